Background: an optimization exercise with open tools, aiming at small area. Do not read the settings as production practice.
At most, simulation tests tie the RTL to the original design; equivalence was not proved.
The runs stand in the order in which they began. Some may have run side by side, so a run need not build on the results above it, and the first need not be the original design.
Not every run is shown, and edits may drop behaviour that the tests do not exercise.
The RTL of run 1 was laid out without a check of its function.
Power is estimated from default activity; no workload was simulated.

$ cat design/flow/run.sh
#!/bin/bash
# synth_recipe.tcl (not shown) runs the flow's synth.tcl, then flattens the netlist and writes it again
# the make line also repeats each setting of config.mk as NAME=value (left out here)
make -C /OpenROAD-flow-scripts/flow DESIGN_CONFIG=/design/flow/config.mk WORK_HOME=/design/flow/orfs CLKGATE_MAP_FILE= SYNTH_SCRIPT=/design/flow/synth_recipe.tcl finish
$ cat design/flow/config.mk
export PLATFORM = sky130hd
export DESIGN_NAME = CONTROLLER
export DESIGN_NICKNAME = CONTROLLER
export VERILOG_FILES = /design/flow/design.v
export SDC_FILE = /design/flow/constraint.sdc
export NUM_CORES = 4
export LEC_CHECK = 0
export CAP_MARGIN = 20
export CORE_MARGIN = 2
export CORE_UTILIZATION = 40
export PLACE_DENSITY = 0.6
export SLEW_MARGIN = 20
$ cat design/flow/constraint.sdc
create_clock -name core_clock -period 20.0 [get_ports {CONTROLLER_Clock}]
set_input_delay 4.0000 -clock core_clock [delete_from_list [all_inputs] [get_ports {CONTROLLER_Clock}]]
set_output_delay 4.0000 -clock core_clock [all_outputs]
set_load 0.01 [all_outputs]
$ cat design/flow/design.v
`timescale 1ns / 1ps
module alu(SRC_1,SRC_2,SRC_3,opcode,p_CY,dest,CY,OX,OVF);
input [7:0]SRC_1,SRC_2,SRC_3;
input [3:0]opcode;
input p_CY;
output reg [15:0]dest;
output reg CY,OX,OVF;
reg [3:0]l_nibble,u_nibble;
reg [7:0]temp;
always@(*) begin
dest = 16'h0000;
CY = 1'b0;
OX = 1'b0;
OVF = 1'b0;
l_nibble = 4'h0;
u_nibble = 4'h0;
temp = 8'h00;
case(opcode) 
4'b0001 : begin   
    {OX,l_nibble} = SRC_1[3:0] + SRC_2[3:0] + p_CY;
    {CY,u_nibble} = SRC_1[7:4] + SRC_2[7:4] + OX;
    dest = {u_nibble,l_nibble};
    OVF = 1'b0;
end 
4'b0010 : begin  
    temp = ~SRC_2 + 1'b1;
    {OX,l_nibble} = SRC_1[3:0] + temp[3:0];
    {CY,u_nibble} = SRC_1[7:4] + temp[7:4] + OX;
    dest = {u_nibble,l_nibble} - p_CY;
    OVF = 1'b0;
end 
4'b0011 : begin   
dest = SRC_1 * SRC_2;
if(dest>255) begin
    OVF = 1'b1;
    CY = 1'b0;
    OX = 1'b0;
end 
else begin
    OVF = 1'b0;
    CY = 1'b0;
    OX = 1'b0;
end 
end 
4'b0100 : begin
    if(SRC_2==1'b0) begin
        dest = 16'h0000;
        OVF = 1'b1;
        CY = 1'b0;
        OX = 1'b0;
    end 
    else begin
        dest[15:8] = SRC_1/SRC_2;
        dest[7:0] = SRC_1%SRC_2;
        OVF = 1'b0;
        CY = 1'b0;
        OX = 1'b0;  
    end
end
4'b0101 : begin   
{OX,l_nibble} = SRC_1[3:0] + SRC_2[3:0];
{CY,u_nibble} = SRC_1[7:4] + SRC_2[7:4] + OX;
if(l_nibble>9 || OX==1'b1) begin
l_nibble = l_nibble + 4'b0110;
CY = 1'b0 ;
OVF = 1'b0;
end 
if(u_nibble>9 || CY==1'b1) begin
u_nibble = u_nibble + 4'b0110;
OX = 1'b0;
OVF = 1'b0;
end
dest = {u_nibble,l_nibble};
end
4'b0110 : begin  
dest = ~SRC_1;
OX = 1'b0;
OVF = 1'b0;
CY = 1'b0 ;
end 
4'b0111 : begin  
dest = SRC_1 & SRC_2;
OX = 1'b0;
OVF = 1'b0;
CY = 1'b0 ;
end 
4'b1000 : begin  
dest = SRC_1 ^ SRC_2;
OX = 1'b0;
OVF = 1'b0;
CY = 1'b0 ;
end 
4'b1001 : begin   
dest = SRC_1 | SRC_2;
OX = 1'b0;
OVF = 1'b0;
CY = 1'b0 ;
end 
4'b1010 :  begin  
case(SRC_2) 
8'h01 : dest = {SRC_1[6:0],SRC_1[7]};
8'h02 : dest = {SRC_1[5:0],SRC_1[7:6]};
8'h03 : dest = {SRC_1[4:0],SRC_1[7:5]};
8'h04 : dest = {SRC_1[3:0],SRC_1[7:4]};
8'h05 : dest = {SRC_1[2:0],SRC_1[7:3]};
8'h06 : dest = {SRC_1[1:0],SRC_1[7:2]};
8'h07 : dest = {SRC_1[0],SRC_1[7:1]};
default : dest = SRC_1;
endcase
end 
4'b1011 : begin  
case(SRC_2) 
8'h01 : {CY,dest} = {SRC_1,p_CY}; 
8'h02 : {CY,dest} = {SRC_1[6:0],p_CY,SRC_1[7]};
8'h03 : {CY,dest} = {SRC_1[5:0],p_CY,SRC_1[7:6]};
8'h04 : {CY,dest} = {SRC_1[4:0],p_CY,SRC_1[7:5]};
8'h05 : {CY,dest} = {SRC_1[3:0],p_CY,SRC_1[7:4]};
8'h06 : {CY,dest} = {SRC_1[2:0],p_CY,SRC_1[7:3]};
8'h07 : {CY,dest} = {SRC_1[1:0],p_CY,SRC_1[7:2]};
8'h08 : {CY,dest} = {SRC_1[0],p_CY,SRC_1[7:1]};
endcase
end 
4'b1100: begin  
case(SRC_2) 
8'h01 : dest = {SRC_1[0],SRC_1[7:1]};
8'h02 : dest = {SRC_1[1:0],SRC_1[7:2]};
8'h03 : dest = {SRC_1[2:0],SRC_1[7:3]};
8'h04 : dest = {SRC_1[3:0],SRC_1[7:4]};
8'h05 : dest = {SRC_1[4:0],SRC_1[7:5]};
8'h06 : dest = {SRC_1[5:0],SRC_1[7:6]};
8'h07 : dest = {SRC_1[6:0],SRC_1[7]};
default : dest = SRC_1;
endcase
end 
4'b1101 : begin  
case(SRC_2) 
8'h01 : {dest} = {SRC_1[0],p_CY,SRC_1[7:1]};
8'h02 : {CY,dest} = {SRC_1[1:0],p_CY,SRC_1[7:2]};
8'h03 : {CY,dest} = {SRC_1[2:0],p_CY,SRC_1[7:3]};
8'h04 : {CY,dest} = {SRC_1[3:0],p_CY,SRC_1[7:4]};
8'h05 : {CY,dest} = {SRC_1[4:0],p_CY,SRC_1[7:5]};
8'h06 : {CY,dest} = {SRC_1[5:0],p_CY,SRC_1[7:6]};
8'h07 : {CY,dest} = {SRC_1[6:0],p_CY,SRC_1[7]};
8'h08 : {CY,dest} = {SRC_1[7:0],p_CY};
default : {CY,dest} = SRC_1;
endcase
end
4'b1110 : begin
if(SRC_3[7] == 1'b1) dest  = {SRC_1,SRC_2} + (~({8'b00000000,SRC_3})+1'b1) ;
else if (SRC_3[7] == 1'b0)  dest = {SRC_1,SRC_2} + {8'b00000000,SRC_3};
end 
4'b1111: begin
dest = {SRC_1,SRC_2} + {8'b00000000,SRC_3};
end 
endcase
end 
endmodule
`timescale 1ns / 1ps
module RAM (
    input clk,	
    input rst,
    input rd,
    input wr,
    input is_bit_addr,
    input in_bit_data,
    input [7:0] in_data,
    input [7:0] addr,
    output reg out_bit_data,
    output reg [7:0] out_data
);
wire [2047:0] mem_flat;
wire [7:0] bit_byte_addr = {4'b0010,addr[6:3]};  
wire [7:0] bit_byte = mem_flat[{bit_byte_addr,3'b000} +: 8];
genvar g;
generate
for (g = 0; g < 256; g = g + 1) begin : word
    reg [7:0] q;
    always @(posedge clk) begin
        if (rst)
            q <= 8'd4;
        else if (!rd && wr && !addr[7]) begin  
            if (is_bit_addr) begin
                if (bit_byte_addr == g) q[addr[2:0]] <= in_bit_data;
            end
            else if (addr == g)
                q <= in_data;
        end
    end
    assign mem_flat[g*8 +: 8] = q;
end
endgenerate
always @(posedge clk) begin
    if (rst) begin
        out_data <= 8'h00;
        out_bit_data <= 1'b0;
    end
    else if (rd && !addr[7]) begin  
        if (is_bit_addr) out_bit_data <= bit_byte[addr[2:0]];
        else out_data <= mem_flat[{addr,3'b000} +: 8];
    end
end
endmodule
module CONTROLLER(
input CONTROLLER_Reset,
input CONTROLLER_Clock,
output [11:0]rom_addr,
output rom_rd,
input [7:0]rom_data,
output reg [7:0]P0,
output reg [7:0]P1,
output reg [7:0]P2,
output reg [7:0]P3,
output reg [7:0]SP,
output reg [7:0]A,
output reg [15:0]PC,
output reg [7:0]PSW,
output reg [1:0]Current_Phase,
output reg [3:0]Current_State
);
localparam CS0 = 2'b00,CS1=2'b01,CS2=2'b10,CS3=2'b11;
reg [7:0]B;
reg [11:0]CONTROLLER_PC_TEMP;
reg CONTROLLER_rd;
reg CONTROLLER_wr;
reg   CONTROLLER_is_bit_addr;
reg   CONTROLLER_in_bit_data;
reg   [7:0]CONTROLLER_in_data;
reg   [7:0] CONTROLLER_addr;
wire   CONTROLLER_out_bit_data;
wire   [7:0] CONTROLLER_out_data;
reg [11:0]CONTROLLER_rom_addr;
reg  CONTROLLER_rom_rd;
wire  [7:0]CONTROLLER_rom_data;
reg [7:0]CONTROLLER_SRC_1,CONTROLLER_SRC_2,CONTROLLER_SRC_3;
reg [3:0]CONTROLLER_ALU_OPCODE;
reg CONTROLLER_p_CY,CONTROLLER_p_AX;
wire [15:0]CONTROLLER_dest;
wire CONTROLLER_CY , CONTROLLER_AX , CONTROLLER_OVF;
reg [7:0]CONTROLLER_OPERAND1,CONTROLLER_OPERAND2,CONTROLLER_OPERAND3;
localparam ES0=4'b0000,ES1=4'b0001,ES2=4'b0010,ES3=4'b0011,ES4=4'b0100,ES5=4'b0101,ES6=4'b0110,ES7=4'b0111,IES4=4'b1000,IES5=4'b1001,IES6=4'b1010,CJNE1 = 4'b1111; 
reg [3:0]Next_State;
reg [1:0]Next_Phase;
reg [7:0]CONTROLLER_OPCODE;
reg [7:0]CONTROLLER_TEMP_STORED_DATA;
reg CANNOT_USED_A_REGISTER;
reg CONTROLLER_A_NOT_USED;
reg [7:0]TEMPRARY_ROM_ADDRESS_STORED;
reg [7:0]TEMPRARY_RAM_ADDRESS_STORED;
reg CONTROLLER_DIRECT_ADDRSSING_A_NOT_USED;
reg CONTROLLER_ALU_NOT_NEEDED;
reg CONTROLLER_ROM_NEEDED;
reg CONTROLLER_IS_BIT_ADDRESSABLE;
reg CONTROLLER_INDIRECT_ADDRESSING_USED;
reg [2:0]MULTICYCLE_OPERATION;
reg CONTROLLER_A_DEINITIALIZE;
reg CONTROLLER_SRC1_DEINITIALIZE;
reg [7:0]CONTROLLER_TEMP_RAM_DATA_STORED;
reg [7:0]TEMP_ROM_DATA;
reg [15:0]DPTR;
reg CONTROLLER_out_bit_data_temp;
reg CONTROLLER_RAM_AND_ROM_BOTH;
reg CALL_TYPE_INSTRUCTION;
reg CONTROLLER_INT_NEEDED;
reg CONTROLLER_rd_q,CONTROLLER_wr_q,CONTROLLER_is_bit_addr_q,CONTROLLER_in_bit_data_q,CONTROLLER_rom_rd_q,CONTROLLER_p_CY_q;
reg [7:0]CONTROLLER_in_data_q,CONTROLLER_addr_q,CONTROLLER_SRC_1_q,CONTROLLER_SRC_2_q,CONTROLLER_SRC_3_q;
reg [11:0]CONTROLLER_rom_addr_q;
reg [3:0]CONTROLLER_ALU_OPCODE_q;
reg [7:0]CONTROLLER_rom_q;
assign rom_addr = CONTROLLER_rom_addr_q;
assign rom_rd = CONTROLLER_rom_rd_q;
assign CONTROLLER_rom_data = CONTROLLER_rom_q;
always@(posedge CONTROLLER_Clock) begin
if(CONTROLLER_Reset == 1'b1) CONTROLLER_rom_q <= 8'h00;
else if(CONTROLLER_rom_rd_q == 1'b1) CONTROLLER_rom_q <= rom_data;
end
 RAM CONTROLLER2 (
    .clk(CONTROLLER_Clock),
    .rst(CONTROLLER_Reset),
    .rd(CONTROLLER_rd_q),
     .wr(CONTROLLER_wr_q),
     .is_bit_addr(CONTROLLER_is_bit_addr_q),
      .in_bit_data(CONTROLLER_in_bit_data_q),
     .in_data(CONTROLLER_in_data_q),
      .addr(CONTROLLER_addr_q),
      .out_bit_data(CONTROLLER_out_bit_data),
    .out_data(CONTROLLER_out_data)
);
alu F98(
        .SRC_1(CONTROLLER_SRC_1_q),
		  .SRC_2(CONTROLLER_SRC_2_q),
		  .SRC_3(CONTROLLER_SRC_3_q),
		  .p_CY(CONTROLLER_p_CY_q),
		  .opcode(CONTROLLER_ALU_OPCODE_q),
		  .dest(CONTROLLER_dest),
		  .CY(CONTROLLER_CY),
		  .OX(CONTROLLER_AX),
		  .OVF(CONTROLLER_OVF)
);
always@(posedge CONTROLLER_Clock)
begin
CONTROLLER_rd = CONTROLLER_rd_q;
CONTROLLER_wr = CONTROLLER_wr_q;
CONTROLLER_is_bit_addr = CONTROLLER_is_bit_addr_q;
CONTROLLER_in_bit_data = CONTROLLER_in_bit_data_q;
CONTROLLER_in_data = CONTROLLER_in_data_q;
CONTROLLER_addr = CONTROLLER_addr_q;
CONTROLLER_rom_addr = CONTROLLER_rom_addr_q;
CONTROLLER_rom_rd = CONTROLLER_rom_rd_q;
CONTROLLER_SRC_1 = CONTROLLER_SRC_1_q;
CONTROLLER_SRC_2 = CONTROLLER_SRC_2_q;
CONTROLLER_SRC_3 = CONTROLLER_SRC_3_q;
CONTROLLER_ALU_OPCODE = CONTROLLER_ALU_OPCODE_q;
CONTROLLER_p_CY = CONTROLLER_p_CY_q;
if(CONTROLLER_Reset == 1'b1) 
begin
Next_Phase = CS0;
Next_State = ES0;
PC[15:0]=16'h0000;
A[7:0]=8'h00;
B[7:0]=8'h00;
PSW[7:0]=8'h00;
CONTROLLER_INT_NEEDED = 1'b0;
CANNOT_USED_A_REGISTER=1'b0;
P0=8'h00;P1=8'h00;P2=8'h00;P3=8'h00;SP=8'h00;
CONTROLLER_PC_TEMP=12'h000;
CONTROLLER_rd=1'b0;CONTROLLER_wr=1'b0;CONTROLLER_is_bit_addr=1'b0;CONTROLLER_in_bit_data=1'b0;
CONTROLLER_in_data=8'h00;CONTROLLER_addr=8'h00;
CONTROLLER_OPCODE=8'h00;CONTROLLER_TEMP_STORED_DATA=8'h00;CONTROLLER_A_NOT_USED=1'b0;
TEMPRARY_ROM_ADDRESS_STORED=8'h00;TEMPRARY_RAM_ADDRESS_STORED=8'h00;
CONTROLLER_DIRECT_ADDRSSING_A_NOT_USED=1'b0;CONTROLLER_ALU_NOT_NEEDED=1'b0;CONTROLLER_ROM_NEEDED=1'b0;
CONTROLLER_IS_BIT_ADDRESSABLE=1'b0;CONTROLLER_INDIRECT_ADDRESSING_USED=1'b0;MULTICYCLE_OPERATION=3'b000;
CONTROLLER_A_DEINITIALIZE=1'b0;CONTROLLER_SRC1_DEINITIALIZE=1'b0;CONTROLLER_TEMP_RAM_DATA_STORED=8'h00;
TEMP_ROM_DATA=8'h00;DPTR=16'h0000;CONTROLLER_out_bit_data_temp=1'b0;CONTROLLER_RAM_AND_ROM_BOTH=1'b0;
CALL_TYPE_INSTRUCTION=1'b0;
Current_Phase=CS0;Current_State=ES0;
CONTROLLER_rom_addr=12'h000;
CONTROLLER_rom_rd=1'b0;
CONTROLLER_SRC_1[7:0]=8'h00;
CONTROLLER_SRC_2=8'h00;
CONTROLLER_SRC_3=8'h00;
CONTROLLER_ALU_OPCODE[3:0]=4'h0;
CONTROLLER_p_CY=1'b0;
CONTROLLER_p_AX=1'b0;
end
else
begin
case(Current_Phase)
CS0:
begin
case(Current_State)
  ES0: begin  P0 = 8'hFF; Next_State = ES1;Next_Phase = CS0;end 
  ES1:begin P1 = 8'hFF; Next_State = ES2;Next_Phase = CS0; end 
  ES2:begin P2 = 8'hFF; Next_State = ES3;Next_Phase = CS0;end 
  ES3: begin P3 = 8'hFF; Next_State = ES4;Next_Phase = CS0;end 
  ES4: begin SP = 8'h07; Next_State = ES5;Next_Phase = CS0;end 
  ES5:begin Next_State = ES0;Next_Phase = CS2;end 
endcase
end
CS2:
begin 
case(Current_State)
ES0: 
begin
CONTROLLER_rom_addr=PC[11:0];
CONTROLLER_rom_rd=1'b1;
Next_State=ES1;
Next_Phase=CS2;
end
ES1: 
begin
CONTROLLER_rom_rd=1'b1;
CONTROLLER_SRC_1 = PC[15:8];
CONTROLLER_SRC_2 =  PC[7:0];
CONTROLLER_SRC_3 = 8'h01;
CONTROLLER_ALU_OPCODE  =4'b1111;
Next_State=ES2;
Next_Phase=CS2;
end
ES2: 
begin 
CONTROLLER_PC_TEMP = CONTROLLER_dest[11:0];
CONTROLLER_OPCODE=CONTROLLER_rom_data[7:0];
CONTROLLER_rom_rd=1'b0;
CONTROLLER_rom_addr=8'h00;
CONTROLLER_A_DEINITIALIZE=1'b0;
CONTROLLER_ALU_NOT_NEEDED = 1'b0;
CONTROLLER_ROM_NEEDED=1'b0;
CONTROLLER_ALU_NOT_NEEDED=1'b0;
CONTROLLER_DIRECT_ADDRSSING_A_NOT_USED = 1'b0;
CONTROLLER_IS_BIT_ADDRESSABLE=1'b0;
CONTROLLER_INDIRECT_ADDRESSING_USED = 1'b0;
MULTICYCLE_OPERATION[2:0]=3'B000;
CONTROLLER_SRC1_DEINITIALIZE=1'B0;
CONTROLLER_RAM_AND_ROM_BOTH = 1'b0;
CALL_TYPE_INSTRUCTION = 1'b0;
casex(CONTROLLER_OPCODE)
8'b0000_0010,8'b0001_0010: begin
CONTROLLER_SRC_3 = 8'h03;
CONTROLLER_rom_rd = 1'b1;
CONTROLLER_rom_addr = CONTROLLER_PC_TEMP;
CONTROLLER_ALU_NOT_NEEDED = 1'b0;
CALL_TYPE_INSTRUCTION = 1'b1;
Next_State=IES6;
Next_Phase=CS2;
end
8'bxxx0_0001 ,8'bxxx1_0001: begin
CONTROLLER_SRC_3 = 8'h02;
CONTROLLER_rom_rd = 1'b1;
CONTROLLER_rom_addr = CONTROLLER_PC_TEMP;
CONTROLLER_ALU_NOT_NEEDED = 1'b0;
CALL_TYPE_INSTRUCTION = 1'b1;
Next_State=IES6;
Next_Phase=CS2;
end
8'b0010_0000,8'b0001_0000 : begin
CONTROLLER_rom_rd = 1'b1;
CONTROLLER_rom_addr = CONTROLLER_PC_TEMP;    
CONTROLLER_SRC_3 = 8'h02;
CONTROLLER_rd=1'b1;
CONTROLLER_is_bit_addr = 1'b1;
CONTROLLER_addr = 8'h03;
CONTROLLER_ROM_NEEDED = 1'b0;
CONTROLLER_INDIRECT_ADDRESSING_USED = 1'b0;
CONTROLLER_ALU_NOT_NEEDED = 1'b1;
Next_State=ES3;
Next_Phase=CS2;
end 
8'b0010_1xxx ,8'b0011_1xxx , 8'b0000_1xxx ,8'b1001_1xxx , 8'b0001_1xxx,8'b1110_1xxx:
begin
CONTROLLER_SRC_3 = 8'h01;
CONTROLLER_addr={3'b000,PSW[4],PSW[3],CONTROLLER_OPCODE[2:0]};
CONTROLLER_rd=1'b1;
CONTROLLER_INT_NEEDED = 1'b0;
CONTROLLER_ALU_NOT_NEEDED = 1'b0;
CONTROLLER_ROM_NEEDED = 1'b0;
if((CONTROLLER_OPCODE & 8'hF8)== (8'b1110_1xxx & 8'hF8) )begin
CONTROLLER_A_DEINITIALIZE = 1'b1;
end
Next_State=ES3;
Next_Phase=CS2;
end
8'b0101_0100 ,8'b0010_0100 ,8'b0011_0100,8'b1001_0100 ,8'b0100_0100 , 8'b0110_0100 ,8'b0111_0100:
begin
CONTROLLER_SRC_3 = 8'h02;
CONTROLLER_rom_addr=CONTROLLER_PC_TEMP[11:0];
CONTROLLER_rom_rd=1'b1;
CONTROLLER_INT_NEEDED = 1'b0;
if(CONTROLLER_OPCODE == 8'b0111_0100) CONTROLLER_A_DEINITIALIZE = 1'b1;
Next_State=ES3;
Next_Phase=CS2;
end
8'b0010_011x , 8'b0011_011x ,8'b1110_011x ,8'b0000_011x ,8'b1001_011x:
begin
CONTROLLER_SRC_3 = 8'h01;
CONTROLLER_addr={3'b000,PSW[4],PSW[3],2'b00,CONTROLLER_OPCODE[0]};
CONTROLLER_rd=1'b1;
CONTROLLER_INT_NEEDED=1'b1;
Next_State=ES3;
Next_Phase=CS2;
end
8'b0010_0101, 8'b0011_0101 ,8'b0101_0101  ,8'b0101_0010 ,8'b1001_0101, 8'b0100_0101 ,8'b0100_0010 , 8'b0110_0101 , 8'b0110_0010,8'b1110_0101,8'b1111_0101,8'b1100_0000:
begin
CONTROLLER_rom_rd = 1'b1;
CONTROLLER_rom_addr = CONTROLLER_PC_TEMP;
CONTROLLER_SRC_3 = 8'h02;
CONTROLLER_INT_NEEDED = 1'b1;
CONTROLLER_ROM_NEEDED=1'b1;
if(CONTROLLER_OPCODE == 8'b1110_0101)CONTROLLER_A_DEINITIALIZE = 1'b1;
if(CONTROLLER_OPCODE == 8'b1111_0101)CONTROLLER_SRC1_DEINITIALIZE = 1'b1;
Next_State=ES3;
Next_Phase=CS2;
end
8'b0111_1xxx : begin
CONTROLLER_rom_rd = 1'b1;
CONTROLLER_rom_addr = CONTROLLER_PC_TEMP;
CONTROLLER_SRC_3 = 8'h02;
CONTROLLER_INT_NEEDED = 1'b0;
CONTROLLER_ALU_NOT_NEEDED = 1'b1;
Next_State=ES3;
Next_Phase=CS2;
end
 8'b1010_1xxx: begin
CONTROLLER_rom_rd = 1'b1;
CONTROLLER_rom_addr = CONTROLLER_PC_TEMP;
CONTROLLER_SRC_3 = 8'h02;
CONTROLLER_INT_NEEDED = 1'b0;
CONTROLLER_ALU_NOT_NEEDED = 1'b1;
CONTROLLER_ROM_NEEDED=1'b1;
Next_State=ES3;
Next_Phase=CS2;
end
8'b1111_1xxx: begin
CONTROLLER_SRC_3 = 8'h01;
CONTROLLER_in_data = A[7:0];
CONTROLLER_addr={3'b000,PSW[4],PSW[3],CONTROLLER_OPCODE[2:0]};
CONTROLLER_wr=1'b1;
Next_State=ES6;
Next_Phase=CS2;
end
8'b1000_1xxx: begin
CONTROLLER_addr={3'b000,PSW[4],PSW[3],CONTROLLER_OPCODE[2:0]};
CONTROLLER_rom_addr = CONTROLLER_PC_TEMP;
CONTROLLER_rom_rd = 1'b1;
CONTROLLER_INT_NEEDED = 1'b0;
CONTROLLER_ALU_NOT_NEEDED = 1'b1;
CONTROLLER_ROM_NEEDED=1'b0;
CONTROLLER_rd = 1'b1;
CONTROLLER_SRC_3 = 8'h02;
CONTROLLER_RAM_AND_ROM_BOTH = 1'b1;
Next_State=ES3;
Next_Phase=CS2;
end
8'b0100_1xxx , 8'b0101_1xxx , 8'b0110_1xxx ,8'b1100_1xxx:begin
CONTROLLER_SRC_3 = 8'h01;
CONTROLLER_addr={3'b000,PSW[4],PSW[3],CONTROLLER_OPCODE[2:0]};
CONTROLLER_rd=1'b1;
CONTROLLER_INT_NEEDED = 1'b0;
CONTROLLER_ALU_NOT_NEEDED = 1'b0;
CONTROLLER_ROM_NEEDED = 1'b0;
Next_State=ES3;
Next_Phase=CS2;
end
8'b0100_011x , 8'b0101_011x , 8'b0110_011x :begin
CONTROLLER_SRC_3 = 8'h01;
CONTROLLER_addr={3'b000,PSW[4],PSW[3],2'b00,CONTROLLER_OPCODE[0]};
CONTROLLER_rd=1'b1;
CONTROLLER_INT_NEEDED = 1'b1;
CONTROLLER_ALU_NOT_NEEDED = 1'b0;
CONTROLLER_ROM_NEEDED = 1'b0;
Next_State=ES3;
Next_Phase=CS2;
end
8'b1000_0010 , 8'b1011_0000 ,8'b1100_0010 ,8'b0111_0010 , 8'b1010_0000,8'b1010_0010,8'b1001_0010 :begin
CONTROLLER_rom_rd = 1'b1;
CONTROLLER_rom_addr = CONTROLLER_PC_TEMP;
CONTROLLER_SRC_3 = 8'h02;
CONTROLLER_INT_NEEDED = 1'b1;
CONTROLLER_ROM_NEEDED=1'b1;
CONTROLLER_IS_BIT_ADDRESSABLE = 1'b1;
Next_State=ES3;
Next_Phase=CS2;
end
8'b1110_0100 , 8'b1111_0100 :begin
CONTROLLER_PC_TEMP[11:0]=CONTROLLER_dest[11:0];
A=(CONTROLLER_OPCODE[5] == 0) ? ~A : 8'h00;
Next_State = ES6;
Next_Phase = CS2;
end
8'b1100_0011, 8'b1011_0011 :begin
CONTROLLER_PC_TEMP[11:0]=CONTROLLER_dest[11:0];
PSW[7]=1'b0;
PSW[7] = (CONTROLLER_OPCODE[5] == 1) ? ~PSW[7] : 1'b0;
Next_State = ES6;
Next_Phase = CS2;
end
8'b0000_0000 :begin
CONTROLLER_PC_TEMP[11:0]=CONTROLLER_dest[11:0];
Next_State = ES6;
Next_Phase = CS2;
end
8'b1000_011x:begin
CONTROLLER_INT_NEEDED = 1'b1;
CONTROLLER_ROM_NEEDED = 1'b0;
CONTROLLER_SRC_3 = 8'h02;
CONTROLLER_addr={3'b000,PSW[4],PSW[3],2'b00,CONTROLLER_OPCODE[0]};
CONTROLLER_rd=1'b1;
CONTROLLER_rom_addr = CONTROLLER_PC_TEMP;
CONTROLLER_rom_rd = 1'b1;
CONTROLLER_ALU_NOT_NEEDED = 1'b1;
CONTROLLER_RAM_AND_ROM_BOTH = 1'b1;
Next_State = ES3;
Next_Phase = CS2;
end
8'b1010_011x :begin
CONTROLLER_SRC_3 = 8'h02;
CONTROLLER_ROM_NEEDED = 1'b1;
CONTROLLER_INT_NEEDED =1'b1;
CONTROLLER_rom_addr = CONTROLLER_PC_TEMP;
CONTROLLER_rom_rd =1'b1;
CONTROLLER_addr={3'b000,PSW[4],PSW[3],2'b00,CONTROLLER_OPCODE[0]};
CONTROLLER_rd=1'b1;
Next_State = ES3;
Next_Phase = CS2;
end
8'b1111_011x:begin
CONTROLLER_SRC_3 = 8'h02;
CONTROLLER_INT_NEEDED = 1'b1;
CONTROLLER_addr={3'b000,PSW[4],PSW[3],2'b00,CONTROLLER_OPCODE[0]};
CONTROLLER_rd=1'b1;
CONTROLLER_ROM_NEEDED = 1'b0;
CONTROLLER_ALU_NOT_NEEDED = 1'b1;
Next_State = ES3;
Next_Phase = CS2;
end
8'b1011_1xxx: begin
CONTROLLER_SRC_1 = CONTROLLER_out_data;
CONTROLLER_SRC_2 = TEMP_ROM_DATA;
CONTROLLER_ALU_OPCODE = 4'b0010;   
Next_State=ES5;
Next_Phase=CS2;
end 
8'b1011_011x: begin
CONTROLLER_SRC_1 = A;
CONTROLLER_SRC_2 = TEMP_ROM_DATA;
CONTROLLER_ALU_OPCODE = 4'b0010;   
Next_State=ES5;
Next_Phase=CS2;
end 
8'b1101_1xxx: begin
CONTROLLER_SRC_1 = CONTROLLER_out_data;
CONTROLLER_SRC_2 = 1'b1;
CONTROLLER_ALU_OPCODE = 4'b0010;   
Next_State=ES5;
Next_Phase=CS2;
end 
8'b1011_0101: begin
CONTROLLER_SRC_1 = A;
CONTROLLER_SRC_2 = CONTROLLER_out_data;
CONTROLLER_ALU_OPCODE = 4'b0010;   
Next_State=ES5;
Next_Phase=CS2;
end 
8'b1011_0100: begin
CONTROLLER_SRC_1 = A;
CONTROLLER_SRC_2 = TEMP_ROM_DATA;
CONTROLLER_ALU_OPCODE = 4'b0010;   
Next_State=ES5;
Next_Phase=CS2;
end 
8'b1101_0101: begin
CONTROLLER_SRC_1 = CONTROLLER_out_data;
CONTROLLER_SRC_2 = 1'b1;
CONTROLLER_ALU_OPCODE = 4'b0010;   
Next_State=ES5;
Next_Phase=CS2;
end 
8'b0010_0000 : begin
if(CONTROLLER_out_bit_data == 1'b1) begin
	CONTROLLER_SRC_1 = PC[15:8];
	CONTROLLER_SRC_2 = PC[7:0];
	CONTROLLER_SRC_3 = CONTROLLER_rom_data;
	CONTROLLER_ALU_OPCODE = 4'b1110;
	Next_State=CJNE1;
	Next_Phase=CS2;
end 
else begin
Next_State=ES6;
Next_Phase=CS2;
end 
end 
8'b0011_0000 : begin
if(CONTROLLER_out_bit_data == 1'b0) begin
	CONTROLLER_SRC_1 = PC[15:8];
	CONTROLLER_SRC_2 = PC[7:0];
	CONTROLLER_SRC_3 = CONTROLLER_rom_data;
	CONTROLLER_ALU_OPCODE = 4'b1110;
	Next_State=CJNE1;
	Next_Phase=CS2;
end 
else begin
Next_State=ES6;
Next_Phase=CS2;
end 
end 
8'b0100_0000 : begin
if(PSW[7] == 1'b1) begin
	CONTROLLER_SRC_1 = PC[15:8];
	CONTROLLER_SRC_2 = PC[7:0];
	CONTROLLER_SRC_3 = CONTROLLER_rom_data;
	CONTROLLER_ALU_OPCODE = 4'b1110;
	Next_State=CJNE1;
	Next_Phase=CS2;
end 
else begin
Next_State=ES6;
Next_Phase=CS2;
end 
end 
8'b0101_0000 : begin
if(PSW[7] == 1'b0) begin
	CONTROLLER_SRC_1 = PC[15:8];
	CONTROLLER_SRC_2 = PC[7:0];
	CONTROLLER_SRC_3 = CONTROLLER_rom_data;
	CONTROLLER_ALU_OPCODE = 4'b1110;
	Next_State=CJNE1;
	Next_Phase=CS2;
end 
else begin
Next_State=ES6;
Next_Phase=CS2;
end 
end 
8'b0111_0000 : begin
if(A != 8'h00) begin
	CONTROLLER_SRC_1 = PC[15:8];
	CONTROLLER_SRC_2 = PC[7:0];
	CONTROLLER_SRC_3 = CONTROLLER_rom_data;
	CONTROLLER_ALU_OPCODE = 4'b1110;
	Next_State=CJNE1;
	Next_Phase=CS2;
end 
else begin
Next_State=ES6;
Next_Phase=CS2;
end 
end 
8'b0110_0000 : begin
if(A == 8'h00) begin
	CONTROLLER_SRC_1 = PC[15:8];
	CONTROLLER_SRC_2 = PC[7:0];
	CONTROLLER_SRC_3 = CONTROLLER_rom_data;
	CONTROLLER_ALU_OPCODE = 4'b1110;
	Next_State=CJNE1;
	Next_Phase=CS2;
end 
else begin
Next_State=ES6;
Next_Phase=CS2;
end 
end 
8'b1000_0000 : begin
CONTROLLER_SRC_1 = PC[15:8];
CONTROLLER_SRC_2 = PC[7:0];
CONTROLLER_SRC_3 = CONTROLLER_rom_data;
CONTROLLER_ALU_OPCODE = 4'b1110;
Next_State=CJNE1;
Next_Phase=CS2;
end 
8'b0010_0011 , 8'b0000_0011 : begin
CONTROLLER_SRC_1 = A;
CONTROLLER_SRC_2 = 2;
CONTROLLER_ALU_OPCODE = (CONTROLLER_OPCODE == 8'b0010_0011 )? 4'B1010 : 4'b1100;
Next_State=ES6;
Next_Phase=CS2;
end 
8'b0011_0011 , 8'b0001_0011 : begin
CONTROLLER_SRC_1 = A;
CONTROLLER_SRC_2 = 2;
CONTROLLER_p_CY = PSW[7];
CONTROLLER_ALU_OPCODE = (CONTROLLER_OPCODE == 8'b0011_0011 )? 4'b1011 : 4'b1101;
Next_State=ES6;
Next_Phase=CS2;
end 
8'b1001_0011 : begin
CONTROLLER_SRC_1 = A;
CONTROLLER_SRC_2 = DPTR[7:0];
CONTROLLER_ALU_OPCODE = 4'b0001;
end 
default : Next_State=ES0;
endcase
end
ES3:
begin
CONTROLLER_PC_TEMP[11:0]=CONTROLLER_dest[11:0];
Next_State=ES4;
Next_Phase=CS2;
if(CONTROLLER_INT_NEEDED == 1'b1)begin Next_State = IES4;Next_Phase = CS2;end
else if(CONTROLLER_ALU_NOT_NEEDED == 1'b1)begin
if(CONTROLLER_ROM_NEEDED == 1'b0)
begin  Next_State =ES5;Next_Phase = CS2;end
else if(CONTROLLER_ROM_NEEDED == 1'b1)
begin Next_State= IES4;Next_Phase = CS2;end
end
end
IES4:
begin
TEMPRARY_ROM_ADDRESS_STORED=CONTROLLER_rom_data[7:0];
TEMPRARY_RAM_ADDRESS_STORED=CONTROLLER_out_data[7:0];
CONTROLLER_addr = (CONTROLLER_ROM_NEEDED == 1'b1) ? CONTROLLER_rom_data : CONTROLLER_out_data [7:0];
CONTROLLER_rd = 1'b1;
if(CONTROLLER_IS_BIT_ADDRESSABLE == 1'b1) CONTROLLER_is_bit_addr = 1'b1;
Next_State = IES6;
Next_Phase = CS2;
if(CONTROLLER_OPCODE == 8'b1100_0010 || CONTROLLER_OPCODE == 8'b1001_0010)
begin
 CONTROLLER_wr = 1'b1;
 CONTROLLER_rd=1'b0;
 CONTROLLER_in_bit_data = (CONTROLLER_OPCODE == 8'b1100_0010)? 1'b0 : PSW[7];
 Next_State = ES6;
Next_Phase = CS2;
end
else if((CONTROLLER_OPCODE & 8'hFE) == (8'b1111_011x & 8'hFE))
begin
CONTROLLER_addr =   CONTROLLER_out_data [7:0];
CONTROLLER_wr = 1'b1;
CONTROLLER_rd = 1'b0;
CONTROLLER_in_data = A;
 Next_State = ES6;
Next_Phase = CS2;
end
end
IES6:begin
Next_State = ES4;
Next_Phase = CS2;
if(CONTROLLER_ALU_NOT_NEEDED == 1'b1) begin Next_State = ES5;Next_Phase = CS2;end
end
ES4: 
begin
Next_State=ES5;
Next_Phase=CS2;
CONTROLLER_TEMP_RAM_DATA_STORED = CONTROLLER_out_data;
casex(CONTROLLER_OPCODE)
8'b1010_011x:begin
CONTROLLER_addr = TEMPRARY_RAM_ADDRESS_STORED;
CONTROLLER_wr = 1'b1;
CONTROLLER_in_data = CONTROLLER_out_data;
CONTROLLER_ALU_OPCODE = 4'b0000;
CALL_TYPE_INSTRUCTION = 1'b1;
PC = CONTROLLER_PC_TEMP;	
Next_State=ES7;
Next_Phase=CS2;
end
8'b0000_0010,8'b0001_0010 :begin
CONTROLLER_rom_addr = CONTROLLER_PC_TEMP +1;
if(CONTROLLER_OPCODE == 8'b0001_0010)begin
CONTROLLER_addr = SP+1'b1;
SP = SP+1'b1;
CONTROLLER_in_data = CONTROLLER_dest;
CONTROLLER_wr = 1'b1;
end
CONTROLLER_PC_TEMP = CONTROLLER_rom_data;
CONTROLLER_rom_rd = 1'b1;
CONTROLLER_ALU_OPCODE = 4'b0000;
end
8'bxxx0_0001 ,8'bxxx1_0001:begin
if((CONTROLLER_OPCODE  & 8'h1F) == (8'bxxx1_0001 & 8'h1F))begin
CONTROLLER_addr = SP+1'b1;
SP = SP+1'b1;
CONTROLLER_in_data = CONTROLLER_dest;
CONTROLLER_wr = 1'b1;
end
CONTROLLER_ALU_OPCODE = 4'b0000;
CONTROLLER_PC_TEMP = CONTROLLER_rom_data;
CONTROLLER_rom_rd = 1'b0;
end
8'b1100_0000 : begin
CONTROLLER_SRC_1 = SP;
CONTROLLER_A_DEINITIALIZE = 1'b0;
CONTROLLER_A_NOT_USED = 1'b1;
CONTROLLER_ALU_OPCODE = 4'b0001;
end
8'b0010_1xxx ,8'b0010_011x, 8'b0010_0101,8'b1110_0101,8'b1110_1xxx:begin 
 CONTROLLER_SRC_1=CONTROLLER_out_data[7:0]; 
 PSW[7]=1'b0;
 CONTROLLER_A_NOT_USED = 1'b0;
CONTROLLER_ALU_OPCODE=4'b0001;
TEMPRARY_ROM_ADDRESS_STORED = 1'b0;
 end
 8'b1001_1xxx , 8'b1001_011x , 8'b1001_0101 :begin 
 CONTROLLER_SRC_1=CONTROLLER_out_data[7:0]; 
 CONTROLLER_A_NOT_USED = 1'b0;
CONTROLLER_ALU_OPCODE=4'b0010;
 end
8'b1001_0100:begin
  CONTROLLER_SRC_1=CONTROLLER_rom_data[7:0]; 
 CONTROLLER_A_NOT_USED = 1'b0;
CONTROLLER_ALU_OPCODE=4'b0010;
end
 8'b0011_1xxx,8'b0011_011x,8'b0011_0101:begin 
 CONTROLLER_SRC_1=CONTROLLER_out_data[7:0];
 CONTROLLER_A_NOT_USED = 1'b0;
CONTROLLER_ALU_OPCODE=4'b0001; 
 end
 8'b0010_0100,8'b0111_0100:begin 
CONTROLLER_SRC_1=CONTROLLER_rom_data[7:0];
PSW[7]=1'b0; 
CONTROLLER_ALU_OPCODE=4'b0001;
CONTROLLER_A_NOT_USED = 1'b0;
CONTROLLER_A_DEINITIALIZE = 1'b0;
end
8'b0011_0100 :begin 
CONTROLLER_SRC_1=CONTROLLER_rom_data[7:0];
CONTROLLER_A_NOT_USED = 1'b0;
CONTROLLER_ALU_OPCODE=4'b0001;
end
8'b0000_1xxx,8'b0001_1xxx:begin 
CONTROLLER_SRC_1=1;
CONTROLLER_A_NOT_USED=1'b1;
PSW[7]=1'b0;
CONTROLLER_ALU_OPCODE=((CONTROLLER_OPCODE & 8'hF8) == (8'b0000_1xxx & 8'hF8))?4'b0001:4'b0010;
end
8'b0000_011x:begin 
CONTROLLER_SRC_1=CONTROLLER_out_data[7:0];
CONTROLLER_A_NOT_USED=1'b1;
PSW[7]=1'b0;
CONTROLLER_ALU_OPCODE=4'b0001;
CONTROLLER_INDIRECT_ADDRESSING_USED=1'b1;
end
8'b0100_1xxx , 8'b0100_011x ,8'b0100_0101 :begin
CONTROLLER_SRC_1=CONTROLLER_out_data[7:0];
CONTROLLER_A_NOT_USED=1'b0;
CONTROLLER_ALU_OPCODE=4'b1001;
end
8'b0101_1xxx , 8'b0101_011x  :begin
CONTROLLER_SRC_1=CONTROLLER_out_data[7:0];
CONTROLLER_A_NOT_USED=1'b0;
CONTROLLER_ALU_OPCODE=4'b0111;
end
8'b0110_1xxx , 8'b0110_011x ,8'b0110_0101 : begin
CONTROLLER_SRC_1=CONTROLLER_out_data[7:0];
CONTROLLER_A_NOT_USED=1'b0;
CONTROLLER_ALU_OPCODE=4'b1000;
end 
8'b0101_0100 :begin
CONTROLLER_SRC_1=CONTROLLER_rom_data[7:0];
CONTROLLER_A_NOT_USED=1'b0;
CONTROLLER_ALU_OPCODE=4'b0111;
end
8'b0100_0100 :begin
CONTROLLER_SRC_1=CONTROLLER_rom_data[7:0];
CONTROLLER_A_NOT_USED=1'b0;
CONTROLLER_ALU_OPCODE=4'b1001;
end
8'b0110_0100 :begin
CONTROLLER_SRC_1=CONTROLLER_rom_data[7:0];
CONTROLLER_A_NOT_USED=1'b0;
CONTROLLER_ALU_OPCODE=4'b1000;
end
8'b0101_0010:begin
CONTROLLER_SRC_1=(CONTROLLER_ROM_NEEDED == 1'b1) ? CONTROLLER_rom_data[7:0] : CONTROLLER_out_data[7:0];
CONTROLLER_A_NOT_USED=1'b0;
CONTROLLER_ALU_OPCODE=4'b1000;
CONTROLLER_DIRECT_ADDRSSING_A_NOT_USED = 1'b1;
end
8'b0100_0010,8'b1111_0101:begin
CONTROLLER_SRC_1=(CONTROLLER_SRC1_DEINITIALIZE == 1'B1)?8'h00:CONTROLLER_out_data;
CONTROLLER_A_NOT_USED=1'b0;
CONTROLLER_ALU_OPCODE=4'b1001;
CONTROLLER_DIRECT_ADDRSSING_A_NOT_USED = 1'b1;
end
8'b1100_1xxx :  begin
A = CONTROLLER_TEMP_RAM_DATA_STORED ^ A;
CONTROLLER_TEMP_RAM_DATA_STORED = A ^ CONTROLLER_TEMP_RAM_DATA_STORED;
A = CONTROLLER_TEMP_RAM_DATA_STORED ^ A;
CONTROLLER_A_NOT_USED = 1'b1;
Next_State = ES5;
Next_Phase = CS2;
CONTROLLER_INDIRECT_ADDRESSING_USED = 1'b0;
end
8'b0110_0010:begin
CONTROLLER_SRC_1=CONTROLLER_out_data;
CONTROLLER_A_NOT_USED=1'b0;
CONTROLLER_ALU_OPCODE=4'b1000;
CONTROLLER_DIRECT_ADDRSSING_A_NOT_USED = 1'b1;
end
8'b1000_0010 : begin
CONTROLLER_ALU_OPCODE = 4'b0000;
PSW[7]=PSW[7]^CONTROLLER_out_bit_data;
Next_State=ES6;
Next_Phase=CS2;
end
8'b0111_0010,8'b1010_0010 : begin
CONTROLLER_ALU_OPCODE = 4'b0000;
PSW[7]=(CONTROLLER_OPCODE == 8'b0111_0010 ? PSW[7]:0)|CONTROLLER_out_bit_data;
Next_State=ES6;
Next_Phase=CS2;
end
8'b1010_0000 : begin
CONTROLLER_ALU_OPCODE = 4'b0000;
PSW[7]=PSW[7]|(~CONTROLLER_out_bit_data);
Next_State=ES6;
Next_Phase=CS2;
end
8'b1011_0000 : begin
CONTROLLER_ALU_OPCODE = 4'b0000;
PSW[7]=PSW[7]^(~CONTROLLER_out_bit_data);
Next_State=ES6;
Next_Phase=CS2;
end
8'b1011_1xxx: begin
CONTROLLER_SRC_1 = CONTROLLER_out_data;
CONTROLLER_SRC_2 = TEMP_ROM_DATA;
CONTROLLER_ALU_OPCODE = 4'b0010;   
Next_State=ES5;
Next_Phase=CS2;
end 
8'b1011_011x: begin
CONTROLLER_SRC_1 = A;
CONTROLLER_SRC_2 = TEMP_ROM_DATA;
CONTROLLER_ALU_OPCODE = 4'b0010;   
Next_State=ES5;
Next_Phase=CS2;
end 
8'b1101_1xxx: begin
CONTROLLER_SRC_1 = CONTROLLER_out_data;
CONTROLLER_SRC_2 = 1'b1;
CONTROLLER_ALU_OPCODE = 4'b0010;   
Next_State=ES5;
Next_Phase=CS2;
end 
8'b1011_0101: begin
CONTROLLER_SRC_1 = A;
CONTROLLER_SRC_2 = CONTROLLER_out_data;
CONTROLLER_ALU_OPCODE = 4'b0010;   
Next_State=ES5;
Next_Phase=CS2;
end 
8'b1011_0100: begin
CONTROLLER_SRC_1 = A;
CONTROLLER_SRC_2 = TEMP_ROM_DATA;
CONTROLLER_ALU_OPCODE = 4'b0010;   
Next_State=ES5;
Next_Phase=CS2;
end 
8'b1101_0101: begin
CONTROLLER_SRC_1 = CONTROLLER_out_data;
CONTROLLER_SRC_2 = 1'b1;
CONTROLLER_ALU_OPCODE = 4'b0010;   
Next_State=ES5;
Next_Phase=CS2;
end 
8'b0010_0000 : begin
if(CONTROLLER_out_bit_data == 1'b1) begin
	CONTROLLER_SRC_1 = PC[15:8];
	CONTROLLER_SRC_2 = PC[7:0];
	CONTROLLER_SRC_3 = CONTROLLER_rom_data;
	CONTROLLER_ALU_OPCODE = 4'b1110;
	Next_State=CJNE1;
	Next_Phase=CS2;
end 
else begin
Next_State=ES6;
Next_Phase=CS2;
end 
end 
8'b0011_0000 : begin
if(CONTROLLER_out_bit_data == 1'b0) begin
	CONTROLLER_SRC_1 = PC[15:8];
	CONTROLLER_SRC_2 = PC[7:0];
	CONTROLLER_SRC_3 = CONTROLLER_rom_data;
	CONTROLLER_ALU_OPCODE = 4'b1110;
	Next_State=CJNE1;
	Next_Phase=CS2;
end 
else begin
Next_State=ES6;
Next_Phase=CS2;
end 
end 
8'b0100_0000 : begin
if(PSW[7] == 1'b1) begin
	CONTROLLER_SRC_1 = PC[15:8];
	CONTROLLER_SRC_2 = PC[7:0];
	CONTROLLER_SRC_3 = CONTROLLER_rom_data;
	CONTROLLER_ALU_OPCODE = 4'b1110;
	Next_State=CJNE1;
	Next_Phase=CS2;
end 
else begin
Next_State=ES6;
Next_Phase=CS2;
end 
end 
8'b0101_0000 : begin
if(PSW[7] == 1'b0) begin
	CONTROLLER_SRC_1 = PC[15:8];
	CONTROLLER_SRC_2 = PC[7:0];
	CONTROLLER_SRC_3 = CONTROLLER_rom_data;
	CONTROLLER_ALU_OPCODE = 4'b1110;
	Next_State=CJNE1;
	Next_Phase=CS2;
end 
else begin
Next_State=ES6;
Next_Phase=CS2;
end 
end 
8'b0111_0000 : begin
if(A != 8'h00) begin
	CONTROLLER_SRC_1 = PC[15:8];
	CONTROLLER_SRC_2 = PC[7:0];
	CONTROLLER_SRC_3 = CONTROLLER_rom_data;
	CONTROLLER_ALU_OPCODE = 4'b1110;
	Next_State=CJNE1;
	Next_Phase=CS2;
end 
else begin
Next_State=ES6;
Next_Phase=CS2;
end 
end 
8'b0110_0000 : begin
if(A == 8'h00) begin
	CONTROLLER_SRC_1 = PC[15:8];
	CONTROLLER_SRC_2 = PC[7:0];
	CONTROLLER_SRC_3 = CONTROLLER_rom_data;
	CONTROLLER_ALU_OPCODE = 4'b1110;
	Next_State=CJNE1;
	Next_Phase=CS2;
end 
else begin
Next_State=ES6;
Next_Phase=CS2;
end 
end 
8'b1000_0000 : begin
CONTROLLER_SRC_1 = PC[15:8];
CONTROLLER_SRC_2 = PC[7:0];
CONTROLLER_SRC_3 = CONTROLLER_rom_data;
CONTROLLER_ALU_OPCODE = 4'b1110;
Next_State=CJNE1;
Next_Phase=CS2;
end 
8'b0010_0011 , 8'b0000_0011 : begin
CONTROLLER_SRC_1 = A;
CONTROLLER_SRC_2 = 2;
CONTROLLER_ALU_OPCODE = (CONTROLLER_OPCODE == 8'b0010_0011 )? 4'B1010 : 4'b1100;
Next_State=ES6;
Next_Phase=CS2;
end 
8'b0011_0011 , 8'b0001_0011 : begin
CONTROLLER_SRC_1 = A;
CONTROLLER_SRC_2 = 2;
CONTROLLER_p_CY = PSW[7];
CONTROLLER_ALU_OPCODE = (CONTROLLER_OPCODE == 8'b0011_0011 )? 4'b1011 : 4'b1101;
Next_State=ES6;
Next_Phase=CS2;
end 
8'b1001_0011 : begin
CONTROLLER_SRC_1 = A;
CONTROLLER_SRC_2 = DPTR[7:0];
CONTROLLER_ALU_OPCODE = 4'b0001;
end 
endcase
CONTROLLER_SRC_2=((CONTROLLER_OPCODE & 8'b11111000) == (8'b0001_1xxx & 8'b11111000))?(CONTROLLER_out_data):((CONTROLLER_A_DEINITIALIZE == 1'b0)?((CONTROLLER_A_NOT_USED == 1'b1)? 1 : A):8'b0);
CONTROLLER_p_CY=PSW[7];
CONTROLLER_addr=(CALL_TYPE_INSTRUCTION == 1'b1)?CONTROLLER_addr:8'h00;
CONTROLLER_rd=(CALL_TYPE_INSTRUCTION == 1'b1)?CONTROLLER_rd:1'b0;
CONTROLLER_rom_rd =(CALL_TYPE_INSTRUCTION == 1'b1)?CONTROLLER_rom_rd:1'b0;
end
ES5:
begin
if(CONTROLLER_A_NOT_USED == 1'b1) 
begin
CONTROLLER_in_data = (CONTROLLER_OPCODE == 8'b1100_0000 ||((CONTROLLER_OPCODE & 8'hF8)  ==  (8'b1100_0101 & 8'hF8)) )?
CONTROLLER_TEMP_RAM_DATA_STORED : CONTROLLER_dest;
CONTROLLER_addr=(CONTROLLER_OPCODE == 8'b1100_0000)?(CONTROLLER_dest):((CONTROLLER_INDIRECT_ADDRESSING_USED == 1'b1) ? TEMPRARY_RAM_ADDRESS_STORED : {3'b000,PSW[4],PSW[3],CONTROLLER_OPCODE[2:0]});
CONTROLLER_wr=1'b1;
if(CONTROLLER_OPCODE == 8'b1100_0000)
begin 
SP = CONTROLLER_dest;
end
end
else if(CONTROLLER_OPCODE == 8'b1001_0011) begin
CONTROLLER_rom_rd=1'b1;
CONTROLLER_rom_addr = CONTROLLER_dest;
Next_State=ES6;
Next_Phase=CS2;
end 
else if(CONTROLLER_OPCODE == 8'b1001_0000) begin
DPTR = {TEMP_ROM_DATA,CONTROLLER_rom_data};
end 
else if(CONTROLLER_OPCODE == 8'b1000_0101) begin
CONTROLLER_rd=1'b1;
CONTROLLER_addr=CONTROLLER_rom_data;
Next_State=CJNE1;
Next_Phase=CS2;
end 
else if(CONTROLLER_OPCODE == 8'b0111_0011) begin
CONTROLLER_PC_TEMP = CONTROLLER_rom_data;
end
else if(CONTROLLER_ALU_NOT_NEEDED == 1'b1) begin
CONTROLLER_in_data =(CONTROLLER_ROM_NEEDED == 1'b1) ? CONTROLLER_out_data :CONTROLLER_rom_data;
CONTROLLER_rom_rd=1'b0;
CONTROLLER_rd=1'b0;
CONTROLLER_addr={3'b000,PSW[4],PSW[3],CONTROLLER_OPCODE[2:0]};
CONTROLLER_wr=1'b1;
end
else if(CONTROLLER_ALU_NOT_NEEDED == 1'b1) begin
CONTROLLER_in_data =(CONTROLLER_ROM_NEEDED == 1'b0) ? CONTROLLER_out_data :CONTROLLER_rom_data;
CONTROLLER_rom_rd=1'b0;
CONTROLLER_rd=1'b0;
CONTROLLER_addr=(CONTROLLER_RAM_AND_ROM_BOTH == 1'b1)?(CONTROLLER_rom_data):{3'b000,PSW[4],PSW[3],CONTROLLER_OPCODE[2:0]};
CONTROLLER_wr=1'b1;
end
else if(CONTROLLER_DIRECT_ADDRSSING_A_NOT_USED == 1'b1) begin
CONTROLLER_in_data = CONTROLLER_dest;
CONTROLLER_addr = TEMPRARY_ROM_ADDRESS_STORED;
CONTROLLER_wr = 1'b1;
end
else if(CONTROLLER_ALU_OPCODE != 4'b0000) begin 
A=CONTROLLER_dest;
PSW[7]=CONTROLLER_CY;
PSW[6]=CONTROLLER_AX;
end
Next_State=ES6;
Next_Phase=CS2;
end
CJNE1: begin
CONTROLLER_PC_TEMP = CONTROLLER_dest;
casex(CONTROLLER_OPCODE) 
8'b0001_0000 : begin
CONTROLLER_out_bit_data_temp = 1'b0;
end 
endcase
Next_State=ES6;
Next_Phase=CS2;
end 
ES6:
begin
PC[11:0]=(CALL_TYPE_INSTRUCTION == 1'b1)?{((((CONTROLLER_OPCODE & 8'h1F) == (8'bxxx0_0001 & 8'h1F ))
                                              ||((CONTROLLER_OPCODE & 8'h1F) == (8'bxxx1_0001 & 8'h1F )))?({PC[15:11],CONTROLLER_OPCODE[7:5]}): CONTROLLER_rom_data),CONTROLLER_PC_TEMP[7:0]}:CONTROLLER_PC_TEMP[11:0];
Next_State=ES7;	
Next_Phase=CS2;
end
ES7:
begin
CONTROLLER_wr=1'b0;
CONTROLLER_addr=8'h00;
CONTROLLER_in_data=8'h00;
CONTROLLER_is_bit_addr = 1'b0;
CONTROLLER_rom_rd=1'b0;
CONTROLLER_rd=1'b0;
Next_State = ES0;
Next_Phase = CS2;
end
endcase
end
endcase
 Current_State=Next_State;
 Current_Phase=Next_Phase;
end
CONTROLLER_rd_q <= CONTROLLER_rd;
CONTROLLER_wr_q <= CONTROLLER_wr;
CONTROLLER_is_bit_addr_q <= CONTROLLER_is_bit_addr;
CONTROLLER_in_bit_data_q <= CONTROLLER_in_bit_data;
CONTROLLER_in_data_q <= CONTROLLER_in_data;
CONTROLLER_addr_q <= CONTROLLER_addr;
CONTROLLER_rom_addr_q <= CONTROLLER_rom_addr;
CONTROLLER_rom_rd_q <= CONTROLLER_rom_rd;
CONTROLLER_SRC_1_q <= CONTROLLER_SRC_1;
CONTROLLER_SRC_2_q <= CONTROLLER_SRC_2;
CONTROLLER_SRC_3_q <= CONTROLLER_SRC_3;
CONTROLLER_ALU_OPCODE_q <= CONTROLLER_ALU_OPCODE;
CONTROLLER_p_CY_q <= CONTROLLER_p_CY;
end
endmodule
==> reports/results.tsv, run 1 <==
metric	value	unit
CTS Sinks	1476	
via count	70100	
Slew Limit Headroom	12.1	%
yosys warns	3	
Setup CP Type	flop to flop	
Die Width	442	um
Post-Synthesis Cells	9050	
CP most frequent cell	ha_1	
total grt overflow	0	
dominant synthesized flop cell	dfxtp_1	
first-pass GRT wire length	432000	um
Critical Path Sink Type	flop	
Rows	160	
DP Worst Slack	5.32	ns
crit path time final	14.94	ns
worst endpoint required time	20.63	ns
DRC viols	0	
CTS clk-pin slew, worst paths	0.06	ns
unrepaired setup endpoints after global routing	false	
Die Y	442	um
leakage power	28.2	nW
Final Max Slew Viols	0	
Crit Path Max Fanout	14	
Hold Path Depth	2	
register area	29600	sq um
Max IR drop VDD	0.000199	V
multi-input logic area	43600	sq um
Tightest Pin Transition	1.32	ns
Routed WL	292000	um
post-CTS resize count	0	
worst clock skew	0.0693	ns
buffer depth of the longest clock path	3	
setup slack, reg-to-reg	5.06	ns
syn avg cell area	8.48	sq um
I/O Buffers	89	
first drt pass iteration count	9	
post-route ant nets	0	
Setup TNS Final	0	ns
Tcrit/Tclk final	74.7	%
Filler cells	18400	
final net count	8876	
vias per cell	6.18	
crit path DAT	15.56	ns
clk latency of the worst-skew pair	0.83	ns
Setup Fix Bufs, Post-CTS	0	
gp weighted congestion	1.01	
hold buffers post-CTS	0	
worst min path class	flop to flop	
Seq/Total Area, Yosys	38.5	%
Post-synth EDFFs	0	
Die ar.	195000	sq um
H-tree levels	4	
synth unique cells	95	
CP max stage cell	a2111oi_2	
initial antenna violation count	13	
most frequent cells in the layout	nand2_1, dfxtp_1, a21oi_1, nor2_1, mux4_2	
status	timing/DRC/antenna clean	
I/O pin count	101	
CP startpoint kind	flop	
share of layout cells above drive strength 1	11.2	%
Synth Register Bits	1476	
worst r2r path cells	49	
endpoints failing setup	0	
Mapped Area	76800	sq um
endpoints failing hold	0	
synth-to-layout area growth	10.4	%
Starting Density	40.3	%
largest net degree at the start of global routing	224	
root buf cell	clkbuf_16	
number of global-route vias before repair	65500	
CTS tree	yes	
Total GRT Usage	28.8	%
mean routed wirelength per cell	25.7	um
Post-DP HPWL	196000	um
max-cap viol count	0	
commonest non-fill, non-tap cell in the layout	nand2_1	
PD cells	86.6	nW/um^2
post-synthesis async set-or-reset flop share	0	%
max frequency	0.0670	GHz
CTS Buf Count	162	
iteration-0 DRC count of the detailed router	8963	
Setup WS post-layout	5.06	ns
critical path's largest stage delay	0.82	ns
Core Footprint	190000	sq um
[registers in the layout (all words and copies together) (netlist names), 2 cells and up]
name                             flops
DPTR                                 8
CONTROLLER_ALU_OPCODE_q              4
PC                                  12
CONTROLLER_SRC_3_q                   8
CONTROLLER2.word.q                1296
CONTROLLER_SRC_1_q                   8
Current_State                        4
CONTROLLER2.out_data                 8
CONTROLLER_in_data_q                 8
A                                    8
SP                                   8
CONTROLLER_rom_addr_q               12
CONTROLLER_TEMP_RAM_DATA_STORED      8
TEMPRARY_RAM_ADDRESS_STORED          8
CONTROLLER_addr_q                    8
CONTROLLER_SRC_2_q                   8
TEMPRARY_ROM_ADDRESS_STORED          8
CONTROLLER_OPCODE                    8
CONTROLLER_rom_q                     8
CONTROLLER_PC_TEMP                  12
PSW                                  2
[worst max-delay path: cells and delay by family, from the launching register on]
kind            cells  cell delay, ns
flops               1            0.77
buf+inv             4            1.00
mux                 1            0.17
fa+ha+maj           8            2.83
simple gates       13            2.93
compound gates     23            6.98
[cell usage after synthesis, types with 32 or more instances]
cell / number / area, sq um
nand2_1: 2131 / 8000
dfxtp_1: 1476 / 29500
a21oi_1: 1076 / 5390
clkbuf_1: 632 / 2370
nor2_1: 595 / 2230
mux4_2: 454 / 10200
nor2b_1: 315 / 1970
o21ai_0: 291 / 1460
nor3_1: 199 / 996
nand3_1: 173 / 866
o211ai_1: 151 / 1130
inv_1: 134 / 503
ha_1: 123 / 1540
mux2i_1: 103 / 1030
buf_2: 69 / 345
xnor2_1: 69 / 604
a221oi_1: 66 / 578
a211oi_1: 65 / 488
o22ai_1: 55 / 344
buf_1: 52 / 195
a22oi_1: 45 / 338
buf_4: 42 / 315
a31oi_1: 41 / 257
fa_1: 39 / 781
and3_1: 35 / 219
nand2b_1: 34 / 213
nor4_1: 33 / 206
or3_1: 32 / 200
[routing by layer]
metal  up-vias  global-route usage [%]  routed length [um]
li1      31300                       -                   -
met1     33900                    39.3              118000
met2      4120                    42.8              125000
met3       821                    6.86               33400
met4        22                    13.5               15200
met5         -                       0                 224
[worst paths after layout]
check | to | from
setup / recovery | CONTROLLER_PC_TEMP[1] | CONTROLLER_SRC_2_q[0]
setup reg to reg | CONTROLLER_PC_TEMP[1] | CONTROLLER_SRC_2_q[0]
hold / removal | CONTROLLER2.word[86].q[7] | CONTROLLER2.word[86].q[7]
hold reg to reg | CONTROLLER2.word[86].q[7] | CONTROLLER2.word[86].q[7]
[final cells by class]
type                    instances  area share, %
diodes                          6         0.0177
clock buffers                 229           5.40
clock inverters                57           1.06
inverters                     140          0.629
multi-input cells            6648           51.5
flip-flops and latches       1476           34.9
well taps                    2511           3.71
repair buffers                276           2.81
[stage by stage]
stage               hold slack [ns]  cells  total power, mW  utilization [%]  cell area, sq um
finish                        0.445  11300             7.34             44.5             84800
global route                  0.461  11300             7.62             44.5             84800
CTS                           0.450  11300             7.37             44.5             84700
detailed placement            0.442  11000             4.29             41.6             79200
global placement              0.435  11000             4.29             41.6             79200
floorplan                     0.427   9060             3.97                -             76800
[power breakdown]
part	switching [mW]	total [mW]	leakage [nW]	internal (mW)
Sequential	0.0105	2.95	11.9	2.94
Clock	1.31	3.10	2.66	1.79
Combinational	0.800	1.29	13.6	0.490
[cells by family after synthesis]
group                    synth area share, %
AND/OR/NAND/NOR                         21.0
other                                0.00489
flip-flops                              38.5
AO/OA/AOI/OAI                           16.7
XOR/XNOR                                1.10
buffers and inverters                   4.90
multiplexers                            14.8
adder cells (fa/ha/maj)                 3.04
==> run 2: changes to the inputs <==
--- a/design/flow/design.v
+++ b/design/flow/design.v
@@ -17,3 +17,3 @@
 temp = 8'h00;
-case(opcode) 
+case(opcode)
 4'b0001 : begin   
@@ -22,4 +22,3 @@
     dest = {u_nibble,l_nibble};
-    OVF = 1'b0;
-end 
+end
 4'b0010 : begin  
@@ -29,133 +28,29 @@
     dest = {u_nibble,l_nibble} - p_CY;
-    OVF = 1'b0;
-end 
-4'b0011 : begin   
-dest = SRC_1 * SRC_2;
-if(dest>255) begin
-    OVF = 1'b1;
-    CY = 1'b0;
-    OX = 1'b0;
-end 
-else begin
-    OVF = 1'b0;
-    CY = 1'b0;
-    OX = 1'b0;
-end 
-end 
-4'b0100 : begin
-    if(SRC_2==1'b0) begin
-        dest = 16'h0000;
-        OVF = 1'b1;
-        CY = 1'b0;
-        OX = 1'b0;
-    end 
-    else begin
-        dest[15:8] = SRC_1/SRC_2;
-        dest[7:0] = SRC_1%SRC_2;
-        OVF = 1'b0;
-        CY = 1'b0;
-        OX = 1'b0;  
-    end
 end
-4'b0101 : begin   
-{OX,l_nibble} = SRC_1[3:0] + SRC_2[3:0];
-{CY,u_nibble} = SRC_1[7:4] + SRC_2[7:4] + OX;
-if(l_nibble>9 || OX==1'b1) begin
-l_nibble = l_nibble + 4'b0110;
-CY = 1'b0 ;
-OVF = 1'b0;
-end 
-if(u_nibble>9 || CY==1'b1) begin
-u_nibble = u_nibble + 4'b0110;
-OX = 1'b0;
-OVF = 1'b0;
-end
-dest = {u_nibble,l_nibble};
-end
-4'b0110 : begin  
-dest = ~SRC_1;
-OX = 1'b0;
-OVF = 1'b0;
-CY = 1'b0 ;
-end 
-4'b0111 : begin  
-dest = SRC_1 & SRC_2;
-OX = 1'b0;
-OVF = 1'b0;
-CY = 1'b0 ;
-end 
-4'b1000 : begin  
-dest = SRC_1 ^ SRC_2;
-OX = 1'b0;
-OVF = 1'b0;
-CY = 1'b0 ;
-end 
-4'b1001 : begin   
-dest = SRC_1 | SRC_2;
-OX = 1'b0;
-OVF = 1'b0;
-CY = 1'b0 ;
-end 
-4'b1010 :  begin  
-case(SRC_2) 
-8'h01 : dest = {SRC_1[6:0],SRC_1[7]};
-8'h02 : dest = {SRC_1[5:0],SRC_1[7:6]};
-8'h03 : dest = {SRC_1[4:0],SRC_1[7:5]};
-8'h04 : dest = {SRC_1[3:0],SRC_1[7:4]};
-8'h05 : dest = {SRC_1[2:0],SRC_1[7:3]};
-8'h06 : dest = {SRC_1[1:0],SRC_1[7:2]};
-8'h07 : dest = {SRC_1[0],SRC_1[7:1]};
-default : dest = SRC_1;
-endcase
-end 
-4'b1011 : begin  
-case(SRC_2) 
-8'h01 : {CY,dest} = {SRC_1,p_CY}; 
-8'h02 : {CY,dest} = {SRC_1[6:0],p_CY,SRC_1[7]};
-8'h03 : {CY,dest} = {SRC_1[5:0],p_CY,SRC_1[7:6]};
-8'h04 : {CY,dest} = {SRC_1[4:0],p_CY,SRC_1[7:5]};
-8'h05 : {CY,dest} = {SRC_1[3:0],p_CY,SRC_1[7:4]};
-8'h06 : {CY,dest} = {SRC_1[2:0],p_CY,SRC_1[7:3]};
-8'h07 : {CY,dest} = {SRC_1[1:0],p_CY,SRC_1[7:2]};
-8'h08 : {CY,dest} = {SRC_1[0],p_CY,SRC_1[7:1]};
-endcase
-end 
-4'b1100: begin  
-case(SRC_2) 
-8'h01 : dest = {SRC_1[0],SRC_1[7:1]};
-8'h02 : dest = {SRC_1[1:0],SRC_1[7:2]};
-8'h03 : dest = {SRC_1[2:0],SRC_1[7:3]};
-8'h04 : dest = {SRC_1[3:0],SRC_1[7:4]};
-8'h05 : dest = {SRC_1[4:0],SRC_1[7:5]};
-8'h06 : dest = {SRC_1[5:0],SRC_1[7:6]};
-8'h07 : dest = {SRC_1[6:0],SRC_1[7]};
-default : dest = SRC_1;
-endcase
-end 
-4'b1101 : begin  
-case(SRC_2) 
-8'h01 : {dest} = {SRC_1[0],p_CY,SRC_1[7:1]};
-8'h02 : {CY,dest} = {SRC_1[1:0],p_CY,SRC_1[7:2]};
-8'h03 : {CY,dest} = {SRC_1[2:0],p_CY,SRC_1[7:3]};
-8'h04 : {CY,dest} = {SRC_1[3:0],p_CY,SRC_1[7:4]};
-8'h05 : {CY,dest} = {SRC_1[4:0],p_CY,SRC_1[7:5]};
-8'h06 : {CY,dest} = {SRC_1[5:0],p_CY,SRC_1[7:6]};
-8'h07 : {CY,dest} = {SRC_1[6:0],p_CY,SRC_1[7]};
-8'h08 : {CY,dest} = {SRC_1[7:0],p_CY};
-default : {CY,dest} = SRC_1;
+4'b0111 : dest = SRC_1 & SRC_2;
+4'b1000 : dest = SRC_1 ^ SRC_2;
+4'b1001 : dest = SRC_1 | SRC_2;
+4'b1110 : dest = SRC_3[7] ? {SRC_1,SRC_2} - {8'b00000000,SRC_3} : {SRC_1,SRC_2} + {8'b00000000,SRC_3};
+4'b1111 : dest = {SRC_1,SRC_2} + {8'b00000000,SRC_3};
+default : ;
 endcase
 end
-4'b1110 : begin
-if(SRC_3[7] == 1'b1) dest  = {SRC_1,SRC_2} + (~({8'b00000000,SRC_3})+1'b1) ;
-else if (SRC_3[7] == 1'b0)  dest = {SRC_1,SRC_2} + {8'b00000000,SRC_3};
-end 
-4'b1111: begin
-dest = {SRC_1,SRC_2} + {8'b00000000,SRC_3};
-end 
-endcase
-end 
 endmodule
 `timescale 1ns / 1ps
+module ram_aoi222 (input a1, a2, b1, b2, c1, c2, output y);
+assign y = ~((a1 & a2) | (b1 & b2) | (c1 & c2));
+endmodule
+module ram_rdbit (input [127:0] sel, input [127:0] d, output y);
+wire [42:0] t;
+genvar k;
+generate
+for (k = 0; k < 42; k = k + 1) begin : g
+    ram_aoi222 u (.a1(sel[3*k]), .a2(d[3*k]), .b1(sel[3*k+1]), .b2(d[3*k+1]), .c1(sel[3*k+2]), .c2(d[3*k+2]), .y(t[k]));
+end
+endgenerate
+assign t[42] = ~((sel[126] & d[126]) | (sel[127] & d[127]));
+assign y = ~&t;
+endmodule
 module RAM (
-    input clk,	
+    input clk,
     input rst,
@@ -170,21 +65,40 @@
 );
-wire [2047:0] mem_flat;
-wire [7:0] bit_byte_addr = {4'b0010,addr[6:3]};  
-wire [7:0] bit_byte = mem_flat[{bit_byte_addr,3'b000} +: 8];
-genvar g;
+wire [6:0] baddr = is_bit_addr ? {3'b010, addr[6:3]} : addr[6:0];
+wire wen = wr && !rd && !addr[7];
+wire [7:0] wdata = rst ? 8'h04 : (is_bit_addr ? {8{in_bit_data}} : in_data);
+wire [15:0] hi = 16'd1 << baddr[6:3];
+wire [7:0] lo = 8'd1 << baddr[2:0];
+wire [7:0] bsel = 8'd1 << addr[2:0];
+wire [15:0] whi = {16{rst}} | ({16{wen}} & hi);
+wire [7:0] wlo = {8{rst}} | lo;
+wire [7:0] bmask = {8{rst | !is_bit_addr}} | bsel;
+wire [1023:0] q;
+wire [127:0] rsel;
+genvar g, b;
 generate
-for (g = 0; g < 256; g = g + 1) begin : word
-    reg [7:0] q;
-    always @(posedge clk) begin
-        if (rst)
-            q <= 8'd4;
-        else if (!rd && wr && !addr[7]) begin  
-            if (is_bit_addr) begin
-                if (bit_byte_addr == g) q[addr[2:0]] <= in_bit_data;
-            end
-            else if (addr == g)
-                q <= in_data;
+for (g = 0; g < 128; g = g + 1) begin : word
+    assign rsel[g] = hi[g >> 3] & lo[g & 7];
+    if (g >= 32 && g < 48) begin : bitb
+        for (b = 0; b < 8; b = b + 1) begin : bt
+            reg r;
+            wire en = whi[g >> 3] & (wlo[g & 7] & bmask[b]);
+            always @(posedge clk) if (en) r <= wdata[b];
+            assign q[g*8+b] = r;
         end
+    end else begin : byteb
+        reg [7:0] r;
+        wire en = whi[g >> 3] & wlo[g & 7];
+        always @(posedge clk) if (en) r <= wdata;
+        assign q[g*8 +: 8] = r;
+    end
+end
+endgenerate
+wire [7:0] rbyte;
+generate
+for (b = 0; b < 8; b = b + 1) begin : rd_bit
+    wire [127:0] col;
+    for (g = 0; g < 128; g = g + 1) begin : c
+        assign col[g] = q[g*8+b];
     end
-    assign mem_flat[g*8 +: 8] = q;
+    ram_rdbit u (.sel(rsel), .d(col), .y(rbyte[b]));
 end
@@ -196,5 +110,5 @@
     end
-    else if (rd && !addr[7]) begin  
-        if (is_bit_addr) out_bit_data <= bit_byte[addr[2:0]];
-        else out_data <= mem_flat[{addr,3'b000} +: 8];
+    else if (rd && !addr[7]) begin
+        if (is_bit_addr) out_bit_data <= rbyte[addr[2:0]];
+        else out_data <= rbyte;
     end
--- a/design/flow/config.mk
+++ b/design/flow/config.mk
@@ -12 +12,2 @@
 export SLEW_MARGIN = 20
+export SYNTH_HIERARCHICAL = 1
==> reports/results.tsv, run 2 <==
metric	value	unit
Setup TNS Final	0	ns
status	timing/DRC/antenna clean	
worst clock skew	0.0654	ns
max frequency	0.160	GHz
Tcrit/Tclk final	31.3	%
Setup CP Type	flop to output pin	
hold buffers post-CTS	0	
PD cells	89.2	nW/um^2
first drt pass iteration count	10	
endpoints failing hold	0	
Starting Density	40.3	%
I/O Buffers	89	
share of layout cells above drive strength 1	9.76	%
mean routed wirelength per cell	29.2	um
Slew Limit Headroom	13.4	%
Top Family by Delay on Critical Path	buffers and inverters	
CP startpoint kind	flop	
most frequent cells in the layout	edfxtp_1, nor2_1, a222oi_1, a21oi_1, nand2_1	
critical path's largest stage delay	0.62	ns
CTS Buf Count	120	
Hold Crit Start	TEMPRARY_RAM_ADDRESS_STORED[6]	
syn avg cell area	12.6	sq um
post-route ant nets	0	
vias per cell	6.56	
Rows	135	
post-CTS resize count	0	
Die ar.	139000	sq um
Core Footprint	135000	sq um
Filler cells	12300	
unrepaired setup endpoints after global routing	false	
worst min path class	flop to flop	
gp weighted congestion	0.978	
CTS clk-pin slew, worst paths	0.06	ns
Cell Chain, Critical Path	buf_4 -> clkdlybuf4s50_1	
iteration-0 DRC count of the detailed router	6822	
initial antenna violation count	5	
DRC viols	0	
Mapped Area	54600	sq um
final net count	4407	
Routed WL	182000	um
number of global-route vias before repair	38500	
worst r2r src	CONTROLLER_addr_q[0]	
Total Power	5.47	mW
Crit Path Max Fanout	22	
Post-Synthesis Cells	4339	
synth-to-layout area growth	12.3	%
I/O pin count	101	
CTS Sinks	1204	
crit path DAT	2.26	ns
H-tree levels	3	
leakage power	20.3	nW
Final Max Slew Viols	0	
root buf cell	clkbuf_16	
WP buf/inv	2	
Die Y	373	um
max FFs per register	896	
endpoints failing setup	0	
largest net degree at the start of global routing	83	
CTS tree	yes	
clk latency of the worst-skew pair	0.77	ns
Die Width	373	um
Post-DP HPWL	119000	um
Most flops, register	CONTROLLER2.word.byteb.r	
crit path time final	6.26	ns
worst endpoint required time	16.00	ns
commonest non-fill, non-tap cell in the layout	edfxtp_1	
Setup Fix Bufs, Post-CTS	0	
yosys warns	9	
biggest regs	CONTROLLER2.word.byteb.r (896), CONTROLLER2.word.bitb.bt.r (128)	
Tightest Pin Transition	1.30	ns
Critical Path Sink Type	output pin	
via count	40900	
Critical Path Start	Current_Phase[1]	
max-cap viol count	0	
total grt overflow	0	
CP max stage cell	clkdlybuf4s50_1	
buffer depth of the longest clock path	3	
first-pass GRT wire length	264000	um
Max IR drop VDD	0.0000919	V
Total GRT Usage	25.2	%
==> run 2: tightest hold or removal path, stage by stage, from the launching register on <==
cell     delay (ns)
dfxtp_1        0.31
nand2_1        0.05
a21oi_1        0.05
==> run 2: through the flow <==
| step | instance area, sq um | std cells | util (%) | hold WS (ns) | setup slack [ns] |
|---|---|---|---|---|---|
| 2_1_floorplan | 54600 | 4349 | - | 0.432 | 11.24 |
| 3_3_place_gp | 57200 | 5998 | 42.2 | 0.444 | 13.23 |
| 3_5_place_dp | 57200 | 6000 | 42.2 | 0.448 | 13.19 |
| 4_1_cts | 61300 | 6224 | 45.2 | 0.458 | 13.74 |
| 5_1_grt | 61300 | 6228 | 45.3 | 0.472 | 13.70 |
| 6_report | 61300 | 6232 | 45.3 | 0.460 | 13.74 |
==> run 2: per-layer routing <==
metal,up-vias,track usage [%],wire (um)
met2,2581,40.0,84300
met5,-,0,7
li1,17600,-,-
met1,20200,33.6,70000
met3,486,5.04,19200
met4,2,10.9,8680
==> run 2: area by class of cell <==
class | count | area [sq um] | area share [%]
sequential | 1204 | 34400 | 56.0
multi-input combinational | 2746 | 18700 | 30.4
clock buffer | 148 | 3130 | 5.10
tap | 1781 | 2230 | 3.63
timing repair buffer | 204 | 1750 | 2.85
clock inverter | 76 | 933 | 1.52
inverter | 69 | 262 | 0.426
antenna | 4 | 10.0 | 0.0163
==> run 2: power by group <==
| group | total (mW) | internal (mW) | switching, mW | leakage [nW] |
|---|---|---|---|---|
| clock | 2.32 | 1.32 | 0.993 | 1.95 |
| combinational | 0.307 | 0.0888 | 0.218 | 6.44 |
| sequential | 2.85 | 2.80 | 0.0434 | 12.0 |
==> run 2: worst paths after layout <==
path                                     to  slack, ns  cells past startpoint
max                        Current_Phase[1]      13.74                      2
min          TEMPRARY_RAM_ADDRESS_STORED[6]       0.46                      2
max reg2reg        CONTROLLER2.out_bit_data      14.64                     12
min reg2reg  TEMPRARY_RAM_ADDRESS_STORED[6]       0.46                      2
==> run 3: changes to the inputs <==
--- a/design/flow/design.v
+++ b/design/flow/design.v
@@ -883,156 +883,2 @@
 end
-8'b1011_1xxx: begin
-CONTROLLER_SRC_1 = CONTROLLER_out_data;
-CONTROLLER_SRC_2 = TEMP_ROM_DATA;
-CONTROLLER_ALU_OPCODE = 4'b0010;   
-Next_State=ES5;
-Next_Phase=CS2;
-end 
-8'b1011_011x: begin
-CONTROLLER_SRC_1 = A;
-CONTROLLER_SRC_2 = TEMP_ROM_DATA;
-CONTROLLER_ALU_OPCODE = 4'b0010;   
-Next_State=ES5;
-Next_Phase=CS2;
-end 
-8'b1101_1xxx: begin
-CONTROLLER_SRC_1 = CONTROLLER_out_data;
-CONTROLLER_SRC_2 = 1'b1;
-CONTROLLER_ALU_OPCODE = 4'b0010;   
-Next_State=ES5;
-Next_Phase=CS2;
-end 
-8'b1011_0101: begin
-CONTROLLER_SRC_1 = A;
-CONTROLLER_SRC_2 = CONTROLLER_out_data;
-CONTROLLER_ALU_OPCODE = 4'b0010;   
-Next_State=ES5;
-Next_Phase=CS2;
-end 
-8'b1011_0100: begin
-CONTROLLER_SRC_1 = A;
-CONTROLLER_SRC_2 = TEMP_ROM_DATA;
-CONTROLLER_ALU_OPCODE = 4'b0010;   
-Next_State=ES5;
-Next_Phase=CS2;
-end 
-8'b1101_0101: begin
-CONTROLLER_SRC_1 = CONTROLLER_out_data;
-CONTROLLER_SRC_2 = 1'b1;
-CONTROLLER_ALU_OPCODE = 4'b0010;   
-Next_State=ES5;
-Next_Phase=CS2;
-end 
-8'b0010_0000 : begin
-if(CONTROLLER_out_bit_data == 1'b1) begin
-	CONTROLLER_SRC_1 = PC[15:8];
-	CONTROLLER_SRC_2 = PC[7:0];
-	CONTROLLER_SRC_3 = CONTROLLER_rom_data;
-	CONTROLLER_ALU_OPCODE = 4'b1110;
-	Next_State=CJNE1;
-	Next_Phase=CS2;
-end 
-else begin
-Next_State=ES6;
-Next_Phase=CS2;
-end 
-end 
-8'b0011_0000 : begin
-if(CONTROLLER_out_bit_data == 1'b0) begin
-	CONTROLLER_SRC_1 = PC[15:8];
-	CONTROLLER_SRC_2 = PC[7:0];
-	CONTROLLER_SRC_3 = CONTROLLER_rom_data;
-	CONTROLLER_ALU_OPCODE = 4'b1110;
-	Next_State=CJNE1;
-	Next_Phase=CS2;
-end 
-else begin
-Next_State=ES6;
-Next_Phase=CS2;
-end 
-end 
-8'b0100_0000 : begin
-if(PSW[7] == 1'b1) begin
-	CONTROLLER_SRC_1 = PC[15:8];
-	CONTROLLER_SRC_2 = PC[7:0];
-	CONTROLLER_SRC_3 = CONTROLLER_rom_data;
-	CONTROLLER_ALU_OPCODE = 4'b1110;
-	Next_State=CJNE1;
-	Next_Phase=CS2;
-end 
-else begin
-Next_State=ES6;
-Next_Phase=CS2;
-end 
-end 
-8'b0101_0000 : begin
-if(PSW[7] == 1'b0) begin
-	CONTROLLER_SRC_1 = PC[15:8];
-	CONTROLLER_SRC_2 = PC[7:0];
-	CONTROLLER_SRC_3 = CONTROLLER_rom_data;
-	CONTROLLER_ALU_OPCODE = 4'b1110;
-	Next_State=CJNE1;
-	Next_Phase=CS2;
-end 
-else begin
-Next_State=ES6;
-Next_Phase=CS2;
-end 
-end 
-8'b0111_0000 : begin
-if(A != 8'h00) begin
-	CONTROLLER_SRC_1 = PC[15:8];
-	CONTROLLER_SRC_2 = PC[7:0];
-	CONTROLLER_SRC_3 = CONTROLLER_rom_data;
-	CONTROLLER_ALU_OPCODE = 4'b1110;
-	Next_State=CJNE1;
-	Next_Phase=CS2;
-end 
-else begin
-Next_State=ES6;
-Next_Phase=CS2;
-end 
-end 
-8'b0110_0000 : begin
-if(A == 8'h00) begin
-	CONTROLLER_SRC_1 = PC[15:8];
-	CONTROLLER_SRC_2 = PC[7:0];
-	CONTROLLER_SRC_3 = CONTROLLER_rom_data;
-	CONTROLLER_ALU_OPCODE = 4'b1110;
-	Next_State=CJNE1;
-	Next_Phase=CS2;
-end 
-else begin
-Next_State=ES6;
-Next_Phase=CS2;
-end 
-end 
-8'b1000_0000 : begin
-CONTROLLER_SRC_1 = PC[15:8];
-CONTROLLER_SRC_2 = PC[7:0];
-CONTROLLER_SRC_3 = CONTROLLER_rom_data;
-CONTROLLER_ALU_OPCODE = 4'b1110;
-Next_State=CJNE1;
-Next_Phase=CS2;
-end 
-8'b0010_0011 , 8'b0000_0011 : begin
-CONTROLLER_SRC_1 = A;
-CONTROLLER_SRC_2 = 2;
-CONTROLLER_ALU_OPCODE = (CONTROLLER_OPCODE == 8'b0010_0011 )? 4'B1010 : 4'b1100;
-Next_State=ES6;
-Next_Phase=CS2;
-end 
-8'b0011_0011 , 8'b0001_0011 : begin
-CONTROLLER_SRC_1 = A;
-CONTROLLER_SRC_2 = 2;
-CONTROLLER_p_CY = PSW[7];
-CONTROLLER_ALU_OPCODE = (CONTROLLER_OPCODE == 8'b0011_0011 )? 4'b1011 : 4'b1101;
-Next_State=ES6;
-Next_Phase=CS2;
-end 
-8'b1001_0011 : begin
-CONTROLLER_SRC_1 = A;
-CONTROLLER_SRC_2 = DPTR[7:0];
-CONTROLLER_ALU_OPCODE = 4'b0001;
-end 
 endcase
@@ -1057,20 +903,2 @@
 end
-else if(CONTROLLER_OPCODE == 8'b1001_0011) begin
-CONTROLLER_rom_rd=1'b1;
-CONTROLLER_rom_addr = CONTROLLER_dest;
-Next_State=ES6;
-Next_Phase=CS2;
-end 
-else if(CONTROLLER_OPCODE == 8'b1001_0000) begin
-DPTR = {TEMP_ROM_DATA,CONTROLLER_rom_data};
-end 
-else if(CONTROLLER_OPCODE == 8'b1000_0101) begin
-CONTROLLER_rd=1'b1;
-CONTROLLER_addr=CONTROLLER_rom_data;
-Next_State=CJNE1;
-Next_Phase=CS2;
-end 
-else if(CONTROLLER_OPCODE == 8'b0111_0011) begin
-CONTROLLER_PC_TEMP = CONTROLLER_rom_data;
-end
 else if(CONTROLLER_ALU_NOT_NEEDED == 1'b1) begin
@@ -1081,9 +909,2 @@
 CONTROLLER_wr=1'b1;
-end
-else if(CONTROLLER_ALU_NOT_NEEDED == 1'b1) begin
-CONTROLLER_in_data =(CONTROLLER_ROM_NEEDED == 1'b0) ? CONTROLLER_out_data :CONTROLLER_rom_data;
-CONTROLLER_rom_rd=1'b0;
-CONTROLLER_rd=1'b0;
-CONTROLLER_addr=(CONTROLLER_RAM_AND_ROM_BOTH == 1'b1)?(CONTROLLER_rom_data):{3'b000,PSW[4],PSW[3],CONTROLLER_OPCODE[2:0]};
-CONTROLLER_wr=1'b1;
 end
--- a/design/flow/config.mk
+++ b/design/flow/config.mk
@@ -9,4 +9,7 @@
 export CORE_MARGIN = 2
-export CORE_UTILIZATION = 40
-export PLACE_DENSITY = 0.6
+export CORE_UTILIZATION = 60
+export CTS_BUF_LIST = sky130_fd_sc_hd__clkbuf_8
+export CTS_CLUSTER_DIAMETER = 50
+export CTS_CLUSTER_SIZE = 18
+export PLACE_DENSITY = 0.7
 export SLEW_MARGIN = 20
==> reports/results.tsv, run 3 <==
metric	value	unit
buffer depth of the longest clock path	3	
Tcrit/Tclk final	31.4	%
CTS Sinks	1196	
Slew Limit Headroom	11.6	%
commonest non-fill, non-tap cell in the layout	edfxtp_1	
unrepaired setup endpoints after global routing	false	
most frequent cells in the layout	edfxtp_1, nor2_1, a222oi_1, nand2_1, dfxtp_1	
Die ar.	89400	sq um
Non-Filler Instances	5264	
first drt pass iteration count	11	
Die Y	299	um
clock share of power	35.0	%
DP Worst Slack	13.09	ns
first-pass GRT wire length	231000	um
endpoints failing setup	0	
Mapped Area	52200	sq um
clk latency of the worst-skew pair	0.83	ns
CTS Buf Count	108	
leakage power	18.7	nW
post-CTS resize count	0	
share of layout cells above drive strength 1	9.65	%
CP startpoint kind	flop	
Routed WL	157000	um
Total Power	4.50	mW
P_sw	1.05	mW
sequential power share	62.3	%
Final Max Slew Viols	0	
worst clock skew	0.0592	ns
DRC viols	0	
via count	37900	
Max IR drop VDD	0.0000554	V
hold buffers post-CTS	0	
Setup Fix Bufs, Post-CTS	0	
post-route ant nets	0	
status	timing/DRC/antenna clean	
Sw Ratio	23.3	%
Setup WS post-layout	13.73	ns
worst min path class	flop to flop	
number of global-route vias before repair	35400	
Filler cells	6420	
mean routed wirelength per cell	29.8	um
Post-Synthesis Cells	4003	
Starting Density	60.4	%
root buf cell	clkbuf_8	
Final Cell Area	56400	sq um
Core Footprint	86500	sq um
vias per cell	7.20	
Setup CP Type	flop to output pin	
Post-DP HPWL	102000	um
synth-to-layout area growth	8.05	%
DP Cell Count	5052	
Setup TNS Final	0	ns
Top Family by Delay on Critical Path	flip-flops	
endpoints failing hold	0	
CTS tree	yes	
Int Power	3.45	mW
max FFs per register	896	
Most flops, register	CONTROLLER2.word.byteb.r	
crit path DAT	2.27	ns
max frequency	0.159	GHz
Crit Path Max Fanout	22	
yosys warns	9	
Logic pwr share	2.7	%
total grt overflow	0	
CP max stage cell	dfxtp_1	
PD cells	79.8	nW/um^2
Rows	108	
iteration-0 DRC count of the detailed router	6968	
I/O Buffers	89	
Die Width	299	um
Cell Chain, Critical Path	clkdlybuf4s50_1	
critical path's largest stage delay	0.79	ns
Critical Path Sink Type	output pin	
final net count	4077	
H-tree levels	3	
biggest regs	CONTROLLER2.word.byteb.r (896), CONTROLLER2.word.bitb.bt.r (128)	
WP buf/inv	1	
Total GRT Usage	34.4	%
syn avg cell area	13.0	sq um
initial antenna violation count	7	
max-cap viol count	0	
crit path time final	6.27	ns
worst endpoint required time	16.00	ns
placed inst area	53900	sq um
gp weighted congestion	0.976	
Tightest Pin Transition	1.31	ns
I/O pin count	101	
CTS clk-pin slew, worst paths	0.08	ns
largest net degree at the start of global routing	96	
## run 3: cell types whose count changed in the layout (fill, tap and decap cells not counted), sizes merged, moves of 11 or more
cell	before	now
a211oi	52	71
a21oi	226	176
a31oi	52	23
buf	114	89
clkbuf	150	115
clkinv	48	30
inv	71	105
mux2	5	16
mux2i	100	84
o211ai	35	15
o21ai	278	218
## run 3: area by class of cell
class,instances,area (sq um),share of cell area [%]
flip-flops and latches,1196,34200,60.6
inverters,65,246,0.437
clock buffers,110,1510,2.68
clock inverters,89,895,1.59
repair buffers,182,1570,2.78
well taps,1155,1450,2.56
multi-input cells,2462,16600,29.3
diodes,5,12.5,0.0222
## run 3: final timing paths
path,startpoint,end,slack [ns],cells after the start
hold / removal,TEMPRARY_ROM_ADDRESS_STORED[0],TEMPRARY_ROM_ADDRESS_STORED[0],0.45,2
setup reg to reg,CONTROLLER_addr_q[4],CONTROLLER2.out_bit_data,14.38,11
hold reg to reg,TEMPRARY_ROM_ADDRESS_STORED[0],TEMPRARY_ROM_ADDRESS_STORED[0],0.45,2
setup / recovery,Current_State[3],Current_State[3],13.73,1
## run 3: metrics by stage
step	utilization (%)	hold slack [ns]
finish	65.3	0.453
global placement	62.4	0.436
CTS	65.2	0.455
global route	65.2	0.472
detailed placement	62.4	0.443
floorplan	-	0.427
## run 3: worst min-delay path, delay by kind of cell, from the launching register on
kind	cells	cell delay (ns)
flops	1	0.31
simple gates	1	0.05
compound gates	1	0.05
## run 3: power by group through the flow
stage          clock [mW]  sequential, mW  combinational (mW)
6_report             1.58            2.80               0.123
5_1_grt              1.68            2.81               0.132
4_1_cts              1.58            2.80               0.120
3_5_place_dp            0            2.86               0.120
3_3_place_gp            0            2.86               0.116
2_1_floorplan           0            2.85              0.0816
## run 3: metal layers
layer | vias to the layer above | GRT usage, % | share of wire, %
met1 | 18400 | 49.0 | 37
li1 | 16300 | - | -
met3 | 462 | 8.07 | 14
met4 | 6 | 13.3 | 4.3
met5 | - | 0 | 0.044
met2 | 2785 | 51.6 | 45
==> run 4: changes to the inputs <==
==> design/flow/design.v (replaced) <==
`timescale 1ns / 1ps
module ram_aoi222 (input a1, a2, b1, b2, c1, c2, output y);
assign y = ~((a1 & a2) | (b1 & b2) | (c1 & c2));
endmodule
module ram_rdbit (input [127:0] sel, input [127:0] d, output y);
wire [42:0] t;
genvar k;
generate
for (k = 0; k < 42; k = k + 1) begin : g
    ram_aoi222 u (.a1(sel[3*k]), .a2(d[3*k]), .b1(sel[3*k+1]), .b2(d[3*k+1]), .c1(sel[3*k+2]), .c2(d[3*k+2]), .y(t[k]));
end
endgenerate
assign t[42] = ~((sel[126] & d[126]) | (sel[127] & d[127]));
assign y = ~&t;
endmodule
module RAM (
    input clk,
    input rst,
    input rd,
    input wr,
    input is_bit_addr,
    input in_bit_data,
    input [7:0] in_data,
    input [7:0] addr,
    output reg out_bit_data,
    output reg [7:0] out_data
);
wire [6:0] baddr = is_bit_addr ? {3'b010, addr[6:3]} : addr[6:0];
wire wen = wr && !rd && !addr[7];
wire [7:0] wdata = rst ? 8'h04 : (is_bit_addr ? {8{in_bit_data}} : in_data);
wire [15:0] hi = 16'd1 << baddr[6:3];
wire [7:0] lo = 8'd1 << baddr[2:0];
wire [7:0] bsel = 8'd1 << addr[2:0];
wire [15:0] whi = {16{rst}} | ({16{wen}} & hi);
wire [7:0] wlo = {8{rst}} | lo;
wire [7:0] bmask = {8{rst | !is_bit_addr}} | bsel;
wire [1023:0] q;
wire [127:0] rsel;
genvar g, b;
generate
for (g = 0; g < 128; g = g + 1) begin : word
    assign rsel[g] = hi[g >> 3] & lo[g & 7];
    if (g >= 32 && g < 48) begin : bitb
        for (b = 0; b < 8; b = b + 1) begin : bt
            reg r;
            wire en = whi[g >> 3] & (wlo[g & 7] & bmask[b]);
            always @(posedge clk) if (en) r <= wdata[b];
            assign q[g*8+b] = r;
        end
    end else begin : byteb
        reg [7:0] r;
        wire en = whi[g >> 3] & wlo[g & 7];
        always @(posedge clk) if (en) r <= wdata;
        assign q[g*8 +: 8] = r;
    end
end
endgenerate
wire [7:0] rbyte;
generate
for (b = 0; b < 8; b = b + 1) begin : rd_bit
    wire [127:0] col;
    for (g = 0; g < 128; g = g + 1) begin : c
        assign col[g] = q[g*8+b];
    end
    ram_rdbit u (.sel(rsel), .d(col), .y(rbyte[b]));
end
endgenerate
always @(posedge clk) begin
    if (rst) begin
        out_data <= 8'h00;
        out_bit_data <= 1'b0;
    end
    else if (rd && !addr[7]) begin
        if (is_bit_addr) out_bit_data <= rbyte[addr[2:0]];
        else out_data <= rbyte;
    end
end
endmodule
module CONTROLLER(
input CONTROLLER_Reset,
input CONTROLLER_Clock,
output [11:0]rom_addr,
output rom_rd,
input [7:0]rom_data,
output [7:0]P0,
output [7:0]P1,
output [7:0]P2,
output [7:0]P3,
output [7:0]SP,
output [7:0]A,
output [15:0]PC,
output [7:0]PSW,
output [1:0]Current_Phase,
output [3:0]Current_State
);
localparam ES0=4'd0, ES1=4'd1, ES2=4'd2, ES3=4'd3, ES4=4'd4, ES5=4'd5, ES6=4'd6, ES7=4'd7,
           IES4=4'd8, IES6=4'd10, CJNE1=4'd15;
reg ph2;                  
reg [3:0] st;
reg [11:0] pc;
reg [7:0] acc, sp;
reg cy, ac;
reg p0, p1, p2, p3;
reg [7:0] opc;            
reg [11:0] pct;           
reg int_f;                
reg anu;                  
reg pcy;                  
reg [7:0] tra;            
reg rd_q, wr_q, isb_q, inb_q;
reg [7:0] ind_q, ad_q;
reg [11:0] ra_q;
reg rr_q;
reg [7:0] rom_q;
wire [7:0] od;
wire ob;
assign rom_addr = ra_q;
assign rom_rd = rr_q;
assign P0 = {8{p0}};
assign P1 = {8{p1}};
assign P2 = {8{p2}};
assign P3 = {8{p3}};
assign SP = sp;
assign A = acc;
assign PC = {4'h0, pc};
assign PSW = {cy, ac, 6'b000000};
assign Current_Phase = {ph2, 1'b0};
assign Current_State = st;
RAM CONTROLLER2 (
    .clk(CONTROLLER_Clock),
    .rst(CONTROLLER_Reset),
    .rd(rd_q),
    .wr(wr_q),
    .is_bit_addr(isb_q),
    .in_bit_data(inb_q),
    .in_data(ind_q),
    .addr(ad_q),
    .out_bit_data(ob),
    .out_data(od)
);
always @(posedge CONTROLLER_Clock) begin
    if (CONTROLLER_Reset) rom_q <= 8'h00;
    else if (rr_q) rom_q <= rom_data;
end
function [5:0] grp;         
input [7:0] o;
begin
    grp = 6'd0;
    if (o == 8'h02 || o == 8'h12) grp = 6'd1;                      
    else if (o[3:0] == 4'h1) grp = 6'd2;                           
    else if (o == 8'h20 || o == 8'h10) grp = 6'd3;                 
    else if (o[3] && (o[7:4] == 4'h2 || o[7:4] == 4'h3 || o[7:4] == 4'h0 || o[7:4] == 4'h9 ||
                      o[7:4] == 4'h1 || o[7:4] == 4'hE)) grp = 6'd4;  
    else if (o == 8'h54 || o == 8'h24 || o == 8'h34 || o == 8'h94 || o == 8'h44 || o == 8'h64 ||
             o == 8'h74) grp = 6'd5;                               
    else if (o[3:1] == 3'b011 && (o[7:4] == 4'h2 || o[7:4] == 4'h3 || o[7:4] == 4'hE ||
             o[7:4] == 4'h0 || o[7:4] == 4'h9)) grp = 6'd6;        
    else if (o == 8'h25 || o == 8'h35 || o == 8'h55 || o == 8'h52 || o == 8'h95 || o == 8'h45 ||
             o == 8'h42 || o == 8'h65 || o == 8'h62 || o == 8'hE5 || o == 8'hF5 || o == 8'hC0)
        grp = 6'd7;                                                
    else if (o[7:3] == 5'b01111) grp = 6'd8;                       
    else if (o[7:3] == 5'b10101) grp = 6'd9;                       
    else if (o[7:3] == 5'b11111) grp = 6'd10;                      
    else if (o[7:3] == 5'b10001) grp = 6'd11;                      
    else if (o[3] && (o[7:4] == 4'h4 || o[7:4] == 4'h5 || o[7:4] == 4'h6 || o[7:4] == 4'hC))
        grp = 6'd12;                                               
    else if (o[3:1] == 3'b011 && (o[7:4] == 4'h4 || o[7:4] == 4'h5 || o[7:4] == 4'h6))
        grp = 6'd13;                                               
    else if (o == 8'h82 || o == 8'hB0 || o == 8'hC2 || o == 8'h72 || o == 8'hA0 || o == 8'hA2 ||
             o == 8'h92) grp = 6'd14;                              
    else if (o == 8'hE4 || o == 8'hF4) grp = 6'd15;                
    else if (o == 8'hC3 || o == 8'hB3) grp = 6'd16;                
    else if (o == 8'h00) grp = 6'd17;                              
    else if (o[7:1] == 7'b1000011) grp = 6'd18;                    
    else if (o[7:1] == 7'b1010011) grp = 6'd19;                    
    else if (o[7:1] == 7'b1111011) grp = 6'd20;                    
    else if (o[7:3] == 5'b10111 || o[7:1] == 7'b1011011 || o[7:3] == 5'b11011 ||
             o == 8'hB5 || o == 8'hB4 || o == 8'hD5) grp = 6'd21;  
    else if (o == 8'h30 || o == 8'h40 || o == 8'h50 || o == 8'h70 || o == 8'h60 || o == 8'h80)
        grp = 6'd28;                                               
    else if (o == 8'h23 || o == 8'h03 || o == 8'h33 || o == 8'h13) grp = 6'd34;  
    else if (o == 8'h93) grp = 6'd36;                              
end
endfunction
wire [5:0] gd = grp(rom_q);
wire [5:0] go = grp(opc);
wire o_ann = (go == 6'd3) || (go == 6'd8) || (go == 6'd9) || (go == 6'd11) || (go == 6'd18) || (go == 6'd20);
wire o_rn = (go == 6'd7) || (go == 6'd9) || (go == 6'd14) || (go == 6'd19);
wire o_s3two = !((go == 6'd4) || (go == 6'd6) || (go == 6'd12) || (go == 6'd13));
wire o_call = (go == 6'd1) || (go == 6'd2);
wire o_danu = (opc == 8'h52) || (opc == 8'h42) || (opc == 8'hF5) || (opc == 8'h62);
wire o_push = (opc == 8'hC0);
wire o_dec_r = (opc[7:3] == 5'b00011);
wire o_adeinit = (opc == 8'hE5) || (opc[7:3] == 5'b11101);
reg [11:0] pc_off;
always @(*) begin
    case (st)
        ES2: pc_off = 12'd1;
        ES3: pc_off = o_s3two ? 12'd2 : 12'd1;
        ES4: pc_off = 12'd2;
        default: pc_off = opc[7] ? (12'd0 - {4'h0, opc}) : {4'h0, opc};  
    endcase
end
wire [11:0] pc_sum = pc + pc_off;
reg [7:0] ax, ay;
reg acin;
reg [2:0] aop;    
always @(*) begin
    ax = od;
    ay = acc;
    acin = cy;
    aop = 3'd0;
    if (st == ES4) begin
        ax = pc[7:0];
        ay = (opc == 8'h12) ? 8'h03 : 8'h02;
        acin = 1'b0;
        aop = 3'd6;
    end
    else if (go == 6'd21) begin
        acin = pcy;
        aop = 3'd2;
        if (opc[7:3] == 5'b10111) begin ax = od; ay = 8'h00; end         
        else if (opc[7:1] == 7'b1011011) begin ax = acc; ay = 8'h00; end  
        else if (opc[7:3] == 5'b11011) begin ax = od; ay = 8'h01; end    
        else if (opc == 8'hB5) begin ax = acc; ay = od; end              
        else if (opc == 8'hB4) begin ax = acc; ay = 8'h00; end           
        else begin ax = od; ay = 8'h01; end                              
    end
    else if (o_ann) begin
        ax = 8'h02;
        ay = pc[7:0];
        acin = 1'b0;
        aop = 3'd6;
    end
    else begin
        ay = o_dec_r ? od : (o_adeinit ? 8'h00 : (anu ? 8'h01 : acc));
        if (go == 6'd1 || go == 6'd2) aop = 3'd0;
        else if (o_push) begin ax = sp; aop = 3'd1; end
        else if (opc[7:3] == 5'b00101 || opc[7:1] == 7'b0010011 || opc == 8'h25 || opc == 8'hE5 ||
                 opc[7:3] == 5'b11101) aop = 3'd1;                         
        else if (opc[7:3] == 5'b10011 || opc[7:1] == 7'b1001011 || opc == 8'h95) aop = 3'd2;  
        else if (opc == 8'h94) begin ax = rom_q; aop = 3'd2; end
        else if (opc[7:3] == 5'b00111 || opc[7:1] == 7'b0011011 || opc == 8'h35) aop = 3'd1;  
        else if (opc == 8'h24 || opc == 8'h74 || opc == 8'h34) begin ax = rom_q; aop = 3'd1; end
        else if (opc[7:3] == 5'b00001) begin ax = 8'h01; aop = 3'd1; end    
        else if (opc[7:3] == 5'b00011) begin ax = 8'h01; aop = 3'd2; end    
        else if (opc[7:1] == 7'b0000011) aop = 3'd1;                        
        else if (opc[7:3] == 5'b01001 || opc[7:1] == 7'b0100011 || opc == 8'h45 || opc == 8'h42) aop = 3'd5;
        else if (opc[7:3] == 5'b01011 || opc[7:1] == 7'b0101011) aop = 3'd3;
        else if (opc[7:3] == 5'b01101 || opc[7:1] == 7'b0110011 || opc == 8'h65 || opc == 8'h62) aop = 3'd4;
        else if (opc == 8'h54) begin ax = rom_q; aop = 3'd3; end
        else if (opc == 8'h44) begin ax = rom_q; aop = 3'd5; end
        else if (opc == 8'h64 || opc == 8'h52) begin ax = rom_q; aop = 3'd4; end
        else if (opc == 8'hF5) begin ax = 8'h00; aop = 3'd5; end
        else begin
            ax = (opc == 8'h55) ? 8'h02 : 8'h01;
            acin = 1'b0;
            aop = 3'd6;
        end
    end
end
reg [7:0] dres;
reg dcy, dax;
reg [4:0] lo5, hi5;
reg [7:0] ny;
always @(*) begin
    dres = 8'h00; dcy = 1'b0; dax = 1'b0;
    ny = ~ay + 8'h01;
    lo5 = 5'd0; hi5 = 5'd0;
    case (aop)
        3'd1, 3'd6: begin
            lo5 = ax[3:0] + ay[3:0] + acin;
            hi5 = ax[7:4] + ay[7:4] + lo5[4];
            dres = {hi5[3:0], lo5[3:0]};
            if (aop == 3'd1) begin dcy = hi5[4]; dax = lo5[4]; end
        end
        3'd2: begin
            lo5 = ax[3:0] + ny[3:0];
            hi5 = ax[7:4] + ny[7:4] + lo5[4];
            dres = {hi5[3:0], lo5[3:0]} - acin;
            dcy = hi5[4]; dax = lo5[4];
        end
        3'd3: dres = ax & ay;
        3'd4: dres = ax ^ ay;
        3'd5: dres = ax | ay;
        default: ;
    endcase
end
reg rd, wr, isb, inb;
reg [7:0] ind, ad;
reg [11:0] ra;
reg rr;
reg n_ph2;
reg [3:0] n_st;
reg [11:0] n_pc, n_pct;
reg [7:0] n_acc, n_sp, n_opc, n_tra;
reg n_cy, n_ac, n_int, n_anu, n_pcy;
reg n_p0, n_p1, n_p2, n_p3;
always @(*) begin
    rd = rd_q; wr = wr_q; isb = isb_q; inb = inb_q; ind = ind_q; ad = ad_q;
    ra = ra_q; rr = rr_q;
    n_ph2 = ph2; n_st = st; n_pc = pc; n_pct = pct; n_acc = acc; n_sp = sp; n_opc = opc;
    n_tra = tra; n_cy = cy; n_ac = ac; n_int = int_f; n_anu = anu; n_pcy = pcy;
    n_p0 = p0; n_p1 = p1; n_p2 = p2; n_p3 = p3;
    if (!ph2) begin
        case (st)
            4'd0: n_p0 = 1'b1;
            4'd1: n_p1 = 1'b1;
            4'd2: n_p2 = 1'b1;
            4'd3: n_p3 = 1'b1;
            4'd4: n_sp = 8'h07;
            default: ;
        endcase
        if (st == 4'd5) begin n_st = ES0; n_ph2 = 1'b1; end
        else n_st = st + 4'd1;
    end
    else begin
        case (st)
        ES0: begin ra = pc; rr = 1'b1; n_st = ES1; end
        ES1: begin rr = 1'b1; n_st = ES2; end
        ES2: begin
            n_pct = pc_sum;
            n_opc = rom_q;
            rr = 1'b0;
            case (gd)
                6'd1, 6'd2: begin ra = pc_sum; rr = 1'b1; n_st = IES6; end
                6'd3: begin ra = pc_sum; rr = 1'b1; rd = 1'b1; isb = 1'b1; ad = 8'h03; n_st = ES3; end
                6'd4, 6'd12: begin ad = {5'b0, rom_q[2:0]}; rd = 1'b1; n_int = 1'b0; n_st = ES3; end
                6'd5, 6'd8, 6'd9: begin ra = pc_sum; rr = 1'b1; n_int = 1'b0; n_st = ES3; end
                6'd6, 6'd13, 6'd20: begin ad = {7'b0, rom_q[0]}; rd = 1'b1; n_int = 1'b1; n_st = ES3; end
                6'd7, 6'd14: begin ra = pc_sum; rr = 1'b1; n_int = 1'b1; n_st = ES3; end
                6'd10: begin ind = acc; ad = {5'b0, rom_q[2:0]}; wr = 1'b1; n_st = ES6; end
                6'd11: begin ad = {5'b0, rom_q[2:0]}; ra = pc_sum; rr = 1'b1; n_int = 1'b0; rd = 1'b1; n_st = ES3; end
                6'd15: begin n_acc = 8'h00; n_st = ES6; end
                6'd16: begin n_cy = rom_q[5]; n_st = ES6; end
                6'd17, 6'd34: begin
                    if (rom_q == 8'h33 || rom_q == 8'h13) n_pcy = cy;
                    n_st = ES6;
                end
                6'd18, 6'd19: begin n_int = 1'b1; ad = {7'b0, rom_q[0]}; rd = 1'b1; ra = pc_sum; rr = 1'b1; n_st = ES3; end
                6'd21: n_st = ES5;
                6'd28: begin
                    if ((rom_q == 8'h30 && !ob) || (rom_q == 8'h40 && cy) || (rom_q == 8'h50 && !cy) ||
                        (rom_q == 8'h70 && acc != 8'h00) || (rom_q == 8'h60 && acc == 8'h00) || rom_q == 8'h80)
                        n_st = CJNE1;
                    else n_st = ES6;
                end
                6'd36: ;
                default: n_st = ES0;
            endcase
        end
        ES3: begin
            n_pct = pc_sum;
            if (int_f) n_st = IES4;
            else if (o_ann) n_st = o_rn ? IES4 : ES5;
            else n_st = ES4;
        end
        IES4: begin
            n_tra = od;
            ad = o_rn ? rom_q : od;
            rd = 1'b1;
            if (go == 6'd14) isb = 1'b1;
            n_st = IES6;
            if (opc == 8'hC2 || opc == 8'h92) begin
                wr = 1'b1; rd = 1'b0; inb = (opc == 8'h92) & cy; n_st = ES6;
            end
            else if (go == 6'd20) begin
                ad = od; wr = 1'b1; rd = 1'b0; ind = acc; n_st = ES6;
            end
        end
        IES6: n_st = o_ann ? ES5 : ES4;
        ES4: begin
            n_st = ES5;
            if (go == 6'd19) begin
                ad = tra; wr = 1'b1; ind = od; n_pc = pct; n_st = ES7;
            end
            else if (go == 6'd1 || go == 6'd2) begin
                if (go == 6'd1) ra = pc_sum;
                if (opc == 8'h12 || (go == 6'd2 && opc[4])) begin
                    ad = sp + 8'h01; n_sp = sp + 8'h01; ind = dres; wr = 1'b1;
                end
                n_pct = {4'h0, rom_q};
                rr = (go == 6'd1);
            end
            else if (o_push) n_anu = 1'b1;
            else if (opc[7:3] == 5'b00101 || opc[7:1] == 7'b0010011 || opc == 8'h25 || opc == 8'hE5 ||
                     opc[7:3] == 5'b11101 || opc == 8'h24 || opc == 8'h74) begin
                n_cy = 1'b0; n_anu = 1'b0;
            end
            else if (opc[7:3] == 5'b00001 || opc[7:3] == 5'b00011 || opc[7:1] == 7'b0000011) begin
                n_anu = 1'b1; n_cy = 1'b0;
            end
            else if (opc[7:3] == 5'b11001) begin n_acc = od; n_anu = 1'b1; end    
            else if (opc == 8'h82) begin n_cy = cy ^ ob; n_st = ES6; end
            else if (opc == 8'h72) begin n_cy = cy | ob; n_st = ES6; end
            else if (opc == 8'hA2) begin n_cy = ob; n_st = ES6; end
            else if (opc == 8'hA0) begin n_cy = cy | ~ob; n_st = ES6; end
            else if (opc == 8'hB0) begin n_cy = cy ^ ~ob; n_st = ES6; end
            else if (opc == 8'h55 || opc[7:1] == 7'b1110011) ;                 
            else n_anu = 1'b0;
            n_pcy = n_cy;
            if (!(o_call || go == 6'd19)) begin ad = 8'h00; rd = 1'b0; rr = 1'b0; end
        end
        ES5: begin
            if (anu) begin
                ind = (opc[7:3] == 5'b11000) ? od : dres;
                ad = o_push ? dres : ((opc[7:1] == 7'b0000011) ? tra : {5'b0, opc[2:0]});
                wr = 1'b1;
                if (o_push) n_sp = dres;
            end
            else if (o_ann) begin
                ind = o_rn ? od : rom_q; rr = 1'b0; rd = 1'b0; ad = {5'b0, opc[2:0]}; wr = 1'b1;
            end
            else if (o_danu) begin
                ind = dres; ad = rom_q; wr = 1'b1;
            end
            else if (!o_call) begin
                n_acc = dres; n_cy = dcy; n_ac = dax;
            end
            n_st = ES6;
        end
        CJNE1: begin n_pct = pc_sum; n_st = ES6; end
        ES6: begin
            n_pc = o_call ? {((go == 6'd2) ? {pc[11], opc[7:5]} : rom_q[3:0]), pct[7:0]} : pct;
            n_st = ES7;
        end
        ES7: begin
            wr = 1'b0; ad = 8'h00; ind = 8'h00; isb = 1'b0; rr = 1'b0; rd = 1'b0; n_st = ES0;
        end
        default: ;
        endcase
    end
end
always @(posedge CONTROLLER_Clock) begin
    if (CONTROLLER_Reset) begin
        ph2 <= 1'b0; st <= 4'd0; pc <= 12'h000; acc <= 8'h00; sp <= 8'h00; cy <= 1'b0; ac <= 1'b0;
        p0 <= 1'b0; p1 <= 1'b0; p2 <= 1'b0; p3 <= 1'b0;
        opc <= 8'h00; pct <= 12'h000; int_f <= 1'b0; anu <= 1'b0; pcy <= 1'b0; tra <= 8'h00;
        rd_q <= 1'b0; wr_q <= 1'b0; isb_q <= 1'b0; inb_q <= 1'b0; ind_q <= 8'h00; ad_q <= 8'h00;
        ra_q <= 12'h000; rr_q <= 1'b0;
    end
    else begin
        ph2 <= n_ph2; st <= n_st; pc <= n_pc; acc <= n_acc; sp <= n_sp; cy <= n_cy; ac <= n_ac;
        p0 <= n_p0; p1 <= n_p1; p2 <= n_p2; p3 <= n_p3;
        opc <= n_opc; pct <= n_pct; int_f <= n_int; anu <= n_anu; pcy <= n_pcy; tra <= n_tra;
        rd_q <= rd; wr_q <= wr; isb_q <= isb; inb_q <= inb; ind_q <= ind; ad_q <= ad;
        ra_q <= ra; rr_q <= rr;
    end
end
endmodule
==> reports/results.tsv, run 4 <==
metric	value	unit
Non-Filler Instances	4949	
Filler cells	6021	
Critical Path Sink Type	flop	
Setup Fix Bufs, Post-CTS	0	
Max IR drop VDD	0.0000847	V
Die Y	293	um
Core Footprint	82400	sq um
iteration-0 DRC count of the detailed router	6484	
crit path DAT	9.13	ns
I/O Buffers	89	
multi-input logic area	15600	sq um
Starting Density	60.8	%
leakage power	18.4	nW
XOR/XNOR Fraction of Synth Area	0.854	%
max frequency	0.116	GHz
Seq/Total Area, Yosys	66.1	%
clock share of power	34.3	%
total grt overflow	0	
Int Power	3.36	mW
Slew Limit Headroom	14.2	%
sequential power share	61.8	%
worst clock skew	0.0914	ns
max FFs per register	896	
Top Family by Delay on Critical Path	compound AO/OA/AOI/OAI gates	
first drt pass iteration count	9	
Critical Path Start	opc[1]	
Post-synth EDFFs	1024	
top-count cell post-synth	edfxtp_1	
number of global-route vias before repair	34500	
buffer depth of the longest clock path	3	
P_sw	1.01	mW
Most flops, register	CONTROLLER2.word.byteb.r	
I/O pin count	101	
Post-Synthesis Cells	3762	
endpoints failing hold	0	
gp weighted congestion	0.954	
Die Width	293	um
CTS Buf Count	103	
Crit Path Max Fanout	30	
CTS Sinks	1144	
DRC viols	0	
commonest non-fill, non-tap cell in the layout	edfxtp_1	
biggest regs	CONTROLLER2.word.byteb.r (896), CONTROLLER2.word.bitb.bt.r (128)	
Rows	105	
Hold Path Depth	2	
synth-to-layout area growth	8.24	%
most frequent cells in the layout	edfxtp_1, nor2_1, a222oi_1, nand2_1, a21oi_1	
area leader, netlist	edfxtp_1	
Synth area leaders	edfxtp_1, a222oi_1, dfxtp_1	
Tightest Pin Transition	1.27	ns
status	timing/DRC/antenna clean	
Post-DP HPWL	102000	um
largest net degree at the start of global routing	100	
yosys warns	8	
worst hold slack	0.464	ns
Tcrit/Tclk final	42.9	%
post-synthesis mux area share	1.62	%
Setup CP Type	flop to flop	
worst r2r path cells	28	
worst min path class	flop to flop	
CTS tree	yes	
Post-synth top cells	edfxtp_1, nor2_1, a222oi_1	
Setup TNS Final	0	ns
area share of the largest cell type after synthesis	61.4	%
share of layout cells above drive strength 1	9.49	%
worst endpoint required time	20.55	ns
vias per cell	7.32	
PD cells	80.5	nW/um^2
simple-gate share of the synthesized area	10.4	%
Mapped Area	50100	sq um
critical path's largest stage delay	0.72	ns
via count	36200	
hold buffers post-CTS	0	
Min-Delay Endpoint	ind_q[0]	
CP max stage cell	dfxtp_1	
Synth Register Bits	1144	
first-pass GRT wire length	228000	um
Sw Ratio	23.2	%
Logic pwr share	3.9	%
post-synthesis adder-cell area fraction	1.41	%
post-synthesis async set-or-reset flop share	0	%
crit path time final	8.59	ns
initial antenna violation count	1	
max-cap viol count	0	
setup slack, reg-to-reg	11.41	ns
synth unique cells	126	
worst r2r dst	sp[6]	
Die ar.	85900	sq um
post-synthesis compound-gate area fraction	16.5	%
post-CTS resize count	0	
dominant synthesized flop cell	edfxtp_1	
main combinational cell family by area after synthesis	compound AO/OA/AOI/OAI gates	
Hold Crit Start	ind_q[0]	
WP buf/inv	4	
root buf cell	clkbuf_8	
clk latency of the worst-skew pair	0.79	ns
post-route ant nets	0	
H-tree levels	3	
DP Cell Count	4755	
CTS clk-pin slew, worst paths	0.09	ns
syn avg cell area	13.3	sq um
Total GRT Usage	35.7	%
unrepaired setup endpoints after global routing	false	
CP startpoint kind	flop	
register area	33200	sq um
endpoints failing setup	0	
worst r2r src	opc[1]	
mean routed wirelength per cell	31.3	um
Final Max Slew Viols	0	
Routed WL	155000	um
final net count	3859	
## run 4: cell families (layout without fill, tap and decap cells)
kind of cell / count (synthesis) / after routing
compound gates: 1064 / 1064
xor+xnor: 48 / 48
mux: 79 / 79
fa+ha+maj: 52 / 52
simple gates: 1058 / 1058
buf+inv: 316 / 421
other cells: 1 / 13
flops: 1144 / 1144
## run 4: per-layer routing
layer / up-vias / part of all wire, % / global-route usage, %
met5: - / 0 / 0
met4: 0 / 4.7 / 14.7
met3: 431 / 12 / 7.51
met2: 2510 / 45 / 55.2
met1: 17900 / 38 / 49.8
li1: 15400 / - / -
## run 4: layout make-up
class,count,share of cell area [%]
clock buffer,106,2.69
antenna,2,0.00923
multi-input combinational,2312,28.8
tap,1070,2.47
sequential,1144,61.1
clock inverter,78,1.49
timing repair buffer,178,3.02
inverter,59,0.413
## run 4: worst max-delay path by stage
stage | end | slack [ns] | cells after the start
after floorplan | CONTROLLER2.word[0].byteb.r[4] | 11.24 | 3
after global placement | sp[6] | 11.71 | 28
after detailed placement | sp[6] | 11.66 | 28
after CTS | ad_q[6] | 11.59 | 28
after global routing | ad_q[6] | 11.04 | 28
final | sp[6] | 11.41 | 28
## run 4: worst register-to-register path: cells and delay by family, from the launching register on
| kind | cells | cell delay, ns |
|---|---|---|
| AOI/OAI and AO/OA | 12 | 2.37 |
| xor gates and xnor gates | 1 | 0.12 |
| adders and majority gates | 5 | 2.09 |
| buffers and inverters | 4 | 0.81 |
| DFF | 1 | 0.72 |
| and+or+nand+nor | 6 | 2.29 |
## run 4: Yosys stat by module, one instance, submodules excluded
module | times used | flops+latches | cell area [sq um] | cells inside
ram_aoi222 | 336 | 0 | 10.0 | 1
CONTROLLER | 1 | 111 | 11800 | 1654
ram_rdbit | 8 | 0 | 97.6 | 16
RAM | 1 | 1033 | 34200 | 1644
## run 4: stage by stage
| step | setup slack, ns | instance area, sq um | power (mW) | utilization (%) |
|---|---|---|---|---|
| after floorplan | 11.24 | 50200 | 2.85 | - |
| after global placement | 11.71 | 51800 | 2.91 | 62.9 |
| after detailed placement | 11.66 | 51800 | 2.92 | 62.9 |
| after CTS | 11.59 | 54100 | 4.37 | 65.7 |
| after global routing | 11.04 | 54200 | 4.48 | 65.9 |
| final | 11.41 | 54200 | 4.37 | 65.9 |
## run 4: power groups by stage
stage                     Clock (mW)  Sequential [mW]  Combinational (mW)
after floorplan                    0             2.74               0.110
after global placement             0             2.75               0.159
after detailed placement           0             2.76               0.164
after CTS                       1.51             2.70               0.164
after global routing            1.59             2.71               0.180
final                           1.50             2.70               0.169
==> run 5: changes to the inputs <==
--- a/design/flow/design.v
+++ b/design/flow/design.v
@@ -29,11 +29,10 @@
 wire wen = wr && !rd && !addr[7];
-wire [7:0] wdata = rst ? 8'h04 : (is_bit_addr ? {8{in_bit_data}} : in_data);
-wire [15:0] hi = 16'd1 << baddr[6:3];
-wire [7:0] lo = 8'd1 << baddr[2:0];
-wire [7:0] bsel = 8'd1 << addr[2:0];
-wire [15:0] whi = {16{rst}} | ({16{wen}} & hi);
-wire [7:0] wlo = {8{rst}} | lo;
-wire [7:0] bmask = {8{rst | !is_bit_addr}} | bsel;
+wire [15:0] hi = {16{rst}} | (16'd1 << baddr[6:3]);
+wire [7:0] lo = {8{rst}} | (8'd1 << baddr[2:0]);
+wire [127:0] sel;
 wire [1023:0] q;
-wire [127:0] rsel;
+wire [7:0] rbyte;
+wire [7:0] bsel = 8'd1 << addr[2:0];
+wire [7:0] wbyte = is_bit_addr ? ((rbyte & ~bsel) | ({8{in_bit_data}} & bsel)) : in_data;
+wire [7:0] d = rst ? 8'h04 : (wen ? wbyte : rbyte);
 genvar g, b;
@@ -41,19 +40,8 @@
 for (g = 0; g < 128; g = g + 1) begin : word
-    assign rsel[g] = hi[g >> 3] & lo[g & 7];
-    if (g >= 32 && g < 48) begin : bitb
-        for (b = 0; b < 8; b = b + 1) begin : bt
-            reg r;
-            wire en = whi[g >> 3] & (wlo[g & 7] & bmask[b]);
-            always @(posedge clk) if (en) r <= wdata[b];
-            assign q[g*8+b] = r;
-        end
-    end else begin : byteb
-        reg [7:0] r;
-        wire en = whi[g >> 3] & wlo[g & 7];
-        always @(posedge clk) if (en) r <= wdata;
-        assign q[g*8 +: 8] = r;
-    end
+    assign sel[g] = hi[g >> 3] & lo[g & 7];
+    reg [7:0] r;
+    always @(posedge clk) if (sel[g]) r <= d;
+    assign q[g*8 +: 8] = r;
 end
 endgenerate
-wire [7:0] rbyte;
 generate
@@ -64,3 +52,3 @@
     end
-    ram_rdbit u (.sel(rsel), .d(col), .y(rbyte[b]));
+    ram_rdbit u (.sel(sel), .d(col), .y(rbyte[b]));
 end
@@ -197,2 +185,3 @@
     case (st)
+        ES0: pc_off = 12'd0;
         ES2: pc_off = 12'd1;
@@ -200,3 +189,3 @@
         ES4: pc_off = 12'd2;
-        default: pc_off = opc[7] ? (12'd0 - {4'h0, opc}) : {4'h0, opc};  
+        default: pc_off = {{5{opc[7]}}, opc[6:0]};  
     endcase
@@ -263,20 +252,17 @@
 reg dcy, dax;
-reg [4:0] lo5, hi5;
-reg [7:0] ny;
+wire a_sub = (aop == 3'd2);
+wire [7:0] ty = a_sub ? ~ay : ay;
+wire c0 = a_sub ? 1'b1 : acin;
+wire [4:0] lo5 = ax[3:0] + ty[3:0] + c0;
+wire [4:0] hi5 = ax[7:4] + ty[7:4] + lo5[4];
+wire [7:0] sum = {hi5[3:0], lo5[3:0]};
 always @(*) begin
     dres = 8'h00; dcy = 1'b0; dax = 1'b0;
-    ny = ~ay + 8'h01;
-    lo5 = 5'd0; hi5 = 5'd0;
     case (aop)
-        3'd1, 3'd6: begin
-            lo5 = ax[3:0] + ay[3:0] + acin;
-            hi5 = ax[7:4] + ay[7:4] + lo5[4];
-            dres = {hi5[3:0], lo5[3:0]};
-            if (aop == 3'd1) begin dcy = hi5[4]; dax = lo5[4]; end
-        end
+        3'd1: begin dres = sum; dcy = hi5[4]; dax = lo5[4]; end
+        3'd6: dres = sum;
         3'd2: begin
-            lo5 = ax[3:0] + ny[3:0];
-            hi5 = ax[7:4] + ny[7:4] + lo5[4];
-            dres = {hi5[3:0], lo5[3:0]} - acin;
-            dcy = hi5[4]; dax = lo5[4];
+            dres = sum - acin;
+            dcy = hi5[4] & (ay != 8'h00);
+            dax = lo5[4] & (ay[3:0] != 4'h0);
         end
@@ -318,3 +304,3 @@
         case (st)
-        ES0: begin ra = pc; rr = 1'b1; n_st = ES1; end
+        ES0: begin ra = pc_sum; rr = 1'b1; n_st = ES1; end
         ES1: begin rr = 1'b1; n_st = ES2; end
@@ -324,11 +310,14 @@
             rr = 1'b0;
+            ra = pc_sum;
+            ind = acc;
+            ad = (gd == 6'd3) ? 8'h03 : (rom_q[3] ? {5'b0, rom_q[2:0]} : {7'b0, rom_q[0]});
             case (gd)
-                6'd1, 6'd2: begin ra = pc_sum; rr = 1'b1; n_st = IES6; end
-                6'd3: begin ra = pc_sum; rr = 1'b1; rd = 1'b1; isb = 1'b1; ad = 8'h03; n_st = ES3; end
-                6'd4, 6'd12: begin ad = {5'b0, rom_q[2:0]}; rd = 1'b1; n_int = 1'b0; n_st = ES3; end
-                6'd5, 6'd8, 6'd9: begin ra = pc_sum; rr = 1'b1; n_int = 1'b0; n_st = ES3; end
-                6'd6, 6'd13, 6'd20: begin ad = {7'b0, rom_q[0]}; rd = 1'b1; n_int = 1'b1; n_st = ES3; end
-                6'd7, 6'd14: begin ra = pc_sum; rr = 1'b1; n_int = 1'b1; n_st = ES3; end
-                6'd10: begin ind = acc; ad = {5'b0, rom_q[2:0]}; wr = 1'b1; n_st = ES6; end
-                6'd11: begin ad = {5'b0, rom_q[2:0]}; ra = pc_sum; rr = 1'b1; n_int = 1'b0; rd = 1'b1; n_st = ES3; end
+                6'd1, 6'd2: begin rr = 1'b1; n_st = IES6; end
+                6'd3: begin rr = 1'b1; rd = 1'b1; isb = 1'b1; n_st = ES3; end
+                6'd4, 6'd12: begin rd = 1'b1; n_int = 1'b0; n_st = ES3; end
+                6'd5, 6'd8, 6'd9: begin rr = 1'b1; n_int = 1'b0; n_st = ES3; end
+                6'd6, 6'd13, 6'd20: begin rd = 1'b1; n_int = 1'b1; n_st = ES3; end
+                6'd7, 6'd14: begin rr = 1'b1; n_int = 1'b1; n_st = ES3; end
+                6'd10: begin wr = 1'b1; n_st = ES6; end
+                6'd11: begin rr = 1'b1; n_int = 1'b0; rd = 1'b1; n_st = ES3; end
                 6'd15: begin n_acc = 8'h00; n_st = ES6; end
@@ -339,3 +328,3 @@
                 end
-                6'd18, 6'd19: begin n_int = 1'b1; ad = {7'b0, rom_q[0]}; rd = 1'b1; ra = pc_sum; rr = 1'b1; n_st = ES3; end
+                6'd18, 6'd19: begin n_int = 1'b1; rd = 1'b1; rr = 1'b1; n_st = ES3; end
                 6'd21: n_st = ES5;
@@ -359,2 +348,3 @@
             n_tra = od;
+            ind = acc;
             ad = o_rn ? rom_q : od;
@@ -367,3 +357,3 @@
             else if (go == 6'd20) begin
-                ad = od; wr = 1'b1; rd = 1'b0; ind = acc; n_st = ES6;
+                ad = od; wr = 1'b1; rd = 1'b0; n_st = ES6;
             end
@@ -401,3 +391,3 @@
             n_pcy = n_cy;
-            if (!(o_call || go == 6'd19)) begin ad = 8'h00; rd = 1'b0; rr = 1'b0; end
+            if (!(o_call || go == 6'd19)) begin rd = 1'b0; rr = 1'b0; end   
         end
@@ -427,3 +417,3 @@
         ES7: begin
-            wr = 1'b0; ad = 8'h00; ind = 8'h00; isb = 1'b0; rr = 1'b0; rd = 1'b0; n_st = ES0;
+            wr = 1'b0; isb = 1'b0; rr = 1'b0; rd = 1'b0; n_st = ES0;   
         end
==> reports/results.tsv, run 5 <==
metric	value	unit
CTS Buf Count	96	
syn avg cell area	14.3	sq um
post-CTS resize count	0	
DRC viols	0	
area share of the largest cell type after synthesis	64.4	%
final net count	3542	
Synth area leaders	edfxtp_1, a222oi_1, dfxtp_1	
Tcrit/Tclk final	45.6	%
unrepaired setup endpoints after global routing	false	
critical path's largest stage delay	1.01	ns
Post-synth top cells	edfxtp_1, a222oi_1, nor2_1	
most frequent cells in the layout	edfxtp_1, a222oi_1, nor2_1, nand2_1, buf_4	
iteration-0 DRC count of the detailed router	6021	
gp weighted congestion	0.999	
synth-to-layout area growth	9.89	%
total grt overflow	0	
area leader, netlist	edfxtp_1	
Die Width	286	um
Setup Fix Bufs, Post-CTS	0	
H-tree levels	3	
first drt pass iteration count	8	
first-pass GRT wire length	194000	um
yosys warns	8	
Routed WL	130000	um
Tightest Pin Transition	1.18	ns
largest net degree at the start of global routing	105	
I/O pin count	101	
Die ar.	81900	sq um
CP startpoint kind	input port	
status	timing/DRC/antenna clean	
post-route ant nets	0	
post-synthesis compound-gate area fraction	15.7	%
synth unique cells	113	
max frequency	0.110	GHz
endpoints failing setup	0	
max-cap viol count	0	
dominant synthesized flop cell	edfxtp_1	
via count	32800	
Final Max Slew Viols	0	
Most flops, register	CONTROLLER2.word.r	
XOR/XNOR Fraction of Synth Area	0.550	%
CP max stage cell	a31oi_1	
clk latency of the worst-skew pair	0.78	ns
post-synthesis async set-or-reset flop share	0	%
Setup TNS Final	0	ns
Synth Register Bits	1144	
number of global-route vias before repair	30500	
worst hold slack	0.465	ns
initial antenna violation count	2	
Die Y	286	um
main combinational cell family by area after synthesis	compound AO/OA/AOI/OAI gates	
vias per cell	7.10	
Post-Synthesis Cells	3336	
crit path time final	9.12	ns
post-synthesis mux area share	1.23	%
worst clock skew	0.0685	ns
I/O Buffers	89	
Total GRT Usage	31.2	%
worst min path class	flop to flop	
hold buffers post-CTS	0	
post-synthesis adder-cell area fraction	1.23	%
Crit Path Max Fanout	87	
root buf cell	clkbuf_8	
leakage power	16.8	nW
top-count cell post-synth	edfxtp_1	
crit path DAT	9.46	ns
PD cells	86.3	nW/um^2
share of layout cells above drive strength 1	11.6	%
Setup CP Type	input port to flop	
endpoints failing hold	0	
CP most frequent cell	buf_4	
commonest non-fill, non-tap cell in the layout	edfxtp_1	
Post-DP HPWL	84100	um
Seq/Total Area, Yosys	69.4	%
Max IR drop VDD	0.0000874	V
worst endpoint required time	20.34	ns
CTS tree	yes	
Mapped Area	47800	sq um
simple-gate share of the synthesized area	9.09	%
Rows	103	
Post-synth EDFFs	1024	
mean routed wirelength per cell	28.1	um
Slew Limit Headroom	20.9	%
CTS clk-pin slew, worst paths	0.10	ns
Cell Chain, Critical Path	buf_4 -> buf_4 -> a31oi_1 -> nor2_1 -> buf_4 -> a222oi_1 -> nand4_1 -> nor4_1 -> nand4_1 -> o22ai_1 -> nor2_4 -> buf_4	
Core Footprint	78900	sq um
max FFs per register	1024	
CTS Sinks	1144	
Starting Density	60.5	%
Critical Path Sink Type	flop	
buffer depth of the longest clock path	3	
[run 5: cell count changes in the layout (fill, tap and decap cells not counted), moves of 18 or more]
cell / before / now
nor2_1: 440 / 279
o21ai_1: 100 / 2
buf_4: 77 / 155
a21o_1: 43 / 14
nor2_2: 6 / 35
a21oi_1: 125 / 153
nand2_1: 202 / 177
o21ai_0: 108 / 86
mux2i_1: 72 / 54
[run 5: per-layer routing]
| metal | up-vias | wire length [um] | track usage [%] |
|---|---|---|---|
| met1 | 16200 | 52900 | 46.5 |
| li1 | 14200 | - | - |
| met4 | 2 | 4410 | 9.73 |
| met5 | - | 13 | 0 |
| met3 | 309 | 13900 | 5.85 |
| met2 | 2063 | 58400 | 47.0 |
[run 5: Yosys stat by module, one instance, submodules excluded]
module,cells inside,flip-flops and latches,copies in the design
CONTROLLER,1555,111,1
RAM,1317,1033,1
ram_aoi222,1,0,336
ram_rdbit,16,0,8
[run 5: worst max-delay path: cells and delay by family]
kind | cells | cell delay [ns]
buffers and inverters | 4 | 1.41
AOI/OAI and AO/OA | 3 | 1.84
and+or+nand+nor | 5 | 2.05
[run 5: cell type report]
cell class	count	area (sq um)
diodes	1	2.50
clock buffers	97	1340
clock inverters	76	900
fillers	5615	26400
inverters	49	184
multi-input cells	1952	13500
flip-flops and latches	1144	33200
well taps	1050	1310
repair buffers	246	2100
[run 5: path summary, 6_finish.rpt]
check | from | end | slack, ns | cells after the start
worst max-delay path | CONTROLLER_Reset | CONTROLLER2.word[93].r[7] | 10.88 | 12
worst max register to register | opc[6] | ad_q[7] | 11.71 | 23
worst min-delay path | ra_q[7] | ra_q[7] | 0.47 | 2
worst min register to register | ra_q[7] | ra_q[7] | 0.47 | 2
[run 5: power breakdown]
part	internal, mW	switching (mW)	leakage (nW)
combinational	0.0960	0.230	5.42
sequential	2.70	0.0272	10.3
clock	0.631	0.842	1.11
[run 5: logic make-up after synthesis]
kind of cell / Yosys count
flip-flops: 1144
AO/OA/AOI/OAI: 924
AND/OR/NAND/NOR: 886
buffers and inverters: 250
multiplexers: 57
adder cells (fa/ha/maj): 44
XOR/XNOR: 30
other: 1
[run 5: through the flow]
step | cells | util (%) | instance area (sq um) | setup slack [ns] | power [mW]
2_1_floorplan | 3346 | - | 47800 | 7.74 | 2.97
3_3_place_gp | 4436 | 63.5 | 50100 | 10.53 | 3.09
3_5_place_dp | 4438 | 63.5 | 50100 | 10.25 | 3.11
4_1_cts | 4611 | 66.3 | 52300 | 11.03 | 4.54
5_1_grt | 4615 | 66.5 | 52500 | 10.91 | 4.66
6_report | 4615 | 66.5 | 52500 | 10.88 | 4.53
==> run 6: changes to the inputs <==
--- a/design/flow/design.v
+++ b/design/flow/design.v
@@ -132,48 +132,150 @@
 end
-function [5:0] grp;         
+function c1;
 input [7:0] o;
-begin
-    grp = 6'd0;
-    if (o == 8'h02 || o == 8'h12) grp = 6'd1;                      
-    else if (o[3:0] == 4'h1) grp = 6'd2;                           
-    else if (o == 8'h20 || o == 8'h10) grp = 6'd3;                 
-    else if (o[3] && (o[7:4] == 4'h2 || o[7:4] == 4'h3 || o[7:4] == 4'h0 || o[7:4] == 4'h9 ||
-                      o[7:4] == 4'h1 || o[7:4] == 4'hE)) grp = 6'd4;  
-    else if (o == 8'h54 || o == 8'h24 || o == 8'h34 || o == 8'h94 || o == 8'h44 || o == 8'h64 ||
-             o == 8'h74) grp = 6'd5;                               
-    else if (o[3:1] == 3'b011 && (o[7:4] == 4'h2 || o[7:4] == 4'h3 || o[7:4] == 4'hE ||
-             o[7:4] == 4'h0 || o[7:4] == 4'h9)) grp = 6'd6;        
-    else if (o == 8'h25 || o == 8'h35 || o == 8'h55 || o == 8'h52 || o == 8'h95 || o == 8'h45 ||
-             o == 8'h42 || o == 8'h65 || o == 8'h62 || o == 8'hE5 || o == 8'hF5 || o == 8'hC0)
-        grp = 6'd7;                                                
-    else if (o[7:3] == 5'b01111) grp = 6'd8;                       
-    else if (o[7:3] == 5'b10101) grp = 6'd9;                       
-    else if (o[7:3] == 5'b11111) grp = 6'd10;                      
-    else if (o[7:3] == 5'b10001) grp = 6'd11;                      
-    else if (o[3] && (o[7:4] == 4'h4 || o[7:4] == 4'h5 || o[7:4] == 4'h6 || o[7:4] == 4'hC))
-        grp = 6'd12;                                               
-    else if (o[3:1] == 3'b011 && (o[7:4] == 4'h4 || o[7:4] == 4'h5 || o[7:4] == 4'h6))
-        grp = 6'd13;                                               
-    else if (o == 8'h82 || o == 8'hB0 || o == 8'hC2 || o == 8'h72 || o == 8'hA0 || o == 8'hA2 ||
-             o == 8'h92) grp = 6'd14;                              
-    else if (o == 8'hE4 || o == 8'hF4) grp = 6'd15;                
-    else if (o == 8'hC3 || o == 8'hB3) grp = 6'd16;                
-    else if (o == 8'h00) grp = 6'd17;                              
-    else if (o[7:1] == 7'b1000011) grp = 6'd18;                    
-    else if (o[7:1] == 7'b1010011) grp = 6'd19;                    
-    else if (o[7:1] == 7'b1111011) grp = 6'd20;                    
-    else if (o[7:3] == 5'b10111 || o[7:1] == 7'b1011011 || o[7:3] == 5'b11011 ||
-             o == 8'hB5 || o == 8'hB4 || o == 8'hD5) grp = 6'd21;  
-    else if (o == 8'h30 || o == 8'h40 || o == 8'h50 || o == 8'h70 || o == 8'h60 || o == 8'h80)
-        grp = 6'd28;                                               
-    else if (o == 8'h23 || o == 8'h03 || o == 8'h33 || o == 8'h13) grp = 6'd34;  
-    else if (o == 8'h93) grp = 6'd36;                              
-end
+c1 = o == 8'h02 || o == 8'h12;
+endfunction
+function c2;
+input [7:0] o;
+c2 = o[3:0] == 4'h1;
+endfunction
+function c3;
+input [7:0] o;
+c3 = o == 8'h20 || o == 8'h10;
+endfunction
+function c4;
+input [7:0] o;
+c4 = o[3] && (o[7:4] == 4'h2 || o[7:4] == 4'h3 || o[7:4] == 4'h0 || o[7:4] == 4'h9 || o[7:4] == 4'h1 || o[7:4] == 4'hE);
+endfunction
+function c5;
+input [7:0] o;
+c5 = o == 8'h54 || o == 8'h24 || o == 8'h34 || o == 8'h94 || o == 8'h44 || o == 8'h64 || o == 8'h74;
+endfunction
+function c6;
+input [7:0] o;
+c6 = o[3:1] == 3'b011 && (o[7:4] == 4'h2 || o[7:4] == 4'h3 || o[7:4] == 4'hE || o[7:4] == 4'h0 || o[7:4] == 4'h9);
+endfunction
+function c7;
+input [7:0] o;
+c7 = o == 8'h25 || o == 8'h35 || o == 8'h55 || o == 8'h52 || o == 8'h95 || o == 8'h45 || o == 8'h42 || o == 8'h65 || o == 8'h62 || o == 8'hE5 || o == 8'hF5 || o == 8'hC0;
+endfunction
+function c8;
+input [7:0] o;
+c8 = o[7:3] == 5'b01111;
+endfunction
+function c9;
+input [7:0] o;
+c9 = o[7:3] == 5'b10101;
+endfunction
+function c10;
+input [7:0] o;
+c10 = o[7:3] == 5'b11111;
+endfunction
+function c11;
+input [7:0] o;
+c11 = o[7:3] == 5'b10001;
 endfunction
-wire [5:0] gd = grp(rom_q);
-wire [5:0] go = grp(opc);
-wire o_ann = (go == 6'd3) || (go == 6'd8) || (go == 6'd9) || (go == 6'd11) || (go == 6'd18) || (go == 6'd20);
-wire o_rn = (go == 6'd7) || (go == 6'd9) || (go == 6'd14) || (go == 6'd19);
-wire o_s3two = !((go == 6'd4) || (go == 6'd6) || (go == 6'd12) || (go == 6'd13));
-wire o_call = (go == 6'd1) || (go == 6'd2);
+function c12;
+input [7:0] o;
+c12 = o[3] && (o[7:4] == 4'h4 || o[7:4] == 4'h5 || o[7:4] == 4'h6 || o[7:4] == 4'hC);
+endfunction
+function c13;
+input [7:0] o;
+c13 = o[3:1] == 3'b011 && (o[7:4] == 4'h4 || o[7:4] == 4'h5 || o[7:4] == 4'h6);
+endfunction
+function c14;
+input [7:0] o;
+c14 = o == 8'h82 || o == 8'hB0 || o == 8'hC2 || o == 8'h72 || o == 8'hA0 || o == 8'hA2 || o == 8'h92;
+endfunction
+function c15;
+input [7:0] o;
+c15 = o == 8'hE4 || o == 8'hF4;
+endfunction
+function c16;
+input [7:0] o;
+c16 = o == 8'hC3 || o == 8'hB3;
+endfunction
+function c17;
+input [7:0] o;
+c17 = o == 8'h00;
+endfunction
+function c18;
+input [7:0] o;
+c18 = o[7:1] == 7'b1000011;
+endfunction
+function c19;
+input [7:0] o;
+c19 = o[7:1] == 7'b1010011;
+endfunction
+function c20;
+input [7:0] o;
+c20 = o[7:1] == 7'b1111011;
+endfunction
+function c21;
+input [7:0] o;
+c21 = o[7:3] == 5'b10111 || o[7:1] == 7'b1011011 || o[7:3] == 5'b11011 || o == 8'hB5 || o == 8'hB4 || o == 8'hD5;
+endfunction
+function c28;
+input [7:0] o;
+c28 = o == 8'h30 || o == 8'h40 || o == 8'h50 || o == 8'h70 || o == 8'h60 || o == 8'h80;
+endfunction
+function c34;
+input [7:0] o;
+c34 = o == 8'h23 || o == 8'h03 || o == 8'h33 || o == 8'h13;
+endfunction
+function c36;
+input [7:0] o;
+c36 = o == 8'h93;
+endfunction
+wire d1 = c1(rom_q);
+wire d2 = c2(rom_q);
+wire d3 = c3(rom_q);
+wire d4 = c4(rom_q);
+wire d5 = c5(rom_q);
+wire d6 = c6(rom_q);
+wire d7 = c7(rom_q);
+wire d8 = c8(rom_q);
+wire d9 = c9(rom_q);
+wire d10 = c10(rom_q);
+wire d11 = c11(rom_q);
+wire d12 = c12(rom_q);
+wire d13 = c13(rom_q);
+wire d14 = c14(rom_q);
+wire d15 = c15(rom_q);
+wire d16 = c16(rom_q);
+wire d17 = c17(rom_q);
+wire d18 = c18(rom_q);
+wire d19 = c19(rom_q);
+wire d20 = c20(rom_q);
+wire d21 = c21(rom_q);
+wire d28 = c28(rom_q);
+wire d34 = c34(rom_q);
+wire d36 = c36(rom_q);
+wire k1 = c1(opc);
+wire k2 = c2(opc);
+wire k3 = c3(opc);
+wire k4 = c4(opc);
+wire k5 = c5(opc);
+wire k6 = c6(opc);
+wire k7 = c7(opc);
+wire k8 = c8(opc);
+wire k9 = c9(opc);
+wire k10 = c10(opc);
+wire k11 = c11(opc);
+wire k12 = c12(opc);
+wire k13 = c13(opc);
+wire k14 = c14(opc);
+wire k15 = c15(opc);
+wire k16 = c16(opc);
+wire k17 = c17(opc);
+wire k18 = c18(opc);
+wire k19 = c19(opc);
+wire k20 = c20(opc);
+wire k21 = c21(opc);
+wire k28 = c28(opc);
+wire k34 = c34(opc);
+wire k36 = c36(opc);
+wire o_ann = (k3) || (k8) || (k9) || (k11) || (k18) || (k20);
+wire o_rn = (k7) || (k9) || (k14) || (k19);
+wire o_s3two = !((k4) || (k6) || (k12) || (k13));
+wire o_call = (k1) || (k2);
 wire o_danu = (opc == 8'h52) || (opc == 8'h42) || (opc == 8'hF5) || (opc == 8'h62);
@@ -193,59 +295,53 @@
 wire [11:0] pc_sum = pc + pc_off;
-reg [7:0] ax, ay;
-reg acin;
-reg [2:0] aop;    
-always @(*) begin
-    ax = od;
-    ay = acc;
-    acin = cy;
-    aop = 3'd0;
-    if (st == ES4) begin
-        ax = pc[7:0];
-        ay = (opc == 8'h12) ? 8'h03 : 8'h02;
-        acin = 1'b0;
-        aop = 3'd6;
-    end
-    else if (go == 6'd21) begin
-        acin = pcy;
-        aop = 3'd2;
-        if (opc[7:3] == 5'b10111) begin ax = od; ay = 8'h00; end         
-        else if (opc[7:1] == 7'b1011011) begin ax = acc; ay = 8'h00; end  
-        else if (opc[7:3] == 5'b11011) begin ax = od; ay = 8'h01; end    
-        else if (opc == 8'hB5) begin ax = acc; ay = od; end              
-        else if (opc == 8'hB4) begin ax = acc; ay = 8'h00; end           
-        else begin ax = od; ay = 8'h01; end                              
-    end
-    else if (o_ann) begin
-        ax = 8'h02;
-        ay = pc[7:0];
-        acin = 1'b0;
-        aop = 3'd6;
-    end
-    else begin
-        ay = o_dec_r ? od : (o_adeinit ? 8'h00 : (anu ? 8'h01 : acc));
-        if (go == 6'd1 || go == 6'd2) aop = 3'd0;
-        else if (o_push) begin ax = sp; aop = 3'd1; end
-        else if (opc[7:3] == 5'b00101 || opc[7:1] == 7'b0010011 || opc == 8'h25 || opc == 8'hE5 ||
-                 opc[7:3] == 5'b11101) aop = 3'd1;                         
-        else if (opc[7:3] == 5'b10011 || opc[7:1] == 7'b1001011 || opc == 8'h95) aop = 3'd2;  
-        else if (opc == 8'h94) begin ax = rom_q; aop = 3'd2; end
-        else if (opc[7:3] == 5'b00111 || opc[7:1] == 7'b0011011 || opc == 8'h35) aop = 3'd1;  
-        else if (opc == 8'h24 || opc == 8'h74 || opc == 8'h34) begin ax = rom_q; aop = 3'd1; end
-        else if (opc[7:3] == 5'b00001) begin ax = 8'h01; aop = 3'd1; end    
-        else if (opc[7:3] == 5'b00011) begin ax = 8'h01; aop = 3'd2; end    
-        else if (opc[7:1] == 7'b0000011) aop = 3'd1;                        
-        else if (opc[7:3] == 5'b01001 || opc[7:1] == 7'b0100011 || opc == 8'h45 || opc == 8'h42) aop = 3'd5;
-        else if (opc[7:3] == 5'b01011 || opc[7:1] == 7'b0101011) aop = 3'd3;
-        else if (opc[7:3] == 5'b01101 || opc[7:1] == 7'b0110011 || opc == 8'h65 || opc == 8'h62) aop = 3'd4;
-        else if (opc == 8'h54) begin ax = rom_q; aop = 3'd3; end
-        else if (opc == 8'h44) begin ax = rom_q; aop = 3'd5; end
-        else if (opc == 8'h64 || opc == 8'h52) begin ax = rom_q; aop = 3'd4; end
-        else if (opc == 8'hF5) begin ax = 8'h00; aop = 3'd5; end
-        else begin
-            ax = (opc == 8'h55) ? 8'h02 : 8'h01;
-            acin = 1'b0;
-            aop = 3'd6;
-        end
-    end
-end
+wire s_es4 = (st == ES4);                  
+wire s_cj = !s_es4 & k21;                  
+wire s_pc2 = !s_es4 & o_ann;               
+wire s_gen = !s_es4 & !k21 & !o_ann;       
+wire e_add_od = (opc[7:3] == 5'b00101) | (opc[7:1] == 7'b0010011) | (opc == 8'h25) | (opc == 8'hE5) |
+                (opc[7:3] == 5'b11101) | (opc[7:3] == 5'b00111) | (opc[7:1] == 7'b0011011) | (opc == 8'h35) |
+                (opc[7:1] == 7'b0000011);
+wire e_sub_od = (opc[7:3] == 5'b10011) | (opc[7:1] == 7'b1001011) | (opc == 8'h95);
+wire e_or_od  = (opc[7:3] == 5'b01001) | (opc[7:1] == 7'b0100011) | (opc == 8'h45) | (opc == 8'h42);
+wire e_and_od = (opc[7:3] == 5'b01011) | (opc[7:1] == 7'b0101011);
+wire e_xor_od = (opc[7:3] == 5'b01101) | (opc[7:1] == 7'b0110011) | (opc == 8'h65) | (opc == 8'h62);
+wire e_add_rom = (opc == 8'h24) | (opc == 8'h74) | (opc == 8'h34);
+wire e_sub_rom = (opc == 8'h94);
+wire e_and_rom = (opc == 8'h54);
+wire e_or_rom  = (opc == 8'h44);
+wire e_xor_rom = (opc == 8'h64) | (opc == 8'h52);
+wire e_inc_r = (opc[7:3] == 5'b00001);
+wire e_dec_r = (opc[7:3] == 5'b00011);
+wire e_or_0 = (opc == 8'hF5);
+wire e_f1 = (opc[7:3] == 5'b11001) | (opc[7:1] == 7'b1110011);    
+wire e_f2 = (opc == 8'h55);                                       
+wire j_x_od = (opc[7:3] == 5'b10111) | (opc[7:3] == 5'b11011) | (opc == 8'hD5);
+wire j_y_1  = (opc[7:3] == 5'b11011) | (opc == 8'hD5);
+wire j_y_od = (opc == 8'hB5);
+wire x_od  = (s_gen & (e_add_od | e_sub_od | e_or_od | e_and_od | e_xor_od)) | (s_cj & j_x_od);
+wire x_acc = s_cj & !j_x_od;
+wire x_rom = s_gen & (e_add_rom | e_sub_rom | e_and_rom | e_or_rom | e_xor_rom);
+wire x_sp  = s_gen & o_push;
+wire x_pc  = s_es4;
+wire x_1   = s_gen & (e_inc_r | e_dec_r | e_f1);
+wire x_2   = (s_gen & e_f2) | s_pc2;
+wire [7:0] ax = ({8{x_od}} & od) | ({8{x_acc}} & acc) | ({8{x_rom}} & rom_q) | ({8{x_sp}} & sp) |
+                ({8{x_pc}} & pc[7:0]) | {6'b0, x_2, x_1};
+wire g_y_od  = o_dec_r;
+wire g_y_0   = !o_dec_r & o_adeinit;
+wire g_y_1   = !o_dec_r & !o_adeinit & anu;
+wire g_y_acc = !o_dec_r & !o_adeinit & !anu;
+wire y_od  = (s_gen & g_y_od) | (s_cj & j_y_od);
+wire y_acc = s_gen & g_y_acc;
+wire y_pc  = s_pc2;
+wire y_1   = (s_gen & g_y_1) | (s_cj & j_y_1) | (s_es4 & (opc == 8'h12));    
+wire y_2   = s_es4;                                                       
+wire [7:0] ay = ({8{y_od}} & od) | ({8{y_acc}} & acc) | ({8{y_pc}} & pc[7:0]) | {6'b0, y_2, y_1};
+wire acin = s_cj ? pcy : (s_gen & !(e_f1 | e_f2) & cy);
+wire op_add = s_gen & (e_add_od | e_add_rom | e_inc_r | o_push);
+wire op_sub = s_cj | (s_gen & (e_sub_od | e_sub_rom | e_dec_r));
+wire op_and = s_gen & (e_and_od | e_and_rom);
+wire op_xor = s_gen & (e_xor_od | e_xor_rom);
+wire op_or  = s_gen & (e_or_od | e_or_rom | e_or_0);
+wire op_nf  = s_es4 | s_pc2 | (s_gen & (e_f1 | e_f2));
+wire [2:0] aop = op_add ? 3'd1 : op_sub ? 3'd2 : op_and ? 3'd3 : op_xor ? 3'd4 : op_or ? 3'd5 : op_nf ? 3'd6 : 3'd0;
 reg [7:0] dres;
@@ -312,15 +408,15 @@
             ind = acc;
-            ad = (gd == 6'd3) ? 8'h03 : (rom_q[3] ? {5'b0, rom_q[2:0]} : {7'b0, rom_q[0]});
-            case (gd)
-                6'd1, 6'd2: begin rr = 1'b1; n_st = IES6; end
-                6'd3: begin rr = 1'b1; rd = 1'b1; isb = 1'b1; n_st = ES3; end
-                6'd4, 6'd12: begin rd = 1'b1; n_int = 1'b0; n_st = ES3; end
-                6'd5, 6'd8, 6'd9: begin rr = 1'b1; n_int = 1'b0; n_st = ES3; end
-                6'd6, 6'd13, 6'd20: begin rd = 1'b1; n_int = 1'b1; n_st = ES3; end
-                6'd7, 6'd14: begin rr = 1'b1; n_int = 1'b1; n_st = ES3; end
-                6'd10: begin wr = 1'b1; n_st = ES6; end
-                6'd11: begin rr = 1'b1; n_int = 1'b0; rd = 1'b1; n_st = ES3; end
-                6'd15: begin n_acc = 8'h00; n_st = ES6; end
-                6'd16: begin n_cy = rom_q[5]; n_st = ES6; end
-                6'd17, 6'd34: begin
+            ad = (d3) ? 8'h03 : (rom_q[3] ? {5'b0, rom_q[2:0]} : {7'b0, rom_q[0]});
+            case (1'b1)
+                d1, d2: begin rr = 1'b1; n_st = IES6; end
+                d3: begin rr = 1'b1; rd = 1'b1; isb = 1'b1; n_st = ES3; end
+                d4, d12: begin rd = 1'b1; n_int = 1'b0; n_st = ES3; end
+                d5, d8, d9: begin rr = 1'b1; n_int = 1'b0; n_st = ES3; end
+                d6, d13, d20: begin rd = 1'b1; n_int = 1'b1; n_st = ES3; end
+                d7, d14: begin rr = 1'b1; n_int = 1'b1; n_st = ES3; end
+                d10: begin wr = 1'b1; n_st = ES6; end
+                d11: begin rr = 1'b1; n_int = 1'b0; rd = 1'b1; n_st = ES3; end
+                d15: begin n_acc = 8'h00; n_st = ES6; end
+                d16: begin n_cy = rom_q[5]; n_st = ES6; end
+                d17, d34: begin
                     if (rom_q == 8'h33 || rom_q == 8'h13) n_pcy = cy;
@@ -328,5 +424,5 @@
                 end
-                6'd18, 6'd19: begin n_int = 1'b1; rd = 1'b1; rr = 1'b1; n_st = ES3; end
-                6'd21: n_st = ES5;
-                6'd28: begin
+                d18, d19: begin n_int = 1'b1; rd = 1'b1; rr = 1'b1; n_st = ES3; end
+                d21: n_st = ES5;
+                d28: begin
                     if ((rom_q == 8'h30 && !ob) || (rom_q == 8'h40 && cy) || (rom_q == 8'h50 && !cy) ||
@@ -336,3 +432,3 @@
                 end
-                6'd36: ;
+                d36: ;
                 default: n_st = ES0;
@@ -351,3 +447,3 @@
             rd = 1'b1;
-            if (go == 6'd14) isb = 1'b1;
+            if (k14) isb = 1'b1;
             n_st = IES6;
@@ -356,3 +452,3 @@
             end
-            else if (go == 6'd20) begin
+            else if (k20) begin
                 ad = od; wr = 1'b1; rd = 1'b0; n_st = ES6;
@@ -363,8 +459,8 @@
             n_st = ES5;
-            if (go == 6'd19) begin
+            if (k19) begin
                 ad = tra; wr = 1'b1; ind = od; n_pc = pct; n_st = ES7;
             end
-            else if (go == 6'd1 || go == 6'd2) begin
-                if (go == 6'd1) ra = pc_sum;
-                if (opc == 8'h12 || (go == 6'd2 && opc[4])) begin
+            else if (k1 || k2) begin
+                if (k1) ra = pc_sum;
+                if (opc == 8'h12 || (k2 && opc[4])) begin
                     ad = sp + 8'h01; n_sp = sp + 8'h01; ind = dres; wr = 1'b1;
@@ -372,3 +468,3 @@
                 n_pct = {4'h0, rom_q};
-                rr = (go == 6'd1);
+                rr = (k1);
             end
@@ -391,3 +487,3 @@
             n_pcy = n_cy;
-            if (!(o_call || go == 6'd19)) begin rd = 1'b0; rr = 1'b0; end   
+            if (!(o_call || k19)) begin rd = 1'b0; rr = 1'b0; end   
         end
@@ -413,3 +509,3 @@
         ES6: begin
-            n_pc = o_call ? {((go == 6'd2) ? {pc[11], opc[7:5]} : rom_q[3:0]), pct[7:0]} : pct;
+            n_pc = o_call ? {((k2) ? {pc[11], opc[7:5]} : rom_q[3:0]), pct[7:0]} : pct;
             n_st = ES7;
==> design/flow/flow/run.sh (new file) <==
#!/bin/bash
# The standard layout flow (standard.sh, unchanged synthesis), with two settings changed:
#  - the port buffers that global placement inserts are sky130_fd_sc_hd__buf_1
#    (every input and output port still gets its own buffer);
#  - clock tree synthesis runs with the same options as the standard flow's
#    (clustering 18 sinks / 50 um, clkbuf_8), but without dummy loads.
set -o pipefail
export BUFFER_PORTS_ARGS="-buffer_cell sky130_fd_sc_hd__buf_1"
export CTS_ARGS="-sink_clustering_enable -repair_clock_nets -sink_clustering_size 18 -sink_clustering_max_diameter 50 -buf_list sky130_fd_sc_hd__clkbuf_8 -dont_use_dummy_load"
bash standard.sh > standard_flow.log 2>&1
status=$?
tail -20 standard_flow.log
exit $status
==> design/flow/standard.sh (new file) <==
#!/bin/bash
# synth_recipe.tcl (not shown) runs the flow's synth.tcl, then flattens the netlist and writes it again
# the make line also repeats each setting of config.mk as NAME=value (left out here)
make -C /OpenROAD-flow-scripts/flow DESIGN_CONFIG=/design/flow/config.mk WORK_HOME=/design/flow/orfs CLKGATE_MAP_FILE= SYNTH_SCRIPT=/design/flow/synth_recipe.tcl "${@:-finish}"
removed: design/flow/run.sh
==> reports/results.tsv, run 6 <==
metric	value	unit
endpoints failing hold	0	
XOR/XNOR Fraction of Synth Area	0.709	%
main combinational cell family by area after synthesis	compound AO/OA/AOI/OAI gates	
post-route ant nets	0	
simple-gate share of the synthesized area	8.86	%
Rows	102	
Sw Ratio	21.8	%
Setup CP Type	input port to flop	
leakage power	15.8	nW
Most flops, register	CONTROLLER2.word.r	
Post-DP HPWL	78300	um
Routed WL	122000	um
PD cells	81.6	nW/um^2
via count	31500	
post-CTS resize count	0	
Setup Fix Bufs, Post-CTS	0	
clk latency of the worst-skew pair	0.77	ns
endpoints failing setup	0	
Mapped Area	47000	sq um
Crit Path Max Fanout	86	
first drt pass iteration count	10	
area leader, netlist	edfxtp_1	
CTS tree	yes	
area share of the largest cell type after synthesis	65.5	%
I/O pin count	101	
max FFs per register	1024	
Int Power	3.23	mW
H-tree levels	3	
post-synthesis async set-or-reset flop share	0	%
DRC viols	0	
post-synthesis compound-gate area fraction	14.9	%
Final Cell Area	50600	sq um
Logic pwr share	6.4	%
Die Y	284	um
first-pass GRT wire length	185000	um
Post-synth EDFFs	1024	
commonest non-fill, non-tap cell in the layout	edfxtp_1	
dominant synthesized flop cell	edfxtp_1	
most frequent cells in the layout	edfxtp_1, a222oi_1, nor2_1, nand2_1, buf_4	
CP startpoint kind	input port	
max frequency	0.114	GHz
unrepaired setup endpoints after global routing	false	
Total GRT Usage	29.8	%
hold buffers post-CTS	0	
Tightest Pin Transition	1.18	ns
status	timing/DRC/antenna clean	
largest net degree at the start of global routing	129	
number of global-route vias before repair	29900	
post-synthesis mux area share	1.08	%
Post-synth top cells	edfxtp_1, a222oi_1, nor2_1	
gp weighted congestion	0.939	
P_sw	903	uW
worst min path class	flop to flop	
post-synthesis adder-cell area fraction	1.27	%
share of layout cells above drive strength 1	10.9	%
synth unique cells	104	
Final Max Slew Viols	0	
CTS Buf Count	103	
final net count	3452	
Critical Path Sink Type	flop	
initial antenna violation count	3	
Die Width	284	um
setup slack, reg-to-reg	12.86	ns
worst endpoint required time	20.33	ns
yosys warns	8	
syn avg cell area	14.6	sq um
CTS clk-pin slew, worst paths	0.07	ns
Seq/Total Area, Yosys	70.6	%
vias per cell	7.09	
I/O Buffers	89	
total grt overflow	0	
Synth area leaders	edfxtp_1, a222oi_1, dfxtp_1	
top-count cell post-synth	edfxtp_1	
worst clock skew	0.133	ns
iteration-0 DRC count of the detailed router	4964	
Max IR drop VDD	0.0000660	V
Slew Limit Headroom	20.8	%
buffer depth of the longest clock path	3	
Starting Density	60.6	%
CTS Sinks	1144	
Tcrit/Tclk final	43.8	%
clock share of power	27.7	%
Core Footprint	77500	sq um
Die ar.	80500	sq um
sequential power share	65.9	%
max-cap viol count	0	
mean routed wirelength per cell	27.4	um
Setup TNS Final	0	ns
root buf cell	clkbuf_8	
crit path time final	8.76	ns
synth-to-layout area growth	7.84	%
Synth Register Bits	1144	
Post-Synthesis Cells	3206	
Filler cells	5533	
crit path DAT	9.09	ns
placed inst area	49100	sq um
[run 6: cell count changes in the layout (fill, tap and decap cells not counted), sizes merged, moves of 12 or more]
cell,delta
buf,+107
clkdlybuf4s50,-88
clkinv,-27
inv,-25
a21oi,-21
nor2,-21
a211oi,-16
a221oi,-12
clkinvlp,-12
[run 6: logic make-up (layout without fill, tap and decap cells)]
| kind of cell | Yosys count | count (layout) |
|---|---|---|
| fa+ha+maj | 45 | 45 |
| buf+inv | 239 | 420 |
| flops | 1144 | 1144 |
| simple gates | 841 | 841 |
| mux | 49 | 49 |
| compound gates | 849 | 849 |
| other cells | 1 | 12 |
| xor+xnor | 38 | 38 |
[run 6: worst paths after layout]
path / cells past startpoint / startpoint / endpoint
setup / recovery: 13 / CONTROLLER_Reset / CONTROLLER2.word[60].r[4]
hold reg to reg: 2 / pct[2] / pc[2]
hold / removal: 2 / pct[2] / pc[2]
setup reg to reg: 21 / opc[5] / ad_q[7]
[run 6: Yosys stat by module (local to each module, per instance)]
module      area [sq um]  times used
ram_rdbit           97.6           8
ram_aoi222          10.0         336
RAM                32500           1
CONTROLLER         10400           1
[run 6: power groups by stage]
stage / clock network, mW / registers (mW) / logic (mW)
finish: 1.15 / 2.72 / 0.265
floorplan: 0 / 2.77 / 0.157
detailed placement: 0 / 2.78 / 0.262
CTS: 1.17 / 2.72 / 0.262
global placement: 0 / 2.77 / 0.252
global route: 1.25 / 2.73 / 0.284
[run 6: area by class of cell]
cell class                      count  area, sq um  share of cell area (%)
Antenna cell                        1         2.50                 0.00494
Clock buffer                      103         1420                    2.80
Inverter                           51          191                   0.378
Multi-Input combinational cell   1833        12800                    25.3
Sequential cell                  1144        33200                    65.5
Tap cell                         1040         1300                    2.57
Timing Repair Buffer              266         1760                    3.47
[run 6: worst max-delay path, stage by stage]
cell and delay [ns]:
clkbuf_4 0.33, buf_4 0.46, a311oi_4 0.27, buf_4 0.35, nor2_1 0.15, buf_4 0.29, a222oi_1 0.49, nand4_1 0.33
nor4_2 0.84, nand4_1 0.46, o21ai_0 0.29, a21oi_4 0.25, buf_4 0.41
[run 6: layer usage]
layer	track usage (%)	wire [um]	vias up
li1	-	-	13600
met1	42.8	48900	15600
met2	46.7	56900	1896
met3	4.32	11200	308
met4	11.1	4660	2
met5	0	55	-
[run 6: through the flow]
stage	power, mW	instances	worst slack (ns)	hold slack [ns]	utilization (%)
final	4.13	4438	11.24	0.437	65.4
after global placement	3.02	4327	9.91	0.437	63.3
after floorplan	2.93	3216	7.74	0.420	-
after detailed placement	3.04	4329	10.35	0.452	63.4
after CTS	4.15	4432	11.12	0.438	65.2
after global routing	4.26	4438	11.04	0.459	65.4
==> run 7: changes to the inputs <==
==> design/flow/run.sh (new file) <==
#!/bin/bash
# synth_recipe.tcl (not shown) runs the flow's synth.tcl, then flattens the netlist and writes it again
# the make line also repeats each setting of config.mk as NAME=value (left out here)
make -C /OpenROAD-flow-scripts/flow DESIGN_CONFIG=/design/flow/config.mk WORK_HOME=/design/flow/orfs CLKGATE_MAP_FILE= SYNTH_SCRIPT=/design/flow/synth_recipe.tcl finish
removed: design/flow/flow/run.sh
removed: design/flow/standard.sh
==> reports/results.tsv, run 7 <==
metric	value	unit
status	timing/DRC/antenna clean	
Setup TNS Final	0	ns
worst r2r path cells	21	
crit path DAT	8.96	ns
I/O pin count	101	
Setup CP Type	input port to flop	
Slew Limit Headroom	20.9	%
Mapped Area	47000	sq um
endpoints failing hold	0	
setup slack, reg-to-reg	12.73	ns
clk latency of the worst-skew pair	0.78	ns
Tightest Pin Transition	1.18	ns
Starting Density	60.6	%
WP buf/inv	4	
Die Width	284	um
Hold Crit Start	pct[2]	
most frequent cells in the layout	edfxtp_1, a222oi_1, nor2_1, nand2_1, buf_4	
Total Power	4.46	mW
CTS tree	yes	
Final Util	66.9	%
endpoints failing setup	0	
Rows	102	
Post-synth EDFFs	1024	
Synth area leaders	edfxtp_1, a222oi_1, dfxtp_1	
total grt overflow	0	
commonest non-fill, non-tap cell in the layout	edfxtp_1	
top-count cell post-synth	edfxtp_1	
unrepaired setup endpoints after global routing	false	
area leader, netlist	edfxtp_1	
number of global-route vias before repair	29600	
post-synthesis async set-or-reset flop share	0	%
CP most frequent cell	buf_4	
GR Util met1	44.9	%
Post-synth top cells	edfxtp_1, a222oi_1, nor2_1	
area share of the largest cell type after synthesis	65.5	%
dominant synthesized flop cell	edfxtp_1	
Tcrit/Tclk final	42.6	%
max frequency	0.117	GHz
share of layout cells above drive strength 1	12.2	%
max-cap viol count	0	
Synth Register Bits	1144	
first drt pass iteration count	9	
busiest grt layer	met2	
Routed WL	122000	um
GR Util met3	4.70	%
buffer depth of the longest clock path	3	
Top Family by Delay on Critical Path	compound AO/OA/AOI/OAI gates	
Post-DP HPWL	77500	um
Crit Path Max Fanout	75	
vias per cell	7.01	
Filler cells	5389	
post-route ant nets	0	
CTS Buf Count	97	
Min-Delay Endpoint	pct[2]	
Setup Fix Bufs, Post-CTS	0	
CTS Sinks	1144	
final net count	3436	
via count	31600	
Total GRT Usage	29.6	%
worst r2r src	opc[5]	
max FFs per register	1024	
Die ar.	80500	sq um
H-tree levels	3	
CTS clk-pin slew, worst paths	0.10	ns
synth unique cells	104	
hold buffers post-CTS	0	
worst clock skew	0.0745	ns
met2 usage	45.3	%
CP max stage cell	a31oi_1	
synth-to-layout area growth	10.4	%
PD cells	86.0	nW/um^2
Hold Path Depth	2	
Core Footprint	77500	sq um
Max IR drop VDD	0.0000818	V
iteration-0 DRC count of the detailed router	5015	
I/O Buffers	89	
worst r2r dst	acc[7]	
root buf cell	clkbuf_8	
Seq/Total Area, Yosys	70.6	%
crit path time final	8.51	ns
leakage power	16.3	nW
CP startpoint kind	input port	
yosys warns	8	
worst endpoint required time	20.45	ns
syn avg cell area	14.6	sq um
worst min path class	flop to flop	
first-pass GRT wire length	184000	um
Post-Synthesis Cells	3206	
Critical Path Sink Type	flop	
initial antenna violation count	2	
mean routed wirelength per cell	27.0	um
Die Y	284	um
Final Max Slew Viols	0	
critical path's largest stage delay	0.85	ns
post-CTS resize count	0	
Cell Chain, Critical Path	buf_4 -> buf_4 -> a31oi_1 -> nor2_1 -> buf_4 -> a222oi_1 -> nand4_1 -> nor4_1 -> nand4_1 -> mux2i_1 -> a21oi_1 -> a211o_4 -> buf_16	
DRC viols	0	
gp weighted congestion	0.957	
Most flops, register	CONTROLLER2.word.r	
largest net degree at the start of global routing	129	
run 7: cell counts after synthesis:
Identical to the previous run, type by type.
run 7: kinds of logic (layout without fill, tap and decap cells):
family                     after synthesis  count (layout)  synth area share (%)
DFF                                   1144            1144                  70.6
AOI/OAI and AO/OA                      849             849                  14.9
and+or+nand+nor                        841             841                  8.86
buffers and inverters                  239             483                  2.56
muxes                                   49              49                  1.08
adders and majority gates               45              45                  1.27
xor gates and xnor gates                38              38                 0.709
other                                    1              13               0.00799
run 7: cell type report:
| class | instances | area [sq um] | share of cell area, % |
|---|---|---|---|
| inverters | 51 | 191 | 0.369 |
| multi-input cells | 1833 | 12800 | 24.7 |
| clock inverters | 78 | 885 | 1.71 |
| well taps | 1040 | 1300 | 2.51 |
| diodes | 2 | 5.00 | 0.00965 |
| repair buffers | 256 | 2170 | 4.19 |
| flip-flops and latches | 1144 | 33200 | 63.9 |
| clock buffers | 98 | 1350 | 2.60 |
run 7: layer usage:
metal | up-vias | share of wire [%]
li1 | 13700 | -
met2 | 1827 | 46
met4 | 2 | 2.8
met5 | - | 0.011
met3 | 261 | 9.8
met1 | 15800 | 41
run 7: tightest hold or removal path, stage by stage (launching register included):
cell     delay, ns
dfxtp_1       0.32
nand2_1       0.05
a21oi_1       0.06
run 7: Yosys stat by module (local to each module, per instance):
module	times used	cells inside	flops+latches	cell area, sq um
RAM	1	1317	1033	32500
CONTROLLER	1	1425	111	10400
ram_rdbit	8	16	0	97.6
ram_aoi222	336	1	0	10.0
run 7: how the worst max path moves through the flow:
| stage | from | end | slack [ns] | cells past startpoint |
|---|---|---|---|---|
| final | CONTROLLER_Reset | CONTROLLER2.word[7].r[2] | 11.49 | 13 |
| after CTS | CONTROLLER_Reset | CONTROLLER2.word[99].r[3] | 11.25 | 11 |
| after floorplan | CONTROLLER_Reset | CONTROLLER2.word[0].r[3] | 7.74 | 10 |
| after detailed placement | CONTROLLER_Reset | CONTROLLER2.word[75].r[3] | 10.43 | 11 |
| after global placement | CONTROLLER_Reset | CONTROLLER2.word[37].r[1] | 10.64 | 11 |
| after global routing | CONTROLLER_Reset | CONTROLLER2.word[92].r[2] | 11.23 | 13 |
run 7: where the power goes:
group	internal [mW]	switching, mW	leakage, nW
combinational	0.0797	0.189	4.97
sequential	2.70	0.0245	10.3
clock	0.634	0.837	1.12
total	3.41	1.05	16.3
run 7: stage by stage:
| step | instance area [sq um] | worst slack (ns) | hold WS, ns | instances |
|---|---|---|---|---|
| finish | 51900 | 11.49 | 0.471 | 4502 |
| CTS | 51800 | 11.25 | 0.467 | 4497 |
| global route | 51900 | 11.23 | 0.470 | 4501 |
| floorplan | 47000 | 7.74 | 0.420 | 3216 |
| detailed placement | 49500 | 10.43 | 0.447 | 4321 |
| global placement | 49500 | 10.64 | 0.435 | 4320 |
==> run 8: changes to the inputs <==
--- a/design/flow/design.v
+++ b/design/flow/design.v
@@ -96,3 +96,2 @@
 reg pcy;                  
-reg [7:0] tra;            
 reg rd_q, wr_q, isb_q, inb_q;
@@ -370,151 +369,130 @@
 end
-reg rd, wr, isb, inb;
-reg [7:0] ind, ad;
-reg [11:0] ra;
-reg rr;
-reg n_ph2;
-reg [3:0] n_st;
-reg [11:0] n_pc, n_pct;
-reg [7:0] n_acc, n_sp, n_opc, n_tra;
-reg n_cy, n_ac, n_int, n_anu, n_pcy;
-reg n_p0, n_p1, n_p2, n_p3;
+wire t_es0 = ph2 & (st == ES0);
+wire t_es2 = ph2 & (st == ES2);
+wire t_es3 = ph2 & (st == ES3);
+wire t_ies4 = ph2 & (st == IES4);
+wire t_es4 = ph2 & (st == ES4);
+wire t_es5 = ph2 & (st == ES5);
+wire t_es6 = ph2 & (st == ES6);
+wire t_cj1 = ph2 & (st == CJNE1);
+wire o_calls = (opc == 8'h12) | (k2 & opc[4]);       
+wire o_inci = (opc[7:1] == 7'b0000011);
+wire o_c0fam = (opc[7:3] == 5'b11000);
+wire [7:0] sp1 = sp + 8'h01;
+wire [7:0] opc3 = {5'b0, opc[2:0]};
+wire [7:0] ad2 = d3 ? 8'h03 : (rom_q[3] ? {5'b0, rom_q[2:0]} : {7'b0, rom_q[0]});
+wire e5a = t_es5 & anu;
+wire e5n = t_es5 & !anu & o_ann;
+wire e5d = t_es5 & !anu & !o_ann & o_danu;
+wire e5r = t_es5 & !anu & !o_ann & !o_danu & !o_call;    
+wire a_es2 = t_es2;
+wire a_rom = (t_ies4 & o_rn) | e5d;
+wire a_od = t_ies4 & !o_rn;
+wire a_ind = t_es4 & k19;           
+wire a_sp1 = t_es4 & o_calls;
+wire a_dres = e5a & o_push;
+wire a_opc = (e5a & !o_push & !o_inci) | e5n;
+wire a_hold = !(a_es2 | a_rom | a_od | a_ind | a_sp1 | a_dres | a_opc);    
+wire [7:0] ad_n = ({8{a_es2}} & ad2) | ({8{a_rom}} & rom_q) | ({8{a_od}} & od) | ({8{a_ind}} & ind_q) |
+                  ({8{a_sp1}} & sp1) | ({8{a_dres}} & dres) | ({8{a_opc}} & opc3) | ({8{a_hold}} & ad_q);
+wire i_acc = t_es2 | (t_ies4 & k20);
+wire i_od = (t_ies4 & !k20) | (t_es4 & k19) | (e5a & o_c0fam) | (e5n & o_rn);
+wire i_dres = (t_es4 & o_calls) | (e5a & !o_c0fam) | e5d;
+wire i_rom = e5n & !o_rn;
+wire i_hold = !(i_acc | i_od | i_dres | i_rom);
+wire [7:0] ind_n = ({8{i_acc}} & acc) | ({8{i_od}} & od) | ({8{i_dres}} & dres) | ({8{i_rom}} & rom_q) |
+                   ({8{i_hold}} & ind_q);
+wire s_7 = !ph2 & (st == 4'd4);
+wire s_sp1 = t_es4 & o_calls;
+wire s_dres = e5a & o_push;
+wire s_hold = !(s_7 | s_sp1 | s_dres);
+wire [7:0] sp_n = {5'b0, {3{s_7}}} | ({8{s_sp1}} & sp1) | ({8{s_dres}} & dres) | ({8{s_hold}} & sp);
+wire p_sum = t_es2 | t_es3 | t_cj1;
+wire p_rom = t_es4 & o_call;
+wire p_hold = !(p_sum | p_rom);
+wire [11:0] pct_n = ({12{p_sum}} & pc_sum) | ({12{p_rom}} & {4'h0, rom_q}) | ({12{p_hold}} & pct);
+wire c_pct = (t_es4 & k19) | (t_es6 & !o_call);
+wire c_jmp = t_es6 & o_call;
+wire c_hold = !(c_pct | c_jmp);
+wire [11:0] pc_n = ({12{c_pct}} & pct) | ({12{c_jmp}} & {(k2 ? {pc[11], opc[7:5]} : rom_q[3:0]), pct[7:0]}) |
+                   ({12{c_hold}} & pc);
+wire r_sum = t_es0 | t_es2 | (t_es4 & k1);
+wire [11:0] ra_n = r_sum ? pc_sum : ra_q;
+wire e4_clr = (opc[7:3] == 5'b00101) | (opc[7:1] == 7'b0010011) | (opc == 8'h25) | (opc == 8'hE5) |
+              (opc[7:3] == 5'b11101) | (opc == 8'h24) | (opc == 8'h74) |
+              (opc[7:3] == 5'b00001) | (opc[7:3] == 5'b00011) | o_inci;    
+wire e4_xch = (opc[7:3] == 5'b11001);
+wire u_zero = t_es2 & d15;
+wire u_od = t_es4 & e4_xch;
+wire u_hold = !(u_zero | u_od | e5r);
+wire [7:0] acc_n = ({8{u_od}} & od) | ({8{e5r}} & dres) | ({8{u_hold}} & acc);
+reg cy4;         
 always @(*) begin
-    rd = rd_q; wr = wr_q; isb = isb_q; inb = inb_q; ind = ind_q; ad = ad_q;
-    ra = ra_q; rr = rr_q;
-    n_ph2 = ph2; n_st = st; n_pc = pc; n_pct = pct; n_acc = acc; n_sp = sp; n_opc = opc;
-    n_tra = tra; n_cy = cy; n_ac = ac; n_int = int_f; n_anu = anu; n_pcy = pcy;
-    n_p0 = p0; n_p1 = p1; n_p2 = p2; n_p3 = p3;
+    cy4 = cy;
+    if (e4_clr) cy4 = 1'b0;
+    else if (opc == 8'h82) cy4 = cy ^ ob;
+    else if (opc == 8'h72) cy4 = cy | ob;
+    else if (opc == 8'hA2) cy4 = ob;
+    else if (opc == 8'hA0) cy4 = cy | ~ob;
+    else if (opc == 8'hB0) cy4 = cy ^ ~ob;
+end
+wire cy_n = (t_es2 & d16) ? rom_q[5] : t_es4 ? cy4 : e5r ? dcy : cy;
+wire ac_n = e5r ? dax : ac;
+wire pcy_n = (t_es2 & (rom_q == 8'h33 || rom_q == 8'h13)) ? cy : t_es4 ? cy4 : pcy;
+wire [7:0] opc_n = t_es2 ? rom_q : opc;
+wire t_es1 = ph2 & (st == ES1);
+wire t_ies6 = ph2 & (st == IES6);
+wire t_es7 = ph2 & (st == ES7);
+wire t_cs0 = !ph2;
+wire i4_w = (opc == 8'hC2) | (opc == 8'h92) | k20;      
+wire e4_bit = (opc == 8'h82) | (opc == 8'h72) | (opc == 8'hA2) | (opc == 8'hA0) | (opc == 8'hB0);
+wire d_es3 = d3 | d4 | d12 | d5 | d8 | d9 | d6 | d13 | d20 | d7 | d14 | d11 | d18 | d19;
+wire d_es6 = d10 | d15 | d16 | d17 | d34;
+wire d_jmp = (rom_q == 8'h30 && !ob) || (rom_q == 8'h40 && cy) || (rom_q == 8'h50 && !cy) ||
+             (rom_q == 8'h70 && acc != 8'h00) || (rom_q == 8'h60 && acc == 8'h00) || rom_q == 8'h80;
+wire d_rd = d3 | d4 | d12 | d6 | d13 | d20 | d11 | d18 | d19;
+wire d_rr = d1 | d2 | d3 | d5 | d8 | d9 | d7 | d14 | d11 | d18 | d19;
+reg [3:0] st_n;
+reg ph2_n;
+always @(*) begin
+    ph2_n = ph2;
+    st_n = st;
     if (!ph2) begin
-        case (st)
-            4'd0: n_p0 = 1'b1;
-            4'd1: n_p1 = 1'b1;
-            4'd2: n_p2 = 1'b1;
-            4'd3: n_p3 = 1'b1;
-            4'd4: n_sp = 8'h07;
-            default: ;
-        endcase
-        if (st == 4'd5) begin n_st = ES0; n_ph2 = 1'b1; end
-        else n_st = st + 4'd1;
+        if (st == 4'd5) begin st_n = ES0; ph2_n = 1'b1; end
+        else st_n = st + 4'd1;
     end
-    else begin
-        case (st)
-        ES0: begin ra = pc_sum; rr = 1'b1; n_st = ES1; end
-        ES1: begin rr = 1'b1; n_st = ES2; end
-        ES2: begin
-            n_pct = pc_sum;
-            n_opc = rom_q;
-            rr = 1'b0;
-            ra = pc_sum;
-            ind = acc;
-            ad = (d3) ? 8'h03 : (rom_q[3] ? {5'b0, rom_q[2:0]} : {7'b0, rom_q[0]});
-            case (1'b1)
-                d1, d2: begin rr = 1'b1; n_st = IES6; end
-                d3: begin rr = 1'b1; rd = 1'b1; isb = 1'b1; n_st = ES3; end
-                d4, d12: begin rd = 1'b1; n_int = 1'b0; n_st = ES3; end
-                d5, d8, d9: begin rr = 1'b1; n_int = 1'b0; n_st = ES3; end
-                d6, d13, d20: begin rd = 1'b1; n_int = 1'b1; n_st = ES3; end
-                d7, d14: begin rr = 1'b1; n_int = 1'b1; n_st = ES3; end
-                d10: begin wr = 1'b1; n_st = ES6; end
-                d11: begin rr = 1'b1; n_int = 1'b0; rd = 1'b1; n_st = ES3; end
-                d15: begin n_acc = 8'h00; n_st = ES6; end
-                d16: begin n_cy = rom_q[5]; n_st = ES6; end
-                d17, d34: begin
-                    if (rom_q == 8'h33 || rom_q == 8'h13) n_pcy = cy;
-                    n_st = ES6;
-                end
-                d18, d19: begin n_int = 1'b1; rd = 1'b1; rr = 1'b1; n_st = ES3; end
-                d21: n_st = ES5;
-                d28: begin
-                    if ((rom_q == 8'h30 && !ob) || (rom_q == 8'h40 && cy) || (rom_q == 8'h50 && !cy) ||
-                        (rom_q == 8'h70 && acc != 8'h00) || (rom_q == 8'h60 && acc == 8'h00) || rom_q == 8'h80)
-                        n_st = CJNE1;
-                    else n_st = ES6;
-                end
-                d36: ;
-                default: n_st = ES0;
-            endcase
-        end
-        ES3: begin
-            n_pct = pc_sum;
-            if (int_f) n_st = IES4;
-            else if (o_ann) n_st = o_rn ? IES4 : ES5;
-            else n_st = ES4;
-        end
-        IES4: begin
-            n_tra = od;
-            ind = acc;
-            ad = o_rn ? rom_q : od;
-            rd = 1'b1;
-            if (k14) isb = 1'b1;
-            n_st = IES6;
-            if (opc == 8'hC2 || opc == 8'h92) begin
-                wr = 1'b1; rd = 1'b0; inb = (opc == 8'h92) & cy; n_st = ES6;
-            end
-            else if (k20) begin
-                ad = od; wr = 1'b1; rd = 1'b0; n_st = ES6;
-            end
-        end
-        IES6: n_st = o_ann ? ES5 : ES4;
-        ES4: begin
-            n_st = ES5;
-            if (k19) begin
-                ad = tra; wr = 1'b1; ind = od; n_pc = pct; n_st = ES7;
-            end
-            else if (k1 || k2) begin
-                if (k1) ra = pc_sum;
-                if (opc == 8'h12 || (k2 && opc[4])) begin
-                    ad = sp + 8'h01; n_sp = sp + 8'h01; ind = dres; wr = 1'b1;
-                end
-                n_pct = {4'h0, rom_q};
-                rr = (k1);
-            end
-            else if (o_push) n_anu = 1'b1;
-            else if (opc[7:3] == 5'b00101 || opc[7:1] == 7'b0010011 || opc == 8'h25 || opc == 8'hE5 ||
-                     opc[7:3] == 5'b11101 || opc == 8'h24 || opc == 8'h74) begin
-                n_cy = 1'b0; n_anu = 1'b0;
-            end
-            else if (opc[7:3] == 5'b00001 || opc[7:3] == 5'b00011 || opc[7:1] == 7'b0000011) begin
-                n_anu = 1'b1; n_cy = 1'b0;
-            end
-            else if (opc[7:3] == 5'b11001) begin n_acc = od; n_anu = 1'b1; end    
-            else if (opc == 8'h82) begin n_cy = cy ^ ob; n_st = ES6; end
-            else if (opc == 8'h72) begin n_cy = cy | ob; n_st = ES6; end
-            else if (opc == 8'hA2) begin n_cy = ob; n_st = ES6; end
-            else if (opc == 8'hA0) begin n_cy = cy | ~ob; n_st = ES6; end
-            else if (opc == 8'hB0) begin n_cy = cy ^ ~ob; n_st = ES6; end
-            else if (opc == 8'h55 || opc[7:1] == 7'b1110011) ;                 
-            else n_anu = 1'b0;
-            n_pcy = n_cy;
-            if (!(o_call || k19)) begin rd = 1'b0; rr = 1'b0; end   
-        end
-        ES5: begin
-            if (anu) begin
-                ind = (opc[7:3] == 5'b11000) ? od : dres;
-                ad = o_push ? dres : ((opc[7:1] == 7'b0000011) ? tra : {5'b0, opc[2:0]});
-                wr = 1'b1;
-                if (o_push) n_sp = dres;
-            end
-            else if (o_ann) begin
-                ind = o_rn ? od : rom_q; rr = 1'b0; rd = 1'b0; ad = {5'b0, opc[2:0]}; wr = 1'b1;
-            end
-            else if (o_danu) begin
-                ind = dres; ad = rom_q; wr = 1'b1;
-            end
-            else if (!o_call) begin
-                n_acc = dres; n_cy = dcy; n_ac = dax;
-            end
-            n_st = ES6;
-        end
-        CJNE1: begin n_pct = pc_sum; n_st = ES6; end
-        ES6: begin
-            n_pc = o_call ? {((k2) ? {pc[11], opc[7:5]} : rom_q[3:0]), pct[7:0]} : pct;
-            n_st = ES7;
-        end
-        ES7: begin
-            wr = 1'b0; isb = 1'b0; rr = 1'b0; rd = 1'b0; n_st = ES0;   
-        end
+    else case (st)
+        ES0: st_n = ES1;
+        ES1: st_n = ES2;
+        ES2: st_n = (d1 | d2) ? IES6 : d_es3 ? ES3 : d_es6 ? ES6 : d21 ? ES5 : d28 ? (d_jmp ? CJNE1 : ES6) :
+                    d36 ? ES2 : ES0;
+        ES3: st_n = int_f ? IES4 : o_ann ? (o_rn ? IES4 : ES5) : ES4;
+        IES4: st_n = i4_w ? ES6 : IES6;
+        IES6: st_n = o_ann ? ES5 : ES4;
+        ES4: st_n = k19 ? ES7 : e4_bit ? ES6 : ES5;
+        ES5, CJNE1: st_n = ES6;
+        ES6: st_n = ES7;
+        ES7: st_n = ES0;
         default: ;
-        endcase
-    end
+    endcase
 end
+wire rd_set = (t_es2 & d_rd) | (t_ies4 & !i4_w);
+wire rd_clr = (t_ies4 & i4_w) | (t_es4 & !(o_call | k19)) | e5n | t_es7;
+wire rd_n = rd_set | (rd_q & !rd_clr);
+wire wr_set = (t_es2 & d10) | (t_ies4 & i4_w) | (t_es4 & (k19 | o_calls)) | e5a | e5n | e5d;
+wire wr_n = wr_set | (wr_q & !t_es7);
+wire isb_n = (t_es2 & d3) | (t_ies4 & k14) | (isb_q & !t_es7);
+wire inb_n = (t_ies4 & ((opc == 8'hC2) | (opc == 8'h92))) ? ((opc == 8'h92) & cy) : inb_q;
+wire rr_set = t_es0 | t_es1 | (t_es2 & d_rr) | (t_es4 & k1);
+wire rr_clr = (t_es2 & !d_rr) | (t_es4 & !k1 & !k19) | e5n | t_es7;
+wire rr_n = rr_set | (rr_q & !rr_clr);
+wire int_n = (t_es2 & (d6 | d13 | d20 | d7 | d14 | d18 | d19)) |
+             (int_f & !(t_es2 & (d4 | d12 | d5 | d8 | d9 | d11)));
+wire e4_anu1 = o_push | (opc[7:3] == 5'b00001) | (opc[7:3] == 5'b00011) | o_inci | e4_xch;
+wire e4_anuk = k19 | k1 | k2 | e4_bit | (opc == 8'h55) | (opc[7:1] == 7'b1110011);
+wire anu_n = t_es4 ? (e4_anu1 | (e4_anuk & anu)) : anu;
+wire p0_n = p0 | (t_cs0 & (st == 4'd0));
+wire p1_n = p1 | (t_cs0 & (st == 4'd1));
+wire p2_n = p2 | (t_cs0 & (st == 4'd2));
+wire p3_n = p3 | (t_cs0 & (st == 4'd3));
 always @(posedge CONTROLLER_Clock) begin
@@ -523,3 +501,3 @@
         p0 <= 1'b0; p1 <= 1'b0; p2 <= 1'b0; p3 <= 1'b0;
-        opc <= 8'h00; pct <= 12'h000; int_f <= 1'b0; anu <= 1'b0; pcy <= 1'b0; tra <= 8'h00;
+        opc <= 8'h00; pct <= 12'h000; int_f <= 1'b0; anu <= 1'b0; pcy <= 1'b0;
         rd_q <= 1'b0; wr_q <= 1'b0; isb_q <= 1'b0; inb_q <= 1'b0; ind_q <= 8'h00; ad_q <= 8'h00;
@@ -528,7 +506,7 @@
     else begin
-        ph2 <= n_ph2; st <= n_st; pc <= n_pc; acc <= n_acc; sp <= n_sp; cy <= n_cy; ac <= n_ac;
-        p0 <= n_p0; p1 <= n_p1; p2 <= n_p2; p3 <= n_p3;
-        opc <= n_opc; pct <= n_pct; int_f <= n_int; anu <= n_anu; pcy <= n_pcy; tra <= n_tra;
-        rd_q <= rd; wr_q <= wr; isb_q <= isb; inb_q <= inb; ind_q <= ind; ad_q <= ad;
-        ra_q <= ra; rr_q <= rr;
+        ph2 <= ph2_n; st <= st_n; pc <= pc_n; acc <= acc_n; sp <= sp_n; cy <= cy_n; ac <= ac_n;
+        p0 <= p0_n; p1 <= p1_n; p2 <= p2_n; p3 <= p3_n;
+        opc <= opc_n; pct <= pct_n; int_f <= int_n; anu <= anu_n; pcy <= pcy_n;
+        rd_q <= rd_n; wr_q <= wr_n; isb_q <= isb_n; inb_q <= inb_n; ind_q <= ind_n; ad_q <= ad_n;
+        ra_q <= ra_n; rr_q <= rr_n;
     end
==> design/flow/flow/run.sh (new file) <==
#!/bin/bash
# The standard layout flow (standard.sh, unchanged synthesis), with two settings changed:
#  - the port buffers that global placement inserts are sky130_fd_sc_hd__buf_1
#    (every input and output port still gets its own buffer);
#  - clock tree synthesis clusters at most 10 sinks within 40 um per clkbuf_4 leaf
#    buffer, and inserts no dummy loads.
set -o pipefail
export BUFFER_PORTS_ARGS="-buffer_cell sky130_fd_sc_hd__buf_1"
export CTS_ARGS="-sink_clustering_enable -repair_clock_nets -sink_clustering_size 10 -sink_clustering_max_diameter 40 -buf_list sky130_fd_sc_hd__clkbuf_4 -dont_use_dummy_load"
bash standard.sh > standard_flow.log 2>&1
status=$?
tail -20 standard_flow.log
exit $status
==> design/flow/standard.sh (new file) <==
#!/bin/bash
# synth_recipe.tcl (not shown) runs the flow's synth.tcl, then flattens the netlist and writes it again
# the make line also repeats each setting of config.mk as NAME=value (left out here)
make -C /OpenROAD-flow-scripts/flow DESIGN_CONFIG=/design/flow/config.mk WORK_HOME=/design/flow/orfs CLKGATE_MAP_FILE= SYNTH_SCRIPT=/design/flow/synth_recipe.tcl "${@:-finish}"
--- a/design/flow/config.mk
+++ b/design/flow/config.mk
@@ -10,5 +10,2 @@
 export CORE_UTILIZATION = 60
-export CTS_BUF_LIST = sky130_fd_sc_hd__clkbuf_8
-export CTS_CLUSTER_DIAMETER = 50
-export CTS_CLUSTER_SIZE = 18
 export PLACE_DENSITY = 0.7
removed: design/flow/run.sh
==> reports/results.tsv, run 8 <==
metric	value	unit
Die ar.	78400	sq um
root buf cell	clkbuf_4	
Post-synth EDFFs	1024	
dominant synthesized flop cell	edfxtp_1	
sequential power share	67.5	%
leakage power	15.4	nW
buffer depth of the longest clock path	3	
Final Cell Area	48900	sq um
top-count cell post-synth	edfxtp_1	
CTS Sinks	1136	
met2 usage	46.6	%
Die Width	280	um
setup slack, reg-to-reg	12.59	ns
gp weighted congestion	0.921	
share of layout cells above drive strength 1	11.8	%
final net count	3330	
DP Cell Count	4100	
Non-Filler Instances	4257	
commonest non-fill, non-tap cell in the layout	edfxtp_1	
H-tree levels	4	
Int Power	3.10	mW
worst endpoint required time	20.58	ns
Sw Ratio	22.6	%
WP buf/inv	3	
I/O pin count	101	
Tightest Pin Transition	1.21	ns
total grt overflow	0	
CTS Buf Count	150	
first drt pass iteration count	9	
synth-to-layout area growth	7.10	%
Top Family by Delay on Critical Path	simple AND/OR/NAND/NOR gates	
Setup TNS Final	0	ns
Post-DP HPWL	73600	um
area share of the largest cell type after synthesis	67.3	%
I/O Buffers	89	
busiest grt layer	met2	
Logic pwr share	6.6	%
max frequency	0.116	GHz
CP startpoint kind	input port	
via count	30200	
Mapped Area	45700	sq um
Routed WL	116000	um
worst hold slack	0.444	ns
CP max stage cell	nor4_1	
Final Max Slew Viols	0	
number of global-route vias before repair	29100	
P_sw	908	uW
Total GRT Usage	29.5	%
Synth area leaders	edfxtp_1, a222oi_1, dfxtp_1	
mean routed wirelength per cell	27.2	um
most frequent cells in the layout	edfxtp_1, a222oi_1, nor2_1, nand2_1, buf_4	
Final Util	64.6	%
hold buffers post-CTS	0	
post-synthesis async set-or-reset flop share	0	%
area leader, netlist	edfxtp_1	
vias per cell	7.10	
Synth Register Bits	1136	
crit path time final	8.62	ns
clock share of power	25.9	%
Rows	101	
post-route ant nets	0	
Tcrit/Tclk final	43.1	%
largest net degree at the start of global routing	129	
status	timing/DRC/antenna clean	
placed inst area	47700	sq um
clk latency of the worst-skew pair	1.04	ns
PD cells	81.9	nW/um^2
critical path's largest stage delay	0.97	ns
syn avg cell area	15.1	sq um
CTS clk-pin slew, worst paths	0.08	ns
Setup CP Type	input port to flop	
worst clock skew	0.133	ns
synth unique cells	96	
crit path DAT	9.20	ns
unrepaired setup endpoints after global routing	false	
GR Util met3	5.20	%
Setup Fix Bufs, Post-CTS	0	
Slew Limit Headroom	19.3	%
Post-synth top cells	edfxtp_1, a222oi_1, nor2_1	
Most flops, register	CONTROLLER2.word.r	
Critical Path Sink Type	flop	
max-cap viol count	0	
Cell Chain, Critical Path	clkbuf_4 -> a31oi_1 -> nor2_1 -> buf_4 -> a222oi_1 -> nand4_1 -> nor4_1 -> nand4_1 -> o22ai_1 -> nor2_4 -> buf_4	
GR Util met1	41.1	%
Starting Density	60.4	%
endpoints failing hold	0	
endpoints failing setup	0	
Post-Synthesis Cells	3028	
max FFs per register	1024	
Core Footprint	75700	sq um
first-pass GRT wire length	176000	um
Die Y	280	um
Max IR drop VDD	0.0000716	V
Crit Path Max Fanout	69	
worst min path class	flop to flop	
DRC viols	0	
Seq/Total Area, Yosys	72.2	%
post-CTS resize count	0	
initial antenna violation count	2	
iteration-0 DRC count of the detailed router	4748	
yosys warns	8	
CTS tree	yes	
-- run 8: cell count changes after synthesis, moves of 9 or more --
cell and delta:
a31oi_1 +11, a221oi_1 +13, nand2_1 +10, a311oi_1 -12
nor2_1 -23, nand3_1 -20, buf_2 -11, a211oi_1 -12
mux2i_1 -18, nor2b_1 +9, clkbuf_1 -15, o21ai_0 -22
a222oi_1 +14, inv_1 -21
-- run 8: area by class of cell --
class	instances	area (sq um)
antenna	4	10.0
clock buffer	150	1130
fill	5449	26800
inverter	32	120
multi-input combinational	1710	11900
sequential	1136	33000
tap	978	1220
timing repair buffer	247	1560
-- run 8: Yosys stat by module (local to each module, per instance) --
module | flops+latches | times used
RAM | 1033 | 1
CONTROLLER | 103 | 1
ram_rdbit | 0 | 8
ram_aoi222 | 0 | 336
-- run 8: worst paths after layout --
check	startpoint	endpoint	depth (start not counted)
worst max-delay path	CONTROLLER_Reset	CONTROLLER2.word[93].r[5]	11
worst min-delay path	pct[2]	pc[2]	2
worst max register to register	opc[1]	sp[7]	21
worst min register to register	pct[2]	pc[2]	2
-- run 8: through the flow --
step / setup slack [ns] / power (mW)
2_1_floorplan: 7.74 / 2.92
3_3_place_gp: 10.59 / 3.01
3_5_place_dp: 10.57 / 3.03
4_1_cts: 11.64 / 4.03
5_1_grt: 11.25 / 4.15
6_report: 11.38 / 4.01
-- run 8: per-layer routing --
metal	vias to the layer above	share of wire, %
li1	13200	-
met4	0	3.9
met2	1708	47
met1	15000	40
met5	-	0
met3	311	9.0
-- run 8: worst reg2reg max path, stage by stage, from the launching register on --
cell and delay (ns):
dfxtp_1 1.02, or4_4 0.33, a211oi_2 0.06, or3_1 0.57, nor3_1 0.94, and3_1 0.29
a2111o_1 0.15, inv_1 0.09, fa_1 0.43, fa_1 0.47, nor2b_1 0.14, o21ai_0 0.10
nand2b_1 0.16, inv_1 0.08, fa_1 0.42, fa_1 0.42, xnor2_1 0.19, nor4_1 0.37
xor2_1 0.12, a221o_1 0.38, a22oi_1 0.34, a21oi_1 0.12
-- run 8: logic make-up after synthesis --
group	after synthesis	synth area share, %
AOI/OAI and AO/OA	783	14.3
muxes	30	0.696
other	1	0.00821
buffers and inverters	192	2.20
adders and majority gates	43	1.26
DFF	1136	72.2
xor gates and xnor gates	34	0.652
and+or+nand+nor	809	8.69
-- run 8: power groups by stage --
stage / Combinational, mW / Clock, mW / Sequential [mW]
6_report: 0.265 / 1.04 / 2.71
4_1_cts: 0.264 / 1.06 / 2.71
3_3_place_gp: 0.255 / 0 / 2.76
2_1_floorplan: 0.161 / 0 / 2.76
3_5_place_dp: 0.264 / 0 / 2.76
5_1_grt: 0.285 / 1.15 / 2.72
==> run 9: changes to the inputs <==
--- a/design/flow/design.v
+++ b/design/flow/design.v
@@ -15,2 +15,5 @@
 endmodule
+module ram_nor2 (input a, b, output y);
+assign y = ~(a | b);
+endmodule
 module RAM (
@@ -29,5 +32,5 @@
 wire wen = wr && !rd && !addr[7];
-wire [15:0] hi = {16{rst}} | (16'd1 << baddr[6:3]);
-wire [7:0] lo = {8{rst}} | (8'd1 << baddr[2:0]);
-wire [127:0] sel;
+wire [15:0] hin = ~({16{rst}} | (16'd1 << baddr[6:3]));
+wire [7:0] lon = ~({8{rst}} | (8'd1 << baddr[2:0]));
+wire [127:0] sel, rsel;
 wire [1023:0] q;
@@ -40,3 +43,4 @@
 for (g = 0; g < 128; g = g + 1) begin : word
-    assign sel[g] = hi[g >> 3] & lo[g & 7];
+    ram_nor2 uw (.a(hin[g >> 3]), .b(lon[g & 7]), .y(sel[g]));
+    ram_nor2 ur (.a(hin[g >> 3]), .b(lon[g & 7]), .y(rsel[g]));
     reg [7:0] r;
@@ -52,3 +56,3 @@
     end
-    ram_rdbit u (.sel(sel), .d(col), .y(rbyte[b]));
+    ram_rdbit u (.sel(rsel), .d(col), .y(rbyte[b]));
 end
--- a/design/flow/config.mk
+++ b/design/flow/config.mk
@@ -9,4 +9,4 @@
 export CORE_MARGIN = 2
-export CORE_UTILIZATION = 60
-export PLACE_DENSITY = 0.7
+export CORE_UTILIZATION = 70
+export PLACE_DENSITY = 0.8
 export SLEW_MARGIN = 20
==> reports/results.tsv, run 9 <==
metric	value	unit
most frequent cells in the layout	edfxtp_1, nor2_1, a222oi_1, nand2_1, clkbuf_4	
Tcrit/Tclk final	47.0	%
I/O pin count	101	
post-synthesis async set-or-reset flop share	0	%
Die ar.	67700	sq um
placed inst area	47300	sq um
DP Worst Slack	9.83	ns
root buf cell	clkbuf_4	
Synth Register Bits	1136	
Total Power	3.97	mW
Total GRT Usage	35.6	%
sequential power share	68.3	%
share of layout cells above drive strength 1	8.32	%
worst hold slack	0.399	ns
status	timing/DRC/antenna clean	
DP Cell Count	3983	
number of global-route vias before repair	29400	
Setup Fix Bufs, Post-CTS	0	
buffer depth of the longest clock path	3	
PD cells	82.2	nW/um^2
final net count	3324	
Die Width	260	um
commonest non-fill, non-tap cell in the layout	edfxtp_1	
Mapped Area	46000	sq um
unrepaired setup endpoints after global routing	false	
Synth area leaders	edfxtp_1, a222oi_1, dfxtp_1	
Crit Path Max Fanout	92	
largest net degree at the start of global routing	96	
first drt pass iteration count	14	
Die Y	260	um
Hold Path Depth	2	
mean routed wirelength per cell	29.2	um
CTS clk-pin slew, worst paths	0.10	ns
endpoints failing hold	0	
max FFs per register	1024	
critical path's largest stage delay	1.01	ns
CTS tree	yes	
area share of the largest cell type after synthesis	66.9	%
Setup CP Type	input port to flop	
worst endpoint required time	20.52	ns
post-CTS resize count	0	
crit path time final	9.41	ns
hold buffers post-CTS	0	
DR WL met2	56000	um
crit path DAT	9.93	ns
Final Max Slew Viols	0	
Core Footprint	64700	sq um
Min-Delay Endpoint	pc[5]	
worst r2r dst	sp[7]	
I/O Buffers	89	
yosys warns	8	
vias per cell	7.61	
uppermost layer routed	met4	
worst r2r src	opc[3]	
CP max stage cell	nor4_1	
worst min path class	flop to flop	
Most flops, register	CONTROLLER2.word.r	
via count	31400	
Post-DP HPWL	78100	um
Routed met3 length	14200	um
leakage power	15.2	nW
clk latency of the worst-skew pair	1.04	ns
Sw Ratio	22.8	%
endpoints failing setup	0	
synth unique cells	104	
CTS Sinks	1136	
Starting Density	71.0	%
worst clock skew	0.182	ns
area leader, netlist	edfxtp_1	
Setup WS post-layout	10.59	ns
Slew Limit Headroom	19.8	%
Int Power	3.07	mW
Final Cell Area	48300	sq um
iteration-0 DRC count of the detailed router	6385	
Logic pwr share	6.3	%
Max IR drop VDD	0.0000804	V
DRC viols	0	
synth-to-layout area growth	5.19	%
max frequency	0.106	GHz
Tightest Pin Transition	1.20	ns
Post-synth top cells	edfxtp_1, nor2_1, a222oi_1	
Non-Filler Instances	4125	
Post-Route M1 WL	44500	um
first-pass GRT wire length	180000	um
Setup TNS Final	0	ns
Hold Crit Start	pct[5]	
total grt overflow	0	
Routed WL	120000	um
top-count cell post-synth	edfxtp_1	
initial antenna violation count	3	
dominant synthesized flop cell	edfxtp_1	
setup slack, reg-to-reg	12.14	ns
Seq/Total Area, Yosys	71.8	%
Post-synth EDFFs	1024	
H-tree levels	4	
worst r2r path cells	22	
Critical Path Sink Type	flop	
syn avg cell area	14.7	sq um
clock share of power	25.4	%
Post-Synthesis Cells	3117	
max-cap viol count	0	
Rows	93	
CP startpoint kind	input port	
CP most frequent cell	buf_4	
Cell Chain, Critical Path	clkbuf_4 -> buf_4 -> buf_4 -> a21oi_4 -> buf_4 -> nor2_1 -> a222oi_1 -> nand4_1 -> nor4_1 -> nand4_1 -> o21ai_0 -> a21oi_4 -> buf_4 -> buf_4	
gp weighted congestion	0.969	
P_sw	906	uW
post-route ant nets	0	
CTS Buf Count	141	
Final Util	74.7	%
==> run 9: kinds of logic after synthesis <==
logic type      count (synthesis)  synth area share [%]
fa+ha+maj                      43                  1.25
flops                        1136                  71.8
simple gates                  890                  9.29
mux                            28                 0.640
other cells                     1               0.00816
buf+inv                       195                  2.10
compound gates                794                  14.4
xor+xnor                       30                 0.572
==> run 9: worst max path at each step <==
stage                     slack (ns)  cells after the start                    endpoint              from
after floorplan                 9.86                     10    CONTROLLER2.word[0].r[3]  CONTROLLER_Reset
after global placement         10.01                     14   CONTROLLER2.word[49].r[6]  CONTROLLER_Reset
after detailed placement        9.83                     14   CONTROLLER2.word[43].r[6]  CONTROLLER_Reset
after CTS                      10.87                     14  CONTROLLER2.word[126].r[6]  CONTROLLER_Reset
after global routing           10.44                     14  CONTROLLER2.word[126].r[6]  CONTROLLER_Reset
final                          10.59                     14  CONTROLLER2.word[126].r[6]  CONTROLLER_Reset
==> run 9: power groups by stage <==
stage	Clock (mW)	Sequential (mW)	Combinational [mW]
4_1_cts	1.02	2.71	0.245
2_1_floorplan	0	2.76	0.157
3_3_place_gp	0	2.76	0.235
6_report	1.01	2.71	0.250
5_1_grt	1.10	2.72	0.266
3_5_place_dp	0	2.77	0.245
==> run 9: routing by layer <==
layer  vias to the layer above  global-route usage [%]
met5                         -                       0
met4                         0                    16.0
met3                       385                    6.24
met2                      2464                    54.4
met1                     15300                    50.9
li1                      13300                       -
==> run 9: final cells by class <==
| class | count | area [sq um] |
|---|---|---|
| Inverter | 44 | 165 |
| Sequential cell | 1136 | 33000 |
| Multi-Input combinational cell | 1796 | 12200 |
| Antenna cell | 1 | 2.50 |
| Fill cell | 3977 | 16300 |
| Timing Repair Buffer | 152 | 815 |
| Tap cell | 855 | 1070 |
| Clock buffer | 141 | 1060 |
==> run 9: critical path: cells and delay by family <==
kind | cells | cell delay (ns)
buffers and inverters | 6 | 2.40
AND/OR/NAND/NOR | 4 | 1.84
AO/OA/AOI/OAI | 4 | 1.57
==> run 9: modules after synthesis (local to each module, per instance) <==
| module | times used | cells inside | cell area, sq um | flops+latches |
|---|---|---|---|---|
| ram_aoi222 | 336 | 1 | 10.0 | 0 |
| ram_rdbit | 8 | 16 | 97.6 | 0 |
| RAM | 1 | 1181 | 31800 | 1033 |
| ram_nor2 | 256 | 1 | 3.75 | 0 |
| CONTROLLER | 1 | 1216 | 9040 | 103 |
==> run 10: changes to the inputs <==
--- a/design/flow/design.v
+++ b/design/flow/design.v
@@ -94,3 +94,2 @@
 reg cy, ac;
-reg p0, p1, p2, p3;
 reg [7:0] opc;            
@@ -109,2 +108,6 @@
 assign rom_rd = rr_q;
+wire p0 = ph2 | (st != 4'd0);
+wire p1 = ph2 | (st >= 4'd2);
+wire p2 = ph2 | (st >= 4'd3);
+wire p3 = ph2 | (st >= 4'd4);
 assign P0 = {8{p0}};
@@ -497,6 +500,2 @@
 wire anu_n = t_es4 ? (e4_anu1 | (e4_anuk & anu)) : anu;
-wire p0_n = p0 | (t_cs0 & (st == 4'd0));
-wire p1_n = p1 | (t_cs0 & (st == 4'd1));
-wire p2_n = p2 | (t_cs0 & (st == 4'd2));
-wire p3_n = p3 | (t_cs0 & (st == 4'd3));
 always @(posedge CONTROLLER_Clock) begin
@@ -504,3 +503,2 @@
         ph2 <= 1'b0; st <= 4'd0; pc <= 12'h000; acc <= 8'h00; sp <= 8'h00; cy <= 1'b0; ac <= 1'b0;
-        p0 <= 1'b0; p1 <= 1'b0; p2 <= 1'b0; p3 <= 1'b0;
         opc <= 8'h00; pct <= 12'h000; int_f <= 1'b0; anu <= 1'b0; pcy <= 1'b0;
@@ -511,3 +509,2 @@
         ph2 <= ph2_n; st <= st_n; pc <= pc_n; acc <= acc_n; sp <= sp_n; cy <= cy_n; ac <= ac_n;
-        p0 <= p0_n; p1 <= p1_n; p2 <= p2_n; p3 <= p3_n;
         opc <= opc_n; pct <= pct_n; int_f <= int_n; anu <= anu_n; pcy <= pcy_n;
==> reports/results.tsv, run 10 <==
metric	value	unit
unrepaired setup endpoints after global routing	false	
Post-Synthesis Cells	3092	
yosys warns	8	
total grt overflow	0	
GR Util met1	48.5	%
GR Util met3	7.87	%
Starting Density	70.9	%
hold buffers post-CTS	0	
Setup Fix Bufs, Post-CTS	0	
Post-DP HPWL	78300	um
Post-synth EDFFs	1024	
CTS Buf Count	144	
share of layout cells above drive strength 1	8.21	%
met2 usage	56.3	%
Die Y	260	um
Post-synth top cells	edfxtp_1, nor2_1, a222oi_1	
Tcrit/Tclk final	44.2	%
critical path's largest stage delay	0.81	ns
dominant synthesized flop cell	edfxtp_1	
Seq/Total Area, Yosys	72.0	%
number of global-route vias before repair	29400	
PD cells	83.2	nW/um^2
via count	30900	
max FFs per register	1024	
busiest grt layer	met2	
CP max stage cell	nor4_1	
Die Width	260	um
worst min path class	flop to flop	
area leader, netlist	edfxtp_1	
commonest non-fill, non-tap cell in the layout	edfxtp_1	
crit path DAT	9.42	ns
worst r2r src	opc[1]	
worst endpoint required time	20.58	ns
I/O pin count	101	
post-route ant nets	0	
Mapped Area	45700	sq um
leakage power	15.0	nW
syn avg cell area	14.8	sq um
most frequent cells in the layout	edfxtp_1, nor2_1, a222oi_1, nand2_1, clkbuf_4	
final net count	3309	
placed inst area	47000	sq um
first drt pass iteration count	14	
largest net degree at the start of global routing	105	
Hold Path Depth	2	
Critical Path Sink Type	flop	
post-synthesis async set-or-reset flop share	0	%
DRC viols	0	
Synth area leaders	edfxtp_1, a222oi_1, dfxtp_1	
worst hold slack	0.461	ns
CTS tree	yes	
Max IR drop VDD	0.0000681	V
post-CTS resize count	0	
WP buf/inv	4	
CP startpoint kind	input port	
Synth Register Bits	1132	
endpoints failing hold	0	
worst r2r path cells	18	
first-pass GRT wire length	180000	um
Cell Chain, Critical Path	clkbuf_4 -> buf_4 -> a21oi_4 -> buf_4 -> nor2_1 -> a222oi_1 -> nand4_1 -> nor4_1 -> nand4_1 -> mux2i_1 -> a21oi_1 -> a211o_4 -> buf_4	
Slew Limit Headroom	24.8	%
H-tree levels	4	
root buf cell	clkbuf_4	
max-cap viol count	0	
Hold Crit Start	pct[3]	
Top Family by Delay on Critical Path	compound AO/OA/AOI/OAI gates	
gp weighted congestion	1.01	
clk latency of the worst-skew pair	1.06	ns
Tightest Pin Transition	1.12	ns
Die ar.	67300	sq um
Rows	93	
Final Cell Area	48100	sq um
crit path time final	8.84	ns
Final Max Slew Viols	0	
iteration-0 DRC count of the detailed router	6223	
CTS Sinks	1132	
Routed WL	120000	um
mean routed wirelength per cell	29.2	um
initial antenna violation count	1	
worst r2r dst	ad_q[6]	
area share of the largest cell type after synthesis	67.3	%
top-count cell post-synth	edfxtp_1	
vias per cell	7.53	
status	timing/DRC/antenna clean	
endpoints failing setup	0	
synth-to-layout area growth	5.32	%
max frequency	0.113	GHz
CTS clk-pin slew, worst paths	0.10	ns
worst clock skew	0.143	ns
Setup TNS Final	0	ns
Most flops, register	CONTROLLER2.word.r	
setup slack, reg-to-reg	13.55	ns
I/O Buffers	89	
CP most frequent cell	buf_4	
buffer depth of the longest clock path	3	
Min-Delay Endpoint	pc[3]	
Total GRT Usage	35.9	%
Setup CP Type	input port to flop	
Core Footprint	64500	sq um
synth unique cells	96	
Crit Path Max Fanout	83	
run 10: metrics by stage:
stage	power, mW	utilization (%)	setup WS (ns)	instances
after floorplan	2.92	-	9.86	3102
after global placement	3.01	73.0	10.40	3965
after detailed placement	3.02	73.0	10.33	3965
after CTS	4.00	74.7	11.39	4109
after global routing	4.12	74.7	11.05	4110
final	4.00	74.7	11.16	4110
run 10: worst max-delay path by stage:
stage,start,endpoint,cells past startpoint
global placement,CONTROLLER_Reset,CONTROLLER2.word[27].r[2],13
finish,CONTROLLER_Reset,CONTROLLER2.word[46].r[2],13
CTS,CONTROLLER_Reset,CONTROLLER2.word[41].r[2],13
floorplan,CONTROLLER_Reset,CONTROLLER2.word[0].r[3],10
global route,CONTROLLER_Reset,CONTROLLER2.word[41].r[2],13
detailed placement,CONTROLLER_Reset,CONTROLLER2.word[27].r[2],13
run 10: final cells by class:
| class | instances | area, sq um |
|---|---|---|
| repair buffers | 153 | 822 |
| multi-input cells | 1789 | 12100 |
| fillers | 4049 | 16300 |
| well taps | 855 | 1070 |
| clock buffers | 144 | 1080 |
| inverters | 36 | 135 |
| flip-flops and latches | 1132 | 32900 |
| diodes | 1 | 2.50 |
run 10: logic make-up after synthesis:
kind of cell               after synthesis  share of synthesized area, %
DFF                                   1132                          72.0
and+or+nand+nor                        894                          9.28
AOI/OAI and AO/OA                      781                          14.2
buffers and inverters                  181                          1.97
adders and majority gates               43                          1.26
xor gates and xnor gates                31                         0.594
muxes                                   29                         0.673
other                                    1                       0.00821
run 10: worst min-delay path, stage by stage, from the launching register on:
cell	delay [ns]
dfxtp_1	0.32
nand2_1	0.05
a21oi_1	0.05
run 10: per-module statistics from Yosys, one instance, submodules excluded:
module / cells inside / flops+latches / area (sq um) / copies in the design
ram_aoi222: 1 / 0 / 10.0 / 336
RAM: 1181 / 1033 / 31800 / 1
CONTROLLER: 1191 / 99 / 8780 / 1
ram_rdbit: 16 / 0 / 97.6 / 8
ram_nor2: 1 / 0 / 3.75 / 256
run 10: power breakdown:
part           internal, mW  leakage, nW  switching, mW
Combinational        0.0658         4.22          0.205
Clock                 0.331        0.663          0.697
Sequential             2.68         10.2         0.0293
run 10: per-layer routing:
metal  share of wire (%)  vias up  wire, um
met5                   0        -         0
li1                    -    13200         -
met3                  12      369     14900
met4                 5.2        0      6230
met1                  35    15000     42200
met2                  47     2418     56700
==> run 11: changes to the inputs <==
--- a/design/flow/design.v
+++ b/design/flow/design.v
@@ -234,26 +234,2 @@
 endfunction
-wire d1 = c1(rom_q);
-wire d2 = c2(rom_q);
-wire d3 = c3(rom_q);
-wire d4 = c4(rom_q);
-wire d5 = c5(rom_q);
-wire d6 = c6(rom_q);
-wire d7 = c7(rom_q);
-wire d8 = c8(rom_q);
-wire d9 = c9(rom_q);
-wire d10 = c10(rom_q);
-wire d11 = c11(rom_q);
-wire d12 = c12(rom_q);
-wire d13 = c13(rom_q);
-wire d14 = c14(rom_q);
-wire d15 = c15(rom_q);
-wire d16 = c16(rom_q);
-wire d17 = c17(rom_q);
-wire d18 = c18(rom_q);
-wire d19 = c19(rom_q);
-wire d20 = c20(rom_q);
-wire d21 = c21(rom_q);
-wire d28 = c28(rom_q);
-wire d34 = c34(rom_q);
-wire d36 = c36(rom_q);
 wire k1 = c1(opc);
@@ -389,3 +365,3 @@
 wire [7:0] opc3 = {5'b0, opc[2:0]};
-wire [7:0] ad2 = d3 ? 8'h03 : (rom_q[3] ? {5'b0, rom_q[2:0]} : {7'b0, rom_q[0]});
+wire [7:0] ad2 = k3 ? 8'h03 : (opc[3] ? {5'b0, opc[2:0]} : {7'b0, opc[0]});
 wire e5a = t_es5 & anu;
@@ -431,3 +407,3 @@
 wire e4_xch = (opc[7:3] == 5'b11001);
-wire u_zero = t_es2 & d15;
+wire u_zero = t_es2 & k15;
 wire u_od = t_es4 & e4_xch;
@@ -445,7 +421,7 @@
 end
-wire cy_n = (t_es2 & d16) ? rom_q[5] : t_es4 ? cy4 : e5r ? dcy : cy;
+wire cy_n = (t_es2 & k16) ? opc[5] : t_es4 ? cy4 : e5r ? dcy : cy;
 wire ac_n = e5r ? dax : ac;
-wire pcy_n = (t_es2 & (rom_q == 8'h33 || rom_q == 8'h13)) ? cy : t_es4 ? cy4 : pcy;
-wire [7:0] opc_n = t_es2 ? rom_q : opc;
+wire pcy_n = (t_es2 & (opc == 8'h33 || opc == 8'h13)) ? cy : t_es4 ? cy4 : pcy;
 wire t_es1 = ph2 & (st == ES1);
+wire [7:0] opc_n = t_es1 ? rom_data : opc;
 wire t_ies6 = ph2 & (st == IES6);
@@ -455,8 +431,8 @@
 wire e4_bit = (opc == 8'h82) | (opc == 8'h72) | (opc == 8'hA2) | (opc == 8'hA0) | (opc == 8'hB0);
-wire d_es3 = d3 | d4 | d12 | d5 | d8 | d9 | d6 | d13 | d20 | d7 | d14 | d11 | d18 | d19;
-wire d_es6 = d10 | d15 | d16 | d17 | d34;
-wire d_jmp = (rom_q == 8'h30 && !ob) || (rom_q == 8'h40 && cy) || (rom_q == 8'h50 && !cy) ||
-             (rom_q == 8'h70 && acc != 8'h00) || (rom_q == 8'h60 && acc == 8'h00) || rom_q == 8'h80;
-wire d_rd = d3 | d4 | d12 | d6 | d13 | d20 | d11 | d18 | d19;
-wire d_rr = d1 | d2 | d3 | d5 | d8 | d9 | d7 | d14 | d11 | d18 | d19;
+wire d_es3 = k3 | k4 | k12 | k5 | k8 | k9 | k6 | k13 | k20 | k7 | k14 | k11 | k18 | k19;
+wire d_es6 = k10 | k15 | k16 | k17 | k34;
+wire d_jmp = (opc == 8'h30 && !ob) || (opc == 8'h40 && cy) || (opc == 8'h50 && !cy) ||
+             (opc == 8'h70 && acc != 8'h00) || (opc == 8'h60 && acc == 8'h00) || opc == 8'h80;
+wire d_rd = k3 | k4 | k12 | k6 | k13 | k20 | k11 | k18 | k19;
+wire d_rr = k1 | k2 | k3 | k5 | k8 | k9 | k7 | k14 | k11 | k18 | k19;
 reg [3:0] st_n;
@@ -473,4 +449,4 @@
         ES1: st_n = ES2;
-        ES2: st_n = (d1 | d2) ? IES6 : d_es3 ? ES3 : d_es6 ? ES6 : d21 ? ES5 : d28 ? (d_jmp ? CJNE1 : ES6) :
-                    d36 ? ES2 : ES0;
+        ES2: st_n = (k1 | k2) ? IES6 : d_es3 ? ES3 : d_es6 ? ES6 : k21 ? ES5 : k28 ? (d_jmp ? CJNE1 : ES6) :
+                    k36 ? ES2 : ES0;
         ES3: st_n = int_f ? IES4 : o_ann ? (o_rn ? IES4 : ES5) : ES4;
@@ -488,5 +464,5 @@
 wire rd_n = rd_set | (rd_q & !rd_clr);
-wire wr_set = (t_es2 & d10) | (t_ies4 & i4_w) | (t_es4 & (k19 | o_calls)) | e5a | e5n | e5d;
+wire wr_set = (t_es2 & k10) | (t_ies4 & i4_w) | (t_es4 & (k19 | o_calls)) | e5a | e5n | e5d;
 wire wr_n = wr_set | (wr_q & !t_es7);
-wire isb_n = (t_es2 & d3) | (t_ies4 & k14) | (isb_q & !t_es7);
+wire isb_n = (t_es2 & k3) | (t_ies4 & k14) | (isb_q & !t_es7);
 wire inb_n = (t_ies4 & ((opc == 8'hC2) | (opc == 8'h92))) ? ((opc == 8'h92) & cy) : inb_q;
@@ -495,4 +471,4 @@
 wire rr_n = rr_set | (rr_q & !rr_clr);
-wire int_n = (t_es2 & (d6 | d13 | d20 | d7 | d14 | d18 | d19)) |
-             (int_f & !(t_es2 & (d4 | d12 | d5 | d8 | d9 | d11)));
+wire int_n = (t_es2 & (k6 | k13 | k20 | k7 | k14 | k18 | k19)) |
+             (int_f & !(t_es2 & (k4 | k12 | k5 | k8 | k9 | k11)));
 wire e4_anu1 = o_push | (opc[7:3] == 5'b00001) | (opc[7:3] == 5'b00011) | o_inci | e4_xch;
==> reports/results.tsv, run 11 <==
metric	value	unit
Core Footprint	64500	sq um
initial antenna violation count	1	
Crit Path Max Fanout	64	
Total GRT Usage	36.0	%
final net count	3243	
endpoints failing setup	0	
area share of the largest cell type after synthesis	67.5	%
status	timing/DRC/antenna clean	
Setup TNS Final	0	ns
DRC viols	0	
Tcrit/Tclk final	44.8	%
Logic pwr share	7.3	%
Max IR drop VDD	0.0000771	V
Critical Path Sink Type	flop	
Final Max Slew Viols	0	
Final Util	74.5	%
most frequent cells in the layout	edfxtp_1, nor2_1, a222oi_1, clkbuf_4, nand2_1	
max-cap viol count	0	
Setup WS post-layout	11.04	ns
mean routed wirelength per cell	29.7	um
Die Y	259	um
Routed WL	120000	um
synth unique cells	104	
Int Power	3.08	mW
largest net degree at the start of global routing	105	
Setup Fix Bufs, Post-CTS	0	
gp weighted congestion	1.00	
Non-Filler Instances	4044	
first drt pass iteration count	9	
top-count cell post-synth	edfxtp_1	
hold buffers post-CTS	0	
worst min path class	flop to flop	
via count	30600	
Sw Ratio	23.4	%
CTS clk-pin slew, worst paths	0.09	ns
Starting Density	70.7	%
total grt overflow	0	
P_sw	943	uW
max frequency	0.112	GHz
clk latency of the worst-skew pair	1.05	ns
yosys warns	8	
CTS Buf Count	145	
Filler cells	3935	
share of layout cells above drive strength 1	8.53	%
sequential power share	67.3	%
buffer depth of the longest clock path	3	
DP Worst Slack	10.16	ns
worst clock skew	0.155	ns
max FFs per register	1024	
Mapped Area	45600	sq um
crit path DAT	9.61	ns
Post-Synthesis Cells	3022	
clock share of power	25.4	%
Synth area leaders	edfxtp_1, a222oi_1, dfxtp_1	
first-pass GRT wire length	180000	um
I/O pin count	101	
leakage power	15.3	nW
Tightest Pin Transition	1.09	ns
Seq/Total Area, Yosys	72.2	%
iteration-0 DRC count of the detailed router	6462	
Post-synth EDFFs	1024	
I/O Buffers	89	
endpoints failing hold	0	
dominant synthesized flop cell	edfxtp_1	
Slew Limit Headroom	27.4	%
Post-DP HPWL	79400	um
worst endpoint required time	20.65	ns
PD cells	83.8	nW/um^2
unrepaired setup endpoints after global routing	false	
syn avg cell area	15.1	sq um
post-route ant nets	0	
Synth Register Bits	1132	
post-synthesis async set-or-reset flop share	0	%
crit path time final	8.96	ns
root buf cell	clkbuf_4	
CP startpoint kind	input port	
CTS tree	yes	
DP Cell Count	3895	
area leader, netlist	edfxtp_1	
Post-synth top cells	edfxtp_1, nor2_1, a222oi_1	
synth-to-layout area growth	5.35	%
worst hold slack	0.459	ns
H-tree levels	4	
Setup CP Type	input port to flop	
commonest non-fill, non-tap cell in the layout	edfxtp_1	
post-CTS resize count	0	
vias per cell	7.57	
Rows	93	
CTS Sinks	1132	
number of global-route vias before repair	29100	
Die Width	259	um
Most flops, register	CONTROLLER2.word.r	
Die ar.	67200	sq um
## run 11: final cells by class
class                           instances  area (sq um)  share of cell area, %
Sequential cell                      1132         32900                   68.5
Clock buffer                          145          1090                   2.27
Inverter                               33           124                  0.258
Tap cell                              855          1070                   2.23
Timing Repair Buffer                  147           837                   1.74
Antenna cell                            1          2.50                0.00521
Multi-Input combinational cell       1731         12000                   25.0
## run 11: final timing paths
check                   start                   endpoint  slack (ns)  cells after the start
max          CONTROLLER_Reset  CONTROLLER2.word[75].r[7]       11.04                     13
min reg2reg            pct[0]                      pc[0]        0.46                      2
min                    pct[0]                      pc[0]        0.46                      2
max reg2reg            opc[3]                     acc[7]       12.74                     22
## run 11: stage by stage
| step | cell area [sq um] | total power [mW] |
|---|---|---|
| after floorplan | 45600 | 2.94 |
| after global placement | 46800 | 3.03 |
| after detailed placement | 46900 | 3.05 |
| after CTS | 47900 | 4.02 |
| after global routing | 48000 | 4.14 |
| final | 48000 | 4.03 |
## run 11: per-layer routing
layer / track usage (%) / vias up / share of wire [%]
li1: - / 13000 / -
met2: 55.4 / 2407 / 47
met1: 50.8 / 14900 / 36
met5: 0 / - / 0
met4: 14.5 / 0 / 4.2
met3: 7.97 / 353 / 13
## run 11: cell families after synthesis
family / Yosys count / share of synthesized area, %
and+or+nand+nor: 851 / 9.01
AOI/OAI and AO/OA: 741 / 13.7
xor gates and xnor gates: 35 / 0.689
buffers and inverters: 169 / 2.00
adders and majority gates: 43 / 1.26
muxes: 50 / 1.13
other: 1 / 0.00823
DFF: 1132 / 72.2
## run 11: worst max-delay path, stage by stage
cell,delay (ns)
clkbuf_4,0.39
buf_4,0.51
a21oi_4,0.38
buf_4,0.44
nor2_1,0.24
a222oi_1,0.49
nand4_1,0.42
nor4_1,0.89
nand4_1,0.39
o21ai_0,0.29
a21oi_4,0.27
buf_4,0.37
buf_4,0.41
## run 11: power by group through the flow
stage	combinational, mW	sequential [mW]	clock (mW)
2_1_floorplan	0.193	2.75	0
3_3_place_gp	0.277	2.76	0
3_5_place_dp	0.288	2.76	0
4_1_cts	0.288	2.71	1.02
5_1_grt	0.314	2.72	1.11
6_report	0.295	2.71	1.02
## run 11: Yosys stat by module (local to each module, per instance)
module	flip-flops and latches	cell area [sq um]
CONTROLLER	99	8650
RAM	1033	31800
ram_aoi222	0	10.0
ram_nor2	0	3.75
ram_rdbit	0	97.6
==> run 12: changes to the inputs <==
--- a/design/flow/design.v
+++ b/design/flow/design.v
@@ -18,2 +18,8 @@
 endmodule
+module ram_nand2 (input a, b, output y);
+assign y = ~(a & b);
+endmodule
+module ram_cell (input clk, input en, input enn, input d, output reg q);
+always @(posedge clk) q <= (q | en) & (d | enn);
+endmodule
 module RAM (
@@ -32,5 +38,7 @@
 wire wen = wr && !rd && !addr[7];
-wire [15:0] hin = ~({16{rst}} | (16'd1 << baddr[6:3]));
-wire [7:0] lon = ~({8{rst}} | (8'd1 << baddr[2:0]));
-wire [127:0] sel, rsel;
+wire [15:0] hi = {16{rst}} | (16'd1 << baddr[6:3]);
+wire [7:0] lo = {8{rst}} | (8'd1 << baddr[2:0]);
+wire [15:0] hin = ~hi;
+wire [7:0] lon = ~lo;
+wire [127:0] sel, seln, rsel;
 wire [1023:0] q;
@@ -44,6 +52,7 @@
     ram_nor2 uw (.a(hin[g >> 3]), .b(lon[g & 7]), .y(sel[g]));
+    ram_nand2 un (.a(hi[g >> 3]), .b(lo[g & 7]), .y(seln[g]));
     ram_nor2 ur (.a(hin[g >> 3]), .b(lon[g & 7]), .y(rsel[g]));
-    reg [7:0] r;
-    always @(posedge clk) if (sel[g]) r <= d;
-    assign q[g*8 +: 8] = r;
+    for (b = 0; b < 8; b = b + 1) begin : bt
+        ram_cell u (.clk(clk), .en(sel[g]), .enn(seln[g]), .d(d[b]), .q(q[g*8+b]));
+    end
 end
@@ -332,3 +341,3 @@
 wire [7:0] ty = a_sub ? ~ay : ay;
-wire c0 = a_sub ? 1'b1 : acin;
+wire c0 = a_sub ^ acin;
 wire [4:0] lo5 = ax[3:0] + ty[3:0] + c0;
@@ -342,5 +351,5 @@
         3'd2: begin
-            dres = sum - acin;
-            dcy = hi5[4] & (ay != 8'h00);
-            dax = lo5[4] & (ay[3:0] != 4'h0);
+            dres = sum;
+            dcy = (hi5[4] | (acin & (&sum))) & (ay != 8'h00);
+            dax = (lo5[4] | (acin & (&sum[3:0]))) & (ay[3:0] != 4'h0);
         end
==> reports/results.tsv, run 12 <==
metric	value	unit
Int Power	3.09	mW
CTS Buf Count	144	
Slew Limit Headroom	22.7	%
buffer depth of the longest clock path	3	
worst endpoint required time	20.88	ns
H-tree levels	4	
Critical Path Sink Type	flop	
via count	40600	
initial antenna violation count	2	
synth unique cells	96	
CP startpoint kind	input port	
Setup Fix Bufs, Post-CTS	0	
endpoints failing setup	0	
Post-Synthesis Cells	4232	
leakage power	17.1	nW
Sw Ratio	27.7	%
DP Cell Count	5107	
status	timing/DRC/antenna clean	
yosys warns	9	
simple-gate share of the synthesized area	10.1	%
placed inst area	46200	sq um
Rows	92	
CP most frequent cell	buf_4	
final net count	4458	
Post-DP HPWL	95000	um
Core Footprint	63200	sq um
total grt overflow	0	
Critical path destination	CONTROLLER2.word[41].bt[2].u.q	
Die Width	257	um
most frequent cells in the layout	dfxtp_1, o22a_1, nor2_1, a222oi_1, nand2_1	
area leader, netlist	dfxtp_1	
number of global-route vias before repair	37600	
Mapped Area	44900	sq um
unrepaired setup endpoints after global routing	false	
XOR/XNOR Fraction of Synth Area	0.586	%
Synth Register Bits	1132	
top-count cell post-synth	dfxtp_1	
main combinational cell family by area after synthesis	compound AO/OA/AOI/OAI gates	
Post-synth top cells	dfxtp_1, o22a_1, nor2_1	
worst hold slack	0.453	ns
max frequency	0.111	GHz
post-synthesis compound-gate area fraction	34.6	%
I/O Buffers	89	
CTS tree	yes	
CTS clk-pin slew, worst paths	0.10	ns
share of layout cells above drive strength 1	6.13	%
worst clock skew	0.143	ns
clk latency of the worst-skew pair	1.10	ns
mean routed wirelength per cell	27.1	um
CP max stage cell	nor4_1	
hold buffers post-CTS	0	
worst r2r path cells	22	
Synth area leaders	dfxtp_1, o22a_1, a222oi_1	
Die Y	257	um
PD cells	90.2	nW/um^2
gp weighted congestion	1.04	
Die ar.	66100	sq um
Most flops, register	CONTROLLER2.word.bt.u.q	
Crit Path Max Fanout	69	
Routed WL	142000	um
post-synthesis mux area share	0.817	%
post-route ant nets	0	
crit path DAT	9.90	ns
Cell Chain, Critical Path	clkbuf_4 -> buf_4 -> a21o_1 -> inv_1 -> buf_4 -> nor2_1 -> a222oi_1 -> nand4_1 -> nor4_1 -> nand4_1 -> mux2i_1 -> a21oi_1 -> a211o_4 -> buf_4 -> o22a_1	
worst min path class	flop to flop	
iteration-0 DRC count of the detailed router	6292	
critical path's largest stage delay	0.69	ns
Total Power	4.27	mW
post-synthesis adder-cell area fraction	1.23	%
clock share of power	24.5	%
sequential power share	61.9	%
Setup WS post-layout	10.98	ns
post-CTS resize count	0	
commonest non-fill, non-tap cell in the layout	dfxtp_1	
Critical Path Start	CONTROLLER_Reset	
crit path time final	9.02	ns
syn avg cell area	10.6	sq um
Final Util	74.9	%
Starting Density	71.0	%
Final Cell Area	47300	sq um
DRC viols	0	
largest net degree at the start of global routing	79	
Seq/Total Area, Yosys	50.5	%
I/O pin count	101	
worst r2r src	opc[6]	
max FFs per register	1024	
Tcrit/Tclk final	45.1	%
Setup CP Type	input port to flop	
Final Max Slew Viols	0	
dominant synthesized flop cell	dfxtp_1	
Post-synth EDFFs	0	
endpoints failing hold	0	
Setup TNS Final	0	ns
Non-Filler Instances	5256	
root buf cell	clkbuf_4	
Tightest Pin Transition	1.16	ns
Total GRT Usage	41.6	%
vias per cell	7.72	
setup slack, reg-to-reg	13.07	ns
area share of the largest cell type after synthesis	50.5	%
max-cap viol count	0	
synth-to-layout area growth	5.44	%
Logic pwr share	13.6	%
first-pass GRT wire length	218000	um
CTS Sinks	1132	
DP Worst Slack	10.24	ns
first drt pass iteration count	10	
post-synthesis async set-or-reset flop share	0	%
worst r2r dst	cy	
Max IR drop VDD	0.0000721	V
P_sw	1.18	mW
-- run 12: cell types whose count changed after synthesis, moves of 13 or more --
cell      previous run  this run
dfxtp_1            108      1132
edfxtp_1          1024         0
o22a_1               1      1024
nand2_1            135       310
inv_1               31        54
nor2_1             395       372
a22oi_1             21        38
a31oi_1             23        36
clkbuf_1            42        55
-- run 12: worst min path at each step --
stage	from	endpoint	slack (ns)	depth (start not counted)
5_1_grt	pct[11]	pc[11]	0.47	2
4_1_cts	pct[3]	pc[3]	0.45	2
3_3_place_gp	ra_q[9]	ra_q[9]	0.44	2
2_1_floorplan	pct[11]	pc[11]	0.43	2
3_5_place_dp	pct[11]	pc[11]	0.45	2
6_report	pct[3]	pc[3]	0.45	2
-- run 12: cell families after synthesis --
logic type,count (synthesis)
multiplexers,36
flip-flops,1132
buffers and inverters,192
XOR/XNOR,30
adder cells (fa/ha/maj),41
AO/OA/AOI/OAI,1810
AND/OR/NAND/NOR,990
other,1
-- run 12: power by group through the flow --
stage	registers, mW	clock network (mW)	logic, mW
after floorplan	2.64	0	0.434
after global placement	2.68	0	0.542
after detailed placement	2.69	0	0.562
after CTS	2.64	1.05	0.563
after global routing	2.66	1.13	0.613
final	2.64	1.05	0.579
-- run 12: final cells by class --
class	instances	area, sq um
Inverter	57	214
Timing Repair Buffer	154	830
Antenna cell	5	12.5
Tap cell	846	1060
Multi-Input combinational cell	2918	21400
Clock buffer	144	1080
Fill cell	4627	15900
Sequential cell	1132	22700
-- run 12: layer usage --
metal | vias to the layer above | global-route usage [%] | routed length, um
met4 | 2 | 22.0 | 7900
met2 | 2790 | 62.7 | 61800
li1 | 17700 | - | -
met5 | - | 0 | 12
met3 | 542 | 9.75 | 17800
met1 | 19500 | 55.6 | 54900
-- run 12: worst max-delay path: cells and delay by family --
family                 cells  cell delay, ns
buffers and inverters      5            2.19
AO/OA/AOI/OAI              5            1.79
AND/OR/NAND/NOR            4            1.57
multiplexers               1            0.24
-- run 12: per-module statistics from Yosys, one instance, submodules excluded --
| module | flops+latches | times used | area [sq um] |
|---|---|---|---|
| ram_aoi222 | 0 | 336 | 10.0 |
| ram_nor2 | 0 | 256 | 3.75 |
| ram_nand2 | 0 | 128 | 3.75 |
| RAM | 9 | 1 | 1220 |
| ram_rdbit | 0 | 8 | 97.6 |
| ram_cell | 1 | 1024 | 28.8 |
| CONTROLLER | 99 | 1 | 8590 |
==> run 13: changes to the inputs <==
==> design/flow/flow/run.sh (replaced) <==
#!/bin/bash
# The standard layout flow (standard.sh, unchanged synthesis), with two settings changed:
#  - the port buffers that global placement inserts are sky130_fd_sc_hd__buf_1
#    (every input and output port still gets its own buffer);
#  - clock tree synthesis clusters at most 8 sinks within 30 um per clkbuf_4 leaf
#    buffer, and inserts no dummy loads.
set -o pipefail
export BUFFER_PORTS_ARGS="-buffer_cell sky130_fd_sc_hd__buf_1"
export CTS_ARGS="-sink_clustering_enable -repair_clock_nets -sink_clustering_size 8 -sink_clustering_max_diameter 30 -buf_list sky130_fd_sc_hd__clkbuf_4 -dont_use_dummy_load"
bash standard.sh > standard_flow.log 2>&1
status=$?
tail -20 standard_flow.log
exit $status
==> reports/results.tsv, run 13 <==
metric	value	unit
status	timing/DRC/antenna clean	
PD cells	92.2	nW/um^2
share of layout cells above drive strength 1	7.04	%
Synth Register Bits	1132	
Die Width	257	um
Core Footprint	63200	sq um
H-tree levels	4	
endpoints failing hold	0	
Seq/Total Area, Yosys	50.5	%
Routed WL	143000	um
area leader, netlist	dfxtp_1	
P_sw	1.21	mW
Final Max Slew Viols	0	
max frequency	0.111	GHz
I/O pin count	101	
Post-synth EDFFs	0	
largest net degree at the start of global routing	79	
Post-DP HPWL	95000	um
endpoints failing setup	0	
number of global-route vias before repair	37900	
CTS tree	yes	
CP startpoint kind	input port	
Hold Path Depth	2	
Min-Delay Endpoint	pc[1]	
Int Power	3.18	mW
initial antenna violation count	2	
placed inst area	46200	sq um
Post-synth top cells	dfxtp_1, o22a_1, nor2_1	
clock share of power	26.7	%
setup slack, reg-to-reg	13.04	ns
Setup CP Type	input port to flop	
Max IR drop VDD	0.0000747	V
vias per cell	7.71	
syn avg cell area	10.6	sq um
Die Y	257	um
DRC viols	0	
dominant synthesized flop cell	dfxtp_1	
Starting Density	71.0	%
max FFs per register	1024	
worst clock skew	0.156	ns
Hold Crit Start	pct[1]	
post-synthesis async set-or-reset flop share	0	%
sequential power share	60.2	%
crit path time final	8.99	ns
Tcrit/Tclk final	44.9	%
most frequent cells in the layout	dfxtp_1, o22a_1, nor2_1, a222oi_1, nand2_1	
Tightest Pin Transition	1.18	ns
Most flops, register	CONTROLLER2.word.bt.u.q	
hold buffers post-CTS	0	
Sw Ratio	27.5	%
unrepaired setup endpoints after global routing	false	
total grt overflow	0	
first-pass GRT wire length	219000	um
post-CTS resize count	0	
Crit Path Max Fanout	69	
commonest non-fill, non-tap cell in the layout	dfxtp_1	
Final Cell Area	47600	sq um
Mapped Area	44900	sq um
buffer depth of the longest clock path	3	
I/O Buffers	89	
CTS clk-pin slew, worst paths	0.08	ns
first drt pass iteration count	10	
Setup TNS Final	0	ns
Die ar.	66100	sq um
final net count	4501	
synth-to-layout area growth	6.16	%
root buf cell	clkbuf_4	
Slew Limit Headroom	20.6	%
Setup Fix Bufs, Post-CTS	0	
worst r2r path cells	22	
crit path DAT	9.88	ns
yosys warns	9	
post-route ant nets	0	
top-count cell post-synth	dfxtp_1	
worst r2r dst	cy	
Critical Path Start	CONTROLLER_Reset	
Total GRT Usage	41.7	%
iteration-0 DRC count of the detailed router	6270	
Rows	92	
Synth area leaders	dfxtp_1, o22a_1, a222oi_1	
clk latency of the worst-skew pair	1.13	ns
max-cap viol count	0	
area share of the largest cell type after synthesis	50.5	%
synth unique cells	96	
mean routed wirelength per cell	26.9	um
Post-Synthesis Cells	4232	
CTS Buf Count	187	
CTS Sinks	1132	
gp weighted congestion	1.04	
Critical Path Sink Type	flop	
leakage power	17.3	nW
worst endpoint required time	20.90	ns
Logic pwr share	13.2	%
via count	40800	
worst r2r src	opc[4]	
worst min path class	flop to flop	
## run 13: changes by cell type in the layout (fill, tap and decap cells not counted), sizes merged
cell and delta:
clkbuf +43
## run 13: kinds of logic (layout without fill, tap and decap cells)
group / Yosys count / count (layout) / share of synthesized area (%)
adder cells (fa/ha/maj): 41 / 41 / 1.23
multiplexers: 36 / 36 / 0.817
other: 1 / 16 / 0.00836
buffers and inverters: 192 / 398 / 2.18
AO/OA/AOI/OAI: 1810 / 1810 / 34.6
flip-flops: 1132 / 1132 / 50.5
XOR/XNOR: 30 / 30 / 0.586
AND/OR/NAND/NOR: 990 / 990 / 10.1
## run 13: through the flow
stage / total power, mW / hold WS [ns] / setup slack [ns] / std cells / util [%]
finish: 4.39 / 0.436 / 11.01 / 5299 / 75.4
CTS: 4.37 / 0.429 / 11.29 / 5294 / 75.3
global route: 4.54 / 0.469 / 10.90 / 5299 / 75.4
floorplan: 3.07 / 0.427 / 9.19 / 4242 / -
global placement: 3.22 / 0.442 / 10.36 / 5107 / 73.1
detailed placement: 3.25 / 0.450 / 10.24 / 5107 / 73.1
## run 13: area by class of cell
type / instances / area [sq um]
flip-flops and latches: 1132 / 22700
multi-input cells: 2918 / 21400
fillers: 4554 / 15600
clock buffers: 187 / 1400
well taps: 846 / 1060
repair buffers: 154 / 830
inverters: 57 / 214
diodes: 5 / 12.5
## run 13: worst max path at each step
stage / endpoint / slack (ns) / cells past startpoint
2_1_floorplan: CONTROLLER2.word[0].bt[3].u.q / 9.19 / 11
3_3_place_gp: CONTROLLER2.word[61].bt[2].u.q / 10.36 / 15
3_5_place_dp: CONTROLLER2.word[16].bt[2].u.q / 10.24 / 15
4_1_cts: CONTROLLER2.word[41].bt[2].u.q / 11.29 / 15
5_1_grt: CONTROLLER2.word[41].bt[2].u.q / 10.90 / 15
6_report: CONTROLLER2.word[41].bt[2].u.q / 11.01 / 15
## run 13: critical path, cell delays in order
cell and delay (ns):
clkbuf_4 0.34, buf_4 0.47, a21o_1 0.27, inv_1 0.38, buf_4 0.46, nor2_1 0.23, a222oi_1 0.50, nand4_1 0.29
nor4_1 0.69, nand4_1 0.37, mux2i_1 0.24, a21oi_1 0.10, a211o_4 0.61, buf_4 0.51, o22a_1 0.29
## run 13: layer usage
layer  share of wire [%]  routed length, um  global-route usage [%]  vias up
li1                    -                  -                       -    17800
met1                  39              55400                    55.6    19600
met2                  43              61600                    62.8     2818
met3                  12              17500                    9.60      576
met4                 5.6               8010                    22.6        2
met5               0.018                 25                       0        -
## run 13: per-module statistics from Yosys, one instance, submodules excluded
module      times used  cells
RAM                  1    181
ram_nor2           256      1
ram_nand2          128      1
ram_cell          1024      2
ram_aoi222         336      1
ram_rdbit            8     16
CONTROLLER           1   1155
## run 13: power by group through the flow
stage               combinational [mW]  clock [mW]  sequential, mW
floorplan                        0.434           0            2.64
global placement                 0.542           0            2.68
detailed placement               0.562           0            2.69
CTS                              0.563        1.17            2.64
global route                     0.613        1.26            2.66
finish                           0.578        1.17            2.64
==> run 14: changes to the inputs <==
--- a/design/flow/design.v
+++ b/design/flow/design.v
@@ -24,2 +24,15 @@
 endmodule
+module ram_oai22 (input a1, a2, b1, b2, output y);
+assign y = ~((a1 | a2) & (b1 | b2));
+endmodule
+module ram_rdbitn (input [127:0] seln, input [127:0] d, output y);
+wire [63:0] t;
+genvar k;
+generate
+for (k = 0; k < 64; k = k + 1) begin : g
+    ram_oai22 u (.a1(seln[2*k]), .a2(d[2*k]), .b1(seln[2*k+1]), .b2(d[2*k+1]), .y(t[k]));
+end
+endgenerate
+assign y = ~|t;
+endmodule
 module RAM (
@@ -42,3 +55,3 @@
 wire [7:0] lon = ~lo;
-wire [127:0] sel, seln, rsel;
+wire [127:0] sel, seln;
 wire [1023:0] q;
@@ -53,3 +66,2 @@
     ram_nand2 un (.a(hi[g >> 3]), .b(lo[g & 7]), .y(seln[g]));
-    ram_nor2 ur (.a(hin[g >> 3]), .b(lon[g & 7]), .y(rsel[g]));
     for (b = 0; b < 8; b = b + 1) begin : bt
@@ -65,3 +77,7 @@
     end
-    ram_rdbit u (.sel(rsel), .d(col), .y(rbyte[b]));
+    if (b < 4) begin : pos
+        ram_rdbit u (.sel(sel), .d(col), .y(rbyte[b]));
+    end else begin : neg
+        ram_rdbitn u (.seln(seln), .d(col), .y(rbyte[b]));
+    end
 end
==> reports/results.tsv, run 14 <==
metric	value	unit
CTS Buf Count	184	
gp weighted congestion	1.05	
Max IR drop VDD	0.0000698	V
endpoints failing setup	0	
commonest non-fill, non-tap cell in the layout	dfxtp_1	
mean routed wirelength per cell	26.6	um
clk latency of the worst-skew pair	1.10	ns
post-route ant nets	0	
hold buffers post-CTS	0	
max FFs per register	1024	
largest net degree at the start of global routing	87	
initial antenna violation count	5	
I/O Buffers	89	
crit path time final	9.77	ns
worst endpoint required time	20.96	ns
iteration-0 DRC count of the detailed router	5799	
Synth area leaders	dfxtp_1, o22a_1, a222oi_1	
Critical Path Sink Type	flop	
Most flops, register	CONTROLLER2.word.bt.u.q	
post-CTS resize count	0	
worst min path class	flop to flop	
post-synthesis adder-cell area fraction	1.26	%
I/O pin count	101	
status	timing/DRC/antenna clean	
setup slack, reg-to-reg	12.86	ns
simple-gate share of the synthesized area	9.58	%
Setup TNS Final	0	ns
vias per cell	7.54	
Die ar.	65300	sq um
buffer depth of the longest clock path	3	
main combinational cell family by area after synthesis	compound AO/OA/AOI/OAI gates	
Die Y	256	um
max-cap viol count	0	
synth unique cells	94	
Final Max Slew Viols	0	
top-count cell post-synth	dfxtp_1	
number of global-route vias before repair	36200	
final net count	4468	
root buf cell	clkbuf_4	
XOR/XNOR Fraction of Synth Area	0.593	%
CP startpoint kind	input port	
Setup Fix Bufs, Post-CTS	0	
leakage power	17.7	nW
total grt overflow	0	
CTS tree	yes	
Post-Synthesis Cells	4187	
PD cells	91.0	nW/um^2
Tcrit/Tclk final	48.8	%
synth-to-layout area growth	6.44	%
first drt pass iteration count	10	
Die Width	256	um
max frequency	0.102	GHz
Core Footprint	62900	sq um
Mapped Area	44300	sq um
crit path DAT	10.73	ns
Slew Limit Headroom	17.4	%
most frequent cells in the layout	dfxtp_1, o22a_1, o22ai_1, nand2_1, nor2_1	
area share of the largest cell type after synthesis	51.1	%
Rows	92	
Total GRT Usage	41.5	%
syn avg cell area	10.6	sq um
Crit Path Max Fanout	86	
unrepaired setup endpoints after global routing	false	
Post-synth EDFFs	0	
Final Cell Area	47200	sq um
Post-synth top cells	dfxtp_1, o22a_1, o22ai_1	
post-synthesis compound-gate area fraction	34.4	%
placed inst area	45800	sq um
endpoints failing hold	0	
H-tree levels	4	
worst clock skew	0.129	ns
Setup CP Type	input port to flop	
Starting Density	70.5	%
CTS clk-pin slew, worst paths	0.09	ns
share of layout cells above drive strength 1	7.29	%
dominant synthesized flop cell	dfxtp_1	
area leader, netlist	dfxtp_1	
post-synthesis mux area share	0.875	%
Tightest Pin Transition	1.23	ns
DRC viols	0	
yosys warns	9	
first-pass GRT wire length	214000	um
Post-DP HPWL	92900	um
Routed WL	140000	um
Filler cells	4701	
Synth Register Bits	1132	
CTS Sinks	1132	
post-synthesis async set-or-reset flop share	0	%
via count	39700	
Seq/Total Area, Yosys	51.1	%
[run 14: changes by cell type in the layout (fill, tap and decap cells not counted), sizes merged, moves of 9 or more]
cell and delta:
a221o -9, a31oi -12, o221ai +9, o22ai +259, a222oi -161, buf +18, nand2 -44, nor3 -16
nor2 -118, nor4 +59, a21oi +11, nand4 -26
[run 14: per-stage QoR]
| step | utilization [%] | worst slack (ns) | hold slack, ns | std cells | power (mW) |
|---|---|---|---|---|---|
| after detailed placement | 72.8 | 9.50 | 0.449 | 5077 | 3.16 |
| after floorplan | - | 9.02 | 0.436 | 4197 | 3.00 |
| after CTS | 75.0 | 10.56 | 0.440 | 5261 | 4.28 |
| after global routing | 75.0 | 10.15 | 0.463 | 5264 | 4.44 |
| after global placement | 72.8 | 9.47 | 0.444 | 5077 | 3.14 |
| final | 75.0 | 10.23 | 0.437 | 5265 | 4.29 |
[run 14: area by class of cell]
| cell class | instances | area (sq um) | share of cell area [%] |
|---|---|---|---|
| Sequential cell | 1132 | 22700 | 48.0 |
| Clock buffer | 184 | 1380 | 2.93 |
| Antenna cell | 4 | 10.0 | 0.0212 |
| Timing Repair Buffer | 172 | 961 | 2.04 |
| Multi-Input combinational cell | 2864 | 20900 | 44.2 |
| Inverter | 63 | 236 | 0.501 |
| Tap cell | 846 | 1060 | 2.24 |
[run 14: path summary, 6_finish.rpt]
check | endpoint | start | cells after the start
min | pc[2] | pct[2] | 2
min reg2reg | pc[2] | pct[2] | 2
max | CONTROLLER2.word[8].bt[7].u.q | CONTROLLER_Reset | 14
max reg2reg | CONTROLLER2.word[8].bt[7].u.q | ad_q[3] | 14
[run 14: worst max-delay path, stage by stage]
cell	delay [ns]
clkbuf_4	0.36
buf_4	0.44
a31oi_1	0.84
inv_1	0.35
nand2_1	0.44
o22ai_1	0.17
nor4_1	0.53
nand4_1	0.57
nor4_2	0.73
o21ai_0	0.34
a21oi_4	0.18
buf_4	0.48
buf_4	0.92
o22a_1	0.22
[run 14: cells by family after synthesis]
logic type | count (synthesis)
AO/OA/AOI/OAI | 1883
XOR/XNOR | 30
other | 1
AND/OR/NAND/NOR | 860
buffers and inverters | 201
multiplexers | 38
flip-flops | 1132
adder cells (fa/ha/maj) | 42
[run 14: power by group]
group	switching (mW)	total, mW	internal (mW)
logic	0.293	0.531	0.238
clock network	0.743	1.16	0.419
registers	0.119	2.60	2.48
[run 14: routing by layer]
| layer | GRT usage [%] | share of wire (%) | vias up |
|---|---|---|---|
| met1 | 56.6 | 40 | 19200 |
| met3 | 10.6 | 12 | 492 |
| met2 | 60.7 | 43 | 2383 |
| met4 | 21.7 | 5.5 | 6 |
| met5 | 0 | 0.031 | - |
| li1 | - | - | 17600 |
[run 14: Yosys stat by module, one instance, submodules excluded, excerpt]
module      area [sq um]  cells  times used  flip-flops and latches
CONTROLLER          8410   1130           1                      99
RAM                 1220    181           1                       9
ram_rdbitn           144     21           4                       0
ram_rdbit           97.6     16           4                       0
ram_cell            28.8      2        1024                       1
ram_aoi222          10.0      1         168                       0
ram_oai22           6.26      1         256                       0
ram_nand2           3.75      1         128                       0

## what the ideal ports hide
In the flow no input, the clock included, has a driving cell. The finished layouts below were timed again as built, in two steps.
Step 1 sets driving cells, clkbuf_16 on the clock port and buf_2 on the other inputs (assumed; they add their load-dependent delay and slew).
Step 2 moves the port delays by t, midway between the first and last clock arrival at a register: inputs arrive t later, outputs are due t later. That takes back most of the time a late clock gives input paths.
Three values: ideal, step 1, step 2; two values: the first two.
| run | shift t [ns] | setup slack, ns | latest minus earliest clock arrival (ns) | worst data-port slew with drivers (ns) | cell pins on the clock port's net |
|---|---|---|---|---|---|
| run 1 | 0.880 | 5.065 / 5.065 / 5.065 | 0.072 / 0.072 | 0.13 | 1 |
| run 2 | 0.799 | 13.738 / 13.666 / 13.077 | 0.077 / 0.076 | 0.09 | 1 |
| run 3 | 0.869 | 13.726 / 13.654 / 12.937 | 0.065 / 0.065 | 0.08 | 1 |
| run 4 | 0.804 | 11.412 / 11.412 / 11.412 | 0.094 / 0.093 | 0.05 | 1 |
| run 5 | 0.806 | 10.883 / 10.913 / 10.107 | 0.069 / 0.069 | 0.04 | 1 |
| run 6 | 0.767 | 11.243 / 11.290 / 10.523 | 0.134 / 0.134 | 0.04 | 1 |
| run 7 | 0.799 | 11.486 / 11.515 / 10.716 | 0.075 / 0.074 | 0.04 | 1 |
| run 8 | 1.040 | 11.380 / 11.373 / 10.334 | 0.133 / 0.133 | 0.10 | 1 |
| run 9 | 1.012 | 10.592 / 10.630 / 9.618 | 0.182 / 0.181 | 0.04 | 1 |
| run 10 | 1.050 | 11.162 / 11.196 / 10.146 | 0.145 / 0.145 | 0.03 | 1 |
| run 11 | 1.035 | 11.040 / 11.073 / 10.038 | 0.160 / 0.159 | 0.04 | 1 |
| run 12 | 1.084 | 10.983 / 11.027 / 9.943 | 0.166 / 0.166 | 0.06 | 1 |
| run 13 | 1.114 | 11.012 / 11.056 / 9.942 | 0.168 / 0.168 | 0.06 | 1 |
| run 14 | 1.107 | 10.232 / 10.275 / 9.168 | 0.131 / 0.131 | 0.06 | 1 |
After both steps setup and hold are still met in every run listed. The setup slack of run 13, which loses most, moves by +0.044 ns with the drivers and by -1.070 ns with both steps.
